This design comes from an exercise in tuning for small area on the open sky130 flow, not from production work. The RTL was checked by simulation tests, not by an equivalence proof against the original design. The runs stand in the order in which they began. Some may have run side by side, so a run need not build on the results above it, and the first need not be the original design. The series may have gaps, and a smaller design here may also do less where the tests do not look. Power and IR drop assume default switching activity. The clock port is modelled as an ideal driver; clocking choices that lean on that would not hold on a real chip.

===== run.sh =====
#!/bin/bash
# synth_recipe.tcl (not shown) runs the flow's synth.tcl, then flattens the netlist and writes it again
# the make line also repeats each setting of config.mk as NAME=value (left out here)
make -C /OpenROAD-flow-scripts/flow DESIGN_CONFIG=/design/flow/config.mk WORK_HOME=/design/flow/orfs CLKGATE_MAP_FILE= SYNTH_SCRIPT=/design/flow/synth_recipe.tcl finish

===== config.mk =====
export PLATFORM = sky130hd
export DESIGN_NAME = adc_processing
export DESIGN_NICKNAME = adc_processing
export VERILOG_FILES = /design/flow/design.v
export SDC_FILE = /design/flow/constraint.sdc
export NUM_CORES = 4
export LEC_CHECK = 0
export CAP_MARGIN = 20
export CORE_MARGIN = 2
export CORE_UTILIZATION = 50
export PLACE_DENSITY = 0.6
export SLEW_MARGIN = 20

===== constraint.sdc =====
create_clock -name core_clock -period 10.0 [get_ports {clk}]
set_input_delay 2.0000 -clock core_clock [delete_from_list [all_inputs] [get_ports {clk}]]
set_output_delay 2.0000 -clock core_clock [all_outputs]
set_load 0.01 [all_outputs]

===== design.v =====
module averager
    #(parameter int
        power = 8,  
        N = 12)     
    (
        input logic clk,
        reset,
        EN,
        input logic [N-1:0] Din,    
        output logic [N-1:0] Q      
    );
    logic [power+N-1:0] sum;
    assign Q = sum[power+N-1:power];
    logic [power-1:0] cnt;
    logic full;
    logic [N-1:0] REG_ARRAY [2**power:1];
    logic [N-1:0] din_d;
    logic shift_d, hold_d;
    logic [N-1:0] oldest;
    assign oldest = !full   ? '0 :
                    shift_d ? REG_ARRAY[2**power-1] : REG_ARRAY[2**power];
    always_ff @(posedge clk) begin
        if (reset) begin
            sum  <= 0;
            cnt  <= 0;
            full <= 1'b0;
        end
        else if (EN) begin
            sum <= sum + Din - oldest;
            cnt <= cnt + 1'b1;
            if (&cnt) full <= 1'b1;
        end
    end
    always_ff @(posedge clk) begin
        din_d   <= Din;
        shift_d <= EN;
        hold_d  <= ~EN;
    end
    always_ff @(posedge clk) begin
        for (int j = 2**power; j > 1; j--) begin
            REG_ARRAY[j] <= ({N{shift_d}} & REG_ARRAY[j-1]) | ({N{hold_d}} & REG_ARRAY[j]);
        end
        REG_ARRAY[1] <= ({N{shift_d}} & din_d) | ({N{hold_d}} & REG_ARRAY[1]);
    end
endmodule
module adc_processing #(
    parameter int SCALING_FACTOR = 310866,
    parameter int SHIFT_FACTOR   = 19,
    parameter int NEGATIVE_FACTOR = 12
) (
    input  logic        clk,
    input  logic        reset,
    input  logic        ready,
    input  logic [15:0] data,
    output logic [15:0] ave_data,
    output logic [15:0] scaled_adc_data
);
    localparam int SCALING_FACTOR_WIDTH = $clog2(SCALING_FACTOR) + 1;
    localparam int INTERMEDIATE_WIDTH = 16 + SCALING_FACTOR_WIDTH;
    logic [INTERMEDIATE_WIDTH-1:0] scaled_adc_data_temp; 
    logic [15:0] scaled_adc_data_pipe;
    averager #(
        .power(8),  
        .N(16)      
    ) AVERAGER (
        .reset(reset),
        .clk(clk),
        .EN(ready),
        .Din(data),
        .Q(ave_data)
    );
    always_ff @(posedge clk) begin
        if (reset) begin
            scaled_adc_data <= 0;
            scaled_adc_data_temp <= 0;
            scaled_adc_data_pipe <= 0;
        end
        else if (ready) begin
            scaled_adc_data_temp <= ave_data * SCALING_FACTOR;             
            scaled_adc_data_pipe <= scaled_adc_data_temp >> SHIFT_FACTOR;  
            scaled_adc_data      <= scaled_adc_data_pipe - 12;             
        end                                                
    end                                                    
endmodule

==> impl_metrics.py, run 1 <==
metrics = {
    "status": {
        "run_status": "timing/DRC/antenna clean",
    },
    "setup_path": {
        "cp_common_cell": "sky130_fd_sc_hd__fa_1",
        "cp_data_required_time_ns": 10.69,
        "worst_path_max_delay_cell": "sky130_fd_sc_hd__dfxtp_1",
        "critPathKind": "flop to flop",
        "cp_data_arrival_time_ns": 7.19,
        "path_max_fanout": 11,
        "critical_path.startpoint_type": "flop",
        "critical_path.max_stage_delay_ns": 0.75,
        "cp.buffers_inverters": 2,
        "path_delay_family": "adder cells",
        "crit_path_end_kind": "flop",
        "cell_chain_of_the_critical_path": "fa_1 > xor2_1 > ha_1 > or2_2 > fa_1 > fa_1 > fa_1 > inv_1 > fa_1 > inv_1 > ha_1 > a21o_1 > a21o_1 > a211oi_2 > a21oi_2 > a211oi_1 > o21ai_1 > a21oi_1 > or4_1 > o211ai_1",
    },
    "detailed_routing": {
        "drt-initial-drc-count": 4983,
        "postRouteWirelength_um": 212000,
        "drtAntennaViolNets": 0,
        "routed_wire_length_per_instance_um": 15.6,
        "drt-vias-per-instance": 5.58,
        "drt-pass1-iter-count": 5,
        "num_vias": 75900,
        "post-route-drc-count": 0,
    },
    "clock_network": {
        "cts.path.max_buffers": 4,
        "cts_tree": "yes",
        "cts.root.buffer_cell": "sky130_fd_sc_hd__clkbuf_16",
        "insertion_delay_ns": 0.92,
        "cts-hold-fix-buffers": 0,
        "cts.sinks": 4195,
        "clkTransAtPathRegs_ns": 0.06,
        "htree_num_levels": 5,
        "cts-buffers-inserted": 411,
        "cts-resized-gates": 0,
        "post_cts.repair.setup_buffers": 0,
    },
    "timing": {
        "worst_slew_pin_slew_ns": 1.30,
        "timing.final.crit_period_ns": 6.50,
        "hold_slack_ns": 0.406,
        "timing.final.hold_violations": 0,
        "fmax_ghz": 0.154,
        "timing.final.max_slew_violations": 0,
        "finClkSkew_ns": 0.0700,
        "slew_headroom_pct": 13.6,
        "rsz0062_at_grt": "no",
        "report.final.setup_viol": 0,
        "final.setup.tns_ns": 0,
        "period_share_pct": 65.0,
    },
    "yosys": {
        "ys_dominant_reg_cell": "sky130_fd_sc_hd__dfxtp_1",
        "dominant_combinational_cell_family_by_area_after_synthesis": "compound AO/OA/AOI/OAI gates",
        "synth_cell_types": 66,
        "synth_area_um2": 131000,
        "yosys-mux-area-fraction_pct": 0.404,
        "postSynth.asyncResetShare_pct": 0,
        "synth_simple_gate_area_share_pct": 0.786,
        "yosys.area_share.adder_pct": 3.11,
        "avgSynthCellArea_um2": 12.9,
        "seq_area_frac_synth_pct": 63.9,
        "synth_xor_xnor_area_share_pct": 0.287,
        "synth_seq_cells": 4195,
        "compound_gate_fraction_of_synth_area_pct": 28.2,
        "syn-num-nets": 10400,
        "synth_enable_flop_cells": 0,
        "yosysWarnings": 3,
        "synthCells": 10200,
    },
    "grt": {
        "antenna_found_initial": 1,
        "grt_pass1_wl_um": 362000,
        "grt_max_degree": 270,
        "gr-total-overflow": 0,
        "track_usage_pct": 15.4,
        "number_of_global_route_vias_before_repair": 73000,
    },
    "floorplan": {
        "die_h_um": 516,
        "fp.coreArea_um2": 262000,
        "placementRows": 188,
        "initial_core_util_pct": 50.2,
        "die-area_um2": 267000,
        "die_w_um": 516,
        "pin_count": 51,
    },
    "placement": {
        "dp_hpwl_um": 110000,
        "place.detailed.instances": 12800,
        "routabilityCongestion": 0.785,
        "place.port_buffers": 50,
    },
    "power": {
        "powerDensity_nw_per_um2": 279,
        "finalPower_mw": 41.2,
        "max_rail_drop_vdd_mv": 0.431,
        "power.leakage_nw": 59.4,
    },
    "final_layout": {
        "drive_gt1_share_pct": 7.59,
        "nNetsFinal": 10000,
        "layout.cells.most_common_list": "4,193 x sky130_fd_sc_hd__dfxtp_1, 4,096 x sky130_fd_sc_hd__a22o_1, 416 x sky130_fd_sc_hd__clkbuf_16",
        "fin_util_pct": 56.4,
        "number_of_standard_cells_in_the_final_layout_excluding_fillers": 13600,
        "area.growth.synth_to_final_pct": 12.5,
        "layout_commonest_cell": "sky130_fd_sc_hd__dfxtp_1",
        "number_of_inserted_filler_cells_in_the_final_layout": 21200,
    },
    "min_path": {
        "min-delay-path-class": "flop to flop",
    },
    "run": {
        "cap_viol_max_count": 0,
    },
}
[synthesized netlist by cell type (3+ instances only)]
cell type / count / area (um2)
sky130_fd_sc_hd__dfxtp_1: 4195 / 84000
sky130_fd_sc_hd__a22o_1: 4096 / 35900
sky130_fd_sc_hd__clkbuf_1: 885 / 3320
sky130_fd_sc_hd__inv_1: 185 / 694
sky130_fd_sc_hd__ha_1: 160 / 2000
sky130_fd_sc_hd__fa_1: 104 / 2080
sky130_fd_sc_hd__nor2_1: 89 / 334
sky130_fd_sc_hd__mux2i_1: 53 / 531
sky130_fd_sc_hd__buf_1: 49 / 184
sky130_fd_sc_hd__nand2_1: 35 / 131
sky130_fd_sc_hd__a21oi_1: 33 / 165
sky130_fd_sc_hd__a21o_1: 23 / 173
sky130_fd_sc_hd__xor2_1: 23 / 201
sky130_fd_sc_hd__a211oi_1: 21 / 158
sky130_fd_sc_hd__nor2b_1: 20 / 125
sky130_fd_sc_hd__xnor2_1: 20 / 175
sky130_fd_sc_hd__buf_4: 16 / 120
sky130_fd_sc_hd__o21ai_0: 15 / 75.1
sky130_fd_sc_hd__nor3_1: 9 / 45.0
sky130_fd_sc_hd__and3_1: 8 / 50.1
sky130_fd_sc_hd__nand3_1: 8 / 40.0
sky130_fd_sc_hd__nand4_1: 8 / 50.1
sky130_fd_sc_hd__o21ai_1: 7 / 35.0
sky130_fd_sc_hd__o21a_1: 6 / 45.0
sky130_fd_sc_hd__or3_1: 6 / 37.5
sky130_fd_sc_hd__a31oi_1: 5 / 31.3
sky130_fd_sc_hd__nand2b_1: 5 / 31.3
sky130_fd_sc_hd__nand3b_1: 5 / 37.5
sky130_fd_sc_hd__o211ai_1: 5 / 37.5
sky130_fd_sc_hd__o21bai_1: 5 / 37.5
sky130_fd_sc_hd__o22ai_1: 5 / 31.3
sky130_fd_sc_hd__a21oi_2: 3 / 26.3
sky130_fd_sc_hd__a311oi_1: 3 / 26.3
sky130_fd_sc_hd__and2_1: 3 / 18.8
sky130_fd_sc_hd__and4_1: 3 / 26.3
sky130_fd_sc_hd__buf_2: 3 / 15.0
sky130_fd_sc_hd__nor3b_1: 3 / 22.5
sky130_fd_sc_hd__nor4_1: 3 / 18.8
[final cells by class]
class                      count  area [um2]  share of cell area [%]
antenna                        1        2.50                 0.00169
clock buffer                 579       11900                    8.06
clock inverter               175        2440                    1.65
inverter                     186         698                   0.473
multi-input combinational   4824       43000                    29.1
sequential                  4195       84000                    56.8
tap                         3515        4400                    2.98
timing repair buffer         116        1310                   0.889
[stage by stage]
| stage | worst slack (ns) | area [um2] |
|---|---|---|
| 2_1_floorplan | 4.30 | 131000 |
| 3_3_place_gp | 3.50 | 133000 |
| 3_5_place_dp | 3.51 | 133000 |
| 4_1_cts | 3.42 | 148000 |
| 5_1_grt | 3.14 | 148000 |
| 6_report | 3.50 | 148000 |
[flip-flops by register name, summed over array words and instances (netlist names)]
signal,cells
AVERAGER.REG_ARRAY,4096
AVERAGER.cnt,8
AVERAGER.din_d,16
AVERAGER.full,1
AVERAGER.hold_d,1
AVERAGER.shift_d,1
AVERAGER.sum,24
scaled_adc_data,16
scaled_adc_data_pipe,16
scaled_adc_data_temp,16
[cells by family after synthesis]
family | after synthesis
multiplexers | 53
buffers and inverters | 1139
XOR/XNOR | 43
AND/OR/NAND/NOR | 213
adder cells (fa/ha/maj) | 264
AO/OA/AOI/OAI | 4251
flip-flops | 4195
[worst paths after layout]
kind,start,endpoint,slack [ns],cells past startpoint
setup / recovery,AVERAGER.sum[14],scaled_adc_data_temp[29],3.50,20
hold / removal,AVERAGER.REG_ARRAY[249][10],AVERAGER.REG_ARRAY[250][10],0.41,1
setup reg to reg,AVERAGER.sum[14],scaled_adc_data_temp[29],3.50,20
hold reg to reg,AVERAGER.REG_ARRAY[249][10],AVERAGER.REG_ARRAY[250][10],0.41,1
[metal layers]
layer,GRT usage (%),wire (um),vias to the layer above
met5,0,0,-
met1,23.3,114000,36900
li1,-,-,37900
met4,4.81,5070,0
met3,2.60,7110,366
met2,22.1,86000,734
[worst reg2reg max path, stage by stage (launching register included)]
cell and delay, ns:
sky130_fd_sc_hd__dfxtp_1 0.75, sky130_fd_sc_hd__fa_1 0.63, sky130_fd_sc_hd__xor2_1 0.18, sky130_fd_sc_hd__ha_1 0.18, sky130_fd_sc_hd__or2_2 0.32, sky130_fd_sc_hd__fa_1 0.51
sky130_fd_sc_hd__fa_1 0.52, sky130_fd_sc_hd__fa_1 0.51, sky130_fd_sc_hd__inv_1 0.05, sky130_fd_sc_hd__fa_1 0.47, sky130_fd_sc_hd__inv_1 0.04, sky130_fd_sc_hd__ha_1 0.31
sky130_fd_sc_hd__a21o_1 0.19, sky130_fd_sc_hd__a21o_1 0.20, sky130_fd_sc_hd__a211oi_2 0.23, sky130_fd_sc_hd__a21oi_2 0.13, sky130_fd_sc_hd__a211oi_1 0.43, sky130_fd_sc_hd__o21ai_1 0.19
sky130_fd_sc_hd__a21oi_1 0.22, sky130_fd_sc_hd__or4_1 0.13, sky130_fd_sc_hd__o211ai_1 0.09
[report_power, final]
| part | internal, mW | leakage (nW) | switching, mW | total, mW |
|---|---|---|---|---|
| Combinational | 3.38 | 18.4 | 4.53 | 7.91 |
| Clock | 9.50 | 7.10 | 6.39 | 15.9 |
| Sequential | 17.1 | 33.9 | 0.327 | 17.4 |
| Total | 30.0 | 59.4 | 11.2 | 41.2 |
==> run 2, diff against run 1 <==
==> design.v (replaced) <==
module averager
    #(parameter int
        power = 8,  
        N = 12)     
    (
        input logic clk,
        reset,
        EN,
        input logic [N-1:0] Din,    
        output logic [N-1:0] Q      
    );
    logic [power+N-1:0] sum;
    assign Q = sum[power+N-1:power];
    logic [N-1:0] REG_ARRAY [2**power:1];
    logic [N-1:0] din_d;
    logic shift_d, hold_d, clear_d;
    logic [N-1:0] oldest;
    assign oldest = clear_d ? '0 :
                    shift_d ? REG_ARRAY[2**power-1] : REG_ARRAY[2**power];
    always_ff @(posedge clk) begin
        if (reset)
            sum <= 0;
        else if (EN)
            sum <= sum + Din - oldest;
    end
    always_ff @(posedge clk) begin
        din_d   <= Din;
        shift_d <= EN & ~reset;
        hold_d  <= ~(EN | reset);
        clear_d <= reset;
    end
    always_ff @(posedge clk) begin
        for (int j = 2**power; j > 1; j--) begin
            REG_ARRAY[j] <= ({N{shift_d}} & REG_ARRAY[j-1]) | ({N{hold_d}} & REG_ARRAY[j]);
        end
        REG_ARRAY[1] <= ({N{shift_d}} & din_d) | ({N{hold_d}} & REG_ARRAY[1]);
    end
endmodule
module adc_processing #(
    parameter int SCALING_FACTOR = 310866,
    parameter int SHIFT_FACTOR   = 19,
    parameter int NEGATIVE_FACTOR = 12
) (
    input  logic        clk,
    input  logic        reset,
    input  logic        ready,
    input  logic [15:0] data,
    output logic [15:0] ave_data,
    output logic [15:0] scaled_adc_data
);
    localparam int SCALING_FACTOR_WIDTH = $clog2(SCALING_FACTOR) + 1;
    localparam int INTERMEDIATE_WIDTH = 16 + SCALING_FACTOR_WIDTH;
    localparam logic [INTERMEDIATE_WIDTH-1:0] OFFSET =
        INTERMEDIATE_WIDTH'(-(longint'(NEGATIVE_FACTOR) << SHIFT_FACTOR));
    localparam logic [15:0] STAGE_RESET = 16'(-NEGATIVE_FACTOR);
    logic [INTERMEDIATE_WIDTH-1:0] product;
    logic [15:0] stage1, stage2;
    averager #(
        .power(8),  
        .N(16)      
    ) AVERAGER (
        .reset(reset),
        .clk(clk),
        .EN(ready),
        .Din(data),
        .Q(ave_data)
    );
    localparam logic [INTERMEDIATE_WIDTH-1:0] NEG_FIX =
        INTERMEDIATE_WIDTH'((64'd1 << 9) - (64'd1 << 25));
    logic [15:0] ave_n;
    logic [INTERMEDIATE_WIDTH-1:0] x, xn;
    assign ave_n = ~ave_data;
    assign x  = INTERMEDIATE_WIDTH'(ave_data);
    assign xn = INTERMEDIATE_WIDTH'(ave_n);
    assign product = (x << 18) + (x << 15) + (x << 14) + (xn << 9) + (x << 6) + (x << 4) + (x << 1)
                   + NEG_FIX + OFFSET;
    always_ff @(posedge clk) begin
        if (reset) begin
            scaled_adc_data <= 0;
            stage1          <= STAGE_RESET;
            stage2          <= STAGE_RESET;
        end
        else if (ready) begin
            stage1          <= product[SHIFT_FACTOR +: 16];
            stage2          <= stage1;
            scaled_adc_data <= stage2;
        end
    end
endmodule
--- a/config.mk
+++ b/config.mk
@@ -8,5 +8,8 @@
 export CAP_MARGIN = 20
 export CORE_MARGIN = 2
-export CORE_UTILIZATION = 50
-export PLACE_DENSITY = 0.6
+export CORE_UTILIZATION = 80
+export CTS_BUF_LIST = sky130_fd_sc_hd__clkbuf_8
+export CTS_CLUSTER_DIAMETER = 40
+export CTS_CLUSTER_SIZE = 18
+export PLACE_DENSITY = 0.88
 export SLEW_MARGIN = 20
==> run 2 against run 1 <==
Largest cell class unchanged. Critical path depth is 6 lower. Die area shrank 38%. Via count increased by 4.0%. Combinational power decreased by 45%. Global-route usage grew 15 points. Setup slack gained 1.3 ns. Cell count shrank 13%.
==> impl_metrics.py, run 2 <==
metrics = {
    "status": {
        "run_status": "timing/DRC/antenna clean",
    },
    "floorplan": {
        "placementRows": 147,
        "fp.coreArea_um2": 160000,
        "initial_core_util_pct": 80.4,
        "die-area_um2": 164000,
        "die_w_um": 406,
        "die_h_um": 406,
        "pin_count": 51,
    },
    "grt": {
        "number_of_global_route_vias_before_repair": 79300,
        "gr-total-overflow": 0,
        "grt_max_degree": 278,
        "grt_pass1_wl_um": 422000,
        "track_usage_pct": 30.6,
        "antenna_found_initial": 2,
    },
    "timing": {
        "final.setup.tns_ns": 0,
        "fmax_ghz": 0.194,
        "timing.final.max_slew_violations": 0,
        "hold_slack_ns": 0.405,
        "postLayoutSetupSlackWorst_ns": 4.84,
        "slew_headroom_pct": 19.1,
        "worst_slew_pin_slew_ns": 1.21,
        "finClkSkew_ns": 0.0814,
        "timing.final.hold_violations": 0,
        "timing.final.crit_period_ns": 5.16,
        "report.final.setup_viol": 0,
        "rsz0062_at_grt": "no",
        "period_share_pct": 51.6,
    },
    "yosys": {
        "synth_cell_types": 59,
        "yosys.area.top_type": "sky130_fd_sc_hd__dfxtp_1",
        "synthCells": 9938,
        "main_area_contributors_after_synthesis": "sky130_fd_sc_hd__dfxtp_1 65%, sky130_fd_sc_hd__a22o_1 28%, sky130_fd_sc_hd__clkbuf_1 2.7%",
        "synth_area_um2": 129000,
        "ys_dominant_reg_cell": "sky130_fd_sc_hd__dfxtp_1",
        "seq_area_frac_synth_pct": 65.0,
        "synth_seq_cells": 4187,
        "postSynth.asyncResetShare_pct": 0,
        "synthDominantCellAreaShare_pct": 65.0,
        "yosysWarnings": 3,
        "post-synth-top-count-cell": "sky130_fd_sc_hd__dfxtp_1",
        "avgSynthCellArea_um2": 13.0,
        "synth_enable_flop_cells": 0,
        "syn-num-nets": 10100,
        "netlist_top_cells_count": "4,187 x sky130_fd_sc_hd__dfxtp_1, 4,097 x sky130_fd_sc_hd__a22o_1, 912 x sky130_fd_sc_hd__clkbuf_1",
    },
    "placement": {
        "place_ws_ns": 4.57,
        "dp_hpwl_um": 119000,
        "place.detailed.instances": 11200,
        "place.port_buffers": 50,
        "routabilityCongestion": 0.836,
    },
    "detailed_routing": {
        "post-route-drc-count": 0,
        "drt-pass1-iter-count": 5,
        "drt-initial-drc-count": 7424,
        "drt-vias-per-instance": 6.64,
        "routed_wire_length_per_instance_um": 21.9,
        "num_vias": 78900,
        "drtAntennaViolNets": 0,
        "postRouteWirelength_um": 260000,
    },
    "final_layout": {
        "area.growth.synth_to_final_pct": 6.34,
        "largest-register": "AVERAGER.REG_ARRAY",
        "largest_register_ff_count": 4096,
        "number_of_inserted_filler_cells_in_the_final_layout": 7149,
        "nNetsFinal": 9632,
        "layout_commonest_cell": "sky130_fd_sc_hd__dfxtp_1",
        "layout.cells.most_common_list": "4,185 x sky130_fd_sc_hd__dfxtp_1, 4,097 x sky130_fd_sc_hd__a22o_1, 404 x sky130_fd_sc_hd__clkbuf_8",
        "number_of_standard_cells_in_the_final_layout_excluding_fillers": 11900,
        "layout_top_registers": "AVERAGER.REG_ARRAY x4096, AVERAGER.sum x24",
        "drive_gt1_share_pct": 6.91,
    },
    "run": {
        "cap_viol_max_count": 0,
    },
    "clock_network": {
        "cts-buffers-inserted": 371,
        "htree_num_levels": 5,
        "cts.sinks": 4187,
        "cts_tree": "yes",
        "cts-resized-gates": 0,
        "cts-hold-fix-buffers": 0,
        "insertion_delay_ns": 1.09,
        "cts.root.buffer_cell": "sky130_fd_sc_hd__clkbuf_8",
        "clkTransAtPathRegs_ns": 0.10,
        "post_cts.repair.setup_buffers": 0,
        "cts.path.max_buffers": 4,
    },
    "power": {
        "powerDensity_nw_per_um2": 233,
        "finalPower_mw": 31.9,
        "max_rail_drop_vdd_mv": 0.554,
        "power.leakage_nw": 54.1,
    },
    "min_path": {
        "timing.hold.worst_path_depth": 1,
        "holdPathEnd": "AVERAGER.REG_ARRAY[1][11]",
        "worstHoldStart": "AVERAGER.din_d[11]",
        "min-delay-path-class": "flop to flop",
    },
    "setup_path": {
        "path_max_fanout": 247,
        "cp_data_arrival_time_ns": 6.12,
        "worst_path_max_delay_cell": "sky130_fd_sc_hd__dfxtp_4",
        "r2r-start": "AVERAGER.shift_d",
        "cp_data_required_time_ns": 10.96,
        "timing.critical_path.depth": 14,
        "rr_worst_depth": 14,
        "cp.buffers_inverters": 2,
        "critical_path.startpoint_type": "flop",
        "cell_chain_of_the_critical_path": "buf_12 > mux2i_1 > nor2_1 > fa_1 > inv_1 > ha_1 > nor2b_1 > o2111ai_1 > a21oi_1 > o311a_1 > o21ai_1 > o211ai_1 > a2111o_1 > nand3_1",
        "crit_path_end_kind": "flop",
        "reg2reg_setup_slack_ns": 4.84,
        "path_delay_family": "compound AO/OA/AOI/OAI gates",
        "critPathKind": "flop to flop",
        "worst_r2r_endpoint": "AVERAGER.sum[22]",
        "critical_path.max_stage_delay_ns": 0.89,
    },
}
[run 2: cell types whose count changed after synthesis, moves of 9 or more]
cell                       change
sky130_fd_sc_hd__inv_1        -46
sky130_fd_sc_hd__clkbuf_1     +27
sky130_fd_sc_hd__a211oi_1     -15
sky130_fd_sc_hd__xor2_1       -14
sky130_fd_sc_hd__ha_1         -69
sky130_fd_sc_hd__buf_1        -24
sky130_fd_sc_hd__fa_1         -36
sky130_fd_sc_hd__nor2_1       -21
sky130_fd_sc_hd__mux2i_1       -9
sky130_fd_sc_hd__a211o_1      +15
[run 2: worst max-delay path by stage]
stage	end	start
floorplan	AVERAGER.sum[22]	data[7]
global placement	AVERAGER.sum[22]	data[2]
global route	AVERAGER.sum[20]	AVERAGER.shift_d
finish	AVERAGER.sum[22]	AVERAGER.shift_d
CTS	stage1[12]	AVERAGER.sum[12]
detailed placement	AVERAGER.sum[22]	data[11]
[run 2: layout make-up]
class / instances / area (um2) / area share (%)
clock buffer: 404 / 5560 / 4.05
sequential: 4187 / 83800 / 61.1
antenna: 5 / 12.5 / 0.00912
inverter: 139 / 522 / 0.380
tap: 2160 / 2700 / 1.97
timing repair buffer: 97 / 1180 / 0.857
clock inverter: 232 / 2370 / 1.73
multi-input combinational: 4658 / 41000 / 29.9
[run 2: kinds of logic after synthesis]
kind of cell | Yosys count | share of synthesized area (%)
xor gates and xnor gates | 28 | 0.190
muxes | 45 | 0.350
AOI/OAI and AO/OA | 4267 | 28.7
and+or+nand+nor | 159 | 0.592
DFF | 4187 | 65.0
adders and majority gates | 159 | 1.94
buffers and inverters | 1093 | 3.23
[run 2: per-layer routing]
metal | GRT usage, % | part of all wire [%] | routed length [um] | vias up
met5 | 0 | 0 | 0 | -
li1 | - | - | - | 37000
met3 | 4.48 | 4.0 | 10400 | 606
met1 | 40.4 | 43 | 113000 | 39300
met4 | 9.75 | 2.7 | 6980 | 0
met2 | 52.0 | 50 | 130000 | 2009
[run 2: metrics by stage]
| step | area (um2) | utilization, % |
|---|---|---|
| final | 137000 | 85.5 |
| after global routing | 137000 | 85.5 |
| after CTS | 137000 | 85.5 |
| after detailed placement | 129000 | 80.6 |
| after global placement | 129000 | 80.6 |
| after floorplan | 129000 | - |
[run 2: where the power goes]
part / switching, mW / internal (mW) / total (mW)
registers: 0.135 / 16.8 / 16.9
clock network: 6.18 / 4.46 / 10.6
logic: 2.65 / 1.74 / 4.39
total: 8.96 / 23.0 / 31.9
==> run 3, diff against run 2 <==
--- a/config.mk
+++ b/config.mk
@@ -8,8 +8,8 @@
 export CAP_MARGIN = 20
 export CORE_MARGIN = 2
-export CORE_UTILIZATION = 80
-export CTS_BUF_LIST = sky130_fd_sc_hd__clkbuf_8
-export CTS_CLUSTER_DIAMETER = 40
-export CTS_CLUSTER_SIZE = 18
-export PLACE_DENSITY = 0.88
+export CORE_UTILIZATION = 70
+export CTS_BUF_LIST = sky130_fd_sc_hd__clkbuf_16
+export CTS_CLUSTER_DIAMETER = 50
+export CTS_CLUSTER_SIZE = 25
+export PLACE_DENSITY = 0.8
 export SLEW_MARGIN = 20
==> run 3 against run 2 <==
Non-clock buffer count rose by 22. Die area is 14% higher. Worst hold slack improved by 0.054 ns. Cell count increased by 0.86%. Utilization down 10 points. Critical path depth shrank 1. Critical path type unchanged. Sequential cell count did not move. Total power up 0.72%. Sequential power about the same. Largest cell class unchanged.
==> impl_metrics.py, run 3 <==
metrics = {
    "clock_network": {
        "cts.path.max_buffers": 3,
        "htree_num_levels": 4,
        "cts-resized-gates": 0,
        "insertion_delay_ns": 0.89,
        "post_cts.repair.setup_buffers": 0,
        "cts-buffers-inserted": 230,
        "cts_tree": "yes",
        "cts.root.buffer_cell": "sky130_fd_sc_hd__clkbuf_16",
        "clkTransAtPathRegs_ns": 0.09,
        "cts.sinks": 4187,
        "cts-hold-fix-buffers": 0,
    },
    "setup_path": {
        "path_max_fanout": 84,
        "critical_path.max_stage_delay_ns": 0.90,
        "critPathKind": "flop to flop",
        "cell_chain_of_the_critical_path": "buf_4 > mux2i_1 > nor2_1 > fa_1 > inv_1 > ha_1 > and3_1 > a31o_2 > o311a_1 > o21ai_1 > o211ai_1 > a2111o_1 > nand3_1",
        "cp_data_required_time_ns": 10.81,
        "path_delay_family": "compound AO/OA/AOI/OAI gates",
        "crit_path_end_kind": "flop",
        "cp_data_arrival_time_ns": 6.02,
        "cp.buffers_inverters": 2,
        "critical_path.startpoint_type": "flop",
        "worst_path_max_delay_cell": "sky130_fd_sc_hd__dfxtp_4",
    },
    "power": {
        "max_rail_drop_vdd_mv": 0.316,
        "finalPower_mw": 32.2,
        "power.leakage_nw": 53.9,
        "powerDensity_nw_per_um2": 234,
    },
    "final_layout": {
        "number_of_inserted_filler_cells_in_the_final_layout": 11600,
        "area.growth.synth_to_final_pct": 6.69,
        "layout_top_registers": "AVERAGER.REG_ARRAY x4096, AVERAGER.sum x24",
        "drive_gt1_share_pct": 4.95,
        "layout.cells.most_common_list": "4,185 x sky130_fd_sc_hd__dfxtp_1, 4,097 x sky130_fd_sc_hd__a22o_1, 232 x sky130_fd_sc_hd__clkbuf_16",
        "layout_commonest_cell": "sky130_fd_sc_hd__dfxtp_1",
        "nNetsFinal": 9513,
        "regArea_um2": 83800,
        "largest-register": "AVERAGER.REG_ARRAY",
        "largest_register_ff_count": 4096,
        "number_of_standard_cells_in_the_final_layout_excluding_fillers": 12000,
        "fin_util_pct": 75.2,
        "multi_input_comb_area_um2": 41000,
    },
    "detailed_routing": {
        "drtAntennaViolNets": 0,
        "post-route-drc-count": 0,
        "drt-pass1-iter-count": 5,
        "drt-vias-per-instance": 6.22,
        "routed_wire_length_per_instance_um": 19.0,
        "drt-initial-drc-count": 5578,
        "met1_length_um": 105000,
        "route.met2.wl_um": 110000,
        "top_layer": "met4",
        "met3_length_um": 5090,
        "num_vias": 74600,
        "postRouteWirelength_um": 227000,
    },
    "grt": {
        "track_usage_pct": 23.5,
        "gr-total-overflow": 0,
        "antenna_found_initial": 1,
        "grt_max_degree": 274,
        "number_of_global_route_vias_before_repair": 72400,
        "grt_pass1_wl_um": 374000,
    },
    "timing": {
        "rsz0062_at_grt": "no",
        "report.final.setup_viol": 0,
        "period_share_pct": 52.1,
        "slew_headroom_pct": 18.7,
        "hold_slack_ns": 0.459,
        "timing.final.crit_period_ns": 5.21,
        "timing.final.hold_violations": 0,
        "final.setup.tns_ns": 0,
        "fmax_ghz": 0.192,
        "finClkSkew_ns": 0.0361,
        "timing.final.max_slew_violations": 0,
        "worst_slew_pin_slew_ns": 1.22,
    },
    "yosys": {
        "compound_gate_fraction_of_synth_area_pct": 28.7,
        "dominant_combinational_cell_family_by_area_after_synthesis": "compound AO/OA/AOI/OAI gates",
        "synth_cell_types": 59,
        "synth_simple_gate_area_share_pct": 0.592,
        "postSynth.asyncResetShare_pct": 0,
        "synthCells": 9938,
        "synth_seq_cells": 4187,
        "netlist_top_cells_count": "4,187 x sky130_fd_sc_hd__dfxtp_1, 4,097 x sky130_fd_sc_hd__a22o_1, 912 x sky130_fd_sc_hd__clkbuf_1",
        "syn-num-nets": 10100,
        "yosysWarnings": 3,
        "synth_enable_flop_cells": 0,
        "yosys-mux-area-fraction_pct": 0.350,
        "avgSynthCellArea_um2": 13.0,
        "synthDominantCellAreaShare_pct": 65.0,
        "synth_xor_xnor_area_share_pct": 0.190,
        "yosys.area_share.adder_pct": 1.94,
        "ys_dominant_reg_cell": "sky130_fd_sc_hd__dfxtp_1",
        "seq_area_frac_synth_pct": 65.0,
        "post-synth-top-count-cell": "sky130_fd_sc_hd__dfxtp_1",
        "yosys.area.top_type": "sky130_fd_sc_hd__dfxtp_1",
        "main_area_contributors_after_synthesis": "sky130_fd_sc_hd__dfxtp_1 65%, sky130_fd_sc_hd__a22o_1 28%, sky130_fd_sc_hd__clkbuf_1 2.7%",
        "synth_area_um2": 129000,
    },
    "run": {
        "cap_viol_max_count": 0,
    },
    "status": {
        "run_status": "timing/DRC/antenna clean",
    },
    "placement": {
        "place.port_buffers": 50,
        "routabilityCongestion": 0.817,
        "place.detailed.instances": 11600,
        "dp_hpwl_um": 130000,
    },
    "floorplan": {
        "pin_count": 51,
        "fp.coreArea_um2": 183000,
        "placementRows": 157,
        "die-area_um2": 188000,
        "initial_core_util_pct": 70.5,
        "die_w_um": 433,
        "die_h_um": 433,
    },
    "min_path": {
        "min-delay-path-class": "flop to flop",
    },
}
run 3: final timing paths:
path | start | end | slack, ns | cells after the start
max | AVERAGER.shift_d | AVERAGER.sum[22] | 4.79 | 13
min | AVERAGER.REG_ARRAY[188][8] | AVERAGER.REG_ARRAY[189][8] | 0.46 | 1
max reg2reg | AVERAGER.shift_d | AVERAGER.sum[22] | 4.79 | 13
min reg2reg | AVERAGER.REG_ARRAY[188][8] | AVERAGER.REG_ARRAY[189][8] | 0.46 | 1
run 3: layout make-up:
cell class | count | area share (%)
timing repair buffer | 119 | 0.904
multi-input combinational | 4658 | 29.8
clock inverter | 181 | 1.55
clock buffer | 232 | 4.22
tap | 2464 | 2.24
inverter | 139 | 0.379
sequential | 4187 | 60.9
antenna | 4 | 0.00727
run 3: cells by family after synthesis:
kind of cell | count (synthesis)
AND/OR/NAND/NOR | 159
multiplexers | 45
AO/OA/AOI/OAI | 4267
adder cells (fa/ha/maj) | 159
flip-flops | 4187
XOR/XNOR | 28
buffers and inverters | 1093
run 3: through the flow:
stage / instance area, um2 / worst slack (ns)
2_1_floorplan: 129000 / 5.43
3_3_place_gp: 130000 / 4.47
3_5_place_dp: 130000 / 4.45
4_1_cts: 138000 / 4.71
5_1_grt: 138000 / 4.49
6_report: 138000 / 4.79
run 3: routing by layer:
layer	GRT usage [%]	vias up
li1	-	36700
met1	32.0	36900
met2	39.0	661
met3	2.90	305
met4	7.96	0
met5	0	-
run 3: report_power, final:
part	leakage [nW]	switching [mW]	internal [mW]	total [mW]
combinational	16.3	2.82	1.78	4.60
sequential	33.7	0.152	16.7	16.9
clock	3.86	5.71	4.94	10.6
==> run 4, diff against run 3 <==
==> flow/run.sh (new file) <==
#!/bin/bash
# Standard layout, except that clock tree synthesis inserts no dummy loads
# and clusters up to 30 flip-flops per leaf buffer.
set -euo pipefail
export CTS_ARGS="-sink_clustering_enable -repair_clock_nets -dont_use_dummy_load -buf_list sky130_fd_sc_hd__clkbuf_16 -sink_clustering_size 30 -sink_clustering_max_diameter 50"
bash standard.sh > standard.log 2>&1
==> standard.sh (new file) <==
#!/bin/bash
# synth_recipe.tcl (not shown) runs the flow's synth.tcl, then flattens the netlist and writes it again
# the make line also repeats each setting of config.mk as NAME=value (left out here)
make -C /OpenROAD-flow-scripts/flow DESIGN_CONFIG=/design/flow/config.mk WORK_HOME=/design/flow/orfs CLKGATE_MAP_FILE= SYNTH_SCRIPT=/design/flow/synth_recipe.tcl "${@:-finish}"
--- a/config.mk
+++ b/config.mk
@@ -9,7 +9,4 @@
 export CORE_MARGIN = 2
 export CORE_UTILIZATION = 70
-export CTS_BUF_LIST = sky130_fd_sc_hd__clkbuf_16
-export CTS_CLUSTER_DIAMETER = 50
-export CTS_CLUSTER_SIZE = 25
 export PLACE_DENSITY = 0.8
 export SLEW_MARGIN = 20
removed: run.sh
==> run 4 against run 3 <==
Design area fell by 1.7%. Combinational power about the same. Clock power is 16% lower. Non-clock buffer count stayed put. Via count decreased by 0.99%. Wire length decreased by 1.2%. Utilization is 1.3 points lower. Critical endpoint unchanged.
==> impl_metrics.py, run 4 <==
metrics = {
    "final_layout": {
        "layout.cells.most_common_list": "4,185 x sky130_fd_sc_hd__dfxtp_1, 4,097 x sky130_fd_sc_hd__a22o_1, 226 x sky130_fd_sc_hd__clkbuf_16",
        "layout_top_registers": "AVERAGER.REG_ARRAY x4096, AVERAGER.sum x24",
        "largest_register_ff_count": 4096,
        "largest-register": "AVERAGER.REG_ARRAY",
        "nNetsFinal": 9509,
        "area.growth.synth_to_final_pct": 4.92,
        "n_antenna_cell": 0,
        "layout_commonest_cell": "sky130_fd_sc_hd__dfxtp_1",
        "drive_gt1_share_pct": 3.31,
    },
    "yosys": {
        "yosysWarnings": 3,
        "synthDominantCellAreaShare_pct": 65.0,
        "netlist_top_cells_count": "4,187 x sky130_fd_sc_hd__dfxtp_1, 4,097 x sky130_fd_sc_hd__a22o_1, 912 x sky130_fd_sc_hd__clkbuf_1",
        "avgSynthCellArea_um2": 13.0,
        "main_area_contributors_after_synthesis": "sky130_fd_sc_hd__dfxtp_1 65%, sky130_fd_sc_hd__a22o_1 28%, sky130_fd_sc_hd__clkbuf_1 2.7%",
        "seq_area_frac_synth_pct": 65.0,
        "ys_dominant_reg_cell": "sky130_fd_sc_hd__dfxtp_1",
        "synth_enable_flop_cells": 0,
        "postSynth.asyncResetShare_pct": 0,
        "syn-num-nets": 10100,
        "synthCells": 9938,
        "post-synth-top-count-cell": "sky130_fd_sc_hd__dfxtp_1",
        "synth_seq_cells": 4187,
        "synth_cell_types": 59,
        "synth_area_um2": 129000,
        "yosys.area.top_type": "sky130_fd_sc_hd__dfxtp_1",
    },
    "timing": {
        "timing.final.hold_violations": 0,
        "period_share_pct": 52.7,
        "final.setup.tns_ns": 0,
        "fmax_ghz": 0.190,
        "report.final.setup_viol": 0,
        "timing.final.max_slew_violations": 0,
        "rsz0062_at_grt": "no",
        "worst_slew_pin_slew_ns": 1.11,
        "finClkSkew_ns": 0.103,
        "timing.final.crit_period_ns": 5.27,
        "slew_headroom_pct": 25.7,
    },
    "clock_network": {
        "cts.root.buffer_cell": "sky130_fd_sc_hd__clkbuf_16",
        "cts-hold-fix-buffers": 0,
        "cts.sinks": 4187,
        "cts.path.max_buffers": 3,
        "post_cts.repair.setup_buffers": 0,
        "cts-resized-gates": 0,
        "cts-buffers-inserted": 226,
        "htree_num_levels": 4,
        "insertion_delay_ns": 0.88,
        "clkTransAtPathRegs_ns": 0.11,
        "cts_tree": "yes",
    },
    "detailed_routing": {
        "postRouteWirelength_um": 225000,
        "drtAntennaViolNets": 0,
        "met3_length_um": 4850,
        "routed_wire_length_per_instance_um": 19.1,
        "num_vias": 73900,
        "drt-vias-per-instance": 6.26,
        "top_layer": "met4",
        "route.met2.wl_um": 110000,
        "post-route-drc-count": 0,
        "drt-pass1-iter-count": 5,
        "drt-initial-drc-count": 5452,
        "met1_length_um": 105000,
    },
    "power": {
        "netSwitchingFraction_pct": 25.8,
        "share_of_power_burned_in_the_clock_network_pct": 29.2,
        "pwr-share-seq_pct": 55.6,
        "power.leakage_nw": 52.8,
        "power.switching_mw": 7.85,
        "internal_power_consumption_mw": 22.5,
        "powerDensity_nw_per_um2": 224,
        "max_rail_drop_vdd_mv": 0.317,
        "finalPower_mw": 30.4,
        "p_comb_share_pct": 15.2,
    },
    "floorplan": {
        "die_w_um": 433,
        "fp.coreArea_um2": 183000,
        "die_h_um": 433,
        "placementRows": 157,
        "initial_core_util_pct": 70.5,
        "die-area_um2": 188000,
        "pin_count": 51,
    },
    "setup_path": {
        "r2r-start": "AVERAGER.shift_d",
        "crit_path_end_kind": "flop",
        "critical_path.startpoint_type": "flop",
        "worst_r2r_endpoint": "AVERAGER.sum[22]",
        "rr_worst_depth": 13,
        "critical_path.max_stage_delay_ns": 0.91,
        "cp.buffers_inverters": 2,
        "reg2reg_setup_slack_ns": 4.73,
        "worst_path_max_delay_cell": "sky130_fd_sc_hd__dfxtp_4",
        "path_delay_family": "compound AO/OA/AOI/OAI gates",
        "cell_chain_of_the_critical_path": "buf_4 > mux2i_1 > nor2_1 > fa_1 > inv_1 > ha_1 > and3_1 > a31o_2 > o311a_1 > o21ai_1 > o211ai_1 > a2111o_1 > nand3_1",
        "critPathKind": "flop to flop",
        "cp_data_required_time_ns": 10.73,
        "path_max_fanout": 84,
        "cp_data_arrival_time_ns": 6.00,
    },
    "placement": {
        "place.port_buffers": 50,
        "dp_hpwl_um": 130000,
        "routabilityCongestion": 0.817,
    },
    "grt": {
        "gr-total-overflow": 0,
        "grt_pass1_wl_um": 371000,
        "track_usage_pct": 23.3,
        "number_of_global_route_vias_before_repair": 72000,
        "antenna_found_initial": 0,
        "grt_max_degree": 274,
    },
    "min_path": {
        "holdPathEnd": "AVERAGER.REG_ARRAY[78][15]",
        "worstHoldStart": "AVERAGER.REG_ARRAY[77][15]",
        "min-delay-path-class": "flop to flop",
        "timing.hold.worst_path_depth": 1,
    },
    "status": {
        "run_status": "timing/DRC/antenna clean",
    },
    "run": {
        "cap_viol_max_count": 0,
    },
}
-- run 4: cell counts after synthesis --
Identical to the previous run, type by type.
-- run 4: worst max path at each step --
stage	endpoint	slack, ns	cells after the start	from
after floorplan	AVERAGER.sum[22]	5.43	11	data[7]
after global placement	AVERAGER.sum[22]	4.47	13	data[2]
after detailed placement	AVERAGER.sum[22]	4.45	13	data[2]
after CTS	AVERAGER.sum[22]	4.67	13	AVERAGER.shift_d
after global routing	AVERAGER.sum[21]	4.45	13	AVERAGER.shift_d
final	AVERAGER.sum[22]	4.73	13	AVERAGER.shift_d
-- run 4: cell families after synthesis --
family                     count (synthesis)  share of synthesized area (%)
buffers and inverters                   1093                           3.23
muxes                                     45                          0.350
AOI/OAI and AO/OA                       4267                           28.7
DFF                                     4187                           65.0
adders and majority gates                159                           1.94
and+or+nand+nor                          159                          0.592
xor gates and xnor gates                  28                          0.190
-- run 4: cell type report --
cell class | count | area (um2)
timing repair buffer | 119 | 1250
fill | 12000 | 47700
multi-input combinational | 4658 | 41000
inverter | 139 | 522
tap | 2464 | 3080
clock buffer | 226 | 5660
sequential | 4187 | 83800
-- run 4: stage by stage --
stage / hold slack (ns) / instances / cell area [um2] / setup slack, ns / utilization, %
after floorplan: 0.416 / 9938 / 129000 / 5.43 / -
after global placement: 0.445 / 11600 / 130000 / 4.47 / 70.8
after detailed placement: 0.444 / 11600 / 130000 / 4.45 / 70.8
after CTS: 0.412 / 11800 / 135000 / 4.67 / 73.9
after global routing: 0.426 / 11800 / 135000 / 4.45 / 73.9
final: 0.415 / 11800 / 135000 / 4.73 / 73.9
-- run 4: metal layers --
layer  GRT usage [%]  vias to the layer above
met2            39.1                      603
met1            31.8                    36500
li1                -                    36500
met3            2.79                      297
met4            6.60                        0
met5               0                        -
-- run 4: power groups by stage --
| stage | combinational, mW | clock [mW] | sequential, mW |
|---|---|---|---|
| 5_1_grt | 5.19 | 9.65 | 16.9 |
| 2_1_floorplan | 3.47 | 0 | 17.2 |
| 3_5_place_dp | 4.60 | 0 | 17.3 |
| 6_report | 4.62 | 8.86 | 16.9 |
| 4_1_cts | 4.63 | 9.04 | 16.9 |
| 3_3_place_gp | 4.65 | 0 | 17.3 |
==> run 5, diff against run 4 <==
==> run.sh (new file) <==
#!/bin/bash
# synth_recipe.tcl (not shown) runs the flow's synth.tcl, then flattens the netlist and writes it again
# the make line also repeats each setting of config.mk as NAME=value (left out here)
make -C /OpenROAD-flow-scripts/flow DESIGN_CONFIG=/design/flow/config.mk WORK_HOME=/design/flow/orfs CLKGATE_MAP_FILE= SYNTH_SCRIPT=/design/flow/synth_recipe.tcl finish
--- a/config.mk
+++ b/config.mk
@@ -9,4 +9,7 @@
 export CORE_MARGIN = 2
 export CORE_UTILIZATION = 70
+export CTS_BUF_LIST = sky130_fd_sc_hd__clkbuf_16
+export CTS_CLUSTER_DIAMETER = 55
+export CTS_CLUSTER_SIZE = 32
 export PLACE_DENSITY = 0.8
 export SLEW_MARGIN = 20
removed: flow/run.sh
removed: standard.sh
==> run 5 against run 4 <==
Still clean. Clock power grew 9.8%. Sequential share of layout area decreased by 0.56 points. Die area did not move. Critical endpoint unchanged.
==> impl_metrics.py, run 5 <==
metrics = {
    "detailed_routing": {
        "post-route-drc-count": 0,
        "num_vias": 74100,
        "drt-pass1-iter-count": 5,
        "drt-vias-per-instance": 6.22,
        "drt-initial-drc-count": 5515,
        "postRouteWirelength_um": 224000,
        "drtAntennaViolNets": 0,
        "routed_wire_length_per_instance_um": 18.8,
    },
    "grt": {
        "grt_max_degree": 274,
        "use_met2_pct": 38.3,
        "gr-total-overflow": 0,
        "use_met3_pct": 2.62,
        "grt_pass1_wl_um": 370000,
        "track_usage_pct": 23.2,
        "number_of_global_route_vias_before_repair": 71600,
        "busiest_layer": "met2",
        "antenna_found_initial": 1,
        "grt_use_met1_pct": 32.0,
    },
    "yosys": {
        "main_area_contributors_after_synthesis": "sky130_fd_sc_hd__dfxtp_1 65%, sky130_fd_sc_hd__a22o_1 28%, sky130_fd_sc_hd__clkbuf_1 2.7%",
        "synth_enable_flop_cells": 0,
        "synth_area_um2": 129000,
        "ys_dominant_reg_cell": "sky130_fd_sc_hd__dfxtp_1",
        "synth_cell_types": 59,
        "synthDominantCellAreaShare_pct": 65.0,
        "yosysWarnings": 3,
        "netlist_top_cells_count": "4,187 x sky130_fd_sc_hd__dfxtp_1, 4,097 x sky130_fd_sc_hd__a22o_1, 912 x sky130_fd_sc_hd__clkbuf_1",
        "synthCells": 9938,
        "seq_area_frac_synth_pct": 65.0,
        "post-synth-top-count-cell": "sky130_fd_sc_hd__dfxtp_1",
        "syn-num-nets": 10100,
        "avgSynthCellArea_um2": 13.0,
        "yosys.area.top_type": "sky130_fd_sc_hd__dfxtp_1",
        "synth_seq_cells": 4187,
        "postSynth.asyncResetShare_pct": 0,
    },
    "floorplan": {
        "die-area_um2": 188000,
        "die_h_um": 433,
        "placementRows": 157,
        "fp.coreArea_um2": 183000,
        "initial_core_util_pct": 70.5,
        "die_w_um": 433,
        "pin_count": 51,
    },
    "timing": {
        "report.final.setup_viol": 0,
        "period_share_pct": 52.4,
        "fmax_ghz": 0.191,
        "finClkSkew_ns": 0.0481,
        "slew_headroom_pct": 27.3,
        "timing.final.hold_violations": 0,
        "timing.final.max_slew_violations": 0,
        "rsz0062_at_grt": "no",
        "timing.final.crit_period_ns": 5.24,
        "worst_slew_pin_slew_ns": 1.09,
        "final.setup.tns_ns": 0,
        "hold_slack_ns": 0.453,
    },
    "final_layout": {
        "layout_commonest_cell": "sky130_fd_sc_hd__dfxtp_1",
        "layout.cells.most_common_list": "4,185 x sky130_fd_sc_hd__dfxtp_1, 4,097 x sky130_fd_sc_hd__a22o_1, 195 x sky130_fd_sc_hd__clkbuf_16",
        "number_of_inserted_filler_cells_in_the_final_layout": 11800,
        "nNetsFinal": 9473,
        "drive_gt1_share_pct": 4.40,
        "layout_top_registers": "AVERAGER.REG_ARRAY x4096, AVERAGER.sum x24",
        "fin_util_pct": 74.6,
        "largest-register": "AVERAGER.REG_ARRAY",
        "largest_register_ff_count": 4096,
        "area.growth.synth_to_final_pct": 5.88,
    },
    "clock_network": {
        "cts-resized-gates": 0,
        "cts.root.buffer_cell": "sky130_fd_sc_hd__clkbuf_16",
        "cts.sinks": 4187,
        "htree_num_levels": 4,
        "post_cts.repair.setup_buffers": 0,
        "cts.path.max_buffers": 3,
        "cts-buffers-inserted": 191,
        "clkTransAtPathRegs_ns": 0.11,
        "insertion_delay_ns": 0.88,
        "cts_tree": "yes",
        "cts-hold-fix-buffers": 0,
    },
    "setup_path": {
        "r2r-start": "AVERAGER.shift_d",
        "path_max_fanout": 84,
        "critical_path.startpoint_type": "flop",
        "cp_data_required_time_ns": 10.78,
        "critPathKind": "flop to flop",
        "crit_path_end_kind": "flop",
        "cp-startpoint": "AVERAGER.shift_d",
        "cp_data_arrival_time_ns": 6.02,
    },
    "placement": {
        "routabilityCongestion": 0.817,
        "place.port_buffers": 50,
        "dp_hpwl_um": 130000,
    },
    "run": {
        "cap_viol_max_count": 0,
    },
    "power": {
        "powerDensity_nw_per_um2": 229,
        "power.leakage_nw": 53.4,
        "max_rail_drop_vdd_mv": 0.323,
    },
    "min_path": {
        "min-delay-path-class": "flop to flop",
        "worstHoldStart": "AVERAGER.REG_ARRAY[121][4]",
    },
    "status": {
        "run_status": "timing/DRC/antenna clean",
    },
}
-- run 5: cell families after synthesis --
| kind of cell | share of synthesized area [%] |
|---|---|
| AND/OR/NAND/NOR | 0.592 |
| flip-flops | 65.0 |
| adder cells (fa/ha/maj) | 1.94 |
| AO/OA/AOI/OAI | 28.7 |
| buffers and inverters | 3.23 |
| multiplexers | 0.350 |
| XOR/XNOR | 0.190 |
-- run 5: critical path: stages, from the launching register on --
cell	delay (ns)
sky130_fd_sc_hd__dfxtp_4	0.91
sky130_fd_sc_hd__buf_4	0.76
sky130_fd_sc_hd__mux2i_1	0.45
sky130_fd_sc_hd__nor2_1	0.13
sky130_fd_sc_hd__fa_1	0.52
sky130_fd_sc_hd__inv_1	0.04
sky130_fd_sc_hd__ha_1	0.33
sky130_fd_sc_hd__and3_1	0.23
sky130_fd_sc_hd__a31o_2	0.27
sky130_fd_sc_hd__o311a_1	0.41
sky130_fd_sc_hd__o21ai_1	0.37
sky130_fd_sc_hd__o211ai_1	0.19
sky130_fd_sc_hd__a2111o_1	0.39
sky130_fd_sc_hd__nand3_1	0.07
-- run 5: per-layer routing --
metal / part of all wire (%) / routed length (um) / up-vias
met1: 47 / 104000 / 36500
met4: 3.2 / 7260 / 0
li1: - / - / 36600
met5: 0 / 0 / -
met3: 2.2 / 4920 / 299
met2: 48 / 108000 / 637
-- run 5: path summary, 6_finish.rpt --
check        cells past startpoint  slack (ns)                    endpoint
min                              1        0.45  AVERAGER.REG_ARRAY[122][4]
max reg2reg                     13        4.76            AVERAGER.sum[22]
min reg2reg                      1        0.45  AVERAGER.REG_ARRAY[122][4]
max                             13        4.76            AVERAGER.sum[22]
-- run 5: report_power, final --
| part | internal [mW] | switching (mW) |
|---|---|---|
| registers | 16.8 | 0.153 |
| clock network | 4.10 | 5.63 |
| logic | 1.79 | 2.82 |
-- run 5: per-stage QoR --
stage	area (um2)	cells	power [mW]	setup slack (ns)
finish	137000	11900	31.2	4.76
global route	137000	11900	32.7	4.51
detailed placement	130000	11600	21.9	4.45
floorplan	129000	9938	20.7	5.43
global placement	130000	11600	21.9	4.47
CTS	137000	11900	31.5	4.71
-- run 5: layout make-up --
cell class	instances	area, um2	share of cell area (%)
well taps	2464	3080	2.26
repair buffers	118	1230	0.899
flip-flops and latches	4187	83800	61.4
clock inverters	150	2030	1.49
multi-input cells	4658	41000	30.0
diodes	1	2.50	0.00183
inverters	139	522	0.382
clock buffers	195	4880	3.57
==> run 6, diff against run 5 <==
--- a/design.v
+++ b/design.v
@@ -18,9 +18,44 @@
     assign oldest = clear_d ? '0 :
                     shift_d ? REG_ARRAY[2**power-1] : REG_ARRAY[2**power];
+    localparam int SW = power + N;
+    localparam int B0 = SW / 3, B1 = SW / 3, B2 = SW - B0 - B1;
+    logic [SW-1:0] opx, opy, cs_s, cs_c, ra, rb, sum_next;
+    assign opx = SW'(Din);
+    assign opy = {{power{1'b1}}, ~oldest};
+    for (genvar i = 0; i < SW; i++) begin : g_csa
+        assign {cs_c[i], cs_s[i]} = sum[i] + opx[i] + opy[i];
+    end
+    assign ra = cs_s;
+    assign rb = {cs_c[SW-2:0], 1'b1};
+    logic [B0:0] k0;
+    logic [B1:0] k1a, k1b;
+    logic [B2:0] k2a, k2b;
+    logic [B1-1:0] q1a, q1b;
+    logic [B2-1:0] q2a, q2b;
+    logic c1;
+    assign k0[0]  = 1'b0;
+    assign k1a[0] = 1'b0;
+    assign k1b[0] = 1'b1;
+    assign k2a[0] = 1'b0;
+    assign k2b[0] = 1'b1;
+    for (genvar i = 0; i < B0; i++) begin : g_rc0
+        assign {k0[i+1], sum_next[i]} = ra[i] + rb[i] + k0[i];
+    end
+    for (genvar i = 0; i < B1; i++) begin : g_rc1
+        assign {k1a[i+1], q1a[i]} = ra[B0+i] + rb[B0+i] + k1a[i];
+        assign {k1b[i+1], q1b[i]} = ra[B0+i] + rb[B0+i] + k1b[i];
+    end
+    for (genvar i = 0; i < B2; i++) begin : g_rc2
+        assign {k2a[i+1], q2a[i]} = ra[B0+B1+i] + rb[B0+B1+i] + k2a[i];
+        assign {k2b[i+1], q2b[i]} = ra[B0+B1+i] + rb[B0+B1+i] + k2b[i];
+    end
+    assign sum_next[B0 +: B1] = k0[B0] ? q1b : q1a;
+    assign c1 = k0[B0] ? k1b[B1] : k1a[B1];
+    assign sum_next[B0+B1 +: B2] = c1 ? q2b : q2a;
     always_ff @(posedge clk) begin
         if (reset)
             sum <= 0;
         else if (EN)
-            sum <= sum + Din - oldest;
+            sum <= sum_next;
     end
     always_ff @(posedge clk) begin
@@ -51,8 +86,5 @@
     localparam int SCALING_FACTOR_WIDTH = $clog2(SCALING_FACTOR) + 1;
     localparam int INTERMEDIATE_WIDTH = 16 + SCALING_FACTOR_WIDTH;
-    localparam logic [INTERMEDIATE_WIDTH-1:0] OFFSET =
-        INTERMEDIATE_WIDTH'(-(longint'(NEGATIVE_FACTOR) << SHIFT_FACTOR));
     localparam logic [15:0] STAGE_RESET = 16'(-NEGATIVE_FACTOR);
-    logic [INTERMEDIATE_WIDTH-1:0] product;
     logic [15:0] stage1, stage2;
     averager #(
@@ -66,13 +98,6 @@
         .Q(ave_data)
     );
-    localparam logic [INTERMEDIATE_WIDTH-1:0] NEG_FIX =
-        INTERMEDIATE_WIDTH'((64'd1 << 9) - (64'd1 << 25));
-    logic [15:0] ave_n;
-    logic [INTERMEDIATE_WIDTH-1:0] x, xn;
-    assign ave_n = ~ave_data;
-    assign x  = INTERMEDIATE_WIDTH'(ave_data);
-    assign xn = INTERMEDIATE_WIDTH'(ave_n);
-    assign product = (x << 18) + (x << 15) + (x << 14) + (xn << 9) + (x << 6) + (x << 4) + (x << 1)
-                   + NEG_FIX + OFFSET;
+    logic [15:0] scaled;
+    scale_mul SCALE (.a(ave_data), .y(scaled));
     always_ff @(posedge clk) begin
         if (reset) begin
@@ -82,5 +107,5 @@
         end
         else if (ready) begin
-            stage1          <= product[SHIFT_FACTOR +: 16];
+            stage1          <= scaled;
             stage2          <= stage1;
             scaled_adc_data <= stage2;
@@ -88,2 +113,233 @@
     end
 endmodule
+module scale_mul (
+    input  logic [15:0] a,
+    output logic [15:0] y
+);
+    logic [15:0] an;
+    assign an = ~a;
+    logic t1;
+    logic t2;
+    logic t3;
+    logic t4;
+    logic t5;
+    logic t6;
+    logic t7;
+    logic t8;
+    logic t9;
+    logic t10;
+    logic t11;
+    logic t12;
+    logic t13;
+    logic t14;
+    logic t15;
+    logic t16;
+    logic t17;
+    logic t18;
+    logic t19;
+    logic t20;
+    logic t21;
+    logic t22;
+    logic t23;
+    logic t24;
+    logic t25;
+    logic t26;
+    logic t27;
+    logic t28;
+    logic t29;
+    logic t30;
+    logic t31;
+    logic t32;
+    logic t33;
+    logic t34;
+    logic t35;
+    logic t36;
+    logic t37;
+    logic t38;
+    logic t39;
+    logic t40;
+    logic t41;
+    logic t42;
+    logic t43;
+    logic t44;
+    logic t45;
+    logic t46;
+    logic t47;
+    logic t48;
+    logic t49;
+    logic t50;
+    logic t51;
+    logic t52;
+    logic t53;
+    logic t54;
+    logic t55;
+    logic t56;
+    logic t57;
+    logic t58;
+    logic t59;
+    logic t60;
+    logic t61;
+    logic t62;
+    logic t63;
+    logic t64;
+    logic t65;
+    logic t66;
+    logic t67;
+    logic t68;
+    logic t69;
+    logic t70;
+    logic t71;
+    logic t72;
+    logic t73;
+    logic t74;
+    logic t75;
+    logic t76;
+    logic t77;
+    logic t78;
+    logic t79;
+    logic t80;
+    logic t81;
+    logic t82;
+    logic t83;
+    logic t84;
+    logic t85;
+    logic t86;
+    logic t87;
+    logic t88;
+    logic t89;
+    logic t90;
+    logic t91;
+    logic t92;
+    logic t93;
+    logic t94;
+    logic t95;
+    logic t96;
+    logic t97;
+    logic t98;
+    logic t99;
+    logic t100;
+    logic t101;
+    logic t102;
+    logic t103;
+    logic t104;
+    logic t105;
+    logic t106;
+    logic t107;
+    logic t108;
+    logic t109;
+    logic t110;
+    logic t111;
+    logic t112;
+    logic t113;
+    logic t114;
+    logic t115;
+    logic t116;
+    logic t117;
+    logic t118;
+    logic t119;
+    logic t120;
+    logic t121;
+    logic t122;
+    logic t123;
+    logic t124;
+    logic t125;
+    logic t126;
+    logic t127;
+    logic t128;
+    logic t129;
+    logic t130;
+    logic t131;
+    logic t132;
+    logic t133;
+    logic t134;
+    logic t135;
+    logic t136;
+    logic t137;
+    logic t138;
+    logic t139;
+    logic t140;
+    logic t141;
+    logic t142;
+    logic t143;
+    logic t144;
+    logic t145;
+    logic t146;
+    assign {t2, t1} = a[8] + a[5];
+    assign {t4, t3} = a[9] + a[6];
+    assign {t6, t5} = a[10] + a[7];
+    assign {t8, t7} = a[11] + a[8];
+    assign {t10, t9} = a[12] + a[9];
+    assign {t12, t11} = a[13] + a[10] + a[8];
+    assign {t14, t13} = an[5] + an[0];
+    assign {t16, t15} = a[14] + a[11] + a[9];
+    assign {t18, t17} = an[6] + an[1];
+    assign {t20, t19} = a[15] + a[12] + a[10];
+    assign {t22, t21} = an[7] + an[2] + a[0];
+    assign {t24, t23} = a[13] + a[11] + an[8];
+    assign {t26, t25} = an[3] + a[1];
+    assign {t28, t27} = a[14] + a[12] + an[9];
+    assign {t30, t29} = an[4] + a[2] + a[0];
+    assign {t32, t31} = a[15] + a[13] + an[10];
+    assign {t34, t33} = an[5] + a[3] + a[1];
+    assign {t36, t35} = a[14] + an[11] + an[6];
+    assign {t38, t37} = a[4] + a[2];
+    assign {t40, t39} = a[15] + an[12] + an[7];
+    assign {t42, t41} = a[5] + a[3] + 1'b1;
+    assign {t44, t43} = an[13] + an[8] + a[6];
+    assign {t46, t45} = an[14] + an[9] + a[7];
+    assign {t48, t47} = an[15] + an[10] + a[8];
+    assign {t50, t49} = a[3] + an[0];
+    assign {t52, t51} = a[4] + an[1] + t3;
+    assign {t54, t53} = a[5] + an[2] + t5;
+    assign {t56, t55} = a[6] + an[3] + t7;
+    assign {t58, t57} = a[7] + an[4] + t9;
+    assign {t60, t59} = 1'b1 + t11 + t13;
+    assign {t62, t61} = t15 + t17 + t12;
+    assign {t64, t63} = t19 + t21 + t16;
+    assign {t66, t65} = t23 + t25 + t20;
+    assign {t68, t67} = t27 + t29 + t24;
+    assign {t70, t69} = t31 + t33 + t28;
+    assign {t72, t71} = t35 + t37 + t32;
+    assign {t74, t73} = t39 + t41 + t36;
+    assign {t76, t75} = a[4] + t43 + t40;
+    assign {t78, t77} = a[5] + 1'b1 + t45;
+    assign {t80, t79} = a[6] + 1'b1 + t47;
+    assign {t82, t81} = an[11] + a[9] + a[7];
+    assign {t84, t83} = an[12] + a[10] + a[8];
+    assign {t86, t85} = an[13] + a[11] + a[9];
+    assign {t88, t87} = an[14] + a[12] + a[10];
+    assign {t90, t89} = an[15] + a[13] + a[11];
+    assign {t92, t91} = a[5] + a[2];
+    assign {t94, t93} = a[6] + a[3] + a[1];
+    assign {t96, t95} = a[7] + a[4] + a[2];
+    assign {t98, t97} = 1'b1 + t1 + t49;
+    assign {t100, t99} = t2 + t51 + t50;
+    assign {t102, t101} = t4 + t53 + t52;
+    assign {t104, t103} = t6 + t55 + t54;
+    assign {t106, t105} = t8 + t57 + t56;
+    assign {t108, t107} = t10 + t59 + t58;
+    assign {t110, t109} = t14 + t61 + t60;
+    assign {t112, t111} = t18 + t63 + t62;
+    assign {t114, t113} = t22 + t65 + t64;
+    assign {t116, t115} = t26 + t67 + t66;
+    assign {t118, t117} = t30 + t69 + t68;
+    assign {t120, t119} = t34 + t71 + t70;
+    assign {t122, t121} = t38 + t73 + t72;
+    assign {t124, t123} = t42 + t75 + t74;
+    assign {t126, t125} = t44 + t77 + t76;
+    assign {t128, t127} = t46 + t79 + t78;
+    assign {t130, t129} = t48 + t81 + t80;
+    assign {t132, t131} = 1'b1 + t83 + t82;
+    assign {t134, t133} = 1'b1 + t85 + t84;
+    assign {t136, t135} = 1'b1 + t87 + t86;
+    assign {t138, t137} = 1'b1 + t89 + t88;
+    assign {t140, t139} = a[14] + a[12] + t90;
+    assign {t142, t141} = a[15] + a[13] + 1'b1;
+    assign {t144, t143} = a[14] + 1'b1;
+    assign {t146, t145} = a[15] + 1'b1;
+    logic [35:0] ra, rb, p;
+    assign ra = {1'b1, 1'b1, t145, t143, t141, t139, t137, t135, t133, t131, t129, t127, t125, t123, t121, t119, t117, t115, t113, t111, t109, t107, t105, t103, t101, t99, t97, t95, t93, a[0], a[4], a[3], a[2], a[1], a[0], 1'b0};
+    assign rb = {1'b0, t146, t144, t142, t140, t138, t136, t134, t132, t130, t128, t126, t124, t122, t120, t118, t116, t114, t112, t110, t108, t106, t104, t102, t100, t98, t96, t94, t92, t91, a[1], a[0], 1'b0, 1'b0, 1'b0, 1'b0};
+    assign p = ra + rb;
+    assign y = p[34:19];
+endmodule
==> flow/run.sh (new file) <==
#!/bin/bash
# Standard layout (standard.sh), except that:
#  - clock tree synthesis inserts no dummy loads and clusters up to 35
#    flip-flops within 60 um per leaf clkbuf_16;
#  - the port buffers are buf_1 cells.
set -euo pipefail
export CTS_ARGS="-sink_clustering_enable -repair_clock_nets -dont_use_dummy_load -buf_list sky130_fd_sc_hd__clkbuf_16 -sink_clustering_size 35 -sink_clustering_max_diameter 60"
export BUFFER_PORTS_ARGS="-buffer_cell sky130_fd_sc_hd__buf_1"
bash standard.sh > standard.log 2>&1
==> standard.sh (new file) <==
#!/bin/bash
# synth_recipe.tcl (not shown) runs the flow's synth.tcl, then flattens the netlist and writes it again
# the make line also repeats each setting of config.mk as NAME=value (left out here)
make -C /OpenROAD-flow-scripts/flow DESIGN_CONFIG=/design/flow/config.mk WORK_HOME=/design/flow/orfs CLKGATE_MAP_FILE= SYNTH_SCRIPT=/design/flow/synth_recipe.tcl "${@:-finish}"
--- a/config.mk
+++ b/config.mk
@@ -9,7 +9,4 @@
 export CORE_MARGIN = 2
 export CORE_UTILIZATION = 70
-export CTS_BUF_LIST = sky130_fd_sc_hd__clkbuf_16
-export CTS_CLUSTER_DIAMETER = 55
-export CTS_CLUSTER_SIZE = 32
 export PLACE_DENSITY = 0.8
 export SLEW_MARGIN = 20
removed: run.sh
==> run 6 against run 5 <==
Sequential cell count did not move. Total power fell by 6.6%. Sequential power about the same. First-iteration DRC count decreased by 11%. Largest power group unchanged. Area after synthesis is 0.19% lower. Cell count shrank 2.1%. Global-route usage down 2.4 points. Die area shrank 0.19%.
==> impl_metrics.py, run 6 <==
metrics = {
    "setup_path": {
        "critical_path.max_stage_delay_ns": 0.62,
        "worst_path_max_delay_cell": "sky130_fd_sc_hd__mux2i_2",
        "cp_data_required_time_ns": 10.75,
        "critPathKind": "primary input to flop",
        "cp_common_cell": "sky130_fd_sc_hd__fa_1",
        "cp-startpoint": "data[8]",
        "path_max_fanout": 9,
        "critical_path.startpoint_type": "primary input",
        "cell_chain_of_the_critical_path": "buf_1 > inv_1 > fa_1 > ha_1 > inv_1 > fa_1 > fa_1 > fa_1 > fa_1 > fa_1 > fa_1 > fa_1 > mux2i_2 > mux2i_1 > xnor2_1 > a211oi_1",
        "crit_path_end_kind": "flop",
        "cp_data_arrival_time_ns": 7.42,
        "r2r-start": "AVERAGER.shift_d",
    },
    "detailed_routing": {
        "drtAntennaViolNets": 0,
        "postRouteWirelength_um": 200000,
        "drt-pass1-iter-count": 5,
        "drt-initial-drc-count": 4907,
        "num_vias": 72400,
        "post-route-drc-count": 0,
        "routed_wire_length_per_instance_um": 17.2,
        "drt-vias-per-instance": 6.21,
    },
    "placement": {
        "place.detailed.instances": 11500,
        "place_ws_ns": 2.43,
        "routabilityCongestion": 0.787,
        "place.port_buffers": 50,
        "post_dp_cell_area_um2": 129000,
        "dp_hpwl_um": 110000,
    },
    "yosys": {
        "avgSynthCellArea_um2": 13.1,
        "postSynth.asyncResetShare_pct": 0,
        "ys_dominant_reg_cell": "sky130_fd_sc_hd__dfxtp_1",
        "post-synth-top-count-cell": "sky130_fd_sc_hd__dfxtp_1",
        "yosys.area.top_type": "sky130_fd_sc_hd__dfxtp_1",
        "synthCells": 9860,
        "synth_cell_types": 56,
        "netlist_top_cells_count": "4,187 x sky130_fd_sc_hd__dfxtp_1, 4,096 x sky130_fd_sc_hd__a22o_1, 861 x sky130_fd_sc_hd__clkbuf_1",
        "synth_enable_flop_cells": 0,
        "main_area_contributors_after_synthesis": "sky130_fd_sc_hd__dfxtp_1 65%, sky130_fd_sc_hd__a22o_1 28%, sky130_fd_sc_hd__clkbuf_1 2.5%",
        "syn-num-nets": 10000,
        "synth_area_um2": 129000,
        "synthDominantCellAreaShare_pct": 65.1,
        "seq_area_frac_synth_pct": 65.1,
        "yosysWarnings": 3,
        "synth_seq_cells": 4187,
    },
    "clock_network": {
        "post_cts.repair.setup_buffers": 0,
        "cts-buffers-inserted": 177,
        "cts.root.buffer_cell": "sky130_fd_sc_hd__clkbuf_16",
        "cts.path.max_buffers": 3,
        "cts_tree": "yes",
        "insertion_delay_ns": 0.87,
        "clkTransAtPathRegs_ns": 0.12,
        "cts.sinks": 4187,
        "htree_num_levels": 4,
        "cts-hold-fix-buffers": 0,
        "cts-resized-gates": 0,
    },
    "floorplan": {
        "pin_count": 51,
        "fp.coreArea_um2": 183000,
        "placementRows": 157,
        "die-area_um2": 187000,
        "die_w_um": 433,
        "initial_core_util_pct": 70.4,
        "die_h_um": 433,
    },
    "final_layout": {
        "layout_top_registers": "AVERAGER.REG_ARRAY x4096, AVERAGER.sum x24",
        "largest_register_ff_count": 4096,
        "layout_commonest_cell": "sky130_fd_sc_hd__dfxtp_1",
        "drive_gt1_share_pct": 2.81,
        "number_of_standard_cells_in_the_final_layout_excluding_fillers": 11700,
        "layout.cells.most_common_list": "4,185 x sky130_fd_sc_hd__dfxtp_1, 4,096 x sky130_fd_sc_hd__a22o_1, 177 x sky130_fd_sc_hd__clkbuf_16",
        "area.growth.synth_to_final_pct": 3.73,
        "largest-register": "AVERAGER.REG_ARRAY",
        "finalInstanceArea_um2": 134000,
        "fin_util_pct": 73.0,
        "nNetsFinal": 9368,
    },
    "timing": {
        "rsz0062_at_grt": "no",
        "timing.final.hold_violations": 0,
        "period_share_pct": 66.7,
        "timing.final.crit_period_ns": 6.67,
        "slew_headroom_pct": 19.6,
        "report.final.setup_viol": 0,
        "fmax_ghz": 0.150,
        "worst_slew_pin_slew_ns": 1.21,
        "finClkSkew_ns": 0.0987,
        "timing.final.max_slew_violations": 0,
        "final.setup.tns_ns": 0,
        "postLayoutSetupSlackWorst_ns": 3.33,
    },
    "power": {
        "powerDensity_nw_per_um2": 218,
        "power.leakage_nw": 51.8,
        "max_rail_drop_vdd_mv": 0.337,
    },
    "grt": {
        "gr-total-overflow": 0,
        "antenna_found_initial": 2,
        "track_usage_pct": 20.8,
        "grt_max_degree": 277,
        "number_of_global_route_vias_before_repair": 70000,
        "grt_pass1_wl_um": 343000,
    },
    "min_path": {
        "worstHoldStart": "AVERAGER.din_d[1]",
        "min-delay-path-class": "flop to flop",
    },
    "status": {
        "run_status": "timing/DRC/antenna clean",
    },
    "run": {
        "cap_viol_max_count": 0,
    },
}
[run 6: cell types whose count changed in the layout (fill, tap and decap cells not counted), moves of 28 or more]
cell | before | now
sky130_fd_sc_hd__inv_6 | 28 | 0
sky130_fd_sc_hd__clkdlybuf4s50_1 | 48 | 0
sky130_fd_sc_hd__clkinv_8 | 33 | 0
sky130_fd_sc_hd__inv_8 | 30 | 0
sky130_fd_sc_hd__buf_1 | 0 | 48
sky130_fd_sc_hd__ha_1 | 91 | 55
sky130_fd_sc_hd__fa_1 | 68 | 99
[run 6: through the flow]
stage / total power [mW] / hold WS (ns)
floorplan: 20.7 / 0.416
detailed placement: 21.7 / 0.430
global route: 30.6 / 0.432
finish: 29.2 / 0.409
global placement: 21.6 / 0.425
CTS: 29.4 / 0.411
[run 6: final cells by class]
class | instances | area [um2]
Sequential cell | 4187 | 83800
Antenna cell | 3 | 7.51
Timing Repair Buffer | 108 | 918
Clock buffer | 177 | 4430
Fill cell | 12200 | 49300
Inverter | 142 | 533
Tap cell | 2464 | 3080
Multi-Input combinational cell | 4579 | 40800
[run 6: worst paths after layout]
check	slack (ns)	to	cells past startpoint
worst max register to register	3.59	AVERAGER.sum[23]	17
worst min register to register	0.41	AVERAGER.REG_ARRAY[1][1]	1
worst max-delay path	3.33	AVERAGER.sum[23]	16
worst min-delay path	0.41	AVERAGER.REG_ARRAY[1][1]	1
[run 6: worst max-delay path, delay by kind of cell]
family,cells,cell delay (ns)
compound gates,1,0.22
xor+xnor,1,0.08
fa+ha+maj,9,3.98
buf+inv,3,0.24
mux,2,0.91
[run 6: metal layers]
metal  vias to the layer above  track usage (%)  wire length [um]
met5                         -                0                 0
met4                         0             4.45              3280
met3                       214             2.60              4390
met2                       488             33.4             92700
met1                     35700             30.4            100000
li1                      35900                -                 -
[run 6: power by group]
part	switching [mW]	internal (mW)	total, mW
clock	4.66	3.17	7.83
combinational	2.75	1.71	4.46
sequential	0.133	16.8	16.9
total	7.53	21.6	29.2
[run 6: kinds of logic after synthesis]
logic type               share of synthesized area, %
AO/OA/AOI/OAI                                    28.5
XOR/XNOR                                       0.0952
adder cells (fa/ha/maj)                          2.07
buffers and inverters                            3.25
flip-flops                                       65.1
multiplexers                                    0.525
AND/OR/NAND/NOR                                 0.488
==> run 7, diff against run 6 <==
==> flow/run.sh (replaced) <==
#!/bin/bash
# Standard layout (standard.sh), except that:
#  - clock tree synthesis inserts no dummy loads and clusters up to 35
#    flip-flops within 80 um per leaf clkbuf_16;
#  - the port buffers are buf_1 cells.
set -euo pipefail
export CTS_ARGS="-sink_clustering_enable -repair_clock_nets -dont_use_dummy_load -buf_list sky130_fd_sc_hd__clkbuf_16 -sink_clustering_size 35 -sink_clustering_max_diameter 80"
export BUFFER_PORTS_ARGS="-buffer_cell sky130_fd_sc_hd__buf_1"
bash standard.sh > standard.log 2>&1
==> run 7 against run 6 <==
Still clean on timing, DRC and antenna. Global-route usage shrank 0.22 points. Maximum frequency down 1.0%. Clock power shrank 9.2%. Design area shrank 0.66%. Total power decreased by 2.5%. Sequential cell count did not move. Critical endpoint unchanged.
==> impl_metrics.py, run 7 <==
metrics = {
    "status": {
        "run_status": "timing/DRC/antenna clean",
    },
    "placement": {
        "routabilityCongestion": 0.787,
        "dp_hpwl_um": 110000,
        "place.port_buffers": 50,
    },
    "yosys": {
        "postSynth.asyncResetShare_pct": 0,
        "syn-num-nets": 10000,
        "ys_dominant_reg_cell": "sky130_fd_sc_hd__dfxtp_1",
        "synth_area_um2": 129000,
        "synth_seq_cells": 4187,
        "seq_area_frac_synth_pct": 65.1,
        "synthCells": 9860,
        "post-synth-top-count-cell": "sky130_fd_sc_hd__dfxtp_1",
        "yosys.area.top_type": "sky130_fd_sc_hd__dfxtp_1",
        "main_area_contributors_after_synthesis": "sky130_fd_sc_hd__dfxtp_1 65%, sky130_fd_sc_hd__a22o_1 28%, sky130_fd_sc_hd__clkbuf_1 2.5%",
        "synthDominantCellAreaShare_pct": 65.1,
        "synth_enable_flop_cells": 0,
        "netlist_top_cells_count": "4,187 x sky130_fd_sc_hd__dfxtp_1, 4,096 x sky130_fd_sc_hd__a22o_1, 861 x sky130_fd_sc_hd__clkbuf_1",
        "avgSynthCellArea_um2": 13.1,
        "synth_cell_types": 56,
        "yosysWarnings": 3,
    },
    "final_layout": {
        "number_of_inserted_filler_cells_in_the_final_layout": 12300,
        "largest_register_ff_count": 4096,
        "layout_top_registers": "AVERAGER.REG_ARRAY x4096, AVERAGER.sum x24",
        "fin_util_pct": 72.5,
        "area.growth.synth_to_final_pct": 3.04,
        "layout.cells.most_common_list": "4,185 x sky130_fd_sc_hd__dfxtp_1, 4,096 x sky130_fd_sc_hd__a22o_1, 142 x sky130_fd_sc_hd__clkbuf_16",
        "nNetsFinal": 9333,
        "layout_commonest_cell": "sky130_fd_sc_hd__dfxtp_1",
        "largest-register": "AVERAGER.REG_ARRAY",
        "drive_gt1_share_pct": 2.44,
    },
    "detailed_routing": {
        "postRouteWirelength_um": 198000,
        "routed_wire_length_per_instance_um": 17.1,
        "drt-vias-per-instance": 6.21,
        "num_vias": 72200,
        "drt-pass1-iter-count": 5,
        "met3_length_um": 4020,
        "drt-initial-drc-count": 4931,
        "met1_length_um": 99500,
        "route.met2.wl_um": 92000,
        "post-route-drc-count": 0,
        "drtAntennaViolNets": 0,
        "top_layer": "met4",
    },
    "timing": {
        "slew_headroom_pct": 14.8,
        "period_share_pct": 67.4,
        "timing.final.max_slew_violations": 0,
        "worst_slew_pin_slew_ns": 1.28,
        "finClkSkew_ns": 0.0911,
        "report.final.setup_viol": 0,
        "rsz0062_at_grt": "no",
        "timing.final.hold_violations": 0,
        "final.setup.tns_ns": 0,
        "timing.final.crit_period_ns": 6.74,
        "fmax_ghz": 0.148,
        "hold_slack_ns": 0.411,
    },
    "clock_network": {
        "cts.path.max_buffers": 3,
        "post_cts.repair.setup_buffers": 0,
        "cts-hold-fix-buffers": 0,
        "cts_tree": "yes",
        "htree_num_levels": 4,
        "cts.sinks": 4187,
        "insertion_delay_ns": 0.82,
        "cts.root.buffer_cell": "sky130_fd_sc_hd__clkbuf_16",
        "clkTransAtPathRegs_ns": 0.12,
        "cts-buffers-inserted": 142,
        "cts-resized-gates": 0,
    },
    "setup_path": {
        "critPathKind": "primary input to flop",
        "path_delay_family": "adder cells",
        "cell_chain_of_the_critical_path": "buf_1 > inv_1 > fa_1 > ha_1 > inv_1 > fa_1 > fa_1 > fa_1 > fa_1 > fa_1 > fa_1 > fa_1 > mux2i_2 > mux2i_1 > xnor2_1 > a211oi_1",
        "cp_data_required_time_ns": 10.67,
        "cp_data_arrival_time_ns": 7.41,
        "cp_common_cell": "sky130_fd_sc_hd__fa_1",
        "cp.buffers_inverters": 3,
        "worst_path_max_delay_cell": "sky130_fd_sc_hd__mux2i_2",
        "crit_path_end_kind": "flop",
        "critical_path.startpoint_type": "primary input",
        "path_max_fanout": 9,
        "critical_path.max_stage_delay_ns": 0.61,
    },
    "floorplan": {
        "die_w_um": 433,
        "fp.coreArea_um2": 183000,
        "initial_core_util_pct": 70.4,
        "die_h_um": 433,
        "pin_count": 51,
        "placementRows": 157,
        "die-area_um2": 187000,
    },
    "power": {
        "power.leakage_nw": 51.3,
        "powerDensity_nw_per_um2": 214,
        "max_rail_drop_vdd_mv": 0.338,
    },
    "grt": {
        "gr-total-overflow": 0,
        "number_of_global_route_vias_before_repair": 69300,
        "grt_pass1_wl_um": 339000,
        "track_usage_pct": 20.6,
        "grt_max_degree": 277,
        "antenna_found_initial": 0,
    },
    "run": {
        "cap_viol_max_count": 0,
    },
    "min_path": {
        "min-delay-path-class": "flop to flop",
    },
}
==> run 7: area by class of cell <==
type / count / area [um2] / share of cell area, %
Sequential cell: 4187 / 83800 / 63.2
Clock buffer: 142 / 3550 / 2.68
Multi-Input combinational cell: 4579 / 40800 / 30.7
Antenna cell: 2 / 5.00 / 0.00377
Timing Repair Buffer: 108 / 918 / 0.692
Inverter: 142 / 533 / 0.402
Tap cell: 2464 / 3080 / 2.32
==> run 7: where the power goes <==
group	leakage, nW	total (mW)	internal, mW	switching (mW)
Sequential	33.7	16.9	16.8	0.133
Clock	1.75	7.11	2.59	4.52
Combinational	15.8	4.46	1.71	2.74
==> run 7: cell families (layout without fill, tap and decap cells) <==
logic type	count (synthesis)	after routing	share of synthesized area [%]
buf+inv	1094	392	3.25
mux	67	67	0.525
simple gates	139	139	0.488
other cells	0	2	0
fa+ha+maj	154	154	2.07
xor+xnor	14	14	0.0952
flops	4187	4187	65.1
compound gates	4205	4205	28.5
==> run 7: worst paths after layout <==
check                                  start                         end  slack [ns]  cells past startpoint
setup reg to reg            AVERAGER.shift_d            AVERAGER.sum[23]        3.56                     17
setup / recovery                     data[8]            AVERAGER.sum[23]        3.26                     16
hold / removal    AVERAGER.REG_ARRAY[11][15]  AVERAGER.REG_ARRAY[12][15]        0.41                      1
hold reg to reg   AVERAGER.REG_ARRAY[11][15]  AVERAGER.REG_ARRAY[12][15]        0.41                      1
==> run 7: metrics by stage <==
step / cells / worst slack, ns / power (mW) / instance area [um2]
CTS: 11600 / 3.27 / 28.7 / 133000
finish: 11600 / 3.26 / 28.5 / 133000
floorplan: 9860 / 3.00 / 20.7 / 129000
global placement: 11500 / 2.52 / 21.6 / 129000
detailed placement: 11500 / 2.43 / 21.7 / 129000
global route: 11600 / 2.99 / 29.9 / 133000
==> run 7: layer usage <==
layer	up-vias	global-route usage (%)
met5	-	0
met2	464	33.0
met4	0	4.02
met1	35700	30.4
li1	35800	-
met3	189	2.42
==> run 8, diff against run 7 <==
--- a/config.mk
+++ b/config.mk
@@ -8,5 +8,5 @@
 export CAP_MARGIN = 20
 export CORE_MARGIN = 2
-export CORE_UTILIZATION = 70
-export PLACE_DENSITY = 0.8
+export CORE_UTILIZATION = 60
+export PLACE_DENSITY = 0.7
 export SLEW_MARGIN = 20
==> run 8 against run 7 <==
Die area rose by 17%. Total power up 0.54%. Sequential cell count is the same. Maximum frequency is 1.1% higher. Largest cell class unchanged. Setup slack better by 0.073 ns. Combinational power hardly changed. Sequential power barely moved. Design area up 0.45%. Worst hold slack got worse by 0.0044 ns. Critical path type unchanged. Still clean on timing, DRC and antenna. Register-to-register slack worse by 0.09 ns.
==> impl_metrics.py, run 8 <==
metrics = {
    "detailed_routing": {
        "routed_wire_length_per_instance_um": 16.2,
        "postRouteWirelength_um": 194000,
        "drt-vias-per-instance": 6.00,
        "drtAntennaViolNets": 0,
        "drt-initial-drc-count": 5222,
        "num_vias": 72000,
        "post-route-drc-count": 0,
        "drt-pass1-iter-count": 5,
    },
    "floorplan": {
        "die_h_um": 467,
        "die_w_um": 467,
        "placementRows": 170,
        "fp.coreArea_um2": 214000,
        "initial_core_util_pct": 60.2,
        "pin_count": 51,
        "die-area_um2": 218000,
    },
    "clock_network": {
        "insertion_delay_ns": 0.83,
        "cts_tree": "yes",
        "cts-resized-gates": 0,
        "cts.path.max_buffers": 3,
        "cts-hold-fix-buffers": 0,
        "clkTransAtPathRegs_ns": 0.10,
        "cts-buffers-inserted": 146,
        "cts.sinks": 4187,
        "cts.root.buffer_cell": "sky130_fd_sc_hd__clkbuf_16",
        "htree_num_levels": 4,
        "post_cts.repair.setup_buffers": 0,
    },
    "timing": {
        "worst_slew_pin_slew_ns": 1.23,
        "slew_headroom_pct": 18.3,
        "finClkSkew_ns": 0.0767,
        "fmax_ghz": 0.150,
        "rsz0062_at_grt": "no",
        "report.final.setup_viol": 0,
        "timing.final.hold_violations": 0,
        "period_share_pct": 66.6,
        "timing.final.crit_period_ns": 6.66,
        "final.setup.tns_ns": 0,
        "timing.final.max_slew_violations": 0,
    },
    "power": {
        "max_rail_drop_vdd_mv": 0.341,
        "netSwitchingFraction_pct": 26.2,
        "powerDensity_nw_per_um2": 215,
        "internal_power_consumption_mw": 21.1,
        "share_of_power_burned_in_the_clock_network_pct": 25.2,
        "power.switching_mw": 7.49,
        "pwr-share-seq_pct": 59.1,
        "finalPower_mw": 28.6,
        "power.leakage_nw": 51.4,
        "p_comb_share_pct": 15.7,
    },
    "placement": {
        "place.port_buffers": 50,
        "dp_hpwl_um": 104000,
        "routabilityCongestion": 0.774,
        "place.detailed.instances": 11900,
    },
    "setup_path": {
        "critPathKind": "primary input to flop",
        "path_max_fanout": 9,
        "cp_data_required_time_ns": 10.68,
        "crit_path_end_kind": "flop",
        "critical_path.startpoint_type": "primary input",
        "cp_data_arrival_time_ns": 7.35,
    },
    "yosys": {
        "synthCells": 9860,
        "synthDominantCellAreaShare_pct": 65.1,
        "main_area_contributors_after_synthesis": "sky130_fd_sc_hd__dfxtp_1 65%, sky130_fd_sc_hd__a22o_1 28%, sky130_fd_sc_hd__clkbuf_1 2.5%",
        "synth_enable_flop_cells": 0,
        "yosys.area.top_type": "sky130_fd_sc_hd__dfxtp_1",
        "seq_area_frac_synth_pct": 65.1,
        "syn-num-nets": 10000,
        "netlist_top_cells_count": "4,187 x sky130_fd_sc_hd__dfxtp_1, 4,096 x sky130_fd_sc_hd__a22o_1, 861 x sky130_fd_sc_hd__clkbuf_1",
        "post-synth-top-count-cell": "sky130_fd_sc_hd__dfxtp_1",
        "synth_area_um2": 129000,
        "synth_seq_cells": 4187,
        "avgSynthCellArea_um2": 13.1,
        "ys_dominant_reg_cell": "sky130_fd_sc_hd__dfxtp_1",
        "synth_cell_types": 56,
        "yosysWarnings": 3,
        "postSynth.asyncResetShare_pct": 0,
    },
    "grt": {
        "grt_pass1_wl_um": 333000,
        "grt_max_degree": 284,
        "antenna_found_initial": 2,
        "gr-total-overflow": 0,
        "number_of_global_route_vias_before_repair": 70500,
        "track_usage_pct": 17.2,
    },
    "final_layout": {
        "drive_gt1_share_pct": 2.47,
        "fin_util_pct": 62.3,
        "layout.cells.most_common_list": "4,185 x sky130_fd_sc_hd__dfxtp_1, 4,096 x sky130_fd_sc_hd__a22o_1, 146 x sky130_fd_sc_hd__clkbuf_16",
        "largest_register_ff_count": 4096,
        "layout_commonest_cell": "sky130_fd_sc_hd__dfxtp_1",
        "nNetsFinal": 9336,
        "area.growth.synth_to_final_pct": 3.50,
        "layout_top_registers": "AVERAGER.REG_ARRAY x4096, AVERAGER.sum x24",
        "number_of_inserted_filler_cells_in_the_final_layout": 16400,
        "number_of_standard_cells_in_the_final_layout_excluding_fillers": 12000,
        "largest-register": "AVERAGER.REG_ARRAY",
    },
    "run": {
        "cap_viol_max_count": 0,
    },
    "status": {
        "run_status": "timing/DRC/antenna clean",
    },
    "min_path": {
        "min-delay-path-class": "flop to flop",
    },
}
==> run 8: cell count changes in the layout (fill, tap and decap cells not counted) <==
cell	previous run	this run
sky130_fd_sc_hd__buf_16	0	1
sky130_fd_sc_hd__buf_4	32	29
sky130_fd_sc_hd__clkbuf_16	142	146
sky130_fd_sc_hd__buf_12	22	23
==> run 8: through the flow <==
step	worst slack, ns	instance area (um2)	hold slack [ns]
finish	3.34	133000	0.407
CTS	3.36	133000	0.411
floorplan	3.00	129000	0.416
detailed placement	2.49	130000	0.422
global route	3.07	133000	0.440
global placement	2.57	130000	0.423
==> run 8: worst max-delay path, stage by stage <==
cell	delay, ns
sky130_fd_sc_hd__buf_1	0.09
sky130_fd_sc_hd__inv_1	0.06
sky130_fd_sc_hd__fa_1	0.57
sky130_fd_sc_hd__ha_1	0.16
sky130_fd_sc_hd__inv_1	0.06
sky130_fd_sc_hd__fa_1	0.44
sky130_fd_sc_hd__fa_1	0.46
sky130_fd_sc_hd__fa_1	0.46
sky130_fd_sc_hd__fa_1	0.47
sky130_fd_sc_hd__fa_1	0.46
sky130_fd_sc_hd__fa_1	0.48
sky130_fd_sc_hd__fa_1	0.45
sky130_fd_sc_hd__mux2i_2	0.59
sky130_fd_sc_hd__mux2i_1	0.29
sky130_fd_sc_hd__xnor2_1	0.08
sky130_fd_sc_hd__a211oi_1	0.22
==> run 8: cells by family after synthesis <==
kind of cell / synth area share, %
compound gates: 28.5
buf+inv: 3.25
xor+xnor: 0.0952
mux: 0.525
simple gates: 0.488
flops: 65.1
fa+ha+maj: 2.07
==> run 8: path summary, 6_finish.rpt <==
check | from | to | slack (ns) | cells after the start
min | AVERAGER.din_d[6] | AVERAGER.REG_ARRAY[1][6] | 0.41 | 1
max reg2reg | AVERAGER.shift_d | AVERAGER.sum[23] | 3.47 | 17
min reg2reg | AVERAGER.din_d[6] | AVERAGER.REG_ARRAY[1][6] | 0.41 | 1
max | data[8] | AVERAGER.sum[23] | 3.34 | 16
==> run 8: final cells by class <==
| cell class | count | area (um2) | area share, % |
|---|---|---|---|
| flip-flops and latches | 4187 | 83800 | 62.9 |
| multi-input cells | 4579 | 40800 | 30.6 |
| clock buffers | 146 | 3650 | 2.74 |
| well taps | 2838 | 3550 | 2.66 |
| repair buffers | 107 | 943 | 0.708 |
| inverters | 142 | 533 | 0.400 |
| diodes | 2 | 5.00 | 0.00376 |
==> run 8: power by group through the flow <==
stage	logic (mW)	registers, mW	clock network (mW)
floorplan	3.48	17.2	0
global placement	4.40	17.3	0
detailed placement	4.45	17.3	0
CTS	4.49	16.9	7.51
global route	5.09	16.9	8.03
finish	4.49	16.9	7.21
==> run 8: metal layers <==
metal | part of all wire (%) | vias up | track usage [%]
met1 | 52 | 35500 | 24.0
met4 | 1.9 | 0 | 4.13
met2 | 44 | 412 | 28.4
li1 | - | 35900 | -
met5 | 0 | - | 0
met3 | 2.2 | 200 | 2.26
==> run 9, diff against run 8 <==
--- a/config.mk
+++ b/config.mk
@@ -6,7 +6,7 @@
 export NUM_CORES = 4
 export LEC_CHECK = 0
-export CAP_MARGIN = 20
+export CAP_MARGIN = 5
 export CORE_MARGIN = 2
-export CORE_UTILIZATION = 60
-export PLACE_DENSITY = 0.7
-export SLEW_MARGIN = 20
+export CORE_UTILIZATION = 70
+export PLACE_DENSITY = 0.8
+export SLEW_MARGIN = 5
==> run 9 against run 8 <==
Still clean on timing, DRC and antenna. Clock power shrank 2%. Sequential share of layout area is 0.30 points higher. Utilization increased by 10 points. Critical endpoint unchanged.
==> impl_metrics.py, run 9 <==
metrics = {
    "timing": {
        "worst_slew_pin_slew_ns": 1.24,
        "period_share_pct": 67.4,
        "report.final.setup_viol": 0,
        "finClkSkew_ns": 0.0908,
        "hold_slack_ns": 0.413,
        "timing.final.max_slew_violations": 0,
        "slew_headroom_pct": 17.3,
        "final.setup.tns_ns": 0,
        "timing.final.hold_violations": 0,
        "rsz0062_at_grt": "no",
        "timing.final.crit_period_ns": 6.74,
        "fmax_ghz": 0.148,
    },
    "detailed_routing": {
        "drt-vias-per-instance": 6.21,
        "num_vias": 72100,
        "drt-pass1-iter-count": 5,
        "postRouteWirelength_um": 198000,
        "drtAntennaViolNets": 0,
        "post-route-drc-count": 0,
        "routed_wire_length_per_instance_um": 17.1,
        "drt-initial-drc-count": 5000,
    },
    "run": {
        "cap_viol_max_count": 0,
    },
    "floorplan": {
        "die_w_um": 433,
        "pin_count": 51,
        "placementRows": 157,
        "die_h_um": 433,
        "die-area_um2": 187000,
        "fp.coreArea_um2": 183000,
        "initial_core_util_pct": 70.4,
    },
    "yosys": {
        "yosys.area.top_type": "sky130_fd_sc_hd__dfxtp_1",
        "avgSynthCellArea_um2": 13.1,
        "post-synth-top-count-cell": "sky130_fd_sc_hd__dfxtp_1",
        "synth_area_um2": 129000,
        "seq_area_frac_synth_pct": 65.1,
        "synthDominantCellAreaShare_pct": 65.1,
        "yosysWarnings": 3,
        "main_area_contributors_after_synthesis": "sky130_fd_sc_hd__dfxtp_1 65%, sky130_fd_sc_hd__a22o_1 28%, sky130_fd_sc_hd__clkbuf_1 2.5%",
        "synth_enable_flop_cells": 0,
        "netlist_top_cells_count": "4,187 x sky130_fd_sc_hd__dfxtp_1, 4,096 x sky130_fd_sc_hd__a22o_1, 861 x sky130_fd_sc_hd__clkbuf_1",
        "postSynth.asyncResetShare_pct": 0,
        "ys_dominant_reg_cell": "sky130_fd_sc_hd__dfxtp_1",
        "syn-num-nets": 10000,
        "synth_seq_cells": 4187,
        "synth_cell_types": 56,
        "synthCells": 9860,
    },
    "final_layout": {
        "layout.cells.most_common_list": "4,185 x sky130_fd_sc_hd__dfxtp_1, 4,096 x sky130_fd_sc_hd__a22o_1, 142 x sky130_fd_sc_hd__clkbuf_16",
        "n_antenna_cell": 0,
        "drive_gt1_share_pct": 2.42,
        "largest_register_ff_count": 4096,
        "finalInstanceArea_um2": 133000,
        "area.growth.synth_to_final_pct": 3.01,
        "number_of_standard_cells_in_the_final_layout_excluding_fillers": 11600,
        "number_of_inserted_filler_cells_in_the_final_layout": 12300,
        "layout_top_registers": "AVERAGER.REG_ARRAY x4096, AVERAGER.sum x24",
        "largest-register": "AVERAGER.REG_ARRAY",
        "nNetsFinal": 9332,
        "layout_commonest_cell": "sky130_fd_sc_hd__dfxtp_1",
    },
    "grt": {
        "gr-total-overflow": 0,
        "number_of_global_route_vias_before_repair": 69300,
        "grt_max_degree": 277,
        "track_usage_pct": 20.6,
        "antenna_found_initial": 0,
        "grt_pass1_wl_um": 339000,
    },
    "clock_network": {
        "cts.sinks": 4187,
        "cts.path.max_buffers": 3,
        "cts-buffers-inserted": 142,
        "htree_num_levels": 4,
        "cts_tree": "yes",
        "cts-resized-gates": 0,
        "cts.root.buffer_cell": "sky130_fd_sc_hd__clkbuf_16",
        "post_cts.repair.setup_buffers": 0,
        "cts-hold-fix-buffers": 0,
        "insertion_delay_ns": 0.82,
        "clkTransAtPathRegs_ns": 0.12,
    },
    "setup_path": {
        "critical_path.startpoint_type": "primary input",
        "critPathKind": "primary input to flop",
        "path_max_fanout": 9,
        "crit_path_end_kind": "flop",
        "cp_data_arrival_time_ns": 7.40,
        "cp_data_required_time_ns": 10.67,
    },
    "power": {
        "power.leakage_nw": 51.3,
        "max_rail_drop_vdd_mv": 0.336,
        "finalPower_mw": 28.5,
        "powerDensity_nw_per_um2": 214,
    },
    "placement": {
        "routabilityCongestion": 0.787,
        "place.port_buffers": 50,
        "post_dp_cell_area_um2": 129000,
        "dp_hpwl_um": 110000,
        "place.detailed.instances": 11500,
    },
    "status": {
        "run_status": "timing/DRC/antenna clean",
    },
    "min_path": {
        "min-delay-path-class": "flop to flop",
    },
}
==> run 9: cell counts after synthesis <==
No cell type changed its count.
==> run 9: per-stage QoR <==
stage | setup WS, ns | util (%)
2_1_floorplan | 3.00 | -
3_3_place_gp | 2.52 | 70.6
3_5_place_dp | 2.43 | 70.6
4_1_cts | 3.27 | 72.5
5_1_grt | 2.99 | 72.5
6_report | 3.26 | 72.5
==> run 9: critical path, cell delays in order <==
cell and delay, ns:
sky130_fd_sc_hd__buf_1 0.10, sky130_fd_sc_hd__inv_1 0.07, sky130_fd_sc_hd__fa_1 0.56, sky130_fd_sc_hd__ha_1 0.16
sky130_fd_sc_hd__inv_1 0.06, sky130_fd_sc_hd__fa_1 0.45, sky130_fd_sc_hd__fa_1 0.46, sky130_fd_sc_hd__fa_1 0.47
sky130_fd_sc_hd__fa_1 0.47, sky130_fd_sc_hd__fa_1 0.47, sky130_fd_sc_hd__fa_1 0.48, sky130_fd_sc_hd__fa_1 0.45
sky130_fd_sc_hd__mux2i_2 0.61, sky130_fd_sc_hd__mux2i_1 0.29, sky130_fd_sc_hd__xnor2_1 0.08, sky130_fd_sc_hd__a211oi_1 0.22
==> run 9: cell type report <==
class                   instances  area, um2  area share, %
clock buffers                 142       3550           2.68
inverters                     142        533          0.402
multi-input cells            4579      40800           30.7
flip-flops and latches       4187      83800           63.2
well taps                    2464       3080           2.32
repair buffers                107        883          0.666
==> run 9: cells by family after synthesis <==
group                      Yosys count  synth area share (%)
AOI/OAI and AO/OA                 4205                  28.5
and+or+nand+nor                    139                 0.488
muxes                               67                 0.525
buffers and inverters             1094                  3.25
xor gates and xnor gates            14                0.0952
DFF                               4187                  65.1
adders and majority gates          154                  2.07
==> run 9: final timing paths <==
kind                             start                         to  slack (ns)  depth (start not counted)
max                            data[8]           AVERAGER.sum[23]        3.26                         16
min          AVERAGER.REG_ARRAY[7][15]  AVERAGER.REG_ARRAY[8][15]        0.41                          1
max reg2reg           AVERAGER.shift_d           AVERAGER.sum[23]        3.56                         17
min reg2reg  AVERAGER.REG_ARRAY[7][15]  AVERAGER.REG_ARRAY[8][15]        0.41                          1
==> run 9: where the power goes <==
| group | switching (mW) | internal, mW |
|---|---|---|
| Combinational | 2.74 | 1.71 |
| Sequential | 0.133 | 16.8 |
| Clock | 4.52 | 2.59 |
| Total | 7.39 | 21.1 |
==> run 9: routing by layer <==
layer | GRT usage (%) | wire (um)
met5 | 0 | 0
met2 | 33.0 | 91700
met3 | 2.42 | 4150
met4 | 4.02 | 2970
met1 | 30.4 | 99400
==> run 10, diff against run 9 <==
==> flow/run.sh (replaced) <==
#!/bin/bash
# Standard layout (standard.sh), except that:
#  - clock tree synthesis inserts no dummy loads and clusters up to 30
#    flip-flops within 80 um per leaf buf_12;
#  - the port buffers are buf_1 cells.
set -euo pipefail
export CTS_ARGS="-sink_clustering_enable -repair_clock_nets -dont_use_dummy_load -buf_list sky130_fd_sc_hd__buf_12 -sink_clustering_size 30 -sink_clustering_max_diameter 80"
export BUFFER_PORTS_ARGS="-buffer_cell sky130_fd_sc_hd__buf_1"
bash standard.sh > standard.log 2>&1
==> run 10 against run 9 <==
Sequential cell count unchanged. Worst hold slack improved by 0.022 ns. Critical path type unchanged. Via count rose by 0.29%. Count of clock-buffer cells in the layout grew 17. Wire length grew 0.25%. Total power increased by 0.13%. Design area is 0.28% lower. Still clean on timing, DRC and antenna.
==> impl_metrics.py, run 10 <==
metrics = {
    "yosys": {
        "ys_dominant_reg_cell": "sky130_fd_sc_hd__dfxtp_1",
        "netlist_top_cells_count": "4,187 x sky130_fd_sc_hd__dfxtp_1, 4,096 x sky130_fd_sc_hd__a22o_1, 861 x sky130_fd_sc_hd__clkbuf_1",
        "synthDominantCellAreaShare_pct": 65.1,
        "synth_enable_flop_cells": 0,
        "synth_xor_xnor_area_share_pct": 0.0952,
        "compound_gate_fraction_of_synth_area_pct": 28.5,
        "main_area_contributors_after_synthesis": "sky130_fd_sc_hd__dfxtp_1 65%, sky130_fd_sc_hd__a22o_1 28%, sky130_fd_sc_hd__clkbuf_1 2.5%",
        "synth_seq_cells": 4187,
        "synth_simple_gate_area_share_pct": 0.488,
        "syn-num-nets": 10000,
        "postSynth.asyncResetShare_pct": 0,
        "post-synth-top-count-cell": "sky130_fd_sc_hd__dfxtp_1",
        "synth_area_um2": 129000,
        "avgSynthCellArea_um2": 13.1,
        "dominant_combinational_cell_family_by_area_after_synthesis": "compound AO/OA/AOI/OAI gates",
        "yosys-mux-area-fraction_pct": 0.525,
        "yosysWarnings": 3,
        "seq_area_frac_synth_pct": 65.1,
        "synthCells": 9860,
        "synth_cell_types": 56,
        "yosys.area.top_type": "sky130_fd_sc_hd__dfxtp_1",
        "yosys.area_share.adder_pct": 2.07,
    },
    "final_layout": {
        "largest-register": "AVERAGER.REG_ARRAY",
        "layout_top_registers": "AVERAGER.REG_ARRAY x4096, AVERAGER.sum x24",
        "n_antenna_cell": 0,
        "drive_gt1_share_pct": 2.61,
        "nNetsFinal": 9349,
        "layout_commonest_cell": "sky130_fd_sc_hd__dfxtp_1",
        "largest_register_ff_count": 4096,
        "number_of_standard_cells_in_the_final_layout_excluding_fillers": 11600,
        "layout.cells.most_common_list": "4,185 x sky130_fd_sc_hd__dfxtp_1, 4,096 x sky130_fd_sc_hd__a22o_1, 180 x sky130_fd_sc_hd__buf_12",
        "area.growth.synth_to_final_pct": 2.72,
    },
    "timing": {
        "report.final.setup_viol": 0,
        "rsz0062_at_grt": "no",
        "timing.final.crit_period_ns": 6.71,
        "timing.final.max_slew_violations": 0,
        "final.setup.tns_ns": 0,
        "slew_headroom_pct": 17.9,
        "finClkSkew_ns": 0.0675,
        "worst_slew_pin_slew_ns": 1.23,
        "period_share_pct": 67.1,
        "timing.final.hold_violations": 0,
        "hold_slack_ns": 0.435,
        "fmax_ghz": 0.149,
        "postLayoutSetupSlackWorst_ns": 3.29,
    },
    "power": {
        "pwr-share-seq_pct": 59.3,
        "netSwitchingFraction_pct": 26.5,
        "power.switching_mw": 7.54,
        "p_comb_share_pct": 15.6,
        "powerDensity_nw_per_um2": 215,
        "internal_power_consumption_mw": 20.9,
        "finalPower_mw": 28.5,
        "share_of_power_burned_in_the_clock_network_pct": 25.1,
        "power.leakage_nw": 51.1,
        "max_rail_drop_vdd_mv": 0.333,
    },
    "placement": {
        "place.detailed.instances": 11500,
        "place_ws_ns": 2.43,
        "dp_hpwl_um": 110000,
        "place.port_buffers": 50,
        "routabilityCongestion": 0.787,
    },
    "status": {
        "run_status": "timing/DRC/antenna clean",
    },
    "grt": {
        "gr-total-overflow": 0,
        "antenna_found_initial": 0,
        "grt_pass1_wl_um": 341000,
        "grt_max_degree": 277,
        "track_usage_pct": 20.7,
        "number_of_global_route_vias_before_repair": 69600,
    },
    "detailed_routing": {
        "drt-initial-drc-count": 5030,
        "postRouteWirelength_um": 199000,
        "routed_wire_length_per_instance_um": 17.1,
        "drt-vias-per-instance": 6.21,
        "drt-pass1-iter-count": 5,
        "post-route-drc-count": 0,
        "drtAntennaViolNets": 0,
        "num_vias": 72300,
    },
    "setup_path": {
        "crit_path_end_kind": "flop",
        "cp_data_required_time_ns": 10.69,
        "reg2reg_setup_slack_ns": 3.60,
        "path_max_fanout": 9,
        "critPathKind": "primary input to flop",
        "critical_path.startpoint_type": "primary input",
        "cp_data_arrival_time_ns": 7.40,
    },
    "floorplan": {
        "die_h_um": 433,
        "die-area_um2": 187000,
        "die_w_um": 433,
        "pin_count": 51,
        "initial_core_util_pct": 70.4,
        "placementRows": 157,
        "fp.coreArea_um2": 183000,
    },
    "clock_network": {
        "cts-resized-gates": 0,
        "cts_tree": "yes",
        "insertion_delay_ns": 0.79,
        "post_cts.repair.setup_buffers": 0,
        "clkTransAtPathRegs_ns": 0.11,
        "cts.root.buffer_cell": "sky130_fd_sc_hd__buf_12",
        "cts-hold-fix-buffers": 0,
        "htree_num_levels": 4,
        "cts-buffers-inserted": 159,
        "cts.sinks": 4187,
        "cts.path.max_buffers": 3,
    },
    "min_path": {
        "min-delay-path-class": "flop to flop",
    },
    "run": {
        "cap_viol_max_count": 0,
    },
}
[run 10: cell count changes in the layout (fill, tap and decap cells not counted)]
cell and delta:
sky130_fd_sc_hd__buf_12 +159, sky130_fd_sc_hd__clkbuf_16 -142
[run 10: final cells by class]
| class | instances | area [um2] |
|---|---|---|
| Timing Repair Buffer | 107 | 883 |
| Multi-Input combinational cell | 4579 | 40800 |
| Tap cell | 2464 | 3080 |
| Clock buffer | 159 | 3180 |
| Fill cell | 12300 | 50600 |
| Sequential cell | 4187 | 83800 |
| Inverter | 142 | 533 |
[run 10: cell families after synthesis]
kind of cell    after synthesis
mux                          67
flops                      4187
compound gates             4205
simple gates                139
buf+inv                    1094
xor+xnor                     14
fa+ha+maj                   154
[run 10: worst paths after layout]
kind | end | startpoint | cells past startpoint
worst max register to register | AVERAGER.sum[23] | AVERAGER.shift_d | 17
worst min-delay path | AVERAGER.REG_ARRAY[2][12] | AVERAGER.REG_ARRAY[1][12] | 1
worst max-delay path | AVERAGER.sum[23] | data[8] | 16
worst min register to register | AVERAGER.REG_ARRAY[2][12] | AVERAGER.REG_ARRAY[1][12] | 1
[run 10: critical path, stage by stage]
cell	delay, ns
sky130_fd_sc_hd__buf_1	0.10
sky130_fd_sc_hd__inv_1	0.07
sky130_fd_sc_hd__fa_1	0.56
sky130_fd_sc_hd__ha_1	0.16
sky130_fd_sc_hd__inv_1	0.06
sky130_fd_sc_hd__fa_1	0.45
sky130_fd_sc_hd__fa_1	0.46
sky130_fd_sc_hd__fa_1	0.47
sky130_fd_sc_hd__fa_1	0.47
sky130_fd_sc_hd__fa_1	0.47
sky130_fd_sc_hd__fa_1	0.48
sky130_fd_sc_hd__fa_1	0.45
sky130_fd_sc_hd__mux2i_2	0.61
sky130_fd_sc_hd__mux2i_1	0.29
sky130_fd_sc_hd__xnor2_1	0.08
sky130_fd_sc_hd__a211oi_1	0.22
[run 10: power groups by stage]
stage	Combinational (mW)	Sequential, mW	Clock [mW]
after floorplan	3.48	17.2	0
after global placement	4.36	17.3	0
after detailed placement	4.43	17.3	0
after CTS	4.47	16.9	7.38
after global routing	5.06	16.9	7.96
final	4.44	16.9	7.16
[run 10: per-layer routing]
layer	vias to the layer above	GRT usage (%)	part of all wire (%)
met5	-	0	0
met4	0	4.37	1.6
met2	477	33.1	46
met1	35700	30.4	50
met3	214	2.43	2.0
li1	35900	-	-
[run 10: per-stage QoR]
stage	util, %	instance area (um2)
after floorplan	-	129000
after detailed placement	70.6	129000
after global placement	70.6	129000
after CTS	72.3	132000
after global routing	72.3	132000
final	72.3	132000
==> run 11, diff against run 10 <==
==> flow/run.sh (replaced) <==
#!/bin/bash
# Standard layout (standard.sh), except that:
#  - clock tree synthesis inserts no dummy loads and clusters up to 32
#    flip-flops within 80 um per leaf buf_12;
#  - the port buffers are buf_1 cells.
set -euo pipefail
export CTS_ARGS="-sink_clustering_enable -repair_clock_nets -dont_use_dummy_load -buf_list sky130_fd_sc_hd__buf_12 -sink_clustering_size 32 -sink_clustering_max_diameter 80"
export BUFFER_PORTS_ARGS="-buffer_cell sky130_fd_sc_hd__buf_1"
bash standard.sh > standard.log 2>&1
==> run 11 against run 10 <==
Still clean. Synthesized cell count stayed put. Wire length hardly changed. Clock power down 2%. Sequential cell count stayed put. Maximum frequency is essentially flat. Cell count barely moved. Total power shrank 0.46%. Global-route usage down 0.084 points. Critical path depth unchanged. Critical path type unchanged. Largest power group unchanged.
==> impl_metrics.py, run 11 <==
metrics = {
    "clock_network": {
        "cts.path.max_buffers": 3,
        "cts-buffers-inserted": 151,
        "insertion_delay_ns": 0.80,
        "cts-resized-gates": 0,
        "htree_num_levels": 4,
        "cts-hold-fix-buffers": 0,
        "cts.sinks": 4187,
        "clkTransAtPathRegs_ns": 0.11,
        "post_cts.repair.setup_buffers": 0,
        "cts.root.buffer_cell": "sky130_fd_sc_hd__buf_12",
        "cts_tree": "yes",
    },
    "yosys": {
        "synth_seq_cells": 4187,
        "avgSynthCellArea_um2": 13.1,
        "seq_area_frac_synth_pct": 65.1,
        "yosys.area.top_type": "sky130_fd_sc_hd__dfxtp_1",
        "main_area_contributors_after_synthesis": "sky130_fd_sc_hd__dfxtp_1 65%, sky130_fd_sc_hd__a22o_1 28%, sky130_fd_sc_hd__clkbuf_1 2.5%",
        "postSynth.asyncResetShare_pct": 0,
        "synthCells": 9860,
        "synth_cell_types": 56,
        "synth_area_um2": 129000,
        "syn-num-nets": 10000,
        "synthDominantCellAreaShare_pct": 65.1,
        "synth_enable_flop_cells": 0,
        "post-synth-top-count-cell": "sky130_fd_sc_hd__dfxtp_1",
        "yosysWarnings": 3,
        "ys_dominant_reg_cell": "sky130_fd_sc_hd__dfxtp_1",
        "netlist_top_cells_count": "4,187 x sky130_fd_sc_hd__dfxtp_1, 4,096 x sky130_fd_sc_hd__a22o_1, 861 x sky130_fd_sc_hd__clkbuf_1",
    },
    "timing": {
        "fmax_ghz": 0.149,
        "rsz0062_at_grt": "no",
        "slew_headroom_pct": 18.8,
        "timing.final.crit_period_ns": 6.71,
        "final.setup.tns_ns": 0,
        "timing.final.max_slew_violations": 0,
        "worst_slew_pin_slew_ns": 1.22,
        "timing.final.hold_violations": 0,
        "period_share_pct": 67.1,
        "finClkSkew_ns": 0.0662,
        "report.final.setup_viol": 0,
    },
    "grt": {
        "grt_pass1_wl_um": 340000,
        "track_usage_pct": 20.6,
        "antenna_found_initial": 0,
        "gr-total-overflow": 0,
        "grt_max_degree": 277,
        "number_of_global_route_vias_before_repair": 69300,
    },
    "final_layout": {
        "multi_input_comb_area_um2": 40800,
        "regArea_um2": 83800,
        "area.growth.synth_to_final_pct": 2.60,
        "finalInstanceArea_um2": 132000,
        "n_antenna_cell": 0,
        "layout.cells.most_common_list": "4,185 x sky130_fd_sc_hd__dfxtp_1, 4,096 x sky130_fd_sc_hd__a22o_1, 172 x sky130_fd_sc_hd__buf_12",
        "nNetsFinal": 9341,
        "layout_top_registers": "AVERAGER.REG_ARRAY x4096, AVERAGER.sum x24",
        "number_of_inserted_filler_cells_in_the_final_layout": 12400,
        "largest_register_ff_count": 4096,
        "layout_commonest_cell": "sky130_fd_sc_hd__dfxtp_1",
        "number_of_standard_cells_in_the_final_layout_excluding_fillers": 11600,
        "largest-register": "AVERAGER.REG_ARRAY",
        "drive_gt1_share_pct": 2.52,
    },
    "detailed_routing": {
        "num_vias": 72200,
        "drtAntennaViolNets": 0,
        "drt-initial-drc-count": 4972,
        "post-route-drc-count": 0,
        "postRouteWirelength_um": 199000,
        "drt-vias-per-instance": 6.21,
        "drt-pass1-iter-count": 5,
        "routed_wire_length_per_instance_um": 17.1,
    },
    "setup_path": {
        "crit_path_end_kind": "flop",
        "critical_path.max_stage_delay_ns": 0.61,
        "reg2reg_setup_slack_ns": 3.59,
        "worst_path_max_delay_cell": "sky130_fd_sc_hd__mux2i_2",
        "path_max_fanout": 9,
        "critPathCapture": "AVERAGER.sum[23]",
        "cp_common_cell": "sky130_fd_sc_hd__fa_1",
        "critical_path.startpoint_type": "primary input",
        "r2r-start": "AVERAGER.shift_d",
        "critPathKind": "primary input to flop",
        "cell_chain_of_the_critical_path": "buf_1 > inv_1 > fa_1 > ha_1 > inv_1 > fa_1 > fa_1 > fa_1 > fa_1 > fa_1 > fa_1 > fa_1 > mux2i_2 > mux2i_1 > xnor2_1 > a211oi_1",
        "cp_data_required_time_ns": 10.69,
        "cp-startpoint": "data[8]",
        "worst_r2r_endpoint": "AVERAGER.sum[23]",
        "rr_worst_depth": 17,
        "cp_data_arrival_time_ns": 7.40,
    },
    "floorplan": {
        "die-area_um2": 187000,
        "fp.coreArea_um2": 183000,
        "placementRows": 157,
        "initial_core_util_pct": 70.4,
        "die_h_um": 433,
        "pin_count": 51,
        "die_w_um": 433,
    },
    "min_path": {
        "min-delay-path-class": "flop to flop",
    },
    "status": {
        "run_status": "timing/DRC/antenna clean",
    },
    "placement": {
        "routabilityCongestion": 0.787,
        "place.detailed.instances": 11500,
        "post_dp_cell_area_um2": 129000,
        "dp_hpwl_um": 110000,
        "place.port_buffers": 50,
    },
    "power": {
        "power.leakage_nw": 51.0,
        "max_rail_drop_vdd_mv": 0.333,
        "powerDensity_nw_per_um2": 215,
    },
    "run": {
        "cap_viol_max_count": 0,
    },
}
## run 11: cell types whose count changed in the layout (fill, tap and decap cells not counted), sizes merged
cell,change
buf,-8
## run 11: per-layer routing
layer  track usage (%)  wire, um  vias up
li1                  -         -    35900
met1              30.4     99800    35700
met2              32.9     91800      486
met3              2.41      4140      192
met4              4.24      2930        0
met5                 0         0        -
## run 11: metrics by stage
| stage | setup WS (ns) | util (%) | power, mW | hold slack [ns] |
|---|---|---|---|---|
| 2_1_floorplan | 3.00 | - | 20.7 | 0.416 |
| 3_3_place_gp | 2.52 | 70.6 | 21.6 | 0.425 |
| 3_5_place_dp | 2.43 | 70.6 | 21.7 | 0.430 |
| 4_1_cts | 3.29 | 72.2 | 28.6 | 0.426 |
| 5_1_grt | 3.02 | 72.2 | 29.8 | 0.436 |
| 6_report | 3.29 | 72.2 | 28.4 | 0.426 |
## run 11: kinds of logic after synthesis
| kind of cell | count (synthesis) | share of synthesized area [%] |
|---|---|---|
| adder cells (fa/ha/maj) | 154 | 2.07 |
| AND/OR/NAND/NOR | 139 | 0.488 |
| multiplexers | 67 | 0.525 |
| buffers and inverters | 1094 | 3.25 |
| AO/OA/AOI/OAI | 4205 | 28.5 |
| XOR/XNOR | 14 | 0.0952 |
| flip-flops | 4187 | 65.1 |
## run 11: critical path, delay by kind of cell
| kind | cells | cell delay, ns |
|---|---|---|
| multiplexers | 2 | 0.90 |
| AO/OA/AOI/OAI | 1 | 0.21 |
| buffers and inverters | 3 | 0.23 |
| XOR/XNOR | 1 | 0.08 |
| adder cells (fa/ha/maj) | 9 | 3.98 |
## run 11: final cells by class
cell class / instances / share of cell area (%)
Sequential cell: 4187 / 63.5
Multi-Input combinational cell: 4579 / 30.9
Tap cell: 2464 / 2.33
Clock buffer: 151 / 2.29
Timing Repair Buffer: 107 / 0.669
Inverter: 142 / 0.403
## run 11: worst min path at each step
stage | start | endpoint | slack [ns] | cells after the start
5_1_grt | AVERAGER.REG_ARRAY[98][15] | AVERAGER.REG_ARRAY[99][15] | 0.44 | 1
3_5_place_dp | AVERAGER.din_d[1] | AVERAGER.REG_ARRAY[1][1] | 0.43 | 1
2_1_floorplan | AVERAGER.din_d[0] | AVERAGER.REG_ARRAY[1][0] | 0.42 | 1
6_report | AVERAGER.REG_ARRAY[84][14] | AVERAGER.REG_ARRAY[85][14] | 0.43 | 1
3_3_place_gp | AVERAGER.din_d[1] | AVERAGER.REG_ARRAY[1][1] | 0.42 | 1
4_1_cts | AVERAGER.REG_ARRAY[58][13] | AVERAGER.REG_ARRAY[59][13] | 0.43 | 1
## run 11: power breakdown
part | switching (mW) | internal (mW) | total [mW]
sequential | 0.133 | 16.7 | 16.9
clock | 4.64 | 2.37 | 7.01
combinational | 2.75 | 1.71 | 4.46
total | 7.52 | 20.8 | 28.4
==> run 12, diff against run 11 <==
--- a/config.mk
+++ b/config.mk
@@ -8,5 +8,5 @@
 export CAP_MARGIN = 5
 export CORE_MARGIN = 2
-export CORE_UTILIZATION = 70
-export PLACE_DENSITY = 0.8
+export CORE_UTILIZATION = 75
+export PLACE_DENSITY = 0.85
 export SLEW_MARGIN = 5
==> run 12 against run 11 <==
Setup slack got worse by 0.11 ns. Global-route usage grew 1.6 points. Maximum frequency fell by 1.7%. Wire length increased by 0.57%. Die area down 6.6%. Critical endpoint unchanged. Area after synthesis stayed put. Sequential share of layout area increased by 0.14 points.
==> impl_metrics.py, run 12 <==
metrics = {
    "final_layout": {
        "largest_register_ff_count": 4096,
        "layout.cells.most_common_list": "4,185 x sky130_fd_sc_hd__dfxtp_1, 4,096 x sky130_fd_sc_hd__a22o_1, 169 x sky130_fd_sc_hd__buf_12",
        "multi_input_comb_area_um2": 40800,
        "finalInstanceArea_um2": 132000,
        "largest-register": "AVERAGER.REG_ARRAY",
        "regArea_um2": 83800,
        "layout_commonest_cell": "sky130_fd_sc_hd__dfxtp_1",
        "fin_util_pct": 77.0,
        "number_of_inserted_filler_cells_in_the_final_layout": 10700,
        "nNetsFinal": 9347,
        "number_of_standard_cells_in_the_final_layout_excluding_fillers": 11400,
        "drive_gt1_share_pct": 2.58,
        "layout_top_registers": "AVERAGER.REG_ARRAY x4096, AVERAGER.sum x24",
        "area.growth.synth_to_final_pct": 2.38,
        "n_antenna_cell": 0,
    },
    "detailed_routing": {
        "num_vias": 72300,
        "drt-initial-drc-count": 5389,
        "drt-pass1-iter-count": 5,
        "drtAntennaViolNets": 0,
        "postRouteWirelength_um": 200000,
        "post-route-drc-count": 0,
        "drt-vias-per-instance": 6.34,
        "routed_wire_length_per_instance_um": 17.5,
    },
    "setup_path": {
        "cp_data_arrival_time_ns": 7.48,
        "cp-startpoint": "AVERAGER.shift_d",
        "critPathKind": "flop to flop",
        "crit_path_end_kind": "flop",
        "cp_data_required_time_ns": 10.66,
        "r2r-start": "AVERAGER.shift_d",
        "critical_path.startpoint_type": "flop",
        "path_max_fanout": 109,
    },
    "timing": {
        "finClkSkew_ns": 0.0996,
        "fmax_ghz": 0.147,
        "worst_slew_pin_slew_ns": 1.20,
        "timing.final.crit_period_ns": 6.82,
        "report.final.setup_viol": 0,
        "rsz0062_at_grt": "no",
        "slew_headroom_pct": 20.3,
        "postLayoutSetupSlackWorst_ns": 3.18,
        "timing.final.hold_violations": 0,
        "timing.final.max_slew_violations": 0,
        "period_share_pct": 68.2,
        "final.setup.tns_ns": 0,
        "hold_slack_ns": 0.408,
    },
    "clock_network": {
        "htree_num_levels": 4,
        "cts-resized-gates": 0,
        "cts-buffers-inserted": 152,
        "cts.path.max_buffers": 3,
        "post_cts.repair.setup_buffers": 0,
        "cts.root.buffer_cell": "sky130_fd_sc_hd__buf_12",
        "cts-hold-fix-buffers": 0,
        "insertion_delay_ns": 0.78,
        "clkTransAtPathRegs_ns": 0.11,
        "cts.sinks": 4187,
        "cts_tree": "yes",
    },
    "yosys": {
        "synthDominantCellAreaShare_pct": 65.1,
        "seq_area_frac_synth_pct": 65.1,
        "ys_dominant_reg_cell": "sky130_fd_sc_hd__dfxtp_1",
        "synth_enable_flop_cells": 0,
        "post-synth-top-count-cell": "sky130_fd_sc_hd__dfxtp_1",
        "avgSynthCellArea_um2": 13.1,
        "synth_cell_types": 56,
        "yosysWarnings": 3,
        "postSynth.asyncResetShare_pct": 0,
        "syn-num-nets": 10000,
        "synth_area_um2": 129000,
        "synthCells": 9860,
        "netlist_top_cells_count": "4,187 x sky130_fd_sc_hd__dfxtp_1, 4,096 x sky130_fd_sc_hd__a22o_1, 861 x sky130_fd_sc_hd__clkbuf_1",
        "yosys.area.top_type": "sky130_fd_sc_hd__dfxtp_1",
        "synth_seq_cells": 4187,
        "main_area_contributors_after_synthesis": "sky130_fd_sc_hd__dfxtp_1 65%, sky130_fd_sc_hd__a22o_1 28%, sky130_fd_sc_hd__clkbuf_1 2.5%",
    },
    "power": {
        "max_rail_drop_vdd_mv": 0.337,
        "powerDensity_nw_per_um2": 214,
        "finalPower_mw": 28.2,
        "power.leakage_nw": 51.0,
    },
    "placement": {
        "place.detailed.instances": 11300,
        "place.port_buffers": 50,
        "dp_hpwl_um": 112000,
        "place_ws_ns": 2.45,
        "routabilityCongestion": 0.776,
        "post_dp_cell_area_um2": 129000,
    },
    "floorplan": {
        "die_w_um": 418,
        "placementRows": 152,
        "die_h_um": 418,
        "initial_core_util_pct": 75.2,
        "fp.coreArea_um2": 171000,
        "pin_count": 51,
        "die-area_um2": 175000,
    },
    "grt": {
        "track_usage_pct": 22.2,
        "number_of_global_route_vias_before_repair": 69400,
        "grt_pass1_wl_um": 342000,
        "grt_max_degree": 281,
        "antenna_found_initial": 0,
        "gr-total-overflow": 0,
    },
    "status": {
        "run_status": "timing/DRC/antenna clean",
    },
    "min_path": {
        "worstHoldStart": "AVERAGER.din_d[4]",
        "min-delay-path-class": "flop to flop",
    },
    "run": {
        "cap_viol_max_count": 0,
    },
}
run 12: cell count changes in the layout (fill, tap and decap cells not counted), sizes merged:
cell,previous run,this run
buf,256,262
run 12: worst max-delay path, stage by stage, from the launching register on:
cell and delay, ns:
sky130_fd_sc_hd__dfxtp_4 1.08, sky130_fd_sc_hd__buf_4 0.75, sky130_fd_sc_hd__mux2i_1 0.25, sky130_fd_sc_hd__nor2_1 0.07
sky130_fd_sc_hd__fa_1 0.51, sky130_fd_sc_hd__inv_1 0.08, sky130_fd_sc_hd__fa_1 0.42, sky130_fd_sc_hd__fa_1 0.47
sky130_fd_sc_hd__fa_1 0.46, sky130_fd_sc_hd__fa_1 0.47, sky130_fd_sc_hd__fa_1 0.46, sky130_fd_sc_hd__fa_1 0.44
sky130_fd_sc_hd__mux2i_2 0.62, sky130_fd_sc_hd__mux2i_1 0.30, sky130_fd_sc_hd__xnor2_1 0.09, sky130_fd_sc_hd__a211oi_1 0.23
run 12: cell families after synthesis:
kind of cell / after synthesis / synth area share, %
muxes: 67 / 0.525
AOI/OAI and AO/OA: 4205 / 28.5
and+or+nand+nor: 139 / 0.488
adders and majority gates: 154 / 2.07
xor gates and xnor gates: 14 / 0.0952
DFF: 4187 / 65.1
buffers and inverters: 1094 / 3.25
run 12: area by class of cell:
cell class | count | area share, %
Inverter | 142 | 0.404
Clock buffer | 152 | 2.31
Timing Repair Buffer | 112 | 0.661
Tap cell | 2233 | 2.12
Multi-Input combinational cell | 4579 | 30.9
Sequential cell | 4187 | 63.6
run 12: routing by layer:
metal	vias up	track usage, %	share of wire, %
met5	-	0	0
met4	0	4.55	1.6
met3	209	2.52	2.1
met2	523	35.4	47
met1	35700	33.0	50
li1	35900	-	-
run 12: power breakdown:
part / internal, mW / switching, mW / leakage (nW) / total [mW]
logic: 1.69 / 2.65 / 15.8 / 4.34
registers: 16.7 / 0.126 / 33.7 / 16.9
clock network: 2.38 / 4.63 / 1.43 / 7.01
total: 20.8 / 7.40 / 51.0 / 28.2
run 12: worst paths after layout:
check,end,slack [ns],depth (start not counted)
min reg2reg,AVERAGER.REG_ARRAY[1][4],0.41,1
min,AVERAGER.REG_ARRAY[1][4],0.41,1
max reg2reg,AVERAGER.sum[23],3.18,15
max,AVERAGER.sum[23],3.18,15
==> run 13, diff against run 12 <==
==> flow/run.sh (replaced) <==
#!/bin/bash
# Standard layout (standard.sh), except that:
#  - clock tree synthesis inserts no dummy loads and clusters up to 33
#    flip-flops within 80 um per leaf buf_12;
#  - the port buffers are buf_1 cells.
set -euo pipefail
export CTS_ARGS="-sink_clustering_enable -repair_clock_nets -dont_use_dummy_load -buf_list sky130_fd_sc_hd__buf_12 -sink_clustering_size 33 -sink_clustering_max_diameter 80"
export BUFFER_PORTS_ARGS="-buffer_cell sky130_fd_sc_hd__buf_1"
bash standard.sh > standard.log 2>&1
--- a/config.mk
+++ b/config.mk
@@ -8,5 +8,5 @@
 export CAP_MARGIN = 5
 export CORE_MARGIN = 2
-export CORE_UTILIZATION = 75
-export PLACE_DENSITY = 0.85
+export CORE_UTILIZATION = 70
+export PLACE_DENSITY = 0.8
 export SLEW_MARGIN = 5
==> run 13 against run 12 <==
Cell count grew 2.0%. First-iteration DRC count down 11%. Worst hold slack gained 0.021 ns. Area after synthesis did not move. Largest power group unchanged. Die area rose by 7.1%. Setup slack better by 0.074 ns. Critical path depth grew 1. Register-to-register slack improved by 0.39 ns. Global-route usage is 1.6 points lower. Total power increased by 0.29%. Clock power shrank 0.6%.
==> impl_metrics.py, run 13 <==
metrics = {
    "yosys": {
        "synth_enable_flop_cells": 0,
        "synth_cell_types": 56,
        "synth_area_um2": 129000,
        "postSynth.asyncResetShare_pct": 0,
        "netlist_top_cells_count": "4,187 x sky130_fd_sc_hd__dfxtp_1, 4,096 x sky130_fd_sc_hd__a22o_1, 861 x sky130_fd_sc_hd__clkbuf_1",
        "yosys.area.top_type": "sky130_fd_sc_hd__dfxtp_1",
        "avgSynthCellArea_um2": 13.1,
        "ys_dominant_reg_cell": "sky130_fd_sc_hd__dfxtp_1",
        "syn-num-nets": 10000,
        "synthDominantCellAreaShare_pct": 65.1,
        "post-synth-top-count-cell": "sky130_fd_sc_hd__dfxtp_1",
        "main_area_contributors_after_synthesis": "sky130_fd_sc_hd__dfxtp_1 65%, sky130_fd_sc_hd__a22o_1 28%, sky130_fd_sc_hd__clkbuf_1 2.5%",
        "synthCells": 9860,
        "yosysWarnings": 3,
        "synth_seq_cells": 4187,
        "seq_area_frac_synth_pct": 65.1,
    },
    "grt": {
        "antenna_found_initial": 0,
        "grt_max_degree": 277,
        "gr-total-overflow": 0,
        "track_usage_pct": 20.6,
        "grt_pass1_wl_um": 339000,
        "number_of_global_route_vias_before_repair": 69400,
    },
    "setup_path": {
        "critical_path.max_stage_delay_ns": 0.61,
        "cp_data_arrival_time_ns": 7.41,
        "cp_data_required_time_ns": 10.66,
        "path_delay_family": "adder cells",
        "cell_chain_of_the_critical_path": "buf_1 > inv_1 > fa_1 > ha_1 > inv_1 > fa_1 > fa_1 > fa_1 > fa_1 > fa_1 > fa_1 > fa_1 > mux2i_2 > mux2i_1 > xnor2_1 > a211oi_1",
        "path_max_fanout": 9,
        "cp.buffers_inverters": 3,
        "critPathKind": "primary input to flop",
        "critical_path.startpoint_type": "primary input",
        "worst_path_max_delay_cell": "sky130_fd_sc_hd__mux2i_2",
        "crit_path_end_kind": "flop",
        "cp_common_cell": "sky130_fd_sc_hd__fa_1",
    },
    "power": {
        "p_comb_share_pct": 15.7,
        "finalPower_mw": 28.3,
        "pwr-share-seq_pct": 59.6,
        "max_rail_drop_vdd_mv": 0.333,
        "power.leakage_nw": 51.0,
        "power.switching_mw": 7.51,
        "powerDensity_nw_per_um2": 214,
        "share_of_power_burned_in_the_clock_network_pct": 24.6,
        "internal_power_consumption_mw": 20.8,
        "netSwitchingFraction_pct": 26.5,
    },
    "floorplan": {
        "fp.coreArea_um2": 183000,
        "placementRows": 157,
        "die_h_um": 433,
        "die_w_um": 433,
        "pin_count": 51,
        "initial_core_util_pct": 70.4,
        "die-area_um2": 187000,
    },
    "status": {
        "run_status": "timing/DRC/antenna clean",
    },
    "timing": {
        "slew_headroom_pct": 19.4,
        "report.final.setup_viol": 0,
        "hold_slack_ns": 0.428,
        "finClkSkew_ns": 0.0744,
        "fmax_ghz": 0.148,
        "worst_slew_pin_slew_ns": 1.21,
        "final.setup.tns_ns": 0,
        "postLayoutSetupSlackWorst_ns": 3.25,
        "rsz0062_at_grt": "no",
        "timing.final.hold_violations": 0,
        "timing.final.crit_period_ns": 6.75,
        "timing.final.max_slew_violations": 0,
        "period_share_pct": 67.5,
    },
    "detailed_routing": {
        "postRouteWirelength_um": 199000,
        "met1_length_um": 100000,
        "routed_wire_length_per_instance_um": 17.1,
        "top_layer": "met4",
        "route.met2.wl_um": 91500,
        "drt-initial-drc-count": 4819,
        "post-route-drc-count": 0,
        "drt-pass1-iter-count": 7,
        "num_vias": 72200,
        "drt-vias-per-instance": 6.21,
        "drtAntennaViolNets": 0,
        "met3_length_um": 3960,
    },
    "final_layout": {
        "finalInstanceArea_um2": 132000,
        "area.growth.synth_to_final_pct": 2.57,
        "fin_util_pct": 72.2,
        "n_antenna_cell": 0,
        "number_of_inserted_filler_cells_in_the_final_layout": 12400,
        "largest_register_ff_count": 4096,
        "nNetsFinal": 9339,
        "layout_top_registers": "AVERAGER.REG_ARRAY x4096, AVERAGER.sum x24",
        "largest-register": "AVERAGER.REG_ARRAY",
        "layout.cells.most_common_list": "4,185 x sky130_fd_sc_hd__dfxtp_1, 4,096 x sky130_fd_sc_hd__a22o_1, 170 x sky130_fd_sc_hd__buf_12",
        "layout_commonest_cell": "sky130_fd_sc_hd__dfxtp_1",
        "drive_gt1_share_pct": 2.50,
        "number_of_standard_cells_in_the_final_layout_excluding_fillers": 11600,
    },
    "placement": {
        "dp_hpwl_um": 110000,
        "place.port_buffers": 50,
        "routabilityCongestion": 0.787,
        "post_dp_cell_area_um2": 129000,
        "place.detailed.instances": 11500,
        "place_ws_ns": 2.43,
    },
    "clock_network": {
        "htree_num_levels": 4,
        "cts.sinks": 4187,
        "cts-hold-fix-buffers": 0,
        "cts_tree": "yes",
        "cts-buffers-inserted": 149,
        "clkTransAtPathRegs_ns": 0.12,
        "insertion_delay_ns": 0.77,
        "cts.root.buffer_cell": "sky130_fd_sc_hd__buf_12",
        "cts.path.max_buffers": 3,
        "cts-resized-gates": 0,
        "post_cts.repair.setup_buffers": 0,
    },
    "min_path": {
        "min-delay-path-class": "flop to flop",
    },
    "run": {
        "cap_viol_max_count": 0,
    },
}
[run 13: changes by cell type in the layout (fill, tap and decap cells not counted)]
cell,before,now
sky130_fd_sc_hd__buf_12,169,170
sky130_fd_sc_hd__buf_4,45,36
[run 13: metal layers]
layer / global-route usage (%) / up-vias
li1: - / 35900
met1: 30.3 / 35700
met2: 33.1 / 439
met3: 2.45 / 196
met4: 3.96 / 0
met5: 0 / -
[run 13: worst paths after layout]
path	startpoint	endpoint	slack (ns)	depth (start not counted)
worst max register to register	AVERAGER.shift_d	AVERAGER.sum[23]	3.57	17
worst max-delay path	data[8]	AVERAGER.sum[23]	3.25	16
worst min-delay path	AVERAGER.REG_ARRAY[7][15]	AVERAGER.REG_ARRAY[8][15]	0.43	1
worst min register to register	AVERAGER.REG_ARRAY[7][15]	AVERAGER.REG_ARRAY[8][15]	0.43	1
[run 13: power groups by stage]
stage,Combinational [mW],Sequential [mW],Clock (mW)
2_1_floorplan,3.48,17.2,0
3_3_place_gp,4.36,17.3,0
3_5_place_dp,4.43,17.3,0
4_1_cts,4.47,16.9,7.18
5_1_grt,5.06,16.9,7.75
6_report,4.46,16.9,6.97
[run 13: kinds of logic after synthesis]
kind of cell,synth area share (%)
multiplexers,0.525
buffers and inverters,3.25
AND/OR/NAND/NOR,0.488
flip-flops,65.1
AO/OA/AOI/OAI,28.5
XOR/XNOR,0.0952
adder cells (fa/ha/maj),2.07
[run 13: final cells by class]
cell class / instances / area [um2] / share of cell area (%)
clock buffer: 149 / 2980 / 2.26
inverter: 142 / 533 / 0.404
multi-input combinational: 4579 / 40800 / 30.9
sequential: 4187 / 83800 / 63.5
tap: 2464 / 3080 / 2.33
timing repair buffer: 107 / 883 / 0.669
[run 13: worst reg2reg max path, delay by kind of cell (launching register included)]
family	cells	cell delay, ns
adders and majority gates	9	3.81
muxes	3	1.07
DFF	1	0.72
and+or+nand+nor	1	0.30
AOI/OAI and AO/OA	1	0.22
buffers and inverters	2	0.14
xor gates and xnor gates	1	0.08
==> run 14, diff against run 13 <==
--- a/design.v
+++ b/design.v
@@ -10,12 +10,12 @@
         output logic [N-1:0] Q      
     );
+    logic load, hold;
+    assign load = EN & ~reset;
+    assign hold = ~(EN | reset);
+    logic [N-1:0] oldest;
+    sample_window #(.DEPTH(2**power), .N(N)) WINDOW (
+        .clk(clk), .load(load), .hold(hold), .din(Din), .oldest(oldest));
     logic [power+N-1:0] sum;
     assign Q = sum[power+N-1:power];
-    logic [N-1:0] REG_ARRAY [2**power:1];
-    logic [N-1:0] din_d;
-    logic shift_d, hold_d, clear_d;
-    logic [N-1:0] oldest;
-    assign oldest = clear_d ? '0 :
-                    shift_d ? REG_ARRAY[2**power-1] : REG_ARRAY[2**power];
     localparam int SW = power + N;
     localparam int B0 = SW / 3, B1 = SW / 3, B2 = SW - B0 - B1;
@@ -53,21 +53,36 @@
     assign c1 = k0[B0] ? k1b[B1] : k1a[B1];
     assign sum_next[B0+B1 +: B2] = c1 ? q2b : q2a;
+    hold_reg #(.W(SW)) SUM (
+        .clk(clk), .load(load), .hold(hold), .d(sum_next), .q(sum));
+endmodule
+module sample_window
+    #(parameter int DEPTH = 256, N = 16)
+    (
+        input  logic clk,
+        input  logic load,
+        input  logic hold,
+        input  logic [N-1:0] din,
+        output logic [N-1:0] oldest
+    );
+    logic [N-1:0] REG_ARRAY [DEPTH:1];
+    assign oldest = REG_ARRAY[DEPTH];
     always_ff @(posedge clk) begin
-        if (reset)
-            sum <= 0;
-        else if (EN)
-            sum <= sum_next;
-    end
-    always_ff @(posedge clk) begin
-        din_d   <= Din;
-        shift_d <= EN & ~reset;
-        hold_d  <= ~(EN | reset);
-        clear_d <= reset;
+        for (int j = DEPTH; j > 1; j--) begin
+            REG_ARRAY[j] <= ({N{load}} & REG_ARRAY[j-1]) | ({N{hold}} & REG_ARRAY[j]);
+        end
+        REG_ARRAY[1] <= ({N{load}} & din) | ({N{hold}} & REG_ARRAY[1]);
     end
+endmodule
+module hold_reg
+    #(parameter int W = 16)
+    (
+        input  logic clk,
+        input  logic load,
+        input  logic hold,
+        input  logic [W-1:0] d,
+        output logic [W-1:0] q
+    );
     always_ff @(posedge clk) begin
-        for (int j = 2**power; j > 1; j--) begin
-            REG_ARRAY[j] <= ({N{shift_d}} & REG_ARRAY[j-1]) | ({N{hold_d}} & REG_ARRAY[j]);
-        end
-        REG_ARRAY[1] <= ({N{shift_d}} & din_d) | ({N{hold_d}} & REG_ARRAY[1]);
+        q <= ({W{load}} & d) | ({W{hold}} & q);
     end
 endmodule
@@ -84,8 +99,5 @@
     output logic [15:0] scaled_adc_data
 );
-    localparam int SCALING_FACTOR_WIDTH = $clog2(SCALING_FACTOR) + 1;
-    localparam int INTERMEDIATE_WIDTH = 16 + SCALING_FACTOR_WIDTH;
-    localparam logic [15:0] STAGE_RESET = 16'(-NEGATIVE_FACTOR);
-    logic [15:0] stage1, stage2;
+    logic [15:0] ave1, ave2, scaled;
     averager #(
         .power(8),  
@@ -98,18 +110,11 @@
         .Q(ave_data)
     );
-    logic [15:0] scaled;
-    scale_mul SCALE (.a(ave_data), .y(scaled));
-    always_ff @(posedge clk) begin
-        if (reset) begin
-            scaled_adc_data <= 0;
-            stage1          <= STAGE_RESET;
-            stage2          <= STAGE_RESET;
-        end
-        else if (ready) begin
-            stage1          <= scaled;
-            stage2          <= stage1;
-            scaled_adc_data <= stage2;
-        end
-    end
+    scale_mul SCALE (.a(ave2), .y(scaled));
+    logic load, hold;
+    assign load = ready & ~reset;
+    assign hold = ~(ready | reset);
+    hold_reg #(.W(16)) STAGE1 (.clk(clk), .load(load), .hold(hold), .d(ave_data), .q(ave1));
+    hold_reg #(.W(16)) STAGE2 (.clk(clk), .load(load), .hold(hold), .d(ave1),     .q(ave2));
+    hold_reg #(.W(16)) OUTPUT (.clk(clk), .load(load), .hold(hold), .d(scaled),   .q(scaled_adc_data));
 endmodule
 module scale_mul (
==> flow/run.sh (replaced) <==
#!/bin/bash
# Standard layout (standard.sh), except that:
#  - clock tree synthesis inserts no dummy loads and clusters up to 32
#    flip-flops within 80 um per leaf buf_12;
#  - the port buffers are buf_1 cells.
set -euo pipefail
export CTS_ARGS="-sink_clustering_enable -repair_clock_nets -dont_use_dummy_load -buf_list sky130_fd_sc_hd__buf_12 -sink_clustering_size 32 -sink_clustering_max_diameter 80"
export BUFFER_PORTS_ARGS="-buffer_cell sky130_fd_sc_hd__buf_1"
bash standard.sh > standard.log 2>&1
--- a/config.mk
+++ b/config.mk
@@ -11,2 +11,3 @@
 export PLACE_DENSITY = 0.8
 export SLEW_MARGIN = 5
+export SYNTH_HIERARCHICAL = 1
==> run 14 against run 13 <==
Still clean. Sequential share of layout area fell by 0.054 points. Synthesized cell count fell by 1.0%. Critical path depth fell by 1. Sequential cell count fell by 19. First-iteration DRC count rose by 7.8%.
==> impl_metrics.py, run 14 <==
metrics = {
    "status": {
        "run_status": "timing/DRC/antenna clean",
    },
    "yosys": {
        "yosysWarnings": 10,
        "synth_area_um2": 130000,
        "synth_enable_flop_cells": 0,
        "netlist_top_cells_count": "4,168 x sky130_fd_sc_hd__dfxtp_1, 4,165 x sky130_fd_sc_hd__a22o_1, 723 x sky130_fd_sc_hd__buf_2",
        "yosys-mux-area-fraction_pct": 0.125,
        "ys_dominant_reg_cell": "sky130_fd_sc_hd__dfxtp_1",
        "synth_cell_types": 54,
        "compound_gate_fraction_of_synth_area_pct": 28.5,
        "yosys.area_share.adder_pct": 2.06,
        "seq_area_frac_synth_pct": 64.3,
        "syn-num-nets": 9934,
        "synthCells": 9761,
        "postSynth.asyncResetShare_pct": 0,
        "main_area_contributors_after_synthesis": "sky130_fd_sc_hd__dfxtp_1 64%, sky130_fd_sc_hd__a22o_1 28%, sky130_fd_sc_hd__buf_2 2.8%",
        "synthDominantCellAreaShare_pct": 64.3,
        "yosys.area.top_type": "sky130_fd_sc_hd__dfxtp_1",
        "synth_seq_cells": 4168,
        "synth_xor_xnor_area_share_pct": 0.0944,
        "avgSynthCellArea_um2": 13.3,
        "synth_simple_gate_area_share_pct": 0.252,
        "post-synth-top-count-cell": "sky130_fd_sc_hd__dfxtp_1",
        "dominant_combinational_cell_family_by_area_after_synthesis": "compound AO/OA/AOI/OAI gates",
    },
    "detailed_routing": {
        "drt-vias-per-instance": 6.20,
        "routed_wire_length_per_instance_um": 16.3,
        "num_vias": 71700,
        "postRouteWirelength_um": 189000,
        "drt-initial-drc-count": 5196,
        "drtAntennaViolNets": 0,
        "post-route-drc-count": 0,
        "drt-pass1-iter-count": 5,
    },
    "clock_network": {
        "cts-resized-gates": 0,
        "cts-buffers-inserted": 152,
        "cts.sinks": 4168,
        "insertion_delay_ns": 0.78,
        "cts-hold-fix-buffers": 0,
        "cts.root.buffer_cell": "sky130_fd_sc_hd__buf_12",
        "cts_tree": "yes",
        "clkTransAtPathRegs_ns": 0.11,
        "post_cts.repair.setup_buffers": 0,
        "htree_num_levels": 4,
        "cts.path.max_buffers": 3,
    },
    "final_layout": {
        "drive_gt1_share_pct": 2.56,
        "layout_top_registers": "AVERAGER.WINDOW.REG_ARRAY x4096, AVERAGER.SUM.q x24",
        "n_antenna_cell": 0,
        "number_of_inserted_filler_cells_in_the_final_layout": 12600,
        "layout.cells.most_common_list": "4,168 x sky130_fd_sc_hd__dfxtp_1, 4,165 x sky130_fd_sc_hd__a22o_1, 182 x sky130_fd_sc_hd__buf_12",
        "fin_util_pct": 71.2,
        "layout_commonest_cell": "sky130_fd_sc_hd__dfxtp_1",
        "area.growth.synth_to_final_pct": 1.31,
        "largest-register": "AVERAGER.WINDOW.REG_ARRAY",
        "nNetsFinal": 9263,
        "largest_register_ff_count": 4096,
    },
    "grt": {
        "grt_max_degree": 292,
        "gr-total-overflow": 0,
        "number_of_global_route_vias_before_repair": 70000,
        "track_usage_pct": 19.4,
        "grt_pass1_wl_um": 331000,
        "antenna_found_initial": 0,
    },
    "timing": {
        "rsz0062_at_grt": "no",
        "timing.final.max_slew_violations": 0,
        "period_share_pct": 66.6,
        "timing.final.crit_period_ns": 6.66,
        "fmax_ghz": 0.150,
        "timing.final.hold_violations": 0,
        "final.setup.tns_ns": 0,
        "slew_headroom_pct": 16.2,
        "report.final.setup_viol": 0,
        "finClkSkew_ns": 0.0936,
        "worst_slew_pin_slew_ns": 1.25,
    },
    "power": {
        "powerDensity_nw_per_um2": 194,
        "max_rail_drop_vdd_mv": 0.209,
        "power.leakage_nw": 50.8,
    },
    "setup_path": {
        "critPathKind": "primary input to flop",
        "worst_r2r_endpoint": "AVERAGER.SUM.q[23]",
        "cp_common_cell": "sky130_fd_sc_hd__fa_1",
        "cell_chain_of_the_critical_path": "buf_1 > inv_1 > fa_1 > inv_1 > fa_1 > fa_1 > fa_1 > fa_1 > fa_1 > fa_1 > fa_1 > mux2i_4 > mux2i_1 > xnor2_1 > a22o_2",
        "cp-startpoint": "data[0]",
        "path_delay_family": "adder cells",
        "timing.critical_path.depth": 15,
        "worst_path_max_delay_cell": "sky130_fd_sc_hd__fa_1",
        "crit_path_end_kind": "flop",
        "cp_data_arrival_time_ns": 7.32,
        "reg2reg_setup_slack_ns": 4.42,
        "r2r-start": "AVERAGER.SUM.q[0]",
        "critical_path.max_stage_delay_ns": 0.65,
        "cp_data_required_time_ns": 10.66,
        "critical_path.startpoint_type": "primary input",
        "cp.buffers_inverters": 3,
        "rr_worst_depth": 14,
        "critPathCapture": "AVERAGER.SUM.q[23]",
        "path_max_fanout": 10,
    },
    "floorplan": {
        "placementRows": 158,
        "die_h_um": 435,
        "pin_count": 51,
        "initial_core_util_pct": 70.3,
        "die-area_um2": 189000,
        "die_w_um": 435,
        "fp.coreArea_um2": 185000,
    },
    "min_path": {
        "worstHoldStart": "AVERAGER.WINDOW.REG_ARRAY[145][3]",
        "min-delay-path-class": "flop to flop",
        "timing.hold.worst_path_depth": 1,
    },
    "placement": {
        "place.port_buffers": 50,
        "routabilityCongestion": 0.766,
        "dp_hpwl_um": 103000,
    },
    "run": {
        "cap_viol_max_count": 0,
    },
}
## run 14: changes by cell type in the layout (fill, tap and decap cells not counted), sizes merged, moves of 19 or more
cell   change
a22o      +73
mux2i     -60
dfxtp     -19
nor2      -61
inv       +31
## run 14: worst min-delay path by stage
stage / end
floorplan: AVERAGER.SUM.q[2]
global placement: AVERAGER.WINDOW.REG_ARRAY[81][15]
detailed placement: AVERAGER.WINDOW.REG_ARRAY[151][15]
CTS: AVERAGER.WINDOW.REG_ARRAY[25][14]
global route: AVERAGER.WINDOW.REG_ARRAY[25][14]
finish: AVERAGER.WINDOW.REG_ARRAY[146][3]
## run 14: where the power goes
part / internal, mW / switching, mW
combinational: 0.635 / 1.14
clock: 2.38 / 4.60
sequential: 16.7 / 0.101
total: 19.7 / 5.84
## run 14: area by class of cell
type | count | area, um2 | area share, %
clock buffers | 152 | 3040 | 2.31
inverters | 172 | 646 | 0.491
multi-input cells | 4489 | 40300 | 30.7
flip-flops and latches | 4168 | 83400 | 63.4
well taps | 2480 | 3100 | 2.36
repair buffers | 107 | 991 | 0.753
## run 14: routing by layer
layer / global-route usage (%) / vias to the layer above / routed length (um)
met3: 2.52 / 213 / 4400
met5: 0 / - / 0
met4: 4.16 / 0 / 2990
li1: - / 35700 / -
met2: 31.3 / 481 / 82800
met1: 28.2 / 35300 / 98900
## run 14: per-stage QoR
stage          setup WS, ns  cell area, um2  power [mW]  hold WS, ns  std cells
2_1_floorplan          3.26          130000        18.6        0.439       9761
3_3_place_gp           2.63          129000        18.9        0.450      11400
3_5_place_dp           2.51          129000        18.9        0.452      11400
4_1_cts                3.37          132000        25.8        0.407      11600
5_1_grt                3.14          132000        26.6        0.406      11600
6_report               3.34          132000        25.5        0.402      11600
## run 14: kinds of logic (layout without fill, tap and decap cells)
family / Yosys count / after routing
AOI/OAI and AO/OA: 4245 / 4245
DFF: 4168 / 4168
buffers and inverters: 1104 / 431
adders and majority gates: 154 / 154
and+or+nand+nor: 62 / 62
xor gates and xnor gates: 14 / 14
muxes: 14 / 14
## run 14: worst register-to-register path: cells and delay by family, from the launching register on
kind            cells  cell delay, ns
mux                 2            0.76
buf+inv             2            0.12
fa+ha+maj           8            3.92
flops               1            0.35
compound gates      1            0.25
xor+xnor            1            0.08
## run 14: modules after synthesis, one instance, submodules excluded, excerpt
module | times used | area, um2 | cells | flip-flops and latches
adc_processing | 1 | 17.5 | 2 | 0
scale_mul | 1 | 2940 | 344 | 0
==> run 15, diff against run 14 <==
--- a/design.v
+++ b/design.v
@@ -346,5 +346,10 @@
     assign ra = {1'b1, 1'b1, t145, t143, t141, t139, t137, t135, t133, t131, t129, t127, t125, t123, t121, t119, t117, t115, t113, t111, t109, t107, t105, t103, t101, t99, t97, t95, t93, a[0], a[4], a[3], a[2], a[1], a[0], 1'b0};
     assign rb = {1'b0, t146, t144, t142, t140, t138, t136, t134, t132, t130, t128, t126, t124, t122, t120, t118, t116, t114, t112, t110, t108, t106, t104, t102, t100, t98, t96, t94, t92, t91, a[1], a[0], 1'b0, 1'b0, 1'b0, 1'b0};
-    assign p = ra + rb;
+    logic [19:0] cy;
+    assign cy[0] = 1'b0;
+    for (genvar i = 0; i < 19; i++) begin : g_rc
+        assign {cy[i+1], p[i]} = ra[i] + rb[i] + cy[i];
+    end
+    assign p[35:19] = ra[35:19] + rb[35:19] + 17'(cy[19]);
     assign y = p[34:19];
 endmodule
==> run 15 against run 14 <==
Total power is 0.46% lower. Combinational power is 6% lower. Design area fell by 0.15%. Via count is 0.69% lower. Utilization increased by 0.42 points. Global-route usage rose by 0.15 points. Sequential power is essentially flat. Die area down 0.20%. Cell count fell by 0.50%. Clock power is essentially flat. Synthesized cell count down 0.50%.
==> impl_metrics.py, run 15 <==
metrics = {
    "setup_path": {
        "critPathKind": "flop to flop",
        "reg2reg_setup_slack_ns": 0.81,
        "cp_data_required_time_ns": 10.60,
        "cp_data_arrival_time_ns": 9.79,
        "path_delay_family": "adder cells",
        "crit_path_end_kind": "flop",
        "path_max_fanout": 5,
        "cp.buffers_inverters": 0,
        "worst_path_max_delay_cell": "sky130_fd_sc_hd__fa_1",
        "critical_path.max_stage_delay_ns": 0.47,
        "critical_path.startpoint_type": "flop",
    },
    "run": {
        "cap_viol_max_count": 0,
    },
    "clock_network": {
        "cts.sinks": 4168,
        "cts-buffers-inserted": 151,
        "cts.root.buffer_cell": "sky130_fd_sc_hd__buf_12",
        "clkTransAtPathRegs_ns": 0.11,
        "htree_num_levels": 4,
        "cts_tree": "yes",
        "cts-hold-fix-buffers": 0,
        "insertion_delay_ns": 0.80,
        "post_cts.repair.setup_buffers": 0,
        "cts.path.max_buffers": 3,
        "cts-resized-gates": 0,
    },
    "power": {
        "pwr-share-seq_pct": 66.0,
        "share_of_power_burned_in_the_clock_network_pct": 27.4,
        "p_comb_share_pct": 6.6,
        "max_rail_drop_vdd_mv": 0.168,
        "power.leakage_nw": 50.7,
        "power.switching_mw": 5.77,
        "netSwitchingFraction_pct": 22.7,
        "internal_power_consumption_mw": 19.6,
        "powerDensity_nw_per_um2": 193,
        "finalPower_mw": 25.4,
    },
    "final_layout": {
        "drive_gt1_share_pct": 2.61,
        "layout_commonest_cell": "sky130_fd_sc_hd__dfxtp_1",
        "fin_util_pct": 71.6,
        "layout_top_registers": "AVERAGER.WINDOW.REG_ARRAY x4096, AVERAGER.SUM.q x24",
        "largest_register_ff_count": 4096,
        "nNetsFinal": 9221,
        "number_of_inserted_filler_cells_in_the_final_layout": 12600,
        "layout.cells.most_common_list": "4,168 x sky130_fd_sc_hd__dfxtp_1, 4,164 x sky130_fd_sc_hd__a22o_1, 186 x sky130_fd_sc_hd__buf_12",
        "area.growth.synth_to_final_pct": 1.36,
        "largest-register": "AVERAGER.WINDOW.REG_ARRAY",
    },
    "timing": {
        "timing.final.crit_period_ns": 9.19,
        "fmax_ghz": 0.109,
        "slew_headroom_pct": 20.9,
        "rsz0062_at_grt": "no",
        "report.final.setup_viol": 0,
        "final.setup.tns_ns": 0,
        "postLayoutSetupSlackWorst_ns": 0.812,
        "timing.final.hold_violations": 0,
        "period_share_pct": 91.9,
        "worst_slew_pin_slew_ns": 1.19,
        "timing.final.max_slew_violations": 0,
        "finClkSkew_ns": 0.114,
    },
    "floorplan": {
        "die_h_um": 434,
        "initial_core_util_pct": 70.6,
        "die-area_um2": 189000,
        "die_w_um": 434,
        "pin_count": 51,
        "placementRows": 157,
        "fp.coreArea_um2": 183000,
    },
    "detailed_routing": {
        "post-route-drc-count": 0,
        "drt-initial-drc-count": 5218,
        "routed_wire_length_per_instance_um": 16.4,
        "num_vias": 71200,
        "drtAntennaViolNets": 0,
        "drt-pass1-iter-count": 7,
        "drt-vias-per-instance": 6.19,
        "postRouteWirelength_um": 189000,
    },
    "yosys": {
        "yosys.area.top_type": "sky130_fd_sc_hd__dfxtp_1",
        "ys_dominant_reg_cell": "sky130_fd_sc_hd__dfxtp_1",
        "syn-num-nets": 9886,
        "main_area_contributors_after_synthesis": "sky130_fd_sc_hd__dfxtp_1 64%, sky130_fd_sc_hd__a22o_1 28%, sky130_fd_sc_hd__buf_2 2.8%",
        "synthCells": 9712,
        "seq_area_frac_synth_pct": 64.4,
        "postSynth.asyncResetShare_pct": 0,
        "synth_area_um2": 130000,
        "synth_seq_cells": 4168,
        "synthDominantCellAreaShare_pct": 64.4,
        "netlist_top_cells_count": "4,168 x sky130_fd_sc_hd__dfxtp_1, 4,164 x sky130_fd_sc_hd__a22o_1, 722 x sky130_fd_sc_hd__buf_2",
        "post-synth-top-count-cell": "sky130_fd_sc_hd__dfxtp_1",
        "yosysWarnings": 10,
        "synth_enable_flop_cells": 0,
        "avgSynthCellArea_um2": 13.3,
        "synth_cell_types": 44,
    },
    "grt": {
        "gr-total-overflow": 0,
        "grt_max_degree": 283,
        "track_usage_pct": 19.6,
        "grt_pass1_wl_um": 328000,
        "number_of_global_route_vias_before_repair": 68100,
        "antenna_found_initial": 2,
    },
    "min_path": {
        "min-delay-path-class": "flop to flop",
    },
    "placement": {
        "dp_hpwl_um": 103000,
        "place_ws_ns": 0.843,
        "routabilityCongestion": 0.787,
        "place.port_buffers": 50,
    },
    "status": {
        "run_status": "timing/DRC/antenna clean",
    },
}
-- run 15: cell count changes in the layout (fill, tap and decap cells not counted), moves of 4 or more --
cell | previous run | this run
sky130_fd_sc_hd__buf_12 | 182 | 186
sky130_fd_sc_hd__a21o_1 | 7 | 18
sky130_fd_sc_hd__o21ai_0 | 16 | 5
sky130_fd_sc_hd__nor2_1 | 13 | 7
sky130_fd_sc_hd__nor3_1 | 6 | 2
sky130_fd_sc_hd__a21oi_1 | 17 | 5
sky130_fd_sc_hd__inv_1 | 172 | 177
-- run 15: cells by family (layout without fill, tap and decap cells) --
group / Yosys count / count (layout) / share of synthesized area, %
AO/OA/AOI/OAI: 4220 / 4220 / 28.5
multiplexers: 13 / 13 / 0.117
buffers and inverters: 1105 / 438 / 4.71
XOR/XNOR: 15 / 15 / 0.101
AND/OR/NAND/NOR: 36 / 36 / 0.140
other: 0 / 1 / 0
flip-flops: 4168 / 4168 / 64.4
adder cells (fa/ha/maj): 155 / 155 / 2.08
-- run 15: area by class of cell --
type	count	area [um2]	share of cell area (%)
Antenna cell	1	2.50	0.00190
Clock buffer	151	3020	2.30
Inverter	177	664	0.506
Multi-Input combinational cell	4439	40100	30.5
Sequential cell	4168	83400	63.5
Tap cell	2464	3080	2.35
Timing Repair Buffer	110	1080	0.819
-- run 15: layer usage --
metal  track usage [%]  wire length, um  vias to the layer above
li1                  -                -                    35500
met1              29.3            98700                    35000
met2              30.6            83100                      475
met3              2.56             4330                      196
met4              3.94             2950                        2
met5                 0               13                        -
-- run 15: power by group through the flow --
stage | logic [mW] | clock network (mW) | registers [mW]
after CTS | 1.70 | 7.22 | 16.8
after global placement | 1.64 | 0 | 17.1
final | 1.68 | 6.97 | 16.8
after detailed placement | 1.70 | 0 | 17.1
after floorplan | 1.42 | 0 | 17.1
after global routing | 1.91 | 7.74 | 16.8
-- run 15: worst register-to-register path, delay by kind of cell, from the launching register on --
family | cells | cell delay, ns
compound gates | 19 | 3.47
simple gates | 1 | 0.11
fa+ha+maj | 17 | 5.04
flops | 1 | 0.45
-- run 15: per-stage QoR --
| stage | cell area [um2] | hold slack, ns | cells |
|---|---|---|---|
| global placement | 128000 | 0.449 | 11400 |
| detailed placement | 128000 | 0.450 | 11400 |
| finish | 131000 | 0.403 | 11500 |
| CTS | 131000 | 0.403 | 11500 |
| global route | 131000 | 0.406 | 11500 |
| floorplan | 130000 | 0.439 | 9712 |
-- run 15: worst paths after layout --
kind                                                         to  cells after the start                            start
worst max-delay path                               OUTPUT.q[12]                     37                      STAGE2.q[3]
worst min-delay path            AVERAGER.WINDOW.REG_ARRAY[5][1]                      1  AVERAGER.WINDOW.REG_ARRAY[4][1]
worst min register to register  AVERAGER.WINDOW.REG_ARRAY[5][1]                      1  AVERAGER.WINDOW.REG_ARRAY[4][1]
worst max register to register                     OUTPUT.q[12]                     37                      STAGE2.q[3]
-- run 15: Yosys stat by module (local to each module, per instance), excerpt --
module,flip-flops and latches,cells
adc_processing,0,2
scale_mul,0,295
==> run 16, diff against run 15 <==
==> flow/run.sh (replaced) <==
#!/bin/bash
# Standard layout (standard.sh), except that:
#  - clock tree synthesis inserts no dummy loads and clusters up to 33
#    flip-flops within 80 um per leaf buf_12;
#  - the port buffers are buf_1 cells.
set -euo pipefail
export CTS_ARGS="-sink_clustering_enable -repair_clock_nets -dont_use_dummy_load -buf_list sky130_fd_sc_hd__buf_12 -sink_clustering_size 33 -sink_clustering_max_diameter 80"
export BUFFER_PORTS_ARGS="-buffer_cell sky130_fd_sc_hd__buf_1"
bash standard.sh > standard.log 2>&1
==> run 16 against run 15 <==
Still clean on timing, DRC and antenna. Count of clock-buffer cells in the layout decreased by 3. Wire length down 0.18%. First-iteration DRC count down 2.2%. Maximum frequency hardly changed. Combinational power about the same. Clock skew shrank 0.037 ns. Setup slack improved by 0.0017 ns. Cell count is essentially flat. Worst hold slack gained 0.022 ns. Critical path type unchanged. Largest cell class unchanged. Largest power group unchanged.
==> impl_metrics.py, run 16 <==
metrics = {
    "yosys": {
        "netlist_top_cells_count": "4,168 x sky130_fd_sc_hd__dfxtp_1, 4,164 x sky130_fd_sc_hd__a22o_1, 722 x sky130_fd_sc_hd__buf_2",
        "synthDominantCellAreaShare_pct": 64.4,
        "synth_cell_types": 44,
        "syn-num-nets": 9886,
        "yosys.area.top_type": "sky130_fd_sc_hd__dfxtp_1",
        "synthCells": 9712,
        "ys_dominant_reg_cell": "sky130_fd_sc_hd__dfxtp_1",
        "avgSynthCellArea_um2": 13.3,
        "postSynth.asyncResetShare_pct": 0,
        "post-synth-top-count-cell": "sky130_fd_sc_hd__dfxtp_1",
        "main_area_contributors_after_synthesis": "sky130_fd_sc_hd__dfxtp_1 64%, sky130_fd_sc_hd__a22o_1 28%, sky130_fd_sc_hd__buf_2 2.8%",
        "seq_area_frac_synth_pct": 64.4,
        "synth_seq_cells": 4168,
        "yosysWarnings": 10,
        "synth_area_um2": 130000,
        "synth_enable_flop_cells": 0,
    },
    "setup_path": {
        "r2r-start": "STAGE2.q[3]",
        "critPathKind": "flop to flop",
        "cp_data_arrival_time_ns": 9.79,
        "rr_worst_depth": 37,
        "crit_path_end_kind": "flop",
        "cp_data_required_time_ns": 10.60,
        "worst_r2r_endpoint": "OUTPUT.q[12]",
        "path_max_fanout": 5,
        "worst_path_max_delay_cell": "sky130_fd_sc_hd__fa_1",
        "reg2reg_setup_slack_ns": 0.81,
        "critical_path.startpoint_type": "flop",
        "critical_path.max_stage_delay_ns": 0.47,
    },
    "placement": {
        "place.port_buffers": 50,
        "post_dp_cell_area_um2": 128000,
        "routabilityCongestion": 0.787,
        "place.detailed.instances": 11400,
        "dp_hpwl_um": 103000,
    },
    "detailed_routing": {
        "routed_wire_length_per_instance_um": 16.4,
        "drtAntennaViolNets": 0,
        "num_vias": 71300,
        "drt-pass1-iter-count": 5,
        "drt-initial-drc-count": 5102,
        "post-route-drc-count": 0,
        "drt-vias-per-instance": 6.20,
        "postRouteWirelength_um": 189000,
    },
    "timing": {
        "worst_slew_pin_slew_ns": 1.27,
        "timing.final.hold_violations": 0,
        "finClkSkew_ns": 0.0770,
        "rsz0062_at_grt": "no",
        "timing.final.max_slew_violations": 0,
        "timing.final.crit_period_ns": 9.19,
        "slew_headroom_pct": 15.6,
        "final.setup.tns_ns": 0,
        "report.final.setup_viol": 0,
        "period_share_pct": 91.9,
        "fmax_ghz": 0.109,
    },
    "power": {
        "powerDensity_nw_per_um2": 193,
        "max_rail_drop_vdd_mv": 0.159,
        "power.leakage_nw": 50.7,
    },
    "final_layout": {
        "layout_commonest_cell": "sky130_fd_sc_hd__dfxtp_1",
        "layout_top_registers": "AVERAGER.WINDOW.REG_ARRAY x4096, AVERAGER.SUM.q x24",
        "largest_register_ff_count": 4096,
        "finalInstanceArea_um2": 131000,
        "fin_util_pct": 71.6,
        "number_of_standard_cells_in_the_final_layout_excluding_fillers": 11500,
        "drive_gt1_share_pct": 2.58,
        "number_of_inserted_filler_cells_in_the_final_layout": 12500,
        "nNetsFinal": 9218,
        "area.growth.synth_to_final_pct": 1.32,
        "layout.cells.most_common_list": "4,168 x sky130_fd_sc_hd__dfxtp_1, 4,164 x sky130_fd_sc_hd__a22o_1, 183 x sky130_fd_sc_hd__buf_12",
        "multi_input_comb_area_um2": 40100,
        "regArea_um2": 83400,
        "n_antenna_cell": 0,
        "largest-register": "AVERAGER.WINDOW.REG_ARRAY",
    },
    "grt": {
        "antenna_found_initial": 2,
        "grt_max_degree": 283,
        "number_of_global_route_vias_before_repair": 68600,
        "grt_pass1_wl_um": 327000,
        "track_usage_pct": 19.6,
        "gr-total-overflow": 0,
    },
    "clock_network": {
        "cts.path.max_buffers": 3,
        "cts-hold-fix-buffers": 0,
        "cts_tree": "yes",
        "insertion_delay_ns": 0.76,
        "htree_num_levels": 4,
        "cts.root.buffer_cell": "sky130_fd_sc_hd__buf_12",
        "post_cts.repair.setup_buffers": 0,
        "cts-resized-gates": 0,
        "clkTransAtPathRegs_ns": 0.12,
        "cts.sinks": 4168,
        "cts-buffers-inserted": 148,
    },
    "min_path": {
        "worstHoldStart": "AVERAGER.WINDOW.REG_ARRAY[107][2]",
        "holdPathEnd": "AVERAGER.WINDOW.REG_ARRAY[108][2]",
        "timing.hold.worst_path_depth": 1,
        "min-delay-path-class": "flop to flop",
    },
    "floorplan": {
        "pin_count": 51,
        "fp.coreArea_um2": 183000,
        "die-area_um2": 189000,
        "initial_core_util_pct": 70.6,
        "die_h_um": 434,
        "placementRows": 157,
        "die_w_um": 434,
    },
    "run": {
        "cap_viol_max_count": 0,
    },
    "status": {
        "run_status": "timing/DRC/antenna clean",
    },
}
-- run 16: changes by cell type in the layout (fill, tap and decap cells not counted) --
cell / change
sky130_fd_sc_hd__diode_2: -1
sky130_fd_sc_hd__buf_12: -3
-- run 16: how the worst max path moves through the flow --
| stage | startpoint | end | slack [ns] | depth (start not counted) |
|---|---|---|---|---|
| 2_1_floorplan | STAGE2.q[0] | OUTPUT.q[12] | 1.34 | 37 |
| 3_3_place_gp | STAGE2.q[3] | OUTPUT.q[12] | 0.80 | 37 |
| 3_5_place_dp | STAGE2.q[3] | OUTPUT.q[12] | 0.84 | 37 |
| 4_1_cts | STAGE2.q[3] | OUTPUT.q[12] | 0.78 | 37 |
| 5_1_grt | STAGE2.q[3] | OUTPUT.q[12] | 0.39 | 38 |
| 6_report | STAGE2.q[3] | OUTPUT.q[12] | 0.81 | 37 |
-- run 16: logic make-up after synthesis --
family / share of synthesized area, %
AO/OA/AOI/OAI: 28.5
XOR/XNOR: 0.101
adder cells (fa/ha/maj): 2.08
buffers and inverters: 4.71
flip-flops: 64.4
multiplexers: 0.117
AND/OR/NAND/NOR: 0.140
-- run 16: critical path: cells and delay by family (launching register included) --
kind                     cells  cell delay (ns)
flip-flops                   1             0.45
adder cells (fa/ha/maj)     17             5.03
AND/OR/NAND/NOR              1             0.11
AO/OA/AOI/OAI               19             3.46
-- run 16: modules after synthesis, one instance, submodules excluded, a selection --
module	area, um2	copies in the design	flip-flops and latches	cells inside
scale_mul	2680	1	0	295
adc_processing	17.5	1	0	2
-- run 16: routing by layer --
layer | GRT usage (%) | vias to the layer above | share of wire, %
met5 | 0 | - | 0.012
met4 | 4.09 | 4 | 1.6
met3 | 2.49 | 194 | 2.3
met2 | 31.1 | 451 | 44
met1 | 28.8 | 35200 | 52
li1 | - | 35500 | -
-- run 16: layout make-up --
cell class,instances,area share (%)
well taps,2464,2.35
repair buffers,110,0.819
multi-input cells,4439,30.5
flip-flops and latches,4168,63.5
clock buffers,148,2.26
inverters,177,0.506
-- run 16: report_power, final --
group	switching (mW)	total, mW	leakage [nW]	internal [mW]
logic	1.08	1.69	15.7	0.603
clock network	4.57	6.89	1.39	2.32
registers	0.0931	16.8	33.6	16.7
-- run 16: through the flow --
step / hold WS, ns / total power, mW / setup slack (ns)
final: 0.425 / 25.3 / 0.814
after global routing: 0.428 / 26.4 / 0.385
after CTS: 0.425 / 25.6 / 0.781
after detailed placement: 0.450 / 18.8 / 0.843
after global placement: 0.449 / 18.8 / 0.800
after floorplan: 0.439 / 18.5 / 1.34

[re-timing with driven ports]
The flow's constraints put no driver on any port. The routed layouts listed below were extracted and timed again, unchanged, in two steps.
Step 1, drivers: a clkbuf_16 drives clk and a buf_2 each remaining input, both assumed.
Step 2 times the ports against the registers' clock, not the clock port: input delays grow and output delays shrink by t, the midpoint of the rising clock arrivals with the driver on.
a / b / c = ideal ports / drivers / drivers and shift; a / b = the first two.
run	shift t [ns]	setup slack, ns	hold WS [ns]	slew at the worst register clock pin (ns)	worst slew at a driven data input, ns
run 1	0.972	3.503 / 3.503 / 3.503	0.406 / 0.406 / 0.406	0.07 / 0.07	0.06
run 2	1.135	4.841 / 4.841 / 4.478	0.405 / 0.405 / 0.405	0.12 / 0.12	0.04
run 3	0.968	4.786 / 4.786 / 4.363	0.459 / 0.459 / 0.459	0.10 / 0.10	0.04
run 4	0.922	4.727 / 4.727 / 4.310	0.415 / 0.415 / 0.415	0.11 / 0.11	0.04
run 5	0.944	4.760 / 4.760 / 4.371	0.453 / 0.453 / 0.453	0.11 / 0.11	0.04
run 6	0.903	3.330 / 3.389 / 2.485	0.409 / 0.409 / 0.409	0.12 / 0.12	0.06
run 7	0.871	3.263 / 3.329 / 2.459	0.411 / 0.411 / 0.411	0.12 / 0.12	0.05
run 8	0.877	3.336 / 3.395 / 2.518	0.407 / 0.407 / 0.407	0.12 / 0.12	0.06
run 9	0.857	3.263 / 3.316 / 2.459	0.413 / 0.413 / 0.413	0.12 / 0.12	0.05
run 10	0.849	3.288 / 3.347 / 2.498	0.435 / 0.435 / 0.435	0.12 / 0.12	0.06
run 11	0.851	3.290 / 3.347 / 2.495	0.426 / 0.426 / 0.426	0.12 / 0.12	0.06
run 12	0.826	3.177 / 3.177 / 2.472	0.408 / 0.408 / 0.408	0.12 / 0.12	0.10
run 13	0.828	3.251 / 3.309 / 2.481	0.428 / 0.428 / 0.428	0.12 / 0.12	0.06
run 14	0.819	3.344 / 3.400 / 2.581	0.402 / 0.402 / 0.402	0.12 / 0.12	0.06
run 15	0.826	0.812 / 0.812 / 0.812	0.403 / 0.403 / 0.403	0.12 / 0.12	0.10
run 16	0.829	0.814 / 0.814 / 0.814	0.425 / 0.425 / 0.425	0.12 / 0.12	0.10
After both steps setup and hold are still met in every run listed. The setup slack of run 6, which loses most, moves by +0.059 ns with the drivers and by -0.845 ns with both steps.
